This design comes from an exercise in tuning for a short achievable clock period and few clock cycles on the open sky130 flow, not from production work.
At most, simulation tests tie the RTL to the original design; equivalence was not proved.
The runs stand in the order in which they began. Some may have run side by side, so a run need not build on the results above it, and the first need not be the original design.
Some runs may be left out. An edit can pass the tests and still lose a function that they never use.
No functional check of the RTL was part of runs 2 to 6.
No activity file was given, so power comes from the tool's default toggle rates.

<file path="flow/config.mk">
export PLATFORM = sky130hd
export DESIGN_NAME = processor
export DESIGN_NICKNAME = processor
export VERILOG_FILES = /design/flow/design.v
export SDC_FILE = /design/flow/constraint.sdc
export NUM_CORES = 4
export LEC_CHECK = 0
export CAP_MARGIN = 20
export CORE_MARGIN = 2
export CORE_UTILIZATION = 40
export SLEW_MARGIN = 20
</file>
<file path="flow/constraint.sdc">
create_clock -name core_clock -period 11.0 [get_ports {clk}]
set_input_delay 2.2000 -clock core_clock [delete_from_list [all_inputs] [get_ports {clk}]]
set_output_delay 2.2000 -clock core_clock [all_outputs]
set_load 0.01 [all_outputs]
</file>
<file path="flow/design.v">
`default_nettype none
module processor( input         clk, reset,
                  output [31:0] pc,
                  input  [31:0] instruction,
                  output        WE,
                  output [31:0] address_to_mem,
                  output [31:0] data_to_mem,
                  input  [31:0] data_from_mem
                );
    wire [31:0]PCPlus4, plusimm, ImmOp, BranchTarget, tores, res, PCn, SrcA, SrcB, writedata;
    wire BranchBeq, BranchJal, BranchJalr, BranchJalx, zero, BranchOutcome, MemWrite;
    wire ALUSrc, MemToReg, RegWrite;
    wire [2:0] ALUControl;
    wire [2:0] immControl; 
    adder pc4(pc, 4, PCPlus4);
    adder pcimm(pc, ImmOp, plusimm);
    mux32_1 branchJalop(address_to_mem, plusimm, BranchJalr, BranchTarget);
    mux32_1 muxa(PCPlus4, address_to_mem, BranchJalx, tores );
    mux32_1 muxres(data_from_mem, tores, MemToReg, res);
    mux32_1 muxPC(BranchTarget, PCPlus4, BranchOutcome, PCn);
    mux32_1 muxALU(ImmOp, writedata, ALUSrc, SrcB );
    alu ALU(SrcA, SrcB, ALUControl, address_to_mem, zero);
    registry registry(instruction [19:15], instruction [24:20], instruction [11:7],
                clk, RegWrite, SrcA, data_to_mem, res);
    pc ProgCount(PCn, clk, reset, pc);
    immDecode immdecoder(instruction, ImmOp, immControl);
    ControlUnit radic( instruction [31:0], BranchBeq, BranchJal, BranchJalr, RegWrite, MemToReg, MemWrite, ALUControl, ALUSrc, immControl [2:0]);
    branch branchout(BranchJalr, BranchJal, BranchBeq, zero, BranchJalx, BranchOutcome);
    assign writedata = data_to_mem;
    assign WE = MemWrite;
endmodule
module mux32_1(input [31:0] a, b, input select,
                 output reg [31:0] y);
    always @(*)
	if(select)
	y=a;
	else y=b;
endmodule
module adder(input [31:0] a,  b, output [31:0] sum);
    assign sum=a+b;
endmodule
module alu (
    input [31:0] SrcA, input [31:0] SrcB, input [2:0] ALUControl, 
    output reg [31:0] ALUResult, output reg zero );
    always @(*) begin
        casez (ALUControl)
        3'b000 :  ALUResult = SrcA + SrcB; 
        3'b001 : ALUResult = SrcA - SrcB;
        3'b010 : ALUResult = SrcA & SrcB;
        3'b011 :ALUResult = $signed(SrcA) >> $signed(SrcB[4:0]);
        3'b100 : ALUResult = $signed(SrcA) >= $signed(SrcB);
        3'b101 : ALUResult = SrcB;
        3'b111 : ALUResult = SrcA[30:23] - 8'd127;
        default: ALUResult = 32'b0;
    endcase
                zero = (ALUResult == 0);
    end
endmodule
module pc( input [31:0] PCN, input clk, input reset, output reg [31:0] pc);
    always @(posedge clk or posedge reset) begin
        if (reset)
            pc <= 32'b0;
        else
            pc <= PCN;
    end
endmodule
module immDecode(input [31:0] instruction, output reg [31:0] ImmOp, input [2:0] operand);
    always @(*) begin
        casez (operand)
            3'b000 : ImmOp = 32'b0;  
            3'b001 : ImmOp = {{20{instruction[31]}},instruction[31:20]};  
            3'b010 : ImmOp = {{20{instruction[31]}},instruction[31:25],instruction[11:7]};  
            3'b011 : ImmOp = {{19{instruction[31]}},instruction[31],instruction[7],instruction[30:25],instruction[11:8], 1'b0};  
            3'b100 : ImmOp = { instruction[31:12], 12'b0};  
            3'b101 : ImmOp = {{11{instruction[31]}},instruction[31],instruction[19:12],instruction[20],instruction[30:21],1'b0};  
            default: ImmOp = 32'b0;
        endcase
    end
endmodule
module ControlUnit(input [31:0] instruction, output reg BranchBeq, output reg BranchJal, output reg BranchJalr, output reg RegWrite, output reg MemToReg, output reg MemWrite, output reg [2:0] ALUControl, output reg ALUSrc, output reg [2:0] immControl);
    always @(*) begin
        BranchBeq = 0;
        BranchJal = 0;
        BranchJalr = 0;
        RegWrite = 0;
        MemToReg = 0;
        MemWrite = 0;
        ALUControl = 3'b000;
        ALUSrc = 0;
        immControl = 3'b000;
        casez (instruction [6:0])
            7'b0110011 : begin
                RegWrite=1;
                immControl=3'b000;
                casez (instruction [14:12])
                    3'b000 : begin
                        casez (instruction [31:30] )
                        2'b00 : ALUControl = 3'b000;
                        2'b01 : ALUControl = 3'b001;
                        endcase
                    end
                    3'b111 : ALUControl = 3'b010;
                    3'b101 : ALUControl = 3'b011;
                endcase
            end
            7'b0010011 : begin
                ALUSrc = 1;
                RegWrite = 1;
                ALUControl = 3'b000; 
                immControl = 3'b001;  
            end
            7'b1100011 : begin    
                immControl = 3'b011;  
                MemToReg = 0;
                BranchBeq = 1;              
                casez(instruction[14:12])
                    3'b000 : ALUControl = 3'b001;  
                    3'b100 : begin 
                        ALUControl = 3'b100;  
                    end
                endcase
            end
            7'b0000011 : begin
               ALUControl = 3'b000;  
               immControl = 3'b001;  
               RegWrite = 1;
               ALUSrc = 1;
               MemToReg = 1;
            end
            7'b0100011 : begin
                ALUControl = 3'b000;  
                MemWrite = 1;
                ALUSrc = 1;
                immControl = 3'b010; 
            end
            7'b0110111 : begin 
                RegWrite = 1; 
                immControl = 3'b100;  
                ALUSrc = 1;
                ALUControl = 3'b101;
            end
            7'b1101111 : begin
                immControl = 3'b101;  
                RegWrite = 1;
                ALUSrc = 1'b0;
                ALUControl = 3'b000;
                BranchJal=1;  
            end
            7'b1100111 : begin
                immControl = 3'b001;
                RegWrite = 1;
                ALUSrc = 1;
                BranchJalr= 1;
                ALUControl = 3'b000;  
            end
            7'b0001011 : begin
             RegWrite = 1;
             ALUControl = 3'b111;
             ALUSrc = 0;
             immControl = 3'b001;  
            end
        endcase
    end
endmodule
module branch(input BranchJalr, input BranchJal, input BranchBeq, input zero, output BranchJalx, output BranchOutcome );
    assign BranchJalx = BranchJalr | BranchJal;
    assign BranchOutcome = (BranchBeq & zero) | BranchJalx;
endmodule
module registry (
    input [4:0] A1, input [4:0] A2, input [4:0] A3, input CLK, input WE3,
    output reg [31:0] RD1, output reg [31:0] RD2, input [31:0] WD3 );
    reg [31:0] registry [31:1];
    always@(*)
    begin
        RD1 = (A1 == 5'd0) ? 32'b0 : registry[A1];
        RD2 = (A2 == 5'd0) ? 32'b0 : registry[A2];
    end
    always @(posedge CLK) begin
            if(A3!=0 && WE3 == 1)   
                registry[A3] <= WD3; 
        end
endmodule
`default_nettype wire
</file>
<file path="flow/run.sh">
#!/bin/bash
# synth_recipe.tcl (not shown) runs the flow's synth.tcl, then flattens the netlist and writes it again
# the make line also repeats each setting of config.mk as NAME=value (left out here)
make -C /OpenROAD-flow-scripts/flow DESIGN_CONFIG=/design/flow/config.mk WORK_HOME=/design/flow/orfs CLKGATE_MAP_FILE= SYNTH_SCRIPT=/design/flow/synth_recipe.tcl finish
</file>
==> flow_summary.toml, run 1 <==
[placement]
gp_congestion = 1.03
post-place-ws_ns = 0.210
dpl_cell_area_um2 = 63500
dp.cells = 6255
port_buffers = 162
dp_hpwl_mm = 147

[global_routing]
grt_antenna_before_repair = 9
overflow = 0
grt_usage_pct = 29.8
grt_pass1_wl_mm = 311
first_global_vias = 41000
grt_max_degree = 57

[critical_path]
start_kind = "primary input"
cp_top_family = "compound AO/OA/AOI/OAI gates"
path_buf_inv = 7
critPathKind = "primary input to primary output"
endpoint_kind = "primary output"
rr_startpoint = "registry.registry[27][5]"
cp_max_fo = 23
reg2reg_depth = 23
reg2reg_slack_ns = 3.50
cpPeakStageDelay_ns = 0.61
critPathMostFrequentCell = "buf_12"
crit_chain = "buf_8 -> buf_12 -> buf_12 -> buf_12 -> mux4_2 -> mux4_2 -> mux2i_1 -> nor2_1 -> nand2_1 -> o21ai_0 -> ha_1 -> inv_1 -> nand3_1 -> o311a_1 -> o31ai_1 -> a211oi_1 -> o21ai_0 -> buf_4 -> a221oi_1 -> o41a_1 -> a2bb2oi_1 -> clkdlybuf4s50_1"
cp_slowest_cell = "clkdlybuf4s50_1"
r2r_end = "ProgCount.pc[18]"
cp.arrival_ns = 8.61
critPathRequiredTime_ns = 8.80

[hold_path]
whs_endpoint = "ProgCount.pc[0]"
hp-class = "register to register"
worstHoldPathCells = 1
holdCritStartpoint = "ProgCount.pc[0]"

[die]
die_w_um = 383
die_h_um = 383
pin_count = 163
die_area_um2 = 147000
rows = 139
start_util_pct = 40.2
coreArea_um2 = 143000

[timing]
min_period_over_period_pct = 98.3
period_minus_slack_ns = 10.81
hold_ws_ns = 0.590
finClkSkew_ns = 0.0414
hold_viol_final = 0
totalNegativeSetupSlack_ns = 0
rsz0062_at_grt = "no"
layout_setup_ws_ns = 0.187
relSlewSlack_pct = 29.0
finalSetupViolCount = 0
timing.final.max_slew_violations = 0
max_freq_mhz = 92.5
worst_slew_pin_slew_ns = 1.06

[power]
power.internal_mw = 8.09
pwr-share-seq_pct = 41.5
switching_power_mw = 3.83
pwr-share-clk_pct = 31.1
ir_worst_vdd_uv = 138
leakagePower_nw = 23.3
powerDensity_nw_per_um2 = 178
sw_frac_of_total_pct = 32.1
p_comb_share_pct = 27.4
p_total_mw = 11.9

[clock_network]
cts-root-buf = "clkbuf_16"
cts_sinks = 1024
numCtsBuffers = 107
ctsHoldBuffers = 0
htreeDepth = 3
clk_latency_ns = 0.76
cts_tree = "yes"
cts_buffer_depth = 3
clkTransAtPathRegs_ns = 0.07

[route]
wire_per_inst_um = 34.5
routed_via_density = 6.61
drt-total-wl_mm = 223
drt_iter0_markers = 6207
vias = 42700
drtPass1Iterations = 8
drc = 0
final_antenna_net_count = 0

[cells_and_area]
syn_to_final_growth_pct = 16.7
final_util_pct = 46.9
nNetsFinal = 4627
final_area_um2 = 67100
multi_input_area_um2 = 25600
drive_above_1_share_pct = 24.4
num-fill-cells = 12500
post_layout_nonfiller_instances = 6459
seqCellArea_um2 = 30600

[logic_synthesis]
synth_cell_types = 99
synth_seq_cells = 1024
yosysMostFrequentCell = "edfxtp_1"
ys_top_cells_by_count = "992 x edfxtp_1, 439 x mux4_2, 285 x nor2_1"
syn_area_per_cell_um2 = 13.9
ys_top_cells_by_area = "edfxtp_1 52%, mux4_2 17%, mux2i_1 4.9%"
synth_top_area_cell = "edfxtp_1"
synth_edf_count = 992
yosysWarnings = 6
synth_async_sr_flop_share_pct = 3.13
syn-num-nets = 4298
syn-cell-area_um2 = 57500
netlist.area_leader.share_pct = 51.8
seq_area_frac_synth_pct = 53.2
synth_flop_cell = "edfxtp_1"
syn_inst = 4132

[run_status]
status = "finished clean"

[run]
max_cap_viol_count = 0
[power groups by stage]
stage / Sequential (mW) / Clock [mW] / Combinational (mW)
3_3_place_gp: 5.03 / 0 / 3.18
5_1_grt: 4.95 / 3.88 / 3.46
4_1_cts: 4.94 / 3.74 / 3.20
3_5_place_dp: 5.02 / 0 / 3.19
2_1_floorplan: 5.01 / 0 / 1.66
6_report: 4.95 / 3.71 / 3.27
[layout by cell type (no fill, tap or decap), types with 19 or more instances in the layout]
cell,n
a21o_1,25
mux2_2,21
a31oi_1,33
and3_1,29
a22oi_1,93
buf_12,21
o22ai_1,24
a221oi_1,37
nand3_1,80
a21oi_1,199
nor2_4,34
mux4_2,439
clkinv_2,20
buf_4,331
a211oi_1,50
mux2i_1,281
xor2_1,33
a21oi_2,24
clkbuf_16,108
and2_1,26
edfxtp_1,992
nand2_1,229
nor2_1,254
clkdlybuf4s50_1,154
a22o_1,27
o211ai_1,33
o21ai_0,164
nand4_1,26
nand2b_1,23
nor2b_1,19
inv_1,117
dfrtp_1,32
ha_1,96
nor3_1,53
xnor2_1,35
[registers in the layout, summed over array words and instances, names as in the netlist]
| register | count |
|---|---|
| registry.registry | 992 |
| ProgCount.pc | 32 |
[metal layers]
layer	global-route usage [%]	share of wire (%)	vias up
met1	39.9	38	22000
li1	-	-	17400
met5	0	0.0054	-
met3	6.61	11	519
met4	14.2	5.3	2
met2	46.2	46	2758
[repair_timing]
action                                  4_1_cts  5_1_grt
endpoints found under the setup margin        0        5
gates resized for setup                       0        8
setup buffers                                 0        0
[layout make-up]
| type | count | share of cell area (%) |
|---|---|---|
| Clock buffer | 125 | 4.12 |
| Clock inverter | 74 | 1.17 |
| Multi-Input combinational cell | 2695 | 38.1 |
| Sequential cell | 1024 | 45.6 |
| Antenna cell | 5 | 0.0186 |
| Inverter | 120 | 0.671 |
| Tap cell | 1903 | 3.55 |
| Timing Repair Buffer | 513 | 6.75 |
[how the worst max path moves through the flow]
stage	startpoint	to	depth (start not counted)	slack, ns
2_1_floorplan	instruction[20]	address_to_mem[31]	25	0.43
3_3_place_gp	instruction[20]	address_to_mem[30]	26	0.21
3_5_place_dp	instruction[20]	address_to_mem[30]	26	0.21
4_1_cts	instruction[15]	address_to_mem[31]	19	0.17
5_1_grt	instruction[20]	address_to_mem[30]	26	0.02
6_report	instruction[20]	address_to_mem[31]	22	0.19
[cells by family (layout without fill, tap and decap cells)]
family / after synthesis / after routing / share of synthesized area [%]
AOI/OAI and AO/OA: 902 / 902 / 10.5
other: 0 / 5 / 0
and+or+nand+nor: 880 / 880 / 7.35
adders and majority gates: 100 / 100 / 2.21
xor gates and xnor gates: 68 / 68 / 1.04
DFF: 1024 / 1024 / 53.2
muxes: 745 / 745 / 22.6
buffers and inverters: 413 / 832 / 3.18
Testbench counts, summed over its fixed seeds: cycles 59,656.
==> run 2: changes to the inputs <==
==> flow/design.v (replaced) <==
`default_nettype none
module processor( input         clk, reset,
                  output [31:0] pc,
                  input  [31:0] instruction,
                  output        WE,
                  output [31:0] address_to_mem,
                  output [31:0] data_to_mem,
                  input  [31:0] data_from_mem
                );
    reg  [31:0] pc_r;
    reg  [31:0] regs [1:31];
    reg  [3:0]  btb_v;
    reg  [31:0] btb_pc [0:3];
    reg  [31:0] btb_tg [0:3];
    reg  [1:0]  btb_ptr;
    reg         d_v;
    reg  [31:0] d_pc, d_pc4, d_imm, d_rv1, d_rv2;
    reg  [4:0]  d_rs1, d_rs2, d_rd;
    reg         d_wr, d_use1, d_use2;
    reg         d_ld, d_st, d_br, d_jal, d_jalr, d_lui, d_early;
    reg         d_sub, d_useimm, d_sel_sum, d_sel_and, d_sel_srl, d_sel_fl;
    reg         d_beq, d_blt, d_j4;
    reg         d_hit;
    reg  [1:0]  d_hidx;
    reg         e_v;
    reg  [31:0] e_pc, e_pc4, e_tgt, e_imm, e_opA, e_opB, e_early;
    reg         e_fA_m, e_fA_l, e_fB_m, e_fB_l;
    reg  [4:0]  e_rd;
    reg         e_wr, e_ld, e_st, e_br, e_jalr_u, e_earlyok;
    reg         e_sub, e_useimm, e_sel_sum, e_sel_and, e_sel_srl, e_sel_fl;
    reg         e_beq, e_blt;
    reg         e_res_d;       
    reg         e_pred;        
    reg         e_hit;
    reg  [1:0]  e_hidx;
    reg         e_uins, e_urem;  
    reg         m_v;
    reg  [31:0] m_res;
    reg  [4:0]  m_rd;
    reg         m_wr, m_ld, m_jalr_u;
    reg  [31:0] ar_r, dr_r;
    reg         we_r;
    reg         m_uins, m_urem;
    reg  [31:0] m_upc, m_utg;
    reg  [1:0]  m_hidx;
    reg         l_v;
    reg  [4:0]  l_rd;
    reg  [31:0] l_val;
    assign pc = pc_r;
    assign address_to_mem = ar_r;
    assign data_to_mem = dr_r;
    assign WE = we_r;
    wire [31:0] ins = instruction;
    wire [6:0]  op  = ins[6:0];
    wire [2:0]  f3  = ins[14:12];
    wire [4:0]  f_rs1 = ins[19:15];
    wire [4:0]  f_rs2 = ins[24:20];
    wire [4:0]  f_rd  = ins[11:7];
    wire f_op   = op == 7'b0110011;
    wire f_opi  = op == 7'b0010011;
    wire f_ld   = op == 7'b0000011;
    wire f_st   = op == 7'b0100011;
    wire f_br   = op == 7'b1100011;
    wire f_lui  = op == 7'b0110111;
    wire f_jal  = op == 7'b1101111;
    wire f_jalr = op == 7'b1100111;
    wire f_fl   = op == 7'b0001011;
    wire [31:0] immI = {{20{ins[31]}}, ins[31:20]};
    wire [31:0] immS = {{20{ins[31]}}, ins[31:25], ins[11:7]};
    wire [31:0] immB = {{19{ins[31]}}, ins[31], ins[7], ins[30:25], ins[11:8], 1'b0};
    wire [31:0] immU = {ins[31:12], 12'b0};
    wire [31:0] immJ = {{11{ins[31]}}, ins[31], ins[19:12], ins[20], ins[30:21], 1'b0};
    wire [31:0] f_imm = f_st ? immS : f_br ? immB : f_lui ? immU : f_jal ? immJ : immI;
    wire [31:0] f_rv1 = (f_rs1 == 5'd0) ? 32'b0 : regs[f_rs1];
    wire [31:0] f_rv2 = (f_rs2 == 5'd0) ? 32'b0 : regs[f_rs2];
    wire [31:0] pc4 = pc_r + 32'd4;
    wire [3:0] f_hitv;
    genvar gi;
    generate for (gi = 0; gi < 4; gi = gi + 1) begin : g_btb
        assign f_hitv[gi] = btb_v[gi] & (btb_pc[gi] == pc_r);
    end endgenerate
    wire f_hit = |f_hitv;
    wire [1:0] f_hidx = {f_hitv[3] | f_hitv[2], f_hitv[3] | f_hitv[1]};
    wire [31:0] f_ptg = ({32{f_hitv[0]}} & btb_tg[0]) | ({32{f_hitv[1]}} & btb_tg[1]) |
                        ({32{f_hitv[2]}} & btb_tg[2]) | ({32{f_hitv[3]}} & btb_tg[3]);
    wire hE1 = e_v & e_wr & (e_rd == d_rs1);
    wire hM1 = m_v & m_wr & (m_rd == d_rs1);
    wire hL1 = l_v & (l_rd == d_rs1);
    wire hE2 = e_v & e_wr & (e_rd == d_rs2);
    wire hM2 = m_v & m_wr & (m_rd == d_rs2);
    wire hL2 = l_v & (l_rd == d_rs2);
    wire [31:0] dv1 = hE1 ? e_early : hM1 ? m_res : hL1 ? l_val : d_rv1;
    wire [31:0] dv2 = hE2 ? e_early : hM2 ? m_res : hL2 ? l_val : d_rv2;
    wire rdy1 = ~(hE1 & ~e_earlyok) & ~(hM1 & m_ld);
    wire rdy2 = ~(hE2 & ~e_earlyok) & ~(hM2 & m_ld);
    wire stall = d_v & e_ld & ((d_use1 & hE1) | (d_use2 & hE2));
    wire d_eq = dv1 == dv2;
    wire d_lt = $signed(dv1) < $signed(dv2);
    wire d_z  = ~|((dv1 ^ dv2) ^ {(dv1 | dv2), 1'b0});
    wire d_taken = d_beq ? d_eq : d_blt ? d_lt : d_z;
    wire [31:0] d_tgt  = d_pc + d_imm;
    wire [31:0] d_jtgt = dv1 + d_imm;
    wire d_brrdy = d_br & rdy1 & rdy2;
    wire d_jrrdy = d_jalr & rdy1;
    wire d_pred = d_br ? (d_brrdy ? d_taken : (d_hit | d_imm[31])) : d_hit;
    wire d_redir_br  = d_br & (d_brrdy ? (d_taken != d_hit) : (~d_hit & d_imm[31]));
    wire d_redir_jal = d_jal & ~d_hit & ~d_j4;
    wire d_redir_bad = d_hit & ~d_br & ~d_jal;
    wire d_redir = d_redir_br | d_redir_jal | d_jrrdy | d_redir_bad;
    wire [31:0] d_rtgt = d_jrrdy ? d_jtgt :
                         ((d_br & d_pred) | d_jal) ? d_tgt : d_pc4;
    wire d_uins = (d_brrdy & d_taken & ~d_hit) | (d_jal & ~d_hit & ~d_j4);
    wire d_urem = d_brrdy & ~d_taken & d_hit;
    wire [31:0] A = e_fA_m ? m_res : e_fA_l ? l_val : e_opA;
    wire [31:0] B = e_fB_m ? m_res : e_fB_l ? l_val : e_opB;
    wire [31:0] bsrc = e_useimm ? e_imm : B;
    wire [31:0] sum = A + (e_sub ? ~bsrc : bsrc) + {31'b0, e_sub};
    wire [31:0] and_r = A & B;
    wire [31:0] srl_r = A >> B[4:0];
    wire [7:0]  flx = A[30:23] - 8'd127;
    wire [31:0] fl_r = {{24{A[30:23] < 8'd127}}, flx};
    wire [31:0] res = e_sel_sum ? sum : e_sel_and ? and_r : e_sel_srl ? srl_r :
                      e_sel_fl ? fl_r : e_early;
    wire e_eq = A == B;
    wire e_lt = $signed(A) < $signed(B);
    wire e_z  = ~|((A ^ B) ^ {(A | B), 1'b0});
    wire e_taken = e_beq ? e_eq : e_blt ? e_lt : e_z;
    wire e_misp = e_v & e_br & ~e_res_d & (e_taken != e_pred);
    wire [31:0] e_rtgt = e_taken ? e_tgt : e_pc4;
    wire e_uins_w = e_br & ~e_res_d ? (e_taken & ~e_hit) : e_uins;
    wire e_urem_w = e_br & ~e_res_d ? (~e_taken & e_hit) : e_urem;
    wire m_redir = m_v & m_jalr_u;
    wire [31:0] wdata = m_ld ? data_from_mem : m_res;
    wire kill_e = m_redir;              
    wire kill_d = m_redir | e_misp;      
    wire d_adv  = ~stall;
    wire d_fire = d_v & ~kill_d & ~stall;    
    always @(posedge clk or posedge reset) begin
        if (reset) begin
            pc_r <= 32'b0;
            d_v <= 1'b0; e_v <= 1'b0; m_v <= 1'b0; l_v <= 1'b0; we_r <= 1'b0;
            btb_v <= 4'b0; btb_ptr <= 2'b0;
            m_uins <= 1'b0; m_urem <= 1'b0;
        end else begin
            if (m_redir)                    pc_r <= ar_r;
            else if (e_misp)                pc_r <= e_rtgt;
            else if (stall)                 pc_r <= pc_r;
            else if (d_v & d_redir)         pc_r <= d_rtgt;
            else if (f_hit)                 pc_r <= f_ptg;
            else                            pc_r <= pc4;
            if (kill_d)                     d_v <= 1'b0;
            else if (stall)                 d_v <= d_v;
            else                            d_v <= ~(d_v & d_redir);
            e_v <= d_fire;
            m_v <= e_v & ~kill_e;
            we_r <= e_v & ~kill_e & e_st;
            l_v <= m_v & m_wr;
            m_uins <= e_v & ~kill_e & e_uins_w;
            m_urem <= e_v & ~kill_e & e_urem_w;
            if (m_v & m_uins) begin
                btb_v[btb_ptr] <= 1'b1;
                btb_ptr <= btb_ptr + 2'd1;
            end else if (m_v & m_urem)
                btb_v[m_hidx] <= 1'b0;
        end
    end
    always @(posedge clk) begin
        if (m_v & m_wr) regs[m_rd] <= wdata;
        l_rd <= m_rd;
        l_val <= wdata;
        if (m_v & m_uins) begin
            btb_pc[btb_ptr] <= m_upc;
            btb_tg[btb_ptr] <= m_utg;
        end
        if (stall) begin
            d_rv1 <= dv1;
            d_rv2 <= dv2;
        end else begin
            d_pc <= pc_r; d_pc4 <= pc4; d_imm <= f_imm;
            d_rv1 <= f_rv1; d_rv2 <= f_rv2;
            d_rs1 <= f_rs1; d_rs2 <= f_rs2; d_rd <= f_rd;
            d_wr <= (f_op | f_opi | f_ld | f_lui | f_jal | f_jalr | f_fl) & (f_rd != 5'd0);
            d_use1 <= (f_op | f_opi | f_ld | f_st | f_br | f_jalr | f_fl) & (f_rs1 != 5'd0);
            d_use2 <= (f_op | f_st | f_br) & (f_rs2 != 5'd0);
            d_ld <= f_ld; d_st <= f_st; d_br <= f_br; d_jal <= f_jal; d_jalr <= f_jalr; d_lui <= f_lui;
            d_early <= f_lui | f_jal | f_jalr;
            d_sub <= f_op & (f3 == 3'b000) & (ins[31:30] == 2'b01);
            d_useimm <= f_opi | f_ld | f_st | f_jalr;
            d_sel_sum <= f_opi | f_ld | f_st | f_jalr | (f_op & (f3 != 3'b111) & (f3 != 3'b101));
            d_sel_and <= f_op & (f3 == 3'b111);
            d_sel_srl <= f_op & (f3 == 3'b101);
            d_sel_fl <= f_fl;
            d_beq <= f3 == 3'b000;
            d_blt <= f3 == 3'b100;
            d_j4 <= f_jal & (immJ == 32'd4);
            d_hit <= f_hit;
            d_hidx <= f_hidx;
        end
        e_pc <= d_pc; e_pc4 <= d_pc4; e_tgt <= d_tgt; e_imm <= d_imm;
        e_opA <= dv1; e_opB <= dv2;
        e_early <= d_lui ? d_imm : d_pc4;
        e_fA_m <= hE1 & ~e_earlyok; e_fA_l <= ~hE1 & hM1 & m_ld;
        e_fB_m <= hE2 & ~e_earlyok; e_fB_l <= ~hE2 & hM2 & m_ld;
        e_rd <= d_rd; e_wr <= d_wr; e_ld <= d_ld; e_st <= d_st; e_br <= d_br;
        e_jalr_u <= d_jalr & ~d_jrrdy;
        e_earlyok <= d_early;
        e_sub <= d_sub; e_useimm <= d_useimm; e_sel_sum <= d_sel_sum & ~d_jalr;
        e_sel_and <= d_sel_and; e_sel_srl <= d_sel_srl; e_sel_fl <= d_sel_fl;
        e_beq <= d_beq; e_blt <= d_blt;
        e_res_d <= d_brrdy;
        e_pred <= d_pred;
        e_hit <= d_hit; e_hidx <= d_hidx;
        e_uins <= d_uins; e_urem <= d_urem;
        m_res <= res;
        m_rd <= e_rd; m_wr <= e_wr; m_ld <= e_ld;
        m_jalr_u <= e_jalr_u;
        ar_r <= sum;
        dr_r <= B;
        m_upc <= e_pc; m_utg <= e_tgt; m_hidx <= e_hidx;
    end
endmodule
`default_nettype wire
==> run 2 against run 1 <==
Net effect:
- still clean
- sequential share of layout area is 5.7 points higher
- cell area is 54% higher
- routed wire length is 43% higher
- flip-flop and latch count is 923 higher
- via count is 37% higher
- core utilization is 1.3 points lower
- die area is 58% higher
- sequential power is 100% higher
- non-clock buffer count is 201 lower
- global-route usage is 2.6 points lower
- combinational power is about 20% higher
- largest cell class unchanged
- largest power group unchanged
==> flow_summary.toml, run 2 <==
[logic_synthesis]
netlist.area_leader.share_pct = 45.4
yosysMostFrequentCell = "edfxtp_1"
synth_top_area_cell = "edfxtp_1"
synth_seq_cells = 1947
synth_cell_types = 91
synth_edf_count = 1379
ys_top_cells_by_count = "1379 x edfxtp_1, 576 x mux4_2, 523 x dfxtp_1"
syn-cell-area_um2 = 91200
yosysWarnings = 1
synth_async_sr_flop_share_pct = 2.31
syn-num-nets = 6562
syn_area_per_cell_um2 = 14.6
syn_inst = 6233
seq_area_frac_synth_pct = 58.1
ys_top_cells_by_area = "edfxtp_1 45%, mux4_2 14%, dfxtp_1 11%"
synth_flop_cell = "edfxtp_1"

[power]
p_total_mw = 20.9
powerDensity_nw_per_um2 = 202
switching_power_mw = 6.51
pwr-share-clk_pct = 33.5
power.internal_mw = 14.4
sw_frac_of_total_pct = 31.2
leakagePower_nw = 36.8
p_comb_share_pct = 18.8
ir_worst_vdd_uv = 144
pwr-share-seq_pct = 47.7

[timing]
rsz0062_at_grt = "no"
finClkSkew_ns = 0.0938
hold_ws_ns = 0.309
min_period_over_period_pct = 61.9
hold_viol_final = 0
relSlewSlack_pct = 23.5
timing.final.max_slew_violations = 0
layout_setup_ws_ns = 4.20
max_freq_mhz = 147
period_minus_slack_ns = 6.80
totalNegativeSetupSlack_ns = 0
worst_slew_pin_slew_ns = 1.15
finalSetupViolCount = 0

[cells_and_area]
num-fill-cells = 19700
drive_above_1_share_pct = 18.9
post_layout_nonfiller_instances = 9561
final_common_cell = "edfxtp_1"
largest_reg_flops = 992
largest_register = "regs"
nNetsFinal = 6694
final_area_um2 = 103000
largestRegisters = "regs: 992 flops, btb_pc: 128 flops, btb_tg: 128 flops"
final_util_pct = 45.6
mostFrequentLayoutCells = "1379 x edfxtp_1, 576 x mux4_2, 517 x dfxtp_1"
syn_to_final_growth_pct = 13.4

[global_routing]
grt_pass1_wl_mm = 444
grt_usage_pct = 27.2
grt_antenna_before_repair = 16
first_global_vias = 57500
grt_max_degree = 155
overflow = 0

[route]
drt_iter0_markers = 7352
routed_via_density = 6.12
drt-total-wl_mm = 320
drc = 0
drtPass1Iterations = 5
wl_met3_mm = 27.7
vias = 58600
wl_met1_mm = 128
final_antenna_net_count = 0
met2_length_mm = 147
wire_per_inst_um = 33.4
maxUsedRoutingLayer = "met5"

[clock_network]
clkTransAtPathRegs_ns = 0.06
cts-root-buf = "clkbuf_16"
cts_sinks = 1947
postCtsSetupRepairBufs = 0
post_cts_resized = 0
ctsHoldBuffers = 0
clk_latency_ns = 0.87
htreeDepth = 4
cts_buffer_depth = 3
cts_tree = "yes"
numCtsBuffers = 203

[critical_path]
endpoint_kind = "register"
start_kind = "register"
cp_max_fo = 32
cp.arrival_ns = 7.60
critPathKind = "register to register"
rr_startpoint = "d_rs1[1]"
critPathRequiredTime_ns = 11.79
crit_start = "d_rs1[1]"

[placement]
dpl_cell_area_um2 = 96600
dp_hpwl_mm = 215
post-place-ws_ns = 4.31
gp_congestion = 1.01
dp.cells = 9169
port_buffers = 162

[die]
die_w_um = 481
die_area_um2 = 232000
pin_count = 163
die_h_um = 481
start_util_pct = 40.2
rows = 175
coreArea_um2 = 227000

[run_status]
status = "finished clean"

[run]
max_cap_viol_count = 0

[hold_path]
hp-class = "register to register"
holdCritStartpoint = "d_rd[2]"
-- run 2: critical path, cell delays in order (launching register included) --
cell,delay (ns)
edfxtp_1,0.44
xor2_1,0.21
nor4_1,0.33
and3_2,0.23
buf_4,0.50
mux2i_1,0.25
a211oi_1,0.09
a21oi_1,0.45
inv_1,0.17
ha_1,0.27
fa_1,0.46
a211oi_1,0.32
o211ai_1,0.19
a211oi_1,0.79
nor2_1,0.14
o31ai_1,0.47
o221ai_1,0.22
o221a_2,0.29
xnor2_1,0.21
a221oi_2,0.40
nand3_1,0.13
a21oi_1,0.16
-- run 2: logic make-up (layout without fill, tap and decap cells) --
kind of cell / Yosys count / count (layout) / synth area share (%)
flip-flops: 1947 / 1947 / 58.1
multiplexers: 1111 / 1111 / 20.2
AO/OA/AOI/OAI: 1016 / 1016 / 7.10
AND/OR/NAND/NOR: 944 / 944 / 4.89
buffers and inverters: 580 / 887 / 2.43
XOR/XNOR: 372 / 372 / 3.57
adder cells (fa/ha/maj): 263 / 263 / 3.63
other: 0 / 12 / 0
-- run 2: power groups by stage --
stage	sequential, mW	clock [mW]	combinational [mW]
5_1_grt	9.97	7.39	4.16
3_5_place_dp	10.1	0	3.84
4_1_cts	9.93	7.10	3.87
3_3_place_gp	10.1	0	3.83
6_report	9.97	7.01	3.93
2_1_floorplan	9.41	0	2.36
-- run 2: path summary, 6_finish.rpt --
path | end | slack (ns) | cells after the start
hold reg to reg | e_rd[2] | 0.31 | 0
max in group asynchronous | pc_r[20] | 8.53 | 3
setup / recovery | pc_r[28] | 4.20 | 21
min in group asynchronous | we_r | 1.85 | 3
setup reg to reg | pc_r[28] | 4.20 | 21
hold / removal | e_rd[2] | 0.31 | 0
-- run 2: area by class of cell --
type / count / area [um2] / share of cell area (%)
well taps: 3009 / 3760 / 3.64
multi-input cells: 3706 / 36300 / 35.1
repair buffers: 312 / 2810 / 2.72
clock inverters: 94 / 1090 / 1.06
diodes: 12 / 30.0 / 0.0290
inverters: 195 / 739 / 0.715
clock buffers: 286 / 5700 / 5.51
flip-flops and latches: 1947 / 53000 / 51.3
-- run 2: per-layer routing --
layer,up-vias,GRT usage [%]
li1,24500,-
met1,30400,36.9
met2,3065,42.6
met3,606,4.76
met4,6,12.5
met5,-,0
==> run 3: changes to the inputs <==
--- a/flow/config.mk
+++ b/flow/config.mk
@@ -7,2 +7,3 @@
 export LEC_CHECK = 0
+export ABC_CLOCK_PERIOD_IN_PS = 3000
 export CAP_MARGIN = 20
==> run 3 against run 2 <==
Net effect:
- combinational power about the same
- area after synthesis unchanged
- clock skew unchanged
- first-iteration DRC count unchanged
- global-route usage unchanged
- largest power group unchanged
- setup slack unchanged
- maximum frequency unchanged
- worst hold slack unchanged
- sequential power about the same
- die area unchanged
- register-to-register slack about the same
- final cell count unchanged
==> flow_summary.toml, run 3 <==
[run_status]
status = "finished clean"

[logic_synthesis]
ys_top_cells_by_area = "edfxtp_1 45%, mux4_2 14%, dfxtp_1 11%"
synth_flop_cell = "edfxtp_1"
synth_seq_cells = 1947
yosysWarnings = 1
syn-num-nets = 6562
synth_cell_types = 91
syn-cell-area_um2 = 91200
syn_inst = 6233
synth_top_area_cell = "edfxtp_1"
yosysMostFrequentCell = "edfxtp_1"
syn_area_per_cell_um2 = 14.6
ys_top_cells_by_count = "1379 x edfxtp_1, 576 x mux4_2, 523 x dfxtp_1"
seq_area_frac_synth_pct = 58.1
synth_edf_count = 1379
synth_async_sr_flop_share_pct = 2.31
netlist.area_leader.share_pct = 45.4

[run]
max_cap_viol_count = 0

[global_routing]
grt_pass1_wl_mm = 444
first_global_vias = 57500
grt_antenna_before_repair = 16
grt_usage_pct = 27.2
overflow = 0
grt_max_degree = 155

[timing]
hold_viol_final = 0
timing.final.max_slew_violations = 0
finClkSkew_ns = 0.0938
min_period_over_period_pct = 61.9
worst_slew_pin_slew_ns = 1.15
period_minus_slack_ns = 6.80
rsz0062_at_grt = "no"
relSlewSlack_pct = 23.5
max_freq_mhz = 147
totalNegativeSetupSlack_ns = 0
finalSetupViolCount = 0

[critical_path]
cpPeakStageDelay_ns = 0.79
start_kind = "register"
endpoint_kind = "register"
path_buf_inv = 2
critPathKind = "register to register"
cp.arrival_ns = 7.60
cp.depth = 21
cp_max_fo = 32
critPathMostFrequentCell = "a211oi_1"
reg2reg_depth = 21
crit_chain = "xor2_1 -> nor4_1 -> and3_2 -> buf_4 -> mux2i_1 -> a211oi_1 -> a21oi_1 -> inv_1 -> ha_1 -> fa_1 -> a211oi_1 -> o211ai_1 -> a211oi_1 -> nor2_1 -> o31ai_1 -> o221ai_1 -> o221a_2 -> xnor2_1 -> a221oi_2 -> nand3_1 -> a21oi_1"
cp_top_family = "compound AO/OA/AOI/OAI gates"
cp_slowest_cell = "a211oi_1"
critPathRequiredTime_ns = 11.79

[clock_network]
cts_buffer_depth = 3
cts_sinks = 1947
ctsHoldBuffers = 0
clk_latency_ns = 0.87
post_cts_resized = 0
numCtsBuffers = 203
cts-root-buf = "clkbuf_16"
htreeDepth = 4
cts_tree = "yes"
postCtsSetupRepairBufs = 0
clkTransAtPathRegs_ns = 0.06

[die]
coreArea_um2 = 227000
start_util_pct = 40.2
die_w_um = 481
die_area_um2 = 232000
rows = 175
die_h_um = 481
pin_count = 163

[route]
wire_per_inst_um = 33.4
vias = 58600
drt_iter0_markers = 7352
drt-total-wl_mm = 320
drc = 0
drtPass1Iterations = 5
final_antenna_net_count = 0
routed_via_density = 6.12

[cells_and_area]
mostFrequentLayoutCells = "1379 x edfxtp_1, 576 x mux4_2, 517 x dfxtp_1"
drive_above_1_share_pct = 18.9
largestRegisters = "regs: 992 flops, btb_pc: 128 flops, btb_tg: 128 flops"
syn_to_final_growth_pct = 13.4
largest_register = "regs"
largest_reg_flops = 992
final_common_cell = "edfxtp_1"
nNetsFinal = 6694
num-fill-cells = 19700
final_util_pct = 45.6

[hold_path]
hp-class = "register to register"
worstHoldPathCells = 0

[power]
ir_worst_vdd_uv = 144
powerDensity_nw_per_um2 = 202
p_total_mw = 20.9
leakagePower_nw = 36.8

[placement]
dp_hpwl_mm = 215
gp_congestion = 1.01
port_buffers = 162
run 3: cell counts in the layout (fill, tap and decap cells not counted):
Identical to the previous run, type by type.
run 3: cell type report:
type / instances / area, um2 / area share [%]
antenna: 12 / 30.0 / 0.0290
clock inverter: 94 / 1090 / 1.06
clock buffer: 286 / 5700 / 5.51
inverter: 195 / 739 / 0.715
tap: 3009 / 3760 / 3.64
timing repair buffer: 312 / 2810 / 2.72
multi-input combinational: 3706 / 36300 / 35.1
sequential: 1947 / 53000 / 51.3
run 3: final timing paths:
check                      startpoint  slack [ns]       end
max                          d_rs1[1]        4.20  pc_r[28]
max reg2reg                  d_rs1[1]        4.20  pc_r[28]
max in group asynchronous       reset        8.53  pc_r[20]
min in group asynchronous       reset        1.85      we_r
min reg2reg                   d_rd[2]        0.31   e_rd[2]
min                           d_rd[2]        0.31   e_rd[2]
run 3: where the power goes:
group / total [mW] / internal [mW] / switching, mW
clock: 7.01 / 3.99 / 3.02
combinational: 3.93 / 1.47 / 2.46
sequential: 9.97 / 8.94 / 1.04
run 3: routing by layer:
metal / part of all wire, % / routed length (um) / vias up / track usage [%]
met5: 0.013 / 43 / - / 0
met4: 5.2 / 16600 / 6 / 12.5
met3: 8.7 / 27700 / 606 / 4.76
met2: 46 / 147000 / 3065 / 42.6
met1: 40 / 128000 / 30400 / 36.9
li1: - / - / 24500 / -
run 3: logic make-up after synthesis:
family	after synthesis	share of synthesized area, %
AND/OR/NAND/NOR	944	4.89
XOR/XNOR	372	3.57
adder cells (fa/ha/maj)	263	3.63
AO/OA/AOI/OAI	1016	7.10
flip-flops	1947	58.1
buffers and inverters	580	2.43
multiplexers	1111	20.2
run 3: stage by stage:
stage | std cells | hold slack, ns | instance area, um2 | setup WS [ns]
2_1_floorplan | 6233 | 0.310 | 91200 | 4.88
3_3_place_gp | 9169 | 0.310 | 96600 | 4.35
3_5_place_dp | 9169 | 0.312 | 96600 | 4.31
4_1_cts | 9549 | 0.305 | 103000 | 4.33
5_1_grt | 9551 | 0.319 | 103000 | 3.87
6_report | 9561 | 0.309 | 103000 | 4.20
run 3: worst register-to-register path: stages (launching register included):
cell      delay [ns]
edfxtp_1        0.44
xor2_1          0.21
nor4_1          0.33
and3_2          0.23
buf_4           0.50
mux2i_1         0.29
a211oi_1        0.09
a21oi_1         0.45
inv_1           0.17
ha_1            0.27
fa_1            0.46
a211oi_1        0.32
o211ai_1        0.19
a211oi_1        0.79
nor2_1          0.15
o31ai_1         0.47
o221ai_1        0.22
o221a_2         0.29
xnor2_1         0.21
a221oi_2        0.40
nand3_1         0.13
a21oi_1         0.16
==> run 4: changes to the inputs <==
==> flow/design.v (replaced) <==
`default_nettype none
module processor( input         clk, reset,
                  output [31:0] pc,
                  input  [31:0] instruction,
                  output        WE,
                  output [31:0] address_to_mem,
                  output [31:0] data_to_mem,
                  input  [31:0] data_from_mem
                );
    reg  [31:0] pc_r;
    reg  [31:0] regs [1:31];
    reg  [3:0]  btb_v;
    reg  [31:0] btb_pc [0:3];
    reg  [31:0] btb_tg [0:3];
    reg  [1:0]  btb_ptr;
    reg         x_v;
    reg  [31:0] x_pc, x_pc4, x_imm, x_rv1, x_rv2, x_ptg;
    reg  [4:0]  x_rd;
    reg         x_wr, x_use1, x_use2;
    reg         x_hM1, x_hL1, x_hM2, x_hL2;
    reg         x_ld, x_st, x_br, x_jal, x_jalr, x_lui, x_ctl, x_j4;
    reg         x_sub, x_useimm, x_sel_sum, x_sel_and, x_sel_srl, x_sel_fl;
    reg         x_beq, x_blt;
    reg         x_hit;
    reg  [1:0]  x_hidx;
    reg         m_v;
    reg  [31:0] m_res;
    reg  [4:0]  m_rd;
    reg         m_wr, m_ld;
    reg  [31:0] ar_r, dr_r;
    reg         we_r;
    reg         m_uins, m_urem;
    reg  [31:0] m_upc, m_utg;
    reg  [1:0]  m_hidx;
    reg         l_v;
    reg  [4:0]  l_rd;
    reg  [31:0] l_val;
    assign pc = pc_r;
    assign address_to_mem = ar_r;
    assign data_to_mem = dr_r;
    assign WE = we_r;
    wire [31:0] ins = instruction;
    wire [6:0]  op  = ins[6:0];
    wire [2:0]  f3  = ins[14:12];
    wire [4:0]  f_rs1 = ins[19:15];
    wire [4:0]  f_rs2 = ins[24:20];
    wire [4:0]  f_rd  = ins[11:7];
    wire f_op   = op == 7'b0110011;
    wire f_opi  = op == 7'b0010011;
    wire f_ld   = op == 7'b0000011;
    wire f_st   = op == 7'b0100011;
    wire f_br   = op == 7'b1100011;
    wire f_lui  = op == 7'b0110111;
    wire f_jal  = op == 7'b1101111;
    wire f_jalr = op == 7'b1100111;
    wire f_fl   = op == 7'b0001011;
    wire [31:0] immI = {{20{ins[31]}}, ins[31:20]};
    wire [31:0] immS = {{20{ins[31]}}, ins[31:25], ins[11:7]};
    wire [31:0] immB = {{19{ins[31]}}, ins[31], ins[7], ins[30:25], ins[11:8], 1'b0};
    wire [31:0] immU = {ins[31:12], 12'b0};
    wire [31:0] immJ = {{11{ins[31]}}, ins[31], ins[19:12], ins[20], ins[30:21], 1'b0};
    wire [31:0] f_imm = f_st ? immS : f_br ? immB : f_lui ? immU : f_jal ? immJ : immI;
    wire [31:0] f_rv1 = (f_rs1 == 5'd0) ? 32'b0 : regs[f_rs1];
    wire [31:0] f_rv2 = (f_rs2 == 5'd0) ? 32'b0 : regs[f_rs2];
    wire [31:0] pc4 = pc_r + 32'd4;
    wire [3:0] f_hitv;
    genvar gi;
    generate for (gi = 0; gi < 4; gi = gi + 1) begin : g_btb
        assign f_hitv[gi] = btb_v[gi] & (btb_pc[gi] == pc_r);
    end endgenerate
    wire f_hit = |f_hitv;
    wire [1:0] f_hidx = {f_hitv[3] | f_hitv[2], f_hitv[3] | f_hitv[1]};
    wire [31:0] f_ptg = ({32{f_hitv[0]}} & btb_tg[0]) | ({32{f_hitv[1]}} & btb_tg[1]) |
                        ({32{f_hitv[2]}} & btb_tg[2]) | ({32{f_hitv[3]}} & btb_tg[3]);
    wire [31:0] A = x_hM1 ? m_res : x_hL1 ? l_val : x_rv1;
    wire [31:0] B = x_hM2 ? m_res : x_hL2 ? l_val : x_rv2;
    wire stall = x_v & m_ld & ((x_use1 & x_hM1) | (x_use2 & x_hM2 & ~x_st));
    wire [31:0] sdata = (x_hM2 & m_ld) ? data_from_mem : B;
    wire [31:0] bsrc = x_useimm ? x_imm : B;
    wire [31:0] sum = A + (x_sub ? ~bsrc : bsrc) + {31'b0, x_sub};
    wire [31:0] and_r = A & B;
    wire [31:0] srl_r = A >> B[4:0];
    wire [7:0]  flx = A[30:23] - 8'd127;
    wire [31:0] fl_r = {{24{A[30:23] < 8'd127}}, flx};
    wire [31:0] early = x_lui ? x_imm : x_pc4;
    wire [31:0] res = x_sel_sum ? sum : x_sel_and ? and_r : x_sel_srl ? srl_r :
                      x_sel_fl ? fl_r : early;
    wire x_eq = A == B;
    wire x_lt = $signed(A) < $signed(B);
    wire x_z  = ~|((A ^ B) ^ {(A | B), 1'b0});
    wire x_taken = x_beq ? x_eq : x_blt ? x_lt : x_z;
    wire x_jfall = ~|((A ^ x_imm ^ x_pc4) ^ {((A & x_imm) | ((A | x_imm) & ~x_pc4)), 1'b0});
    wire [31:0] x_tgt = x_pc + x_imm;
    wire redir_br  = x_br & (x_taken != x_hit);
    wire redir_jal = x_jal & ~x_hit & ~x_j4;
    wire redir_jr  = x_jalr & ~(~x_hit & x_jfall);
    wire redir_bad = x_hit & ~x_ctl;
    wire redir = x_v & ~stall & (redir_br | redir_jal | redir_jr | redir_bad);
    wire [31:0] rtgt = x_jalr ? sum : ((x_br & x_taken) | x_jal) ? x_tgt : x_pc4;
    wire x_uins = (x_br & x_taken & ~x_hit) | (x_jal & ~x_hit & ~x_j4);
    wire x_urem = x_br & ~x_taken & x_hit;
    wire [31:0] wdata = m_ld ? data_from_mem : m_res;
    always @(posedge clk or posedge reset) begin
        if (reset) begin
            pc_r <= 32'b0;
            x_v <= 1'b0; m_v <= 1'b0; l_v <= 1'b0; we_r <= 1'b0;
            btb_v <= 4'b0; btb_ptr <= 2'b0;
            m_uins <= 1'b0; m_urem <= 1'b0;
        end else begin
            if (redir)          pc_r <= rtgt;
            else if (stall)     pc_r <= pc_r;
            else if (f_hit)     pc_r <= f_ptg;
            else                pc_r <= pc4;
            if (redir)          x_v <= 1'b0;
            else if (~stall)    x_v <= 1'b1;
            m_v <= x_v & ~stall;
            we_r <= x_v & ~stall & x_st;
            l_v <= m_v & m_wr;
            m_uins <= x_v & ~stall & x_uins;
            m_urem <= x_v & ~stall & x_urem;
            if (m_uins) begin
                btb_v[btb_ptr] <= 1'b1;
                btb_ptr <= btb_ptr + 2'd1;
            end else if (m_urem)
                btb_v[m_hidx] <= 1'b0;
        end
    end
    always @(posedge clk) begin
        if (m_v & m_wr) regs[m_rd] <= wdata;
        l_rd <= m_rd;
        l_val <= wdata;
        if (m_uins) begin
            btb_pc[btb_ptr] <= m_upc;
            btb_tg[btb_ptr] <= m_utg;
        end
        if (stall) begin
            x_rv1 <= A;  x_rv2 <= B;
            x_hM1 <= 1'b0; x_hL1 <= x_hM1;
            x_hM2 <= 1'b0; x_hL2 <= x_hM2;
        end else begin
            x_pc <= pc_r; x_pc4 <= pc4; x_imm <= f_imm; x_ptg <= f_ptg;
            x_rv1 <= f_rv1; x_rv2 <= f_rv2;
            x_hM1 <= x_v & x_wr & (x_rd == f_rs1);
            x_hM2 <= x_v & x_wr & (x_rd == f_rs2);
            x_hL1 <= m_v & m_wr & (m_rd == f_rs1);
            x_hL2 <= m_v & m_wr & (m_rd == f_rs2);
            x_rd <= f_rd;
            x_wr <= (f_op | f_opi | f_ld | f_lui | f_jal | f_jalr | f_fl) & (f_rd != 5'd0);
            x_use1 <= (f_op | f_opi | f_ld | f_st | f_br | f_jalr | f_fl) & (f_rs1 != 5'd0);
            x_use2 <= (f_op | f_st | f_br) & (f_rs2 != 5'd0);
            x_ld <= f_ld; x_st <= f_st; x_br <= f_br; x_jal <= f_jal; x_jalr <= f_jalr; x_lui <= f_lui;
            x_ctl <= f_br | f_jal;
            x_j4 <= f_jal & (immJ == 32'd4);
            x_sub <= f_op & (f3 == 3'b000) & (ins[31:30] == 2'b01);
            x_useimm <= f_opi | f_ld | f_st | f_jalr;
            x_sel_sum <= f_opi | f_ld | f_st | (f_op & (f3 != 3'b111) & (f3 != 3'b101));
            x_sel_and <= f_op & (f3 == 3'b111);
            x_sel_srl <= f_op & (f3 == 3'b101);
            x_sel_fl <= f_fl;
            x_beq <= f3 == 3'b000;
            x_blt <= f3 == 3'b100;
            x_hit <= f_hit;
            x_hidx <= f_hidx;
        end
        m_res <= res;
        m_rd <= x_rd; m_wr <= x_wr; m_ld <= x_ld;
        ar_r <= sum;
        dr_r <= sdata;
        m_upc <= x_pc; m_utg <= x_tgt; m_hidx <= x_hidx;
    end
endmodule
`default_nettype wire
==> flow/flow/run.sh (new file) <==
#!/bin/bash
# Standard ORFS layout, with timing repair aimed below the design's clock period.
set -euo pipefail
bash standard.sh SETUP_SLACK_MARGIN=7.6 finish > std_flow.log 2>&1
==> flow/standard.sh (new file) <==
#!/bin/bash
# synth_recipe.tcl (not shown) runs the flow's synth.tcl, then flattens the netlist and writes it again
# the make line also repeats each setting of config.mk as NAME=value (left out here)
make -C /OpenROAD-flow-scripts/flow DESIGN_CONFIG=/design/flow/config.mk WORK_HOME=/design/flow/orfs CLKGATE_MAP_FILE= SYNTH_SCRIPT=/design/flow/synth_recipe.tcl "${@:-finish}"
--- a/flow/config.mk
+++ b/flow/config.mk
@@ -7,3 +7,2 @@
 export LEC_CHECK = 0
-export ABC_CLOCK_PERIOD_IN_PS = 3000
 export CAP_MARGIN = 20
removed: flow/run.sh
==> run 4 against run 3 <==
Net effect:
- count of clock-buffer cells in the layout shrank 61
- largest cell class unchanged
- clock power shrank 12%
- sequential power shrank 19%
- critical path depth shrank 2
- synthesized cell count shrank 15%
- sequential share of layout area shrank 4.6 points
- area after synthesis shrank 11%
==> flow_summary.toml, run 4 <==
[power]
pwr-share-seq_pct = 42.7
sw_frac_of_total_pct = 30.5
switching_power_mw = 5.74
leakagePower_nw = 35.8
ir_worst_vdd_uv = 186
power.internal_mw = 13.1
pwr-share-clk_pct = 32.8
p_total_mw = 18.8
powerDensity_nw_per_um2 = 184
p_comb_share_pct = 24.5

[route]
final_antenna_net_count = 0
wl_met3_mm = 25.7
drt-total-wl_mm = 303
wl_met1_mm = 109
met2_length_mm = 147
drtPass1Iterations = 6
drt_iter0_markers = 7013
wire_per_inst_um = 34.8
drc = 0
vias = 54100
routed_via_density = 6.21
maxUsedRoutingLayer = "met5"

[clock_network]
ctsHoldBuffers = 0
htreeDepth = 4
cts-root-buf = "clkbuf_16"
clk_latency_ns = 0.86
numCtsBuffers = 179
cts_sinks = 1681
cts_tree = "yes"
cts_buffer_depth = 3
clkTransAtPathRegs_ns = 0.06

[cells_and_area]
largest_register = "regs"
post_layout_nonfiller_instances = 8723
final_common_cell = "edfxtp_1"
nNetsFinal = 6160
syn_to_final_growth_pct = 26.5
seqCellArea_um2 = 47700
largest_reg_flops = 992
mostFrequentLayoutCells = "1369 x edfxtp_1, 576 x mux4_2, 344 x buf_4"
multi_input_area_um2 = 35400
largestRegisters = "regs: 992 flops, btb_pc: 128 flops, btb_tg: 128 flops"
final_util_pct = 50.7
num-fill-cells = 16500
drive_above_1_share_pct = 36.8

[global_routing]
grt_max_degree = 93
grt_antenna_before_repair = 15
grt_pass1_wl_mm = 409
first_global_vias = 52700
overflow = 0
grt_usage_pct = 28.4

[run_status]
status = "finished clean"

[critical_path]
cp_max_fo = 8
cpPeakStageDelay_ns = 0.50
path_buf_inv = 5
critPathRequiredTime_ns = 11.72
endpoint_kind = "register"
reg2reg_slack_ns = 6.55
crit_chain = "buf_12 -> buf_16 -> mux2_4 -> mux2i_4 -> ha_4 -> nand2b_4 -> a221oi_2 -> nor3_2 -> o31ai_2 -> o311ai_4 -> a311o_2 -> a41oi_4 -> buf_12 -> buf_4 -> clkbuf_16 -> mux2i_1 -> nor2_1 -> a21oi_1 -> o21ai_1"
cp.arrival_ns = 5.18
cp_top_family = "compound AO/OA/AOI/OAI gates"
critPathKind = "register to register"
start_kind = "register"
cp_slowest_cell = "a311o_2"
critPathMostFrequentCell = "buf_12"

[logic_synthesis]
yosysMostFrequentCell = "edfxtp_1"
syn-cell-area_um2 = 80900
synth_seq_cells = 1681
synth_flop_cell = "edfxtp_1"
syn-num-nets = 5577
synth_edf_count = 1369
synth_top_area_cell = "edfxtp_1"
syn_inst = 5310
seq_area_frac_synth_pct = 58.8
ys_top_cells_by_area = "edfxtp_1 51%, mux4_2 16%, dfxtp_1 6.7%"
netlist.area_leader.share_pct = 50.8
syn_area_per_cell_um2 = 15.2
synth_cell_types = 77
yosysWarnings = 1
ys_top_cells_by_count = "1369 x edfxtp_1, 576 x mux4_2, 324 x mux2i_1, 324 x nor2_1, 269 x dfxtp_1"
synth_async_sr_flop_share_pct = 2.56

[placement]
dp.cells = 7892
dp_hpwl_mm = 171
gp_congestion = 0.984
port_buffers = 162

[timing]
finalSetupViolCount = 0
relSlewSlack_pct = 21.3
totalNegativeSetupSlack_ns = 0
period_minus_slack_ns = 4.45
min_period_over_period_pct = 40.5
hold_viol_final = 0
worst_slew_pin_slew_ns = 1.17
finClkSkew_ns = 0.0491
timing.final.max_slew_violations = 0
rsz0062_at_grt = "yes"
max_freq_mhz = 225

[hold_path]
hp-class = "register to register"

[die]
coreArea_um2 = 202000
start_util_pct = 40.1
die_w_um = 454
die_h_um = 454
die_area_um2 = 206000
rows = 165
pin_count = 163

[run]
max_cap_viol_count = 0
==> run 4: cell types whose count changed after synthesis, sizes merged, moves of 31 or more <==
cell    previous run  this run
fa                 3        34
a21oi            323       230
xor2             187       131
mux2i            432       324
ha               260       167
inv              194       154
mux2             103        67
dfxtp            523       269
a211oi           100        46
==> run 4: timing repair <==
item,in CTS,in global routing
pin swaps,103,117
buffers inserted,284,117
endpoints found under the hold margin,0,0
gates cloned,61,30
endpoints found under the setup margin,295,275
gates resized for setup,1181,326
==> run 4: through the flow <==
step / hold WS, ns / setup WS, ns / instance area [um2]
detailed placement: 0.329 / 5.13 / 86000
finish: 0.341 / 6.55 / 102000
floorplan: 0.323 / 7.02 / 82200
global route: 0.349 / 6.47 / 102000
global placement: 0.325 / 5.17 / 86000
CTS: 0.341 / 6.61 / 99200
==> run 4: worst paths after layout <==
path	cells past startpoint	end	from
min	0	m_hidx[0]	x_hidx[0]
max in group asynchronous	3	pc_r[19]	reset
min reg2reg	0	m_hidx[0]	x_hidx[0]
min in group asynchronous	3	we_r	reset
max reg2reg	19	pc_r[0]	x_hL1
max	19	pc_r[0]	x_hL1
==> run 4: power groups by stage <==
stage / clock, mW / combinational [mW] / sequential [mW]
floorplan: 0 / 2.02 / 7.94
global placement: 0 / 3.26 / 8.17
detailed placement: 0 / 3.28 / 8.18
CTS: 6.21 / 4.17 / 8.01
global route: 6.46 / 4.79 / 8.07
finish: 6.17 / 4.61 / 8.04
==> run 4: cell type report <==
type,instances,area share [%]
sequential,1681,46.6
multi-input combinational,3118,34.6
timing repair buffer,757,9.05
clock buffer,225,4.76
tap,2672,3.27
clock inverter,110,1.08
inverter,155,0.626
antenna,4,0.00978
timing repair inverter,1,0.00734
==> run 4: cells by family (layout without fill, tap and decap cells) <==
group                    count (synthesis)  in the layout  synth area share [%]
AO/OA/AOI/OAI                          800            800                  6.20
XOR/XNOR                               335            335                  3.63
adder cells (fa/ha/maj)                201            201                  3.42
buffers and inverters                  511           1248                  2.43
flip-flops                            1681           1681                  58.8
multiplexers                           967            967                  21.0
other                                    0              4                     0
AND/OR/NAND/NOR                        815            815                  4.55
==> run 4: metal layers <==
metal | up-vias | GRT usage, %
li1 | 22000 | -
met1 | 28000 | 35.4
met2 | 3225 | 47.1
met3 | 824 | 4.58
met4 | 4 | 16.4
met5 | - | 0
==> run 5: changes to the inputs <==
==> flow/run.sh (new file) <==
#!/bin/bash
# synth_recipe.tcl (not shown) runs the flow's synth.tcl, then flattens the netlist and writes it again
# the make line also repeats each setting of config.mk as NAME=value (left out here)
make -C /OpenROAD-flow-scripts/flow DESIGN_CONFIG=/design/flow/config.mk WORK_HOME=/design/flow/orfs CLKGATE_MAP_FILE= SYNTH_SCRIPT=/design/flow/synth_recipe.tcl finish
--- a/flow/config.mk
+++ b/flow/config.mk
@@ -10,2 +10,3 @@
 export CORE_UTILIZATION = 40
+export SETUP_SLACK_MARGIN = 5
 export SLEW_MARGIN = 20
removed: flow/flow/run.sh
removed: flow/standard.sh
==> run 5 against run 4 <==
Net effect:
- still clean
- count of clock-buffer cells in the layout grew 10
- non-clock buffer count decreased by 475
- critical path depth down 1
- sequential share of layout area increased by 5.3 points
- clock power fell by 2%
- global-route usage is 2.7 points lower
- register-to-register slack got worse by 1.3 ns
- routed wire length decreased by 12%
- clock skew grew 0.035 ns
- setup slack got worse by 1.3 ns
- critical path type unchanged
- largest cell class unchanged
- largest power group unchanged
==> flow_summary.toml, run 5 <==
[run_status]
status = "finished clean"

[timing]
min_period_over_period_pct = 52.8
totalNegativeSetupSlack_ns = 0
max_freq_mhz = 172
layout_setup_ws_ns = 5.20
finClkSkew_ns = 0.0844
timing.final.max_slew_violations = 0
worst_slew_pin_slew_ns = 1.25
period_minus_slack_ns = 5.80
rsz0062_at_grt = "no"
hold_ws_ns = 0.342
relSlewSlack_pct = 15.8
finalSetupViolCount = 0
hold_viol_final = 0

[cells_and_area]
largest_reg_flops = 992
post_layout_nonfiller_instances = 8244
drive_above_1_share_pct = 20.0
largestRegisters = "regs: 992 flops, btb_pc: 128 flops, btb_tg: 128 flops"
num-fill-cells = 17600
final_common_cell = "edfxtp_1"
nNetsFinal = 5681
mostFrequentLayoutCells = "1369 x edfxtp_1, 576 x mux4_2, 320 x mux2i_1"
syn_to_final_growth_pct = 13.3
largest_register = "regs"

[route]
drt-total-wl_mm = 267
drc = 0
routed_via_density = 6.06
drt_iter0_markers = 6145
drtPass1Iterations = 6
wire_per_inst_um = 32.4
vias = 50000
final_antenna_net_count = 0

[logic_synthesis]
yosysWarnings = 1
netlist.area_leader.share_pct = 50.8
synth_edf_count = 1369
syn_inst = 5310
ys_top_cells_by_count = "1369 x edfxtp_1, 576 x mux4_2, 324 x mux2i_1, 324 x nor2_1, 269 x dfxtp_1"
syn-num-nets = 5577
synthSimpleGateAreaFrac_pct = 4.55
synth_top_family_by_area = "multiplexers"
synth_async_sr_flop_share_pct = 2.56
syn_area_per_cell_um2 = 15.2
synthXorXnorAreaFrac_pct = 3.63
seq_area_frac_synth_pct = 58.8
synth_top_area_cell = "edfxtp_1"
yosysMostFrequentCell = "edfxtp_1"
ys_top_cells_by_area = "edfxtp_1 51%, mux4_2 16%, dfxtp_1 6.7%"
synth_adder_area_share_pct = 3.42
synth_flop_cell = "edfxtp_1"
syn-cell-area_um2 = 80900
synth_compound_area_share_pct = 6.20
synth_cell_types = 77
synth_mux_area_share_pct = 21.0
synth_seq_cells = 1681

[power]
ir_worst_vdd_uv = 139
sw_frac_of_total_pct = 29.5
powerDensity_nw_per_um2 = 190
p_comb_share_pct = 19.0
switching_power_mw = 5.14
pwr-share-seq_pct = 46.2
power.internal_mw = 12.3
pwr-share-clk_pct = 34.8
leakagePower_nw = 31.6

[die]
die_h_um = 454
coreArea_um2 = 202000
pin_count = 163
rows = 165
die_area_um2 = 206000
start_util_pct = 40.1
die_w_um = 454

[clock_network]
htreeDepth = 4
numCtsBuffers = 176
cts_sinks = 1681
ctsHoldBuffers = 0
clkTransAtPathRegs_ns = 0.06
clk_latency_ns = 0.87
cts-root-buf = "clkbuf_16"
cts_tree = "yes"
cts_buffer_depth = 3

[placement]
post-place-ws_ns = 4.78
gp_congestion = 1.01
dp_hpwl_mm = 171
dp.cells = 7908
port_buffers = 162

[global_routing]
grt_max_degree = 119
overflow = 0
grt_pass1_wl_mm = 375
first_global_vias = 49400
grt_antenna_before_repair = 26
grt_usage_pct = 25.7

[critical_path]
cp.arrival_ns = 6.45
start_kind = "register"
critPathRequiredTime_ns = 11.65
endpoint_kind = "register"
cp_max_fo = 32
critPathKind = "register to register"

[run]
max_cap_viol_count = 0

[hold_path]
hp-class = "register to register"
## run 5: changes by cell type in the layout (fill, tap and decap cells not counted), moves of 31 or more
cell,previous run,this run
o21ai_1,46,3
dfxtp_1,218,264
dfrtp_1,12,43
clkdlybuf4s50_1,53,152
buf_6,167,2
buf_12,54,4
buf_16,70,0
mux2i_4,96,0
a21oi_1,176,225
dfxtp_2,38,5
o21ai_0,91,172
mux2i_1,203,320
buf_4,344,120
## run 5: final cells by class
class / instances / area (um2) / area share, %
clock buffers: 235 / 4840 / 5.28
flip-flops and latches: 1681 / 47600 / 51.9
inverters: 155 / 589 / 0.643
repair buffers: 282 / 2580 / 2.82
multi-input cells: 3118 / 31700 / 34.6
well taps: 2672 / 3340 / 3.65
clock inverters: 95 / 1040 / 1.14
diodes: 6 / 15.0 / 0.0164
## run 5: cells by family (layout without fill, tap and decap cells)
| logic type | Yosys count | count (layout) |
|---|---|---|
| buf+inv | 511 | 767 |
| compound gates | 800 | 800 |
| simple gates | 815 | 815 |
| flops | 1681 | 1681 |
| fa+ha+maj | 201 | 201 |
| xor+xnor | 335 | 335 |
| mux | 967 | 967 |
| other cells | 0 | 6 |
## run 5: repair_timing
action	in CTS	in global routing
buffers inserted	0	0
resized for setup	2	7
cloned	0	0
setup endpoints to repair	31	34
## run 5: worst max-delay path: stages, from the launching register on
cell       delay [ns]
dfxtp_2          0.31
buf_4            0.53
mux2i_1          0.26
nor2_1           0.06
a21oi_1          0.77
o21ai_0          0.21
xor2_1           0.19
ha_1             0.26
a211oi_1         0.35
o21bai_1         0.18
a21oi_1          0.29
nor2_1           0.12
a21oi_1          0.31
a21oi_1          0.19
o2111ai_1        0.47
o21ai_0          0.21
xor2_1           0.44
nand2_1          0.16
o21ai_0          0.32
## run 5: routing by layer
layer | global-route usage [%] | wire length, um | share of wire [%] | up-vias
met5 | 0 | 39 | 0.015 | -
met4 | 11.1 | 12400 | 4.7 | 6
met3 | 4.17 | 18700 | 7.0 | 456
met2 | 43.2 | 132000 | 50 | 2224
met1 | 33.0 | 104000 | 39 | 26300
li1 | - | - | - | 21000
## run 5: power by group through the flow
stage               clock network [mW]  registers, mW  logic, mW
CTS                               6.14           8.04       3.27
detailed placement                   0           8.17       3.25
floorplan                            0           7.93       1.95
global route                      6.40           8.08       3.50
global placement                     0           8.16       3.23
finish                            6.05           8.05       3.31
## run 5: through the flow
stage / power (mW) / utilization, % / instance area (um2)
2_1_floorplan: 9.88 / - / 80900
3_3_place_gp: 11.4 / 42.5 / 85700
3_5_place_dp: 11.4 / 42.5 / 85800
4_1_cts: 17.5 / 45.4 / 91600
5_1_grt: 18.0 / 45.5 / 91700
6_report: 17.4 / 45.5 / 91700
## run 5: final timing paths
kind / from / endpoint / slack [ns] / cells after the start
setup / recovery: x_hL2 / m_res[27] / 5.20 / 18
hold / removal: x_hidx[1] / m_hidx[1] / 0.34 / 0
setup reg to reg: x_hL2 / m_res[27] / 5.20 / 18
hold reg to reg: x_hidx[1] / m_hidx[1] / 0.34 / 0
max in group asynchronous: reset / pc_r[21] / 8.45 / 3
min in group asynchronous: reset / we_r / 1.95 / 3
==> run 6: changes to the inputs <==
==> flow/design.v (replaced) <==
`default_nettype none
module processor( input         clk, reset,
                  output [31:0] pc,
                  input  [31:0] instruction,
                  output        WE,
                  output [31:0] address_to_mem,
                  output [31:0] data_to_mem,
                  input  [31:0] data_from_mem
                );
    reg  [31:0] pc_r;
    reg  [31:0] regs [1:31];
    reg         x_v;
    reg  [31:0] x_pc, x_pc4, x_imm, x_rv1, x_rv2;
    reg  [4:0]  x_rd;
    reg         x_wr, x_use1, x_use2;
    reg         x_hM1, x_hL1, x_hM2, x_hL2;       
    reg         x_hS1, x_hO1, x_hS2, x_hO2;       
    reg         x_ld, x_st, x_br, x_jalr, x_lui, x_pt;
    reg         x_sub, x_useimm, x_sel_sum, x_sel_and, x_sel_srl, x_sel_fl;
    reg         x_beq, x_blt;
    reg         m_v;
    reg  [31:0] m_sum, m_oth;
    reg         m_issum;
    reg  [4:0]  m_rd;
    reg         m_wr, m_ld;
    reg  [31:0] ar_r, dr_r;
    reg         we_r;
    reg         l_v;
    reg  [4:0]  l_rd;
    reg  [31:0] l_val;
    assign pc = pc_r;
    assign address_to_mem = ar_r;
    assign data_to_mem = dr_r;
    assign WE = we_r;
    wire [31:0] ins = instruction;
    wire [6:0]  op  = ins[6:0];
    wire [2:0]  f3  = ins[14:12];
    wire [4:0]  f_rs1 = ins[19:15];
    wire [4:0]  f_rs2 = ins[24:20];
    wire [4:0]  f_rd  = ins[11:7];
    wire f_op   = op == 7'b0110011;
    wire f_opi  = op == 7'b0010011;
    wire f_ld   = op == 7'b0000011;
    wire f_st   = op == 7'b0100011;
    wire f_br   = op == 7'b1100011;
    wire f_lui  = op == 7'b0110111;
    wire f_jal  = op == 7'b1101111;
    wire f_jalr = op == 7'b1100111;
    wire f_fl   = op == 7'b0001011;
    wire [31:0] immI = {{20{ins[31]}}, ins[31:20]};
    wire [31:0] immS = {{20{ins[31]}}, ins[31:25], ins[11:7]};
    wire [31:0] immB = {{19{ins[31]}}, ins[31], ins[7], ins[30:25], ins[11:8], 1'b0};
    wire [31:0] immU = {ins[31:12], 12'b0};
    wire [31:0] immJ = {{11{ins[31]}}, ins[31], ins[19:12], ins[20], ins[30:21], 1'b0};
    wire [31:0] f_imm = f_st ? immS : f_br ? immB : f_lui ? immU : f_jal ? immJ : immI;
    wire [31:0] f_rv1 = (f_rs1 == 5'd0) ? 32'b0 : regs[f_rs1];
    wire [31:0] f_rv2 = (f_rs2 == 5'd0) ? 32'b0 : regs[f_rs2];
    wire [31:0] pc4 = pc_r + 32'd4;
    wire        f_bneg = f_br & ins[31];
    wire        f_spred = f_bneg | f_jal;
    wire [13:0] bsum = {1'b0, pc_r[12:0]} + {1'b0, immB[12:0]};
    wire [18:0] pcb_hi = pc_r[31:13];
    wire [18:0] pcb_hm = pc_r[31:13] - 19'd1;
    wire [31:0] btgt = {bsum[13] ? pcb_hi : pcb_hm, bsum[12:0]};
    wire [21:0] jsum = {1'b0, pc_r[20:0]} + {1'b0, immJ[20:0]};
    wire [10:0] pcj_hi = pc_r[31:21];
    wire [10:0] pcj_hp = pc_r[31:21] + 11'd1;
    wire [10:0] pcj_hm = pc_r[31:21] - 11'd1;
    wire [10:0] jhi = ins[31] ? (jsum[21] ? pcj_hi : pcj_hm) : (jsum[21] ? pcj_hp : pcj_hi);
    wire [31:0] jtgt = {jhi, jsum[20:0]};
    wire [31:0] f_stgt = f_jal ? jtgt : btgt;
    wire [31:0] A = ({32{x_hS1}} & m_sum) | ({32{x_hO1}} & m_oth) | ({32{x_hL1}} & l_val) |
                    ({32{~(x_hM1 | x_hL1)}} & x_rv1);
    wire [31:0] B = ({32{x_hS2}} & m_sum) | ({32{x_hO2}} & m_oth) | ({32{x_hL2}} & l_val) |
                    ({32{~(x_hM2 | x_hL2)}} & x_rv2);
    wire stall = x_v & m_ld & ((x_use1 & x_hM1) | (x_use2 & x_hM2 & ~x_st));
    wire [31:0] sdata = (x_hM2 & m_ld) ? data_from_mem : B;
    wire [31:0] bsrc = x_useimm ? x_imm : B;
    wire [31:0] sum = A + (x_sub ? ~bsrc : bsrc) + {31'b0, x_sub};
    wire [31:0] and_r = A & B;
    wire [31:0] srl_r = A >> B[4:0];
    wire [7:0]  flx = A[30:23] - 8'd127;
    wire [31:0] fl_r = {{24{A[30:23] < 8'd127}}, flx};
    wire [31:0] early = x_lui ? x_imm : x_pc4;
    wire [31:0] oth = x_sel_and ? and_r : x_sel_srl ? srl_r : x_sel_fl ? fl_r : early;
    wire x_eq = A == B;
    wire x_lt = $signed(A) < $signed(B);
    wire x_z  = ~|((A ^ B) ^ {(A[30:0] | B[30:0]), 1'b0});
    wire x_taken = x_beq ? x_eq : x_blt ? x_lt : x_z;
    wire [31:0] jcy = (A & x_imm) | ((A | x_imm) & ~x_pc4);
    wire x_jfall = ~|((A ^ x_imm ^ x_pc4) ^ {jcy[30:0], 1'b0});
    wire [31:0] x_tgt = x_pc + x_imm;
    wire xgo = x_v & ~stall;
    wire redir_t  = xgo & x_br & ~x_pt;           
    wire redir_nt = xgo & x_br & x_pt;            
    wire redir_jr = xgo & x_jalr & ~x_jfall;
    wire tk = x_taken;
    wire xredir = redir_jr | (tk ? redir_t : redir_nt);
    wire [31:0] xtgt = x_jalr ? sum : (tk ? x_tgt : x_pc4);
    wire [31:0] seq_pc = stall ? pc_r : f_spred ? f_stgt : pc4;
    wire [31:0] pc_next = xredir ? xtgt : seq_pc;
    wire xv_next = ~xredir & (x_v | ~stall);
    wire [31:0] wdata = m_ld ? data_from_mem : m_issum ? m_sum : m_oth;
    always @(posedge clk or posedge reset) begin
        if (reset) begin
            pc_r <= 32'b0;
            x_v <= 1'b0; m_v <= 1'b0; l_v <= 1'b0; we_r <= 1'b0;
        end else begin
            pc_r <= pc_next;
            x_v <= xv_next;
            m_v <= xgo;
            we_r <= xgo & x_st;
            l_v <= m_v & m_wr;
        end
    end
    always @(posedge clk) begin
        if (m_v & m_wr) regs[m_rd] <= wdata;
        l_rd <= m_rd;
        l_val <= wdata;
        if (stall) begin
            x_rv1 <= A;  x_rv2 <= B;
            x_hM1 <= 1'b0; x_hL1 <= x_hM1; x_hS1 <= 1'b0; x_hO1 <= 1'b0;
            x_hM2 <= 1'b0; x_hL2 <= x_hM2; x_hS2 <= 1'b0; x_hO2 <= 1'b0;
        end else begin
            x_pc <= pc_r; x_pc4 <= pc4; x_imm <= f_imm;
            x_rv1 <= f_rv1; x_rv2 <= f_rv2;
            x_hM1 <= x_v & x_wr & (x_rd == f_rs1);
            x_hM2 <= x_v & x_wr & (x_rd == f_rs2);
            x_hS1 <= x_v & x_wr & x_sel_sum & ~x_ld & (x_rd == f_rs1);
            x_hS2 <= x_v & x_wr & x_sel_sum & ~x_ld & (x_rd == f_rs2);
            x_hO1 <= x_v & x_wr & ~x_sel_sum & ~x_ld & (x_rd == f_rs1);
            x_hO2 <= x_v & x_wr & ~x_sel_sum & ~x_ld & (x_rd == f_rs2);
            x_hL1 <= m_v & m_wr & (m_rd == f_rs1) & ~(x_v & x_wr & (x_rd == f_rs1));
            x_hL2 <= m_v & m_wr & (m_rd == f_rs2) & ~(x_v & x_wr & (x_rd == f_rs2));
            x_rd <= f_rd;
            x_wr <= (f_op | f_opi | f_ld | f_lui | f_jal | f_jalr | f_fl) & (f_rd != 5'd0);
            x_use1 <= (f_op | f_opi | f_ld | f_st | f_br | f_jalr | f_fl) & (f_rs1 != 5'd0);
            x_use2 <= (f_op | f_st | f_br) & (f_rs2 != 5'd0);
            x_ld <= f_ld; x_st <= f_st; x_br <= f_br; x_jalr <= f_jalr; x_lui <= f_lui;
            x_pt <= f_bneg;
            x_sub <= f_op & (f3 == 3'b000) & (ins[31:30] == 2'b01);
            x_useimm <= f_opi | f_ld | f_st | f_jalr;
            x_sel_sum <= f_opi | f_ld | f_st | (f_op & (f3 != 3'b111) & (f3 != 3'b101));
            x_sel_and <= f_op & (f3 == 3'b111);
            x_sel_srl <= f_op & (f3 == 3'b101);
            x_sel_fl <= f_fl;
            x_beq <= f3 == 3'b000;
            x_blt <= f3 == 3'b100;
        end
        m_sum <= sum; m_oth <= oth; m_issum <= x_sel_sum;
        m_rd <= x_rd; m_wr <= x_wr; m_ld <= x_ld;
        ar_r <= sum;
        dr_r <= sdata;
    end
endmodule
`default_nettype wire
==> flow/flow/run.sh (new file) <==
#!/bin/bash
# Standard ORFS layout, with timing repair aimed below the design's clock period.
set -euo pipefail
bash standard.sh SETUP_SLACK_MARGIN=7.6 finish > std_flow.log 2>&1
==> flow/standard.sh (new file) <==
#!/bin/bash
# synth_recipe.tcl (not shown) runs the flow's synth.tcl, then flattens the netlist and writes it again
# the make line also repeats each setting of config.mk as NAME=value (left out here)
make -C /OpenROAD-flow-scripts/flow DESIGN_CONFIG=/design/flow/config.mk WORK_HOME=/design/flow/orfs CLKGATE_MAP_FILE= SYNTH_SCRIPT=/design/flow/synth_recipe.tcl "${@:-finish}"
--- a/flow/config.mk
+++ b/flow/config.mk
@@ -10,3 +10,2 @@
 export CORE_UTILIZATION = 40
-export SETUP_SLACK_MARGIN = 5
 export SLEW_MARGIN = 20
removed: flow/run.sh
==> run 6 against run 5 <==
Net effect:
- synthesized cell count increased by 4.1%
- core utilization increased by 6.3 points
- total power increased by 3.2%
- via count increased by 14%
- global-route usage increased by 6.5 points
- flip-flop and latch count decreased by 330
- non-clock buffer count increased by 550
- maximum frequency increased by 25%
==> flow_summary.toml, run 6 <==
[critical_path]
critPathRequiredTime_ns = 11.69
cp_slowest_cell = "or4b_4"
crit_chain = "buf_12 -> buf_4 -> a222oi_1 -> and2_4 -> ha_4 -> nor4_4 -> and3_4 -> a21boi_4 -> or4b_4 -> a31oi_4 -> a221oi_4 -> buf_6 -> buf_12 -> nor2_4 -> buf_12 -> mux2i_1 -> o21ai_0 -> mux2_4"
cp_max_fo = 17
cp.arrival_ns = 5.35
critPathMostFrequentCell = "buf_12"
critPathKind = "register to register"
cpPeakStageDelay_ns = 0.48
cp_top_family = "simple AND/OR/NAND/NOR gates"
path_buf_inv = 5
reg2reg_slack_ns = 6.34
start_kind = "register"
endpoint_kind = "register"

[clock_network]
cts_buffer_depth = 3
cts-root-buf = "clkbuf_16"
htreeDepth = 4
cts_tree = "yes"
ctsHoldBuffers = 0
numCtsBuffers = 146
cts_sinks = 1351
clk_latency_ns = 0.82
clkTransAtPathRegs_ns = 0.06

[global_routing]
overflow = 0
first_global_vias = 53900
grt_antenna_before_repair = 8
grt_max_degree = 73
grt_pass1_wl_mm = 418
grt_usage_pct = 32.2

[cells_and_area]
mostFrequentLayoutCells = "1108 x edfxtp_1, 479 x nor2_1, 450 x mux2i_1"
largest_register = "regs"
final_common_cell = "edfxtp_1"
largest_reg_flops = 992
final_util_pct = 51.7
nNetsFinal = 6433
drive_above_1_share_pct = 32.6
syn_to_final_growth_pct = 28.9

[route]
drt-total-wl_mm = 312
vias = 57100
drc = 0
drtPass1Iterations = 10
wire_per_inst_um = 36.2
final_antenna_net_count = 0
drt_iter0_markers = 8515
routed_via_density = 6.61

[logic_synthesis]
synth_top_area_cell = "edfxtp_1"
synth_compound_area_share_pct = 10.7
synth_mux_area_share_pct = 19.8
yosysMostFrequentCell = "edfxtp_1"
ys_top_cells_by_count = "1108 x edfxtp_1, 542 x nor2_1, 510 x mux2i_1"
synth_edf_count = 1108
syn-num-nets = 5816
synth_top_family_by_area = "multiplexers"
syn_area_per_cell_um2 = 13.1
syn_inst = 5526
synth_cell_types = 91
synth_seq_cells = 1351
synth_async_sr_flop_share_pct = 2.59
synth_flop_cell = "edfxtp_1"
synthSimpleGateAreaFrac_pct = 6.69
syn-cell-area_um2 = 72300
ys_top_cells_by_area = "edfxtp_1 46%, mux4_2 13%, mux2i_1 7.1%"
netlist.area_leader.share_pct = 46.0
seq_area_frac_synth_pct = 53.0
yosysWarnings = 1
synth_adder_area_share_pct = 4.23
synthXorXnorAreaFrac_pct = 2.80

[placement]
gp_congestion = 1.00
port_buffers = 162
post-place-ws_ns = 4.63
dp_hpwl_mm = 174

[power]
power.internal_mw = 11.7
powerDensity_nw_per_um2 = 193
ir_worst_vdd_uv = 184
leakagePower_nw = 34.0
pwr-share-clk_pct = 27.8
switching_power_mw = 6.26
p_comb_share_pct = 33.4
sw_frac_of_total_pct = 34.8
pwr-share-seq_pct = 38.8

[run_status]
status = "finished clean"

[run]
max_cap_viol_count = 0

[timing]
finClkSkew_ns = 0.0402
period_minus_slack_ns = 4.66
timing.final.max_slew_violations = 0
relSlewSlack_pct = 23.2
hold_ws_ns = 0.482
hold_viol_final = 0
rsz0062_at_grt = "yes"
max_freq_mhz = 215
totalNegativeSetupSlack_ns = 0
finalSetupViolCount = 0
worst_slew_pin_slew_ns = 1.15
min_period_over_period_pct = 42.4
layout_setup_ws_ns = 6.34

[die]
start_util_pct = 40.1
rows = 156
die_h_um = 429
coreArea_um2 = 180000
die_w_um = 429
die_area_um2 = 184000
pin_count = 163

[hold_path]
hp-class = "register to register"
run 6: cell type report:
cell class              count  area [um2]
diodes                      5        12.5
clock buffers             190        4000
clock inverters            81         792
fillers                 14800       87000
inverters                 158         721
multi-input cells        3653       35500
flip-flops and latches   1351       38500
well taps                2370        2970
repair buffers            832       10700
repair inverters            1        11.3
run 6: final timing paths:
path | startpoint | endpoint | cells after the start
worst max-delay path | x_hL2 | pc_r[0] | 18
worst min-delay path | x_rd[3] | m_rd[3] | 0
worst max register to register | x_hL2 | pc_r[0] | 18
worst min register to register | x_rd[3] | m_rd[3] | 0
max in group asynchronous | reset | pc_r[15] | 3
min in group asynchronous | reset | pc_r[1] | 3
run 6: timing repair:
item / in CTS / in global routing
hold endpoints to repair: 0 / 0
pin swaps: 115 / 150
setup endpoints to repair: 285 / 242
setup buffers: 284 / 166
gates cloned: 81 / 31
gates resized for setup: 1151 / 355
run 6: kinds of logic after synthesis:
kind of cell             Yosys count
AND/OR/NAND/NOR                 1095
XOR/XNOR                         231
multiplexers                     925
flip-flops                      1351
buffers and inverters            529
AO/OA/AOI/OAI                   1170
adder cells (fa/ha/maj)          225
run 6: through the flow:
step / total power, mW / instance area, um2 / std cells
floorplan: 9.62 / 74200 / 5526
global placement: 11.5 / 77500 / 7803
detailed placement: 11.6 / 77600 / 7803
CTS: 17.4 / 89600 / 8439
global route: 18.4 / 93200 / 8637
finish: 18.0 / 93200 / 8641
run 6: per-layer routing:
layer | track usage (%) | vias to the layer above | wire, um
met5 | 0 | - | 13
met3 | 8.25 | 1090 | 37000
met1 | 40.0 | 28800 | 110000
li1 | - | 22900 | -
met4 | 20.4 | 2 | 24400
met2 | 50.1 | 4267 | 141000
run 6: power groups by stage:
stage                     Clock (mW)  Combinational (mW)  Sequential, mW
final                           4.99                6.00            6.98
after global routing            5.21                6.23            6.98
after CTS                       5.01                5.41            6.96
after detailed placement           0                4.42            7.15
after global placement             0                4.37            7.16
after floorplan                    0                2.76            6.85
==> run 7: changes to the inputs <==
==> flow/design.v (replaced) <==
`default_nettype none
module processor( input         clk, reset,
                  output [31:0] pc,
                  input  [31:0] instruction,
                  output        WE,
                  output [31:0] address_to_mem,
                  output [31:0] data_to_mem,
                  input  [31:0] data_from_mem
                );
    reg  [31:0] pc_r;
    reg  [31:0] regs [1:31];
    reg  [3:0]  btb_v;
    reg  [31:0] btb_pc [0:3];
    reg  [31:0] btb_tg [0:3];
    reg  [1:0]  btb_ptr;
    reg         x_v;
    reg  [31:0] x_pc, x_pc4, x_imm, x_rv1, x_rv2, x_ptg;
    reg  [4:0]  x_rd;
    reg         x_wr, x_use1, x_use2;
    reg         x_hM1, x_hL1, x_hM2, x_hL2;
    reg         x_ld, x_st, x_br, x_jal, x_jalr, x_lui, x_ctl, x_j4;
    reg         x_sub, x_useimm, x_sel_sum, x_sel_and, x_sel_srl, x_sel_fl;
    reg         x_beq, x_blt;
    reg         x_hit;
    reg  [1:0]  x_hidx;
    reg         m_v;
    reg  [31:0] m_res;
    reg  [4:0]  m_rd;
    reg         m_wr, m_ld;
    reg  [31:0] ar_r, dr_r;
    reg         we_r;
    reg         m_uins, m_urem;
    reg  [31:0] m_upc, m_utg;
    reg  [1:0]  m_hidx;
    reg         l_v;
    reg  [4:0]  l_rd;
    reg  [31:0] l_val;
    assign pc = pc_r;
    assign address_to_mem = ar_r;
    assign data_to_mem = dr_r;
    assign WE = we_r;
    wire [31:0] ins = instruction;
    wire [6:0]  op  = ins[6:0];
    wire [2:0]  f3  = ins[14:12];
    wire [4:0]  f_rs1 = ins[19:15];
    wire [4:0]  f_rs2 = ins[24:20];
    wire [4:0]  f_rd  = ins[11:7];
    wire f_op   = op == 7'b0110011;
    wire f_opi  = op == 7'b0010011;
    wire f_ld   = op == 7'b0000011;
    wire f_st   = op == 7'b0100011;
    wire f_br   = op == 7'b1100011;
    wire f_lui  = op == 7'b0110111;
    wire f_jal  = op == 7'b1101111;
    wire f_jalr = op == 7'b1100111;
    wire f_fl   = op == 7'b0001011;
    wire [31:0] immI = {{20{ins[31]}}, ins[31:20]};
    wire [31:0] immS = {{20{ins[31]}}, ins[31:25], ins[11:7]};
    wire [31:0] immB = {{19{ins[31]}}, ins[31], ins[7], ins[30:25], ins[11:8], 1'b0};
    wire [31:0] immU = {ins[31:12], 12'b0};
    wire [31:0] immJ = {{11{ins[31]}}, ins[31], ins[19:12], ins[20], ins[30:21], 1'b0};
    wire [31:0] f_imm = f_st ? immS : f_br ? immB : f_lui ? immU : f_jal ? immJ : immI;
    wire [31:0] f_rv1 = (f_rs1 == 5'd0) ? 32'b0 : regs[f_rs1];
    wire [31:0] f_rv2 = (f_rs2 == 5'd0) ? 32'b0 : regs[f_rs2];
    wire [31:0] pc4 = pc_r + 32'd4;
    wire [3:0] f_hitv;
    genvar gi;
    generate for (gi = 0; gi < 4; gi = gi + 1) begin : g_btb
        assign f_hitv[gi] = btb_v[gi] & (btb_pc[gi] == pc_r);
    end endgenerate
    wire f_hit = |f_hitv;
    wire [1:0] f_hidx = {f_hitv[3] | f_hitv[2], f_hitv[3] | f_hitv[1]};
    wire [31:0] f_ptg = ({32{f_hitv[0]}} & btb_tg[0]) | ({32{f_hitv[1]}} & btb_tg[1]) |
                        ({32{f_hitv[2]}} & btb_tg[2]) | ({32{f_hitv[3]}} & btb_tg[3]);
    wire [31:0] A = x_hM1 ? m_res : x_hL1 ? l_val : x_rv1;
    wire [31:0] B = x_hM2 ? m_res : x_hL2 ? l_val : x_rv2;
    wire stall = x_v & m_ld & ((x_use1 & x_hM1) | (x_use2 & x_hM2 & ~x_st));
    wire [31:0] sdata = (x_hM2 & m_ld) ? data_from_mem : B;
    wire [31:0] bsrc = x_useimm ? x_imm : B;
    wire [31:0] sum = A + (x_sub ? ~bsrc : bsrc) + {31'b0, x_sub};
    wire [31:0] and_r = A & B;
    wire [31:0] srl_r = A >> B[4:0];
    wire [7:0]  flx = A[30:23] - 8'd127;
    wire [31:0] fl_r = {{24{A[30:23] < 8'd127}}, flx};
    wire [31:0] early = x_lui ? x_imm : x_pc4;
    wire [31:0] res = x_sel_sum ? sum : x_sel_and ? and_r : x_sel_srl ? srl_r :
                      x_sel_fl ? fl_r : early;
    wire x_eq = A == B;
    wire x_lt = $signed(A) < $signed(B);
    wire x_z  = ~|((A ^ B) ^ {(A[30:0] | B[30:0]), 1'b0});
    wire x_taken = x_beq ? x_eq : x_blt ? x_lt : x_z;
    wire [31:0] jcy = (A & x_imm) | ((A | x_imm) & ~x_pc4);
    wire x_jfall = ~|((A ^ x_imm ^ x_pc4) ^ {jcy[30:0], 1'b0});
    wire [31:0] x_tgt = x_pc + x_imm;
    wire redir_br  = x_br & (x_taken != x_hit);
    wire redir_jal = x_jal & ~x_hit & ~x_j4;
    wire redir_jr  = x_jalr & ~(~x_hit & x_jfall);
    wire redir_bad = x_hit & ~x_ctl;
    wire redir = x_v & ~stall & (redir_br | redir_jal | redir_jr | redir_bad);
    wire [31:0] rtgt = x_jalr ? sum : ((x_br & x_taken) | x_jal) ? x_tgt : x_pc4;
    wire x_uins = (x_br & x_taken & ~x_hit) | (x_jal & ~x_hit & ~x_j4);
    wire x_urem = x_br & ~x_taken & x_hit;
    wire [31:0] wdata = m_ld ? data_from_mem : m_res;
    always @(posedge clk or posedge reset) begin
        if (reset) begin
            pc_r <= 32'b0;
            x_v <= 1'b0; m_v <= 1'b0; l_v <= 1'b0; we_r <= 1'b0;
            btb_v <= 4'b0; btb_ptr <= 2'b0;
            m_uins <= 1'b0; m_urem <= 1'b0;
        end else begin
            if (redir)          pc_r <= rtgt;
            else if (stall)     pc_r <= pc_r;
            else if (f_hit)     pc_r <= f_ptg;
            else                pc_r <= pc4;
            if (redir)          x_v <= 1'b0;
            else if (~stall)    x_v <= 1'b1;
            m_v <= x_v & ~stall;
            we_r <= x_v & ~stall & x_st;
            l_v <= m_v & m_wr;
            m_uins <= x_v & ~stall & x_uins;
            m_urem <= x_v & ~stall & x_urem;
            if (m_uins) begin
                btb_v[btb_ptr] <= 1'b1;
                btb_ptr <= btb_ptr + 2'd1;
            end else if (m_urem)
                btb_v[m_hidx] <= 1'b0;
        end
    end
    always @(posedge clk) begin
        if (m_v & m_wr) regs[m_rd] <= wdata;
        l_rd <= m_rd;
        l_val <= wdata;
        if (m_uins) begin
            btb_pc[btb_ptr] <= m_upc;
            btb_tg[btb_ptr] <= m_utg;
        end
        if (stall) begin
            x_rv1 <= A;  x_rv2 <= B;
            x_hM1 <= 1'b0; x_hL1 <= x_hM1;
            x_hM2 <= 1'b0; x_hL2 <= x_hM2;
        end else begin
            x_pc <= pc_r; x_pc4 <= pc4; x_imm <= f_imm; x_ptg <= f_ptg;
            x_rv1 <= f_rv1; x_rv2 <= f_rv2;
            x_hM1 <= x_v & x_wr & (x_rd == f_rs1);
            x_hM2 <= x_v & x_wr & (x_rd == f_rs2);
            x_hL1 <= m_v & m_wr & (m_rd == f_rs1);
            x_hL2 <= m_v & m_wr & (m_rd == f_rs2);
            x_rd <= f_rd;
            x_wr <= (f_op | f_opi | f_ld | f_lui | f_jal | f_jalr | f_fl) & (f_rd != 5'd0);
            x_use1 <= (f_op | f_opi | f_ld | f_st | f_br | f_jalr | f_fl) & (f_rs1 != 5'd0);
            x_use2 <= (f_op | f_st | f_br) & (f_rs2 != 5'd0);
            x_ld <= f_ld; x_st <= f_st; x_br <= f_br; x_jal <= f_jal; x_jalr <= f_jalr; x_lui <= f_lui;
            x_ctl <= f_br | f_jal;
            x_j4 <= f_jal & (immJ == 32'd4);
            x_sub <= f_op & (f3 == 3'b000) & (ins[31:30] == 2'b01);
            x_useimm <= f_opi | f_ld | f_st | f_jalr;
            x_sel_sum <= f_opi | f_ld | f_st | (f_op & (f3 != 3'b111) & (f3 != 3'b101));
            x_sel_and <= f_op & (f3 == 3'b111);
            x_sel_srl <= f_op & (f3 == 3'b101);
            x_sel_fl <= f_fl;
            x_beq <= f3 == 3'b000;
            x_blt <= f3 == 3'b100;
            x_hit <= f_hit;
            x_hidx <= f_hidx;
        end
        m_res <= res;
        m_rd <= x_rd; m_wr <= x_wr; m_ld <= x_ld;
        ar_r <= sum;
        dr_r <= sdata;
        m_upc <= x_pc; m_utg <= x_tgt; m_hidx <= x_hidx;
    end
endmodule
`default_nettype wire
==> run 7 against run 6 <==
Net effect:
- sequential share of layout area increased by 5.7 points
- non-clock buffer count shrank 129
- register-to-register slack improved by 0.32 ns
- final cell count up 3.1%
- via count down 1.7%
- count of clock-buffer cells in the layout increased by 52
- clock power rose by 22%
- area after synthesis up 13%
- flip-flop and latch count up 330
- die area up 13%
- maximum frequency increased by 7.3%
- highest routed layer unchanged
==> flow_summary.toml, run 7 <==
[cells_and_area]
largestRegisters = "regs: 992 flops, btb_pc: 128 flops, btb_tg: 128 flops"
largest_register = "regs"
final_common_cell = "edfxtp_1"
syn_to_final_growth_pct = 24.2
mostFrequentLayoutCells = "1369 x edfxtp_1, 506 x mux4_2, 341 x buf_4"
num-fill-cells = 16800
drive_above_1_share_pct = 33.2
largest_reg_flops = 992
nNetsFinal = 6343

[critical_path]
critPathRequiredTime_ns = 11.71
cp_max_fo = 8
start_kind = "register"
endpoint_kind = "register"
critPathKind = "register to register"
cp.arrival_ns = 5.05
reg2reg_depth = 19

[logic_synthesis]
syn-cell-area_um2 = 81700
yosysWarnings = 1
ys_top_cells_by_count = "1369 x edfxtp_1, 506 x mux4_2, 344 x mux2i_1"
syn_inst = 5555
synth_async_sr_flop_share_pct = 2.56
syn-num-nets = 5820
synth_edf_count = 1369
synth_seq_cells = 1681
yosysMostFrequentCell = "edfxtp_1"
synth_top_area_cell = "edfxtp_1"
ys_top_cells_by_area = "edfxtp_1 50%, mux4_2 14%, dfxtp_1 6.6%"
syn_area_per_cell_um2 = 14.7
netlist.area_leader.share_pct = 50.3
synth_flop_cell = "edfxtp_1"
seq_area_frac_synth_pct = 58.2
synth_cell_types = 84

[timing]
finClkSkew_ns = 0.0688
rsz0062_at_grt = "yes"
totalNegativeSetupSlack_ns = 0
layout_setup_ws_ns = 6.66
relSlewSlack_pct = 5.51
finalSetupViolCount = 0
timing.final.max_slew_violations = 0
hold_viol_final = 0
max_freq_mhz = 230
min_period_over_period_pct = 39.5
worst_slew_pin_slew_ns = 1.40
period_minus_slack_ns = 4.34

[clock_network]
clk_latency_ns = 0.88
ctsHoldBuffers = 0
numCtsBuffers = 180
cts_tree = "yes"
clkTransAtPathRegs_ns = 0.06
htreeDepth = 4
cts_sinks = 1681
cts-root-buf = "clkbuf_16"
cts_buffer_depth = 3

[global_routing]
grt_usage_pct = 28.8
first_global_vias = 54800
overflow = 0
grt_pass1_wl_mm = 424
grt_max_degree = 65
grt_antenna_before_repair = 11

[hold_path]
hp-class = "register to register"
worstHoldPathCells = 0

[die]
die_area_um2 = 208000
rows = 165
die_w_um = 456
start_util_pct = 40.3
pin_count = 163
die_h_um = 456
coreArea_um2 = 203000

[power]
switching_power_mw = 5.84
powerDensity_nw_per_um2 = 185
ir_worst_vdd_uv = 144
pwr-share-seq_pct = 43.3
leakagePower_nw = 35.6
sw_frac_of_total_pct = 31.1
p_comb_share_pct = 24.2
pwr-share-clk_pct = 32.5
power.internal_mw = 13.0
p_total_mw = 18.8

[run]
max_cap_viol_count = 0

[route]
vias = 56100
drtPass1Iterations = 6
final_antenna_net_count = 0
wire_per_inst_um = 35.0
drt_iter0_markers = 7104
drt-total-wl_mm = 312
drc = 0
routed_via_density = 6.30

[run_status]
status = "finished clean"

[placement]
post-place-ws_ns = 5.09
port_buffers = 162
gp_congestion = 1.01
dp_hpwl_mm = 184
run 7: worst paths after layout:
kind / from / to / slack (ns)
worst max-delay path: x_hL2 / m_res[25] / 6.66
max in group asynchronous: reset / pc_r[17] / 8.53
worst min-delay path: x_ld / m_ld / 0.35
min in group asynchronous: reset / btb_ptr[0] / 1.86
worst min register to register: x_ld / m_ld / 0.35
worst max register to register: x_hL2 / m_res[25] / 6.66
run 7: logic make-up after synthesis:
| group | after synthesis | share of synthesized area, % |
|---|---|---|
| buffers and inverters | 520 | 2.46 |
| AO/OA/AOI/OAI | 945 | 7.52 |
| AND/OR/NAND/NOR | 938 | 5.47 |
| flip-flops | 1681 | 58.2 |
| adder cells (fa/ha/maj) | 199 | 3.35 |
| XOR/XNOR | 334 | 3.58 |
| multiplexers | 938 | 19.4 |
run 7: through the flow:
| stage | hold slack (ns) | utilization (%) | std cells | instance area (um2) |
|---|---|---|---|---|
| after floorplan | 0.323 | - | 5555 | 83300 |
| after global placement | 0.326 | 43.0 | 8143 | 87100 |
| after detailed placement | 0.337 | 43.0 | 8146 | 87200 |
| after CTS | 0.351 | 48.6 | 8731 | 98400 |
| after global routing | 0.359 | 50.1 | 8909 | 101000 |
| final | 0.346 | 50.1 | 8913 | 101000 |
run 7: final cells by class:
type | instances | area [um2] | area share (%)
Sequential cell | 1681 | 47700 | 47.0
Multi-Input combinational cell | 3358 | 35400 | 34.9
Timing Repair Buffer | 703 | 8320 | 8.20
Clock buffer | 242 | 4960 | 4.89
Tap cell | 2672 | 3340 | 3.29
Clock inverter | 94 | 962 | 0.948
Inverter | 152 | 688 | 0.678
Timing Repair inverter | 2 | 32.5 | 0.0321
Antenna cell | 9 | 22.5 | 0.0222
run 7: critical path: stages (launching register included):
cell and delay, ns:
dfxtp_4 0.46, buf_12 0.20, mux2i_2 0.25, nor2_2 0.08, a21oi_4 0.16, buf_12 0.13, o21ai_2 0.05, xor2_1 0.17
ha_1 0.36, a21o_1 0.18, a21o_1 0.18, a21o_1 0.19, a21o_1 0.18, a211o_1 0.29, a311oi_4 0.27, buf_12 0.17
or2_4 0.12, nor3_1 0.06, or3_4 0.42, mux2_4 0.27
run 7: layer usage:
layer | wire length (um) | vias up | global-route usage [%]
met5 | 43 | - | 0
met3 | 27300 | 811 | 5.08
met2 | 148000 | 3349 | 46.8
met4 | 22600 | 8 | 16.7
li1 | - | 22900 | -
met1 | 114000 | 29000 | 36.3
run 7: what timing repair did:
item,CTS,global route
pin swaps,72,93
setup buffers,207,149
setup endpoints to repair,310,305
resized for setup,1026,295
cloned,42,24
run 7: power by group through the flow:
stage | Combinational (mW) | Clock (mW) | Sequential [mW]
floorplan | 2.11 | 0 | 7.99
global placement | 3.40 | 0 | 8.27
detailed placement | 3.41 | 0 | 8.28
CTS | 4.18 | 6.17 | 8.11
global route | 4.75 | 6.42 | 8.16
finish | 4.56 | 6.11 | 8.13
Testbench counts for the RTL of run 7, summed over its fixed seeds: cycles 64,204.
==> run 8: changes to the inputs <==
==> flow/flow/run.sh (replaced) <==
#!/bin/bash
# Standard ORFS layout, with timing repair aimed below the design's clock
# period, plain buffers on the ports and free resizing of cells.
set -euo pipefail
bash standard.sh SETUP_SLACK_MARGIN=7.6 'BUFFER_PORTS_ARGS=-buffer_cell sky130_fd_sc_hd__buf_8' MATCH_CELL_FOOTPRINT=0 finish > std_flow.log 2>&1
==> run 8 against run 7 <==
Net effect:
- first-iteration DRC count is 0.76% higher
- flip-flop and latch count stayed put
- routed wire length is 0.26% lower
- still clean on timing, DRC and antenna
- via count is 0.18% higher
==> flow_summary.toml, run 8 <==
[die]
start_util_pct = 40.3
die_h_um = 456
coreArea_um2 = 203000
die_w_um = 456
rows = 165
pin_count = 163
die_area_um2 = 208000

[timing]
worst_slew_pin_slew_ns = 1.15
layout_setup_ws_ns = 6.63
relSlewSlack_pct = 22.4
rsz0062_at_grt = "yes"
finalSetupViolCount = 0
hold_viol_final = 0
finClkSkew_ns = 0.0905
totalNegativeSetupSlack_ns = 0
max_freq_mhz = 229
timing.final.max_slew_violations = 0
min_period_over_period_pct = 39.7
period_minus_slack_ns = 4.37

[logic_synthesis]
seq_area_frac_synth_pct = 58.2
synth_adder_area_share_pct = 3.35
synth_edf_count = 1369
syn_area_per_cell_um2 = 14.7
syn-cell-area_um2 = 81700
synth_seq_cells = 1681
synthXorXnorAreaFrac_pct = 3.58
netlist.area_leader.share_pct = 50.3
synth_top_area_cell = "edfxtp_1"
yosysMostFrequentCell = "edfxtp_1"
yosysWarnings = 1
synth_async_sr_flop_share_pct = 2.56
syn_inst = 5555
syn-num-nets = 5820
synth_cell_types = 84
synthSimpleGateAreaFrac_pct = 5.47
synth_flop_cell = "edfxtp_1"
synth_top_family_by_area = "multiplexers"
ys_top_cells_by_count = "1369 x edfxtp_1, 506 x mux4_2, 344 x mux2i_1"
synth_compound_area_share_pct = 7.52
synth_mux_area_share_pct = 19.4
ys_top_cells_by_area = "edfxtp_1 50%, mux4_2 14%, dfxtp_1 6.6%"

[route]
drc = 0
drt-total-wl_mm = 311
final_antenna_net_count = 0
wire_per_inst_um = 34.8
routed_via_density = 6.30
drtPass1Iterations = 6
vias = 56200
drt_iter0_markers = 7158

[critical_path]
critPathRequiredTime_ns = 11.73
cp_max_fo = 5
start_kind = "register"
cp.arrival_ns = 5.10
endpoint_kind = "register"
critPathKind = "register to register"
r2r_end = "m_res[25]"
rr_startpoint = "x_hL2"
reg2reg_slack_ns = 6.63
reg2reg_depth = 19

[clock_network]
numCtsBuffers = 178
cts_buffer_depth = 3
clk_latency_ns = 0.89
htreeDepth = 4
cts_sinks = 1681
cts_tree = "yes"
clkTransAtPathRegs_ns = 0.06
cts-root-buf = "clkbuf_16"

[cells_and_area]
largestRegisters = "regs: 992 flops, btb_pc: 128 flops, btb_tg: 128 flops"
largest_reg_flops = 992
drive_above_1_share_pct = 34.0
mostFrequentLayoutCells = "1369 x edfxtp_1, 506 x mux4_2, 364 x buf_4"
nNetsFinal = 6350
num-fill-cells = 16800
final_common_cell = "edfxtp_1"
syn_to_final_growth_pct = 24.6
largest_register = "regs"
multi_input_area_um2 = 35000
seqCellArea_um2 = 47700

[power]
leakagePower_nw = 35.9
ir_worst_vdd_uv = 156
p_total_mw = 19.2
powerDensity_nw_per_um2 = 189

[placement]
dp_hpwl_mm = 184
port_buffers = 162
gp_congestion = 0.954
post-place-ws_ns = 4.91

[global_routing]
grt_usage_pct = 28.9
met1_usage_pct = 36.7
overflow = 0
first_global_vias = 54500
use_met2_pct = 47.0
grt_max_degree = 88
grt_pass1_wl_mm = 424
grt_use_met3_pct = 5.23
grt_antenna_before_repair = 9
top_usage_layer = "met2"

[run]
max_cap_viol_count = 0

[hold_path]
holdCritStartpoint = "x_hidx[0]"
worstHoldPathCells = 0
hp-class = "register to register"
whs_endpoint = "m_hidx[0]"

[run_status]
status = "finished clean"
## run 8: cell counts after synthesis
Identical to the previous run, type by type.
## run 8: layout make-up
class	count	share of cell area, %
inverters	152	0.664
multi-input cells	3361	34.4
well taps	2672	3.29
flip-flops and latches	1681	46.9
repair buffers	708	8.47
clock inverters	82	1.03
clock buffers	253	5.14
repair inverters	3	0.0566
diodes	12	0.0295
## run 8: cells by family (layout without fill, tap and decap cells)
| logic type | count (synthesis) | after routing |
|---|---|---|
| flops | 1681 | 1681 |
| compound gates | 945 | 945 |
| mux | 938 | 938 |
| simple gates | 938 | 945 |
| buf+inv | 520 | 1198 |
| xor+xnor | 334 | 334 |
| fa+ha+maj | 199 | 199 |
| other cells | 0 | 12 |
## run 8: critical path, stage by stage (launching register included)
cell and delay, ns:
dfxtp_4 0.45, buf_12 0.17, buf_12 0.14, mux2i_1 0.19, nor2_1 0.07, a21oi_2 0.20, buf_6 0.17, o21ai_4 0.07
xor2_1 0.16, ha_2 0.41, and3_4 0.21, and2_1 0.24, nand4_1 0.14, o21ai_2 0.24, a311oi_4 0.08, buf_12 0.18
or2_4 0.25, and3_4 0.17, or3_4 0.40, mux2_4 0.27
## run 8: through the flow
step / instance area, um2 / util, % / instances / hold WS (ns)
3_5_place_dp: 88000 / 43.4 / 8148 / 0.330
4_1_cts: 99000 / 48.9 / 8734 / 0.344
6_report: 102000 / 50.3 / 8924 / 0.342
2_1_floorplan: 83200 / - / 5555 / 0.323
5_1_grt: 102000 / 50.2 / 8919 / 0.354
3_3_place_gp: 87900 / 43.4 / 8147 / 0.327
## run 8: worst max path at each step
stage               start        end  slack [ns]  cells after the start
CTS                 x_hL2    pc_r[3]        6.61                     18
global placement    x_hM1    pc_r[8]        4.87                     16
floorplan           x_hL2  m_res[25]        6.91                     17
finish              x_hL2  m_res[25]        6.63                     19
detailed placement  x_hM1    pc_r[7]        4.91                     16
global route        x_hL2   pc_r[23]        6.54                     20
## run 8: metal layers
| layer | part of all wire, % | vias up |
|---|---|---|
| met5 | 0.011 | - |
| met4 | 6.7 | 6 |
| met3 | 9.1 | 800 |
| met2 | 47 | 3396 |
| met1 | 37 | 29100 |
| li1 | - | 22900 |
## run 8: timing repair
| item | in CTS | in global routing |
|---|---|---|
| hold buffers | 0 | 0 |
| endpoints found under the setup margin | 287 | 233 |
| resized for setup | 526 | 240 |
| pin swaps | 52 | 95 |
| buffers inserted | 210 | 163 |
| gates cloned | 41 | 13 |
## run 8: report_power, final
| part | internal (mW) | total (mW) | switching (mW) |
|---|---|---|---|
| Clock | 3.71 | 6.40 | 2.70 |
| Sequential | 7.68 | 8.16 | 0.480 |
| Combinational | 1.95 | 4.63 | 2.69 |
| Total | 13.3 | 19.2 | 5.86 |
==> run 9: changes to the inputs <==
--- a/flow/design.v
+++ b/flow/design.v
@@ -10,3 +10,2 @@
     reg  [31:0] pc_r;
-    reg  [31:0] regs [1:31];
     reg  [3:0]  btb_v;
@@ -15,14 +14,18 @@
     reg  [1:0]  btb_ptr;
+    reg  [31:0] regs [1:31];
     reg         x_v;
-    reg  [31:0] x_pc, x_pc4, x_imm, x_rv1, x_rv2, x_ptg;
+    reg  [31:0] x_pc, x_pc4, x_imm, x_rv1, x_rv2;
     reg  [4:0]  x_rd;
     reg         x_wr, x_use1, x_use2;
-    reg         x_hM1, x_hL1, x_hM2, x_hL2;
+    reg         x_hM1, x_hM2;                     
+    reg         x_hS1, x_hO1, x_hS2, x_hO2;       
+    reg         x_bS, x_bO, x_bR;                 
     reg         x_ld, x_st, x_br, x_jal, x_jalr, x_lui, x_ctl, x_j4;
+    reg         x_hit;
+    reg  [1:0]  x_hidx;
     reg         x_sub, x_useimm, x_sel_sum, x_sel_and, x_sel_srl, x_sel_fl;
     reg         x_beq, x_blt;
-    reg         x_hit;
-    reg  [1:0]  x_hidx;
     reg         m_v;
-    reg  [31:0] m_res;
+    reg  [31:0] m_sum, m_oth;
+    reg         m_issum;
     reg  [4:0]  m_rd;
@@ -34,5 +37,2 @@
     reg  [1:0]  m_hidx;
-    reg         l_v;
-    reg  [4:0]  l_rd;
-    reg  [31:0] l_val;
     assign pc = pc_r;
@@ -62,4 +62,8 @@
     wire [31:0] f_imm = f_st ? immS : f_br ? immB : f_lui ? immU : f_jal ? immJ : immI;
-    wire [31:0] f_rv1 = (f_rs1 == 5'd0) ? 32'b0 : regs[f_rs1];
-    wire [31:0] f_rv2 = (f_rs2 == 5'd0) ? 32'b0 : regs[f_rs2];
+    wire f_useimm = f_opi | f_ld | f_st | f_jalr;
+    wire [31:0] wdata;
+    wire f_mh1 = m_v & m_wr & (m_rd == f_rs1);
+    wire f_mh2 = m_v & m_wr & (m_rd == f_rs2);
+    wire [31:0] f_rv1 = f_mh1 ? wdata : (f_rs1 == 5'd0) ? 32'b0 : regs[f_rs1];
+    wire [31:0] f_rv2 = f_mh2 ? wdata : (f_rs2 == 5'd0) ? 32'b0 : regs[f_rs2];
     wire [31:0] pc4 = pc_r + 32'd4;
@@ -74,8 +78,10 @@
                         ({32{f_hitv[2]}} & btb_tg[2]) | ({32{f_hitv[3]}} & btb_tg[3]);
-    wire [31:0] A = x_hM1 ? m_res : x_hL1 ? l_val : x_rv1;
-    wire [31:0] B = x_hM2 ? m_res : x_hL2 ? l_val : x_rv2;
+    wire [31:0] A = ({32{x_hS1}} & m_sum) | ({32{x_hO1}} & m_oth) | ({32{~x_hM1}} & x_rv1);
+    wire [31:0] B = ({32{x_hS2}} & m_sum) | ({32{x_hO2}} & m_oth) | ({32{~x_hM2}} & x_rv2);
     wire stall = x_v & m_ld & ((x_use1 & x_hM1) | (x_use2 & x_hM2 & ~x_st));
     wire [31:0] sdata = (x_hM2 & m_ld) ? data_from_mem : B;
-    wire [31:0] bsrc = x_useimm ? x_imm : B;
-    wire [31:0] sum = A + (x_sub ? ~bsrc : bsrc) + {31'b0, x_sub};
+    wire [31:0] bsrc = ({32{x_bS}} & m_sum) | ({32{x_bO}} & m_oth) |
+                       ({32{x_bR}} & x_rv2) | ({32{x_useimm}} & x_imm);
+    wire [31:0] sum = A + (bsrc ^ {32{x_sub}}) + {31'b0, x_sub};
+    wire [31:0] jrsum = A + x_imm;
     wire [31:0] and_r = A & B;
@@ -85,4 +91,3 @@
     wire [31:0] early = x_lui ? x_imm : x_pc4;
-    wire [31:0] res = x_sel_sum ? sum : x_sel_and ? and_r : x_sel_srl ? srl_r :
-                      x_sel_fl ? fl_r : early;
+    wire [31:0] oth = x_sel_and ? and_r : x_sel_srl ? srl_r : x_sel_fl ? fl_r : early;
     wire x_eq = A == B;
@@ -94,11 +99,20 @@
     wire [31:0] x_tgt = x_pc + x_imm;
-    wire redir_br  = x_br & (x_taken != x_hit);
+    wire xgo = x_v & ~stall;
     wire redir_jal = x_jal & ~x_hit & ~x_j4;
-    wire redir_jr  = x_jalr & ~(~x_hit & x_jfall);
     wire redir_bad = x_hit & ~x_ctl;
-    wire redir = x_v & ~stall & (redir_br | redir_jal | redir_jr | redir_bad);
-    wire [31:0] rtgt = x_jalr ? sum : ((x_br & x_taken) | x_jal) ? x_tgt : x_pc4;
+    wire redir_t  = xgo & ((x_br & ~x_hit) | redir_jal | redir_bad);    
+    wire redir_nt = xgo & ((x_br & x_hit) | redir_jal | redir_bad);     
+    wire redir_jr = xgo & x_jalr & ~(~x_hit & x_jfall);
+    wire [31:0] seq_pc = stall ? pc_r : f_hit ? f_ptg : pc4;
+    wire [31:0] tgt_t  = (x_br | x_jal) ? x_tgt : x_pc4;
+    wire [31:0] tgt_nt = x_jal ? x_tgt : x_pc4;
+    wire [31:0] pc_tk = redir_jr ? jrsum : redir_t  ? tgt_t  : seq_pc;
+    wire [31:0] pc_nt = redir_jr ? jrsum : redir_nt ? tgt_nt : seq_pc;
     wire x_uins = (x_br & x_taken & ~x_hit) | (x_jal & ~x_hit & ~x_j4);
     wire x_urem = x_br & ~x_taken & x_hit;
-    wire [31:0] wdata = m_ld ? data_from_mem : m_res;
+    wire [31:0] pc_next = x_taken ? pc_tk : pc_nt;
+    wire xv_tk = ~redir_jr & ~redir_t  & (x_v | ~stall);
+    wire xv_nt = ~redir_jr & ~redir_nt & (x_v | ~stall);
+    wire xv_next = x_taken ? xv_tk : xv_nt;
+    assign wdata = m_ld ? data_from_mem : m_issum ? m_sum : m_oth;
     always @(posedge clk or posedge reset) begin
@@ -106,3 +120,3 @@
             pc_r <= 32'b0;
-            x_v <= 1'b0; m_v <= 1'b0; l_v <= 1'b0; we_r <= 1'b0;
+            x_v <= 1'b0; m_v <= 1'b0; we_r <= 1'b0;
             btb_v <= 4'b0; btb_ptr <= 2'b0;
@@ -110,13 +124,8 @@
         end else begin
-            if (redir)          pc_r <= rtgt;
-            else if (stall)     pc_r <= pc_r;
-            else if (f_hit)     pc_r <= f_ptg;
-            else                pc_r <= pc4;
-            if (redir)          x_v <= 1'b0;
-            else if (~stall)    x_v <= 1'b1;
-            m_v <= x_v & ~stall;
-            we_r <= x_v & ~stall & x_st;
-            l_v <= m_v & m_wr;
-            m_uins <= x_v & ~stall & x_uins;
-            m_urem <= x_v & ~stall & x_urem;
+            pc_r <= pc_next;
+            x_v <= xv_next;
+            m_v <= xgo;
+            we_r <= xgo & x_st;
+            m_uins <= xgo & x_uins;
+            m_urem <= xgo & x_urem;
             if (m_uins) begin
@@ -130,4 +139,2 @@
         if (m_v & m_wr) regs[m_rd] <= wdata;
-        l_rd <= m_rd;
-        l_val <= wdata;
         if (m_uins) begin
@@ -137,7 +144,9 @@
         if (stall) begin
-            x_rv1 <= A;  x_rv2 <= B;
-            x_hM1 <= 1'b0; x_hL1 <= x_hM1;
-            x_hM2 <= 1'b0; x_hL2 <= x_hM2;
+            if (x_hM1) x_rv1 <= data_from_mem;
+            if (x_hM2) x_rv2 <= data_from_mem;
+            x_hM1 <= 1'b0; x_hS1 <= 1'b0; x_hO1 <= 1'b0;
+            x_hM2 <= 1'b0; x_hS2 <= 1'b0; x_hO2 <= 1'b0;
+            x_bS <= 1'b0; x_bO <= 1'b0; x_bR <= ~x_useimm;
         end else begin
-            x_pc <= pc_r; x_pc4 <= pc4; x_imm <= f_imm; x_ptg <= f_ptg;
+            x_pc <= pc_r; x_pc4 <= pc4; x_imm <= f_imm;
             x_rv1 <= f_rv1; x_rv2 <= f_rv2;
@@ -145,4 +154,9 @@
             x_hM2 <= x_v & x_wr & (x_rd == f_rs2);
-            x_hL1 <= m_v & m_wr & (m_rd == f_rs1);
-            x_hL2 <= m_v & m_wr & (m_rd == f_rs2);
+            x_hS1 <= x_v & x_wr & x_sel_sum & ~x_ld & (x_rd == f_rs1);
+            x_hS2 <= x_v & x_wr & x_sel_sum & ~x_ld & (x_rd == f_rs2);
+            x_hO1 <= x_v & x_wr & ~x_sel_sum & ~x_ld & (x_rd == f_rs1);
+            x_hO2 <= x_v & x_wr & ~x_sel_sum & ~x_ld & (x_rd == f_rs2);
+            x_bS <= x_v & x_wr & x_sel_sum & ~x_ld & (x_rd == f_rs2) & ~f_useimm;
+            x_bO <= x_v & x_wr & ~x_sel_sum & ~x_ld & (x_rd == f_rs2) & ~f_useimm;
+            x_bR <= ~(x_v & x_wr & (x_rd == f_rs2)) & ~f_useimm;
             x_rd <= f_rd;
@@ -154,4 +168,6 @@
             x_j4 <= f_jal & (immJ == 32'd4);
+            x_hit <= f_hit;
+            x_hidx <= f_hidx;
             x_sub <= f_op & (f3 == 3'b000) & (ins[31:30] == 2'b01);
-            x_useimm <= f_opi | f_ld | f_st | f_jalr;
+            x_useimm <= f_useimm;
             x_sel_sum <= f_opi | f_ld | f_st | (f_op & (f3 != 3'b111) & (f3 != 3'b101));
@@ -162,6 +178,5 @@
             x_blt <= f3 == 3'b100;
-            x_hit <= f_hit;
-            x_hidx <= f_hidx;
         end
-        m_res <= res;
+        m_sum <= sum; m_oth <= oth; m_issum <= x_sel_sum;
+        m_upc <= x_pc; m_utg <= x_tgt; m_hidx <= x_hidx;
         m_rd <= x_rd; m_wr <= x_wr; m_ld <= x_ld;
@@ -169,3 +184,2 @@
         dr_r <= sdata;
-        m_upc <= x_pc; m_utg <= x_tgt; m_hidx <= x_hidx;
     end
==> run 9 against run 8 <==
Net effect:
- sequential share of layout area shrank 1.9 points
- total power increased by 7.8%
- count of clock-buffer cells in the layout shrank 33
- critical endpoint is now pc_r[16]
- sequential power up 7.8%
==> flow_summary.toml, run 9 <==
[cells_and_area]
largestRegisters = "regs: 992 flops, btb_pc: 128 flops, btb_tg: 128 flops"
nNetsFinal = 7012
drive_above_1_share_pct = 32.0
seqCellArea_um2 = 47900
post_layout_nonfiller_instances = 9694
largest_reg_flops = 992
final_common_cell = "edfxtp_1"
mostFrequentLayoutCells = "1433 x edfxtp_1, 506 x mux4_2, 405 x buf_4"
num-fill-cells = 17700
largest_register = "regs"
multi_input_area_um2 = 38000
syn_to_final_growth_pct = 25.2

[power]
p_total_mw = 20.7
ir_worst_vdd_uv = 201
leakagePower_nw = 37.8
powerDensity_nw_per_um2 = 194

[die]
rows = 169
die_h_um = 465
die_area_um2 = 217000
pin_count = 163
start_util_pct = 40.2
coreArea_um2 = 212000
die_w_um = 465

[clock_network]
cts_sinks = 1655
cts-root-buf = "clkbuf_16"
numCtsBuffers = 176
cts_tree = "yes"
htreeDepth = 4
ctsHoldBuffers = 0
clkTransAtPathRegs_ns = 0.06
clk_latency_ns = 0.87
cts_buffer_depth = 3

[logic_synthesis]
ys_top_cells_by_area = "edfxtp_1 51%, mux4_2 13%, dfxtp_1 4.2%"
synth_cell_types = 96
ys_top_cells_by_count = "1433 x edfxtp_1, 506 x mux4_2, 382 x nor2_1"
synth_flop_cell = "edfxtp_1"
synth_async_sr_flop_share_pct = 2.60
yosysMostFrequentCell = "edfxtp_1"
netlist.area_leader.share_pct = 50.5
syn-num-nets = 6430
syn_area_per_cell_um2 = 13.9
syn_inst = 6130
synth_top_area_cell = "edfxtp_1"
seq_area_frac_synth_pct = 56.0
yosysWarnings = 1
synth_edf_count = 1433
synth_seq_cells = 1655
syn-cell-area_um2 = 85100

[placement]
dp.cells = 8902
dp_hpwl_mm = 204
gp_congestion = 1.00
port_buffers = 162
post-place-ws_ns = 4.93

[run]
max_cap_viol_count = 0

[timing]
min_period_over_period_pct = 38.9
timing.final.max_slew_violations = 0
finalSetupViolCount = 0
hold_viol_final = 0
period_minus_slack_ns = 4.28
totalNegativeSetupSlack_ns = 0
worst_slew_pin_slew_ns = 1.12
rsz0062_at_grt = "yes"
max_freq_mhz = 233
relSlewSlack_pct = 24.6
finClkSkew_ns = 0.0877
layout_setup_ws_ns = 6.72

[critical_path]
cp_max_fo = 16
cp.arrival_ns = 5.01
critPathKind = "register to register"
reg2reg_depth = 17
endpoint_kind = "register"
rr_startpoint = "x_hS1"
start_kind = "register"
critPathRequiredTime_ns = 11.73
crit_start = "x_hS1"

[route]
routed_via_density = 6.59
vias = 63900
wire_per_inst_um = 37.1
drt_iter0_markers = 9807
final_antenna_net_count = 0
drtPass1Iterations = 7
maxUsedRoutingLayer = "met5"
wl_met3_mm = 42.9
wl_met1_mm = 125
drc = 0
met2_length_mm = 162
drt-total-wl_mm = 360

[global_routing]
grt_pass1_wl_mm = 487
grt_usage_pct = 32.2
grt_antenna_before_repair = 14
first_global_vias = 61400
overflow = 0
grt_max_degree = 93

[hold_path]
holdCritStartpoint = "x_hidx[1]"
hp-class = "register to register"
worstHoldPathCells = 0

[run_status]
status = "finished clean"
-- run 9: cell types whose count changed in the layout (fill, tap and decap cells not counted), sizes merged, moves of 68 or more --
| cell | change |
|---|---|
| nor2 | +139 |
| a21oi | +131 |
| dfxtp | -90 |
| buf | +68 |
| mux2i | -111 |
| o21ai | +84 |
-- run 9: power by group --
| part | internal, mW | leakage [nW] | switching [mW] | total, mW |
|---|---|---|---|---|
| clock | 3.44 | 2.82 | 2.65 | 6.09 |
| sequential | 7.96 | 15.4 | 0.842 | 8.80 |
| combinational | 2.37 | 19.6 | 3.43 | 5.80 |
-- run 9: path summary, 6_finish.rpt --
check | slack [ns] | endpoint
worst max register to register | 6.72 | pc_r[16]
max in group asynchronous | 8.73 | pc_r[23]
worst min register to register | 0.30 | m_hidx[1]
worst min-delay path | 0.30 | m_hidx[1]
min in group asynchronous | 1.53 | btb_v[1]
worst max-delay path | 6.72 | pc_r[16]
-- run 9: area by class of cell --
class,count,share of cell area [%]
clock buffer,220,4.39
clock inverter,106,1.09
multi-input combinational,3878,35.6
sequential,1655,45.0
inverter,181,0.693
tap,2821,3.31
timing repair buffer,819,9.88
timing repair inverter,1,0.00470
antenna,13,0.0305
-- run 9: through the flow --
| stage | hold WS (ns) | util (%) | area (um2) |
|---|---|---|---|
| 2_1_floorplan | 0.323 | - | 86400 |
| 3_3_place_gp | 0.327 | 43.4 | 91900 |
| 3_5_place_dp | 0.330 | 43.4 | 91900 |
| 4_1_cts | 0.299 | 49.4 | 105000 |
| 5_1_grt | 0.312 | 50.3 | 107000 |
| 6_report | 0.300 | 50.3 | 107000 |
-- run 9: critical path: stages, from the launching register on --
cell and delay (ns):
dfxtp_4 0.44, clkbuf_16 0.23, a22oi_1 0.09, o21ai_0 0.09, buf_4 0.23, clkinvlp_4 0.21
fa_1 0.49, xnor2_1 0.14, nor4_1 0.26, nand4_1 0.33, nor3_4 0.28, nand3_2 0.11
o211ai_1 0.34, clkbuf_16 0.22, nand3_4 0.14, buf_12 0.18, clkbuf_16 0.15, o211ai_1 0.20
-- run 9: repair_timing --
action,in CTS,in global routing
buffers inserted,257,85
endpoints found under the setup margin,306,295
pin swaps,104,99
gates cloned,99,11
gates resized for setup,673,175
-- run 9: routing by layer --
layer / vias to the layer above / GRT usage [%]
met5: - / 0
met4: 10 / 21.2
met3: 1258 / 8.59
met2: 4820 / 50.2
met1: 32400 / 39.5
li1: 25400 / -
-- run 9: logic make-up (layout without fill, tap and decap cells) --
group,after synthesis,count (layout),share of synthesized area [%]
compound gates,1306,1306,10.1
xor+xnor,350,350,3.60
fa+ha+maj,244,244,3.79
buf+inv,599,1327,2.73
flops,1655,1655,56.0
mux,843,843,17.5
other cells,0,13,0
simple gates,1133,1135,6.26
Testbench counts for the RTL of run 9, summed over its fixed seeds: cycles 64,204.
==> run 10: changes to the inputs <==
--- a/flow/design.v
+++ b/flow/design.v
@@ -79,2 +79,3 @@
     wire [31:0] A = ({32{x_hS1}} & m_sum) | ({32{x_hO1}} & m_oth) | ({32{~x_hM1}} & x_rv1);
+    wire [31:0] A2 = x_hS1 ? m_sum : x_hO1 ? m_oth : x_rv1;
     wire [31:0] B = ({32{x_hS2}} & m_sum) | ({32{x_hO2}} & m_oth) | ({32{~x_hM2}} & x_rv2);
@@ -85,15 +86,35 @@
     wire [31:0] sum = A + (bsrc ^ {32{x_sub}}) + {31'b0, x_sub};
-    wire [31:0] jrsum = A + x_imm;
-    wire [31:0] and_r = A & B;
-    wire [31:0] srl_r = A >> B[4:0];
-    wire [7:0]  flx = A[30:23] - 8'd127;
-    wire [31:0] fl_r = {{24{A[30:23] < 8'd127}}, flx};
+    wire [31:0] and_r = A2 & B;
+    wire [31:0] srl_r = A2 >> B[4:0];
+    wire [7:0]  flx = A2[30:23] - 8'd127;
+    wire [31:0] fl_r = {{24{A2[30:23] < 8'd127}}, flx};
     wire [31:0] early = x_lui ? x_imm : x_pc4;
     wire [31:0] oth = x_sel_and ? and_r : x_sel_srl ? srl_r : x_sel_fl ? fl_r : early;
-    wire x_eq = A == B;
-    wire x_lt = $signed(A) < $signed(B);
-    wire x_z  = ~|((A ^ B) ^ {(A[30:0] | B[30:0]), 1'b0});
-    wire x_taken = x_beq ? x_eq : x_blt ? x_lt : x_z;
-    wire [31:0] jcy = (A & x_imm) | ((A | x_imm) & ~x_pc4);
-    wire x_jfall = ~|((A ^ x_imm ^ x_pc4) ^ {jcy[30:0], 1'b0});
+    wire [31:0] srcA [0:2];
+    wire [31:0] srcB [0:2];
+    assign srcA[0] = m_sum; assign srcA[1] = m_oth; assign srcA[2] = x_rv1;
+    assign srcB[0] = m_sum; assign srcB[1] = m_oth; assign srcB[2] = x_rv2;
+    wire [2:0] selA = {~x_hM1, x_hO1, x_hS1};
+    wire [2:0] selB = {~x_hM2, x_hO2, x_hS2};
+    wire [8:0] cmp_ab;
+    wire [31:0] jr_m [0:2];
+    genvar ga, gb;
+    generate
+        for (ga = 0; ga < 3; ga = ga + 1) begin : g_a
+            for (gb = 0; gb < 3; gb = gb + 1) begin : g_c
+                wire [31:0] a = srcA[ga];
+                wire [31:0] b = srcB[gb];
+                wire eq = a == b;
+                wire lt = $signed(a) < $signed(b);
+                wire z  = ~|((a ^ b) ^ {(a[30:0] | b[30:0]), 1'b0});
+                assign cmp_ab[ga*3+gb] = selA[ga] & selB[gb] & (x_beq ? eq : x_blt ? lt : z);
+            end
+            wire [31:0] jr = srcA[ga] + x_imm;
+            assign jr_m[ga] = {32{selA[ga]}} & jr;
+        end
+    endgenerate
+    wire x_taken = |cmp_ab;
+    wire [31:0] jrsum = jr_m[0] | jr_m[1] | jr_m[2];
+    wire [31:0] jcy = (A2 & x_imm) | ((A2 | x_imm) & ~x_pc4);
+    wire x_jfall = ~|((A2 ^ x_imm ^ x_pc4) ^ {jcy[30:0], 1'b0});
     wire [31:0] x_tgt = x_pc + x_imm;
==> run 10 against run 9 <==
Net effect:
- still clean
- cell area rose by 16%
- routed wire length rose by 26%
- maximum frequency rose by 2.3%
- count of clock-buffer cells in the layout rose by 15
- combinational power rose by 110%
- final cell count rose by 20%
- flip-flop and latch count did not move
- via count rose by 21%
- area after synthesis rose by 12%
- worst hold slack improved by 0.042 ns
- die area rose by 12%
- sequential share of layout area fell by 6.1 points
- largest power group is now combinational cells
- highest routed layer unchanged
==> flow_summary.toml, run 10 <==
[clock_network]
numCtsBuffers = 181
clkTransAtPathRegs_ns = 0.07
clk_latency_ns = 0.89
ctsHoldBuffers = 0
cts_buffer_depth = 3
cts-root-buf = "clkbuf_16"
htreeDepth = 4
cts_sinks = 1655
cts_tree = "yes"

[logic_synthesis]
synth_compound_area_share_pct = 11.3
seq_area_frac_synth_pct = 50.1
yosysMostFrequentCell = "edfxtp_1"
synth_cell_types = 97
synth_async_sr_flop_share_pct = 2.60
syn-num-nets = 7996
syn_area_per_cell_um2 = 12.9
synthXorXnorAreaFrac_pct = 5.23
synth_edf_count = 1433
synth_top_family_by_area = "multiplexers"
yosysWarnings = 1
synth_seq_cells = 1655
ys_top_cells_by_count = "1433 x edfxtp_1, 542 x ha_1, 494 x mux4_2"
synth_flop_cell = "edfxtp_1"
syn-cell-area_um2 = 95100
syn_inst = 7352
synth_mux_area_share_pct = 15.8
synth_adder_area_share_pct = 7.89
netlist.area_leader.share_pct = 45.2
ys_top_cells_by_area = "edfxtp_1 45%, mux4_2 12%, ha_1 7.1%"
synthSimpleGateAreaFrac_pct = 6.73
synth_top_area_cell = "edfxtp_1"

[die]
coreArea_um2 = 237000
start_util_pct = 40.1
die_h_um = 492
rows = 179
die_area_um2 = 242000
pin_count = 163
die_w_um = 492

[global_routing]
grt_usage_pct = 36.1
first_global_vias = 73400
grt_antenna_before_repair = 18
grt_pass1_wl_mm = 606
grt_use_met3_pct = 11.3
met1_usage_pct = 44.5
grt_max_degree = 73
use_met2_pct = 53.6
top_usage_layer = "met2"
overflow = 0

[critical_path]
critPathRequiredTime_ns = 11.75
start_kind = "register"
cp.arrival_ns = 4.94
crit_chain = "inv_1 -> o211ai_1 -> o221ai_2 -> a2111o_1 -> nor4_4 -> nand4_4 -> buf_12 -> clkbuf_16 -> buf_4 -> nand2_2 -> a221oi_1 -> a211o_1"
cp_slowest_cell = "edfxtp_1"
endpoint_kind = "register"
cp_max_fo = 9
critPathKind = "register to register"
cpPeakStageDelay_ns = 1.05

[power]
leakagePower_nw = 44.8
powerDensity_nw_per_um2 = 222
ir_worst_vdd_uv = 198
p_total_mw = 27.3

[cells_and_area]
drive_above_1_share_pct = 33.6
final_common_cell = "edfxtp_1"
largest_register = "regs"
largestRegisters = "regs: 992 flops, btb_pc: 128 flops, btb_tg: 128 flops"
num-fill-cells = 19700
final_area_um2 = 123000
nNetsFinal = 8907
syn_to_final_growth_pct = 29.5
mostFrequentLayoutCells = "1433 x edfxtp_1, 622 x buf_4, 494 x mux4_2"
largest_reg_flops = 992

[placement]
port_buffers = 162
gp_congestion = 1.06
dp_hpwl_mm = 271
dpl_cell_area_um2 = 103000

[timing]
finClkSkew_ns = 0.0998
period_minus_slack_ns = 4.19
max_freq_mhz = 239
hold_viol_final = 0
totalNegativeSetupSlack_ns = 0
min_period_over_period_pct = 38.1
timing.final.max_slew_violations = 0
finalSetupViolCount = 0
worst_slew_pin_slew_ns = 1.23
relSlewSlack_pct = 17.0
rsz0062_at_grt = "yes"

[route]
drt_iter0_markers = 11800
wire_per_inst_um = 39.0
routed_via_density = 6.67
drtPass1Iterations = 10
drc = 0
final_antenna_net_count = 0
vias = 77300
drt-total-wl_mm = 452

[hold_path]
hp-class = "register to register"

[run_status]
status = "finished clean"

[run]
max_cap_viol_count = 0
-- run 10: changes by cell type in the layout (fill, tap and decap cells not counted), moves of 48 or more --
cell,change
ha_4,+50
ha_1,+276
clkinvlp_4,+48
buf_4,+217
inv_1,+59
buf_12,+86
a21oi_1,+72
xor2_1,+146
-- run 10: path summary, 6_finish.rpt --
| check | from | cells after the start | slack, ns | endpoint |
|---|---|---|---|---|
| max in group asynchronous | reset | 3 | 8.81 | pc_r[8] |
| worst max register to register | x_beq | 12 | 6.81 | pc_r[18] |
| worst min register to register | x_hidx[1] | 0 | 0.34 | m_hidx[1] |
| worst min-delay path | x_hidx[1] | 0 | 0.34 | m_hidx[1] |
| min in group asynchronous | reset | 3 | 1.53 | btb_ptr[1] |
| worst max-delay path | x_beq | 12 | 6.81 | pc_r[18] |
-- run 10: stage by stage --
stage | util, % | hold WS [ns] | std cells | setup WS (ns)
global route | 51.9 | 0.353 | 11600 | 6.88
finish | 51.9 | 0.342 | 11600 | 6.81
detailed placement | 43.4 | 0.329 | 10500 | 4.56
CTS | 49.8 | 0.344 | 11400 | 6.89
floorplan | - | 0.323 | 7352 | 6.64
global placement | 43.3 | 0.327 | 10500 | 4.58
-- run 10: cell families after synthesis --
| kind of cell | count (synthesis) |
|---|---|
| buffers and inverters | 721 |
| AND/OR/NAND/NOR | 1327 |
| flip-flops | 1655 |
| XOR/XNOR | 568 |
| multiplexers | 867 |
| adder cells (fa/ha/maj) | 578 |
| AO/OA/AOI/OAI | 1636 |
-- run 10: critical path, delay by kind of cell (launching register included) --
kind	cells	cell delay, ns
buffers and inverters	4	1.12
AOI/OAI and AO/OA	5	1.33
and+or+nand+nor	3	0.60
DFF	1	1.05
-- run 10: power breakdown --
part | internal [mW] | switching, mW | leakage [nW]
combinational | 4.75 | 7.62 | 26.5
sequential | 8.03 | 0.606 | 15.4
clock | 3.60 | 2.71 | 2.95
-- run 10: cell type report --
cell class	instances	area (um2)	area share (%)
multi-input cells	4984	49700	40.4
flip-flops and latches	1655	47900	38.9
repair buffers	1155	14200	11.5
clock buffers	235	4920	3.99
well taps	3167	3960	3.22
inverters	286	1310	1.07
clock inverters	96	1190	0.969
diodes	9	22.5	0.0183
-- run 10: repair_timing --
action | 4_1_cts | 5_1_grt
pin swaps | 86 | 230
cloned | 90 | 9
setup endpoints to repair | 417 | 252
buffers inserted | 381 | 219
gates resized for setup | 888 | 535
-- run 10: metal layers --
metal	routed length, um	part of all wire (%)
met3	58400	13
met2	196000	43
met1	157000	35
met5	242	0.054
met4	40400	8.9
Testbench counts for the RTL of run 10, summed over its fixed seeds: cycles 64,204.
==> run 11: changes to the inputs <==
--- a/flow/design.v
+++ b/flow/design.v
@@ -17,2 +17,4 @@
     reg  [31:0] x_pc, x_pc4, x_imm, x_rv1, x_rv2;
+    reg  [31:0] x_pc_h, x_pc4_h, x_imm_h;
+    reg         x_sub_h, x_useimm_h, x_beq_h, x_blt_h;
     reg  [4:0]  x_rd;
@@ -34,3 +36,3 @@
     reg         we_r;
-    reg         m_uins, m_urem;
+    reg         m_ubr, m_ujal, m_tk, m_uhit;    
     reg  [31:0] m_upc, m_utg;
@@ -63,2 +65,3 @@
     wire f_useimm = f_opi | f_ld | f_st | f_jalr;
+    wire f_sub = f_op & (f3 == 3'b000) & (ins[31:30] == 2'b01);
     wire [31:0] wdata;
@@ -80,2 +83,3 @@
     wire [31:0] A2 = x_hS1 ? m_sum : x_hO1 ? m_oth : x_rv1;
+    wire [31:0] B2 = x_hS2 ? m_sum : x_hO2 ? m_oth : x_rv2;
     wire [31:0] B = ({32{x_hS2}} & m_sum) | ({32{x_hO2}} & m_oth) | ({32{~x_hM2}} & x_rv2);
@@ -131,4 +135,4 @@
     wire [31:0] pc_nt = redir_jr ? jrsum : redir_nt ? tgt_nt : seq_pc;
-    wire x_uins = (x_br & x_taken & ~x_hit) | (x_jal & ~x_hit & ~x_j4);
-    wire x_urem = x_br & ~x_taken & x_hit;
+    wire m_uins = (m_ubr & m_tk & ~m_uhit) | m_ujal;
+    wire m_urem = m_ubr & ~m_tk & m_uhit;
     wire [31:0] pc_next = x_taken ? pc_tk : pc_nt;
@@ -143,3 +147,3 @@
             btb_v <= 4'b0; btb_ptr <= 2'b0;
-            m_uins <= 1'b0; m_urem <= 1'b0;
+            m_ubr <= 1'b0; m_ujal <= 1'b0;
         end else begin
@@ -149,4 +153,4 @@
             we_r <= xgo & x_st;
-            m_uins <= xgo & x_uins;
-            m_urem <= xgo & x_urem;
+            m_ubr <= xgo & x_br;
+            m_ujal <= xgo & x_jal & ~x_hit & ~x_j4;
             if (m_uins) begin
@@ -165,4 +169,4 @@
         if (stall) begin
-            if (x_hM1) x_rv1 <= data_from_mem;
-            if (x_hM2) x_rv2 <= data_from_mem;
+            x_rv1 <= x_hM1 ? data_from_mem : A2;
+            x_rv2 <= x_hM2 ? data_from_mem : B2;
             x_hM1 <= 1'b0; x_hS1 <= 1'b0; x_hO1 <= 1'b0;
@@ -171,3 +175,3 @@
         end else begin
-            x_pc <= pc_r; x_pc4 <= pc4; x_imm <= f_imm;
+            x_pc_h <= pc_r; x_pc4_h <= pc4; x_imm_h <= f_imm;
             x_rv1 <= f_rv1; x_rv2 <= f_rv2;
@@ -191,4 +195,4 @@
             x_hidx <= f_hidx;
-            x_sub <= f_op & (f3 == 3'b000) & (ins[31:30] == 2'b01);
-            x_useimm <= f_useimm;
+            x_sub_h <= f_sub;
+            x_useimm_h <= f_useimm;
             x_sel_sum <= f_opi | f_ld | f_st | (f_op & (f3 != 3'b111) & (f3 != 3'b101));
@@ -197,6 +201,14 @@
             x_sel_fl <= f_fl;
-            x_beq <= f3 == 3'b000;
-            x_blt <= f3 == 3'b100;
-        end
+            x_beq_h <= f3 == 3'b000;
+            x_blt_h <= f3 == 3'b100;
+        end
+        x_pc <= stall ? x_pc_h : pc_r;
+        x_pc4 <= stall ? x_pc4_h : pc4;
+        x_imm <= stall ? x_imm_h : f_imm;
+        x_sub <= stall ? x_sub_h : f_sub;
+        x_useimm <= stall ? x_useimm_h : f_useimm;
+        x_beq <= stall ? x_beq_h : (f3 == 3'b000);
+        x_blt <= stall ? x_blt_h : (f3 == 3'b100);
         m_sum <= sum; m_oth <= oth; m_issum <= x_sel_sum;
+        m_tk <= x_taken; m_uhit <= x_hit;
         m_upc <= x_pc; m_utg <= x_tgt; m_hidx <= x_hidx;
==> run 11 against run 10 <==
Net effect:
- total power down 0.23%
- flip-flop and latch count up 2
- sequential power up 2%
- count of clock-buffer cells in the layout down 21
- global-route usage down 0.76 points
- register-to-register slack better by 0.03 ns
- sequential share of layout area up 0.20 points
- maximum frequency up 0.80%
- setup slack better by 0.033 ns
- routed wire length down 1.1%
- final cell count up 0.16%
- critical path type unchanged
==> flow_summary.toml, run 11 <==
[run_status]
status = "finished clean"

[route]
drt_iter0_markers = 12200
drtPass1Iterations = 9
wire_per_inst_um = 38.5
drt-total-wl_mm = 447
vias = 78200
drc = 0
final_antenna_net_count = 0
routed_via_density = 6.74

[global_routing]
first_global_vias = 73600
overflow = 0
grt_max_degree = 106
grt_usage_pct = 35.3
grt_pass1_wl_mm = 600
grt_antenna_before_repair = 39

[logic_synthesis]
synth_async_sr_flop_share_pct = 2.60
synth_top_family_by_area = "multiplexers"
synth_top_area_cell = "edfxtp_1"
syn_inst = 7520
syn-cell-area_um2 = 97000
synth_mux_area_share_pct = 16.6
synth_cell_types = 99
synth_flop_cell = "edfxtp_1"
syn_area_per_cell_um2 = 12.9
synth_adder_area_share_pct = 7.68
yosysWarnings = 1
ys_top_cells_by_count = "1401 x edfxtp_1, 544 x mux4_2, 538 x ha_1"
syn-num-nets = 8160
yosysMostFrequentCell = "edfxtp_1"
synth_seq_cells = 1657
synth_edf_count = 1401
seq_area_frac_synth_pct = 48.9
synthXorXnorAreaFrac_pct = 5.09
netlist.area_leader.share_pct = 43.4
ys_top_cells_by_area = "edfxtp_1 43%, mux4_2 13%, ha_1 6.9%"
synthSimpleGateAreaFrac_pct = 6.78
synth_compound_area_share_pct = 11.7

[placement]
port_buffers = 162
dp_hpwl_mm = 262
gp_congestion = 1.10

[die]
coreArea_um2 = 241000
die_h_um = 496
rows = 180
start_util_pct = 40.3
pin_count = 163
die_w_um = 496
die_area_um2 = 246000

[timing]
hold_viol_final = 0
min_period_over_period_pct = 37.8
period_minus_slack_ns = 4.16
timing.final.max_slew_violations = 0
totalNegativeSetupSlack_ns = 0
worst_slew_pin_slew_ns = 1.37
max_freq_mhz = 241
relSlewSlack_pct = 7.77
finalSetupViolCount = 0
finClkSkew_ns = 0.0860
rsz0062_at_grt = "yes"

[power]
powerDensity_nw_per_um2 = 223
p_comb_share_pct = 44.5
pwr-share-seq_pct = 32.3
sw_frac_of_total_pct = 40.5
pwr-share-clk_pct = 23.2
ir_worst_vdd_uv = 162
leakagePower_nw = 44.1
power.internal_mw = 16.2
switching_power_mw = 11.0

[clock_network]
ctsHoldBuffers = 0
clk_latency_ns = 0.91
htreeDepth = 4
cts-root-buf = "clkbuf_16"
clkTransAtPathRegs_ns = 0.06
cts_tree = "yes"
cts_sinks = 1657
cts_buffer_depth = 3
numCtsBuffers = 178

[cells_and_area]
nNetsFinal = 8881
final_common_cell = "edfxtp_1"
largestRegisters = "regs: 992 flops, btb_pc: 128 flops, btb_tg: 128 flops"
seqCellArea_um2 = 47700
final_util_pct = 50.7
largest_register = "regs"
num-fill-cells = 20200
multi_input_area_um2 = 49700
drive_above_1_share_pct = 30.8
mostFrequentLayoutCells = "1401 x edfxtp_1, 544 x mux4_2, 515 x buf_4"
syn_to_final_growth_pct = 25.9
largest_reg_flops = 992

[critical_path]
critPathRequiredTime_ns = 11.73
start_kind = "register"
endpoint_kind = "register"
cp.arrival_ns = 4.89
critPathKind = "register to register"
cp_max_fo = 5

[run]
max_cap_viol_count = 0

[hold_path]
hp-class = "register to register"
## run 11: cell count changes in the layout (fill, tap and decap cells not counted), sizes merged, moves of 32 or more
cell / previous run / this run
xor2: 308 / 216
buf: 1084 / 938
dfxtp: 179 / 213
a211oi: 61 / 159
mux4: 494 / 544
nor2: 426 / 359
o211ai: 71 / 104
nand2: 317 / 364
a21oi: 481 / 408
xnor2: 260 / 348
o221ai: 64 / 3
edfxtp: 1433 / 1401
## run 11: metrics by stage
stage          instance area (um2)  setup slack (ns)  hold WS, ns  instances  power [mW]
2_1_floorplan                97800              6.76        0.323       7520        14.2
3_3_place_gp                104000              4.98        0.327      10700        18.2
3_5_place_dp                104000              4.97        0.336      10700        18.3
6_report                    122000              6.84        0.348      11600        27.3
5_1_grt                     122000              6.92        0.358      11600        27.9
4_1_cts                     119000              7.00        0.352      11500        26.2
## run 11: cell type report
cell class                      instances  share of cell area, %
Tap cell                             3185                   3.26
Inverter                              296                   1.09
Timing Repair Buffer                 1018                   10.8
Clock buffer                          214                   3.86
Multi-Input combinational cell       5090                   40.7
Sequential cell                      1657                   39.0
Clock inverter                        118                   1.18
Antenna cell                           28                 0.0574
## run 11: final timing paths
path | startpoint | endpoint | slack [ns] | depth (start not counted)
setup reg to reg | x_rv1[28] | pc_r[7] | 6.84 | 18
setup / recovery | x_rv1[28] | pc_r[7] | 6.84 | 18
hold reg to reg | x_hidx[0] | m_hidx[0] | 0.35 | 0
min in group asynchronous | reset | pc_r[15] | 1.54 | 3
max in group asynchronous | reset | we_r | 8.80 | 3
hold / removal | x_hidx[0] | m_hidx[0] | 0.35 | 0
## run 11: critical path, cell delays in order, from the launching register on
cell        delay, ns
dfxtp_4          0.39
buf_12           0.15
clkinvlp_4       0.22
buf_6            0.19
ha_4             0.23
or4b_4           0.52
nor3_4           0.25
a31o_1           0.19
o31a_1           0.16
or4b_1           0.13
a21oi_2          0.08
o41ai_2          0.31
o211ai_1         0.18
buf_6            0.18
clkbuf_16        0.18
buf_12           0.15
o211ai_1         0.08
o21ai_1          0.11
mux2_2           0.26
## run 11: cells by family (layout without fill, tap and decap cells)
logic type / Yosys count / count (layout)
fa+ha+maj: 574 / 574
other cells: 0 / 28
compound gates: 1696 / 1696
simple gates: 1334 / 1338
mux: 918 / 918
flops: 1657 / 1657
xor+xnor: 564 / 564
buf+inv: 777 / 1646
## run 11: what timing repair did
item	CTS	global route
gates resized for setup	866	268
pin swaps	82	105
setup endpoints to repair	295	256
setup buffers	365	95
hold endpoints to repair	0	0
gates cloned	109	12
## run 11: metal layers
metal	wire length (um)	vias to the layer above	track usage (%)	share of wire, %
met2	191000	6471	51.8	43
met5	218	-	0	0.049
met3	60200	1838	12.5	13
met4	44700	30	27.6	10
li1	-	31000	-	-
met1	151000	38900	42.3	34
## run 11: power by group through the flow
stage	combinational [mW]	clock, mW	sequential, mW
final	12.1	6.33	8.80
after global routing	12.5	6.61	8.80
after CTS	11.1	6.36	8.73
after detailed placement	9.35	0	8.98
after global placement	9.24	0	8.96
after floorplan	5.54	0	8.63
Testbench counts for the RTL of run 11, summed over its fixed seeds: cycles 64,204.
==> run 12: changes to the inputs <==
==> flow/design.v: back to that of run 10 <==
--- a/flow/config.mk
+++ b/flow/config.mk
@@ -10,2 +10,4 @@
 export CORE_UTILIZATION = 40
+export CTS_CLUSTER_DIAMETER = 50
+export CTS_CLUSTER_SIZE = 30
 export SLEW_MARGIN = 20
==> run 12 against run 11 <==
Net effect:
- the layout now fails its checks (max-slew violations)
- count of clock-buffer cells in the layout is 14 lower
- routed wire length is 1.7% higher
- worst hold slack worse by 0.00073 ns
- critical path depth is 2 lower
- largest cell class unchanged
==> flow_summary.toml, run 12 <==
[run_status]
status = "complete, but fails checks"
so_faults = "max-slew violations"

[route]
drc = 0
final_antenna_net_count = 0
routed_via_density = 6.69
vias = 77700
drtPass1Iterations = 17
drt_iter0_markers = 12000
drt-total-wl_mm = 455
wire_per_inst_um = 39.1

[cells_and_area]
drive_above_1_share_pct = 34.5
seqCellArea_um2 = 47900
largestRegisters = "regs: 992 flops, btb_pc: 128 flops, btb_tg: 128 flops"
multi_input_area_um2 = 49800
syn_to_final_growth_pct = 30.4
largest_register = "regs"
nNetsFinal = 8917
num-fill-cells = 19600
final_common_cell = "edfxtp_1"
mostFrequentLayoutCells = "1433 x edfxtp_1, 609 x buf_4, 494 x mux4_2"
largest_reg_flops = 992

[power]
leakagePower_nw = 45.1
ir_worst_vdd_uv = 169
powerDensity_nw_per_um2 = 224

[clock_network]
cts_tree = "yes"
numCtsBuffers = 180
ctsHoldBuffers = 0
cts_sinks = 1655
cts_buffer_depth = 3
cts-root-buf = "clkbuf_16"
htreeDepth = 4
clkTransAtPathRegs_ns = 0.08
clk_latency_ns = 0.90

[global_routing]
first_global_vias = 73600
grt_antenna_before_repair = 22
overflow = 0
grt_max_degree = 73
grt_usage_pct = 36.3
grt_pass1_wl_mm = 609

[logic_synthesis]
synth_flop_cell = "edfxtp_1"
ys_top_cells_by_count = "1433 x edfxtp_1, 542 x ha_1, 494 x mux4_2"
synth_edf_count = 1433
yosysWarnings = 1
netlist.area_leader.share_pct = 45.2
synthSimpleGateAreaFrac_pct = 6.73
synth_async_sr_flop_share_pct = 2.60
ys_top_cells_by_area = "edfxtp_1 45%, mux4_2 12%, ha_1 7.1%"
syn_area_per_cell_um2 = 12.9
seq_area_frac_synth_pct = 50.1
synth_seq_cells = 1655
synth_compound_area_share_pct = 11.3
syn_inst = 7352
synth_top_family_by_area = "multiplexers"
yosysMostFrequentCell = "edfxtp_1"
synth_top_area_cell = "edfxtp_1"
syn-num-nets = 7996
synthXorXnorAreaFrac_pct = 5.23
synth_cell_types = 97
syn-cell-area_um2 = 95100
synth_adder_area_share_pct = 7.89
synth_mux_area_share_pct = 15.8

[timing]
max_freq_mhz = 241
min_period_over_period_pct = 37.7
relSlewSlack_pct = -9.55
rsz0062_at_grt = "yes"
layout_setup_ws_ns = 6.85
timing.final.max_slew_violations = 2
worst_slew_pin_slew_ns = 1.64
finClkSkew_ns = 0.0977
hold_viol_final = 0
period_minus_slack_ns = 4.15
finalSetupViolCount = 0
totalNegativeSetupSlack_ns = 0

[placement]
post-place-ws_ns = 4.56
gp_congestion = 1.06
dp_hpwl_mm = 271
port_buffers = 162

[critical_path]
endpoint_kind = "register"
start_kind = "register"
crit_chain = "clkbuf_8 -> a22oi_2 -> a211oi_2 -> nor2_1 -> fa_2 -> a21o_4 -> a21oi_4 -> nor2b_2 -> or4_4 -> a21oi_4 -> o21ai_4 -> a41oi_4 -> a211oi_4 -> a211oi_2 -> a21oi_1 -> xor2_1"
critPathRequiredTime_ns = 11.74
rr_startpoint = "x_bO"
cp.arrival_ns = 4.89
cpPeakStageDelay_ns = 0.46
cp_slowest_cell = "or4_4"
crit_start = "x_bO"
critPathKind = "register to register"
cp_max_fo = 32

[die]
die_area_um2 = 242000
start_util_pct = 40.1
die_w_um = 492
coreArea_um2 = 237000
die_h_um = 492
pin_count = 163
rows = 179

[hold_path]
holdCritStartpoint = "x_hidx[1]"
hp-class = "register to register"

[run]
max_cap_viol_count = 0
## run 12: cell count changes after synthesis, sizes merged, moves of 36 or more
cell / change
nor2: +69
nand2: -48
o221ai: +61
clkbuf: -36
mux4: -50
xor2: +92
a211oi: -98
a21oi: +73
xnor2: -88
## run 12: report_power, final
group          switching, mW  total, mW  leakage (nW)  internal (mW)
registers              0.571       8.60          15.4           8.03
clock network           3.01       6.56          3.12           3.56
logic                   7.79       12.6          26.6           4.82
total                   11.4       27.8          45.1           16.4
## run 12: final cells by class
cell class              count  area share, %
flip-flops and latches   1655           38.6
clock inverters           141           1.49
well taps                3167           3.19
clock buffers             200           3.77
inverters                 286           1.06
multi-input cells        4982           40.1
repair buffers           1168           11.8
diodes                     17         0.0343
## run 12: repair_timing
item,in CTS,in global routing
setup endpoints to repair,415,277
buffers inserted,469,136
cloned,91,14
pin swaps,133,170
resized for setup,1073,360
## run 12: path summary, 6_finish.rpt
kind                       slack (ns)         end  depth (start not counted)
setup / recovery                 6.85    ar_r[30]                         16
hold / removal                   0.35   m_hidx[1]                          0
setup reg to reg                 6.85    ar_r[30]                         16
hold reg to reg                  0.35   m_hidx[1]                          0
max in group asynchronous        8.81    pc_r[18]                          3
min in group asynchronous        1.49  btb_ptr[1]                          3
## run 12: cells by family after synthesis
group / count (synthesis)
DFF: 1655
AOI/OAI and AO/OA: 1636
and+or+nand+nor: 1327
muxes: 867
buffers and inverters: 721
adders and majority gates: 578
xor gates and xnor gates: 568
## run 12: metrics by stage
step / total power [mW] / instances / area [um2] / util [%] / hold slack, ns
2_1_floorplan: 13.8 / 7352 / 96400 / - / 0.323
3_3_place_gp: 18.0 / 10500 / 103000 / 43.3 / 0.327
3_5_place_dp: 18.0 / 10500 / 103000 / 43.4 / 0.329
4_1_cts: 26.7 / 11400 / 121000 / 50.9 / 0.349
5_1_grt: 28.3 / 11600 / 124000 / 52.3 / 0.358
6_report: 27.8 / 11600 / 124000 / 52.3 / 0.347
## run 12: layer usage
metal	share of wire [%]	vias up	wire, um	global-route usage [%]
li1	-	30700	-	-
met1	35	39200	159000	45.0
met2	43	6204	195000	53.9
met3	13	1676	59500	11.3
met4	9.1	14	41200	25.4
met5	0.066	-	300	0.496
## run 12: critical path: cells and delay by family (launching register included)
| family | cells | cell delay, ns |
|---|---|---|
| AND/OR/NAND/NOR | 3 | 0.63 |
| flip-flops | 1 | 0.33 |
| XOR/XNOR | 1 | 0.28 |
| AO/OA/AOI/OAI | 10 | 2.01 |
| buffers and inverters | 1 | 0.37 |
| adder cells (fa/ha/maj) | 1 | 0.39 |
Testbench counts for the RTL of run 12, summed over its fixed seeds: cycles 64,204.
==> run 13: changes to the inputs <==
==> flow/flow/run.sh (replaced) <==
#!/bin/bash
# Standard ORFS layout, with timing repair aimed below the design's clock
# period, plain buffers on the ports and free resizing of cells.
set -euo pipefail
bash standard.sh SETUP_SLACK_MARGIN=7.2 'BUFFER_PORTS_ARGS=-buffer_cell sky130_fd_sc_hd__buf_8' MATCH_CELL_FOOTPRINT=0 finish > std_flow.log 2>&1
--- a/flow/config.mk
+++ b/flow/config.mk
@@ -10,4 +10,2 @@
 export CORE_UTILIZATION = 40
-export CTS_CLUSTER_DIAMETER = 50
-export CTS_CLUSTER_SIZE = 30
 export SLEW_MARGIN = 20
==> run 13 against run 12 <==
Net effect:
- now clean on timing, DRC and antenna
- flip-flop and latch count is the same
- first-iteration DRC count down 1.9%
- synthesized cell count did not move
- setup slack gained 0.051 ns
- clock skew grew 0.0085 ns
- worst hold slack worse by 0.064 ns
- maximum frequency up 1.2%
- core utilization is 2.6 points lower
- critical path type unchanged
- largest cell class unchanged
- largest power group unchanged
==> flow_summary.toml, run 13 <==
[logic_synthesis]
synth_flop_cell = "edfxtp_1"
syn_inst = 7352
netlist.area_leader.share_pct = 45.2
syn-cell-area_um2 = 95100
syn-num-nets = 7996
ys_top_cells_by_area = "edfxtp_1 45%, mux4_2 12%, ha_1 7.1%"
yosysMostFrequentCell = "edfxtp_1"
synth_async_sr_flop_share_pct = 2.60
seq_area_frac_synth_pct = 50.1
ys_top_cells_by_count = "1433 x edfxtp_1, 542 x ha_1, 494 x mux4_2"
synth_seq_cells = 1655
yosysWarnings = 1
synth_edf_count = 1433
synth_cell_types = 97
syn_area_per_cell_um2 = 12.9
synth_top_area_cell = "edfxtp_1"

[critical_path]
start_kind = "register"
reg2reg_slack_ns = 6.90
endpoint_kind = "register"
cp_max_fo = 9
cp.arrival_ns = 4.86
critPathKind = "register to register"
r2r_end = "pc_r[31]"
rr_startpoint = "m_oth[0]"
reg2reg_depth = 15
critPathRequiredTime_ns = 11.77

[route]
drt_iter0_markers = 11800
final_antenna_net_count = 0
wire_per_inst_um = 38.8
drt-total-wl_mm = 438
drtPass1Iterations = 9
routed_via_density = 6.65
drc = 0
vias = 75200

[clock_network]
cts-root-buf = "clkbuf_16"
numCtsBuffers = 180
cts_tree = "yes"
cts_sinks = 1655
clkTransAtPathRegs_ns = 0.06
cts_buffer_depth = 3
clk_latency_ns = 0.92
htreeDepth = 4

[die]
die_h_um = 492
rows = 179
pin_count = 163
coreArea_um2 = 237000
start_util_pct = 40.1
die_area_um2 = 242000
die_w_um = 492

[run]
max_cap_viol_count = 0

[run_status]
status = "finished clean"

[hold_path]
worstHoldPathCells = 0
holdCritStartpoint = "x_hidx[0]"
hp-class = "register to register"
whs_endpoint = "m_hidx[0]"

[cells_and_area]
syn_to_final_growth_pct = 23.8
final_util_pct = 49.7
drive_above_1_share_pct = 28.5
mostFrequentLayoutCells = "1433 x edfxtp_1, 494 x mux4_2, 485 x buf_4"
largestRegisters = "regs: 992 flops, btb_pc: 128 flops, btb_tg: 128 flops"
final_area_um2 = 118000
largest_register = "regs"
post_layout_nonfiller_instances = 11300
largest_reg_flops = 992
final_common_cell = "edfxtp_1"
nNetsFinal = 8624

[power]
ir_worst_vdd_uv = 248
leakagePower_nw = 42.2
powerDensity_nw_per_um2 = 226

[placement]
dp.cells = 10500
gp_congestion = 1.13
dp_hpwl_mm = 275
port_buffers = 162
dpl_cell_area_um2 = 103000

[timing]
min_period_over_period_pct = 37.3
period_minus_slack_ns = 4.10
finalSetupViolCount = 0
max_freq_mhz = 244
timing.final.max_slew_violations = 0
totalNegativeSetupSlack_ns = 0
hold_ws_ns = 0.283
finClkSkew_ns = 0.106
worst_slew_pin_slew_ns = 1.32
rsz0062_at_grt = "yes"
hold_viol_final = 0
relSlewSlack_pct = 11.3

[global_routing]
overflow = 0
first_global_vias = 72000
grt_antenna_before_repair = 20
grt_max_degree = 85
grt_pass1_wl_mm = 591
grt_usage_pct = 35.2
[run 13: kinds of logic after synthesis]
logic type	count (synthesis)	share of synthesized area, %
flip-flops	1655	50.1
AO/OA/AOI/OAI	1636	11.3
AND/OR/NAND/NOR	1327	6.73
multiplexers	867	15.8
buffers and inverters	721	2.97
adder cells (fa/ha/maj)	578	7.89
XOR/XNOR	568	5.23
[run 13: per-stage QoR]
| stage | setup slack [ns] | power, mW |
|---|---|---|
| floorplan | 6.64 | 13.7 |
| global placement | 4.56 | 18.0 |
| global route | 6.88 | 27.1 |
| finish | 6.90 | 26.6 |
| detailed placement | 4.52 | 18.0 |
| CTS | 7.05 | 25.6 |
[run 13: how the worst max path moves through the flow]
stage          slack [ns]       startpoint   endpoint
4_1_cts              7.05        x_rv1[30]   pc_r[16]
5_1_grt              6.88            x_hS1   ar_r[30]
6_report             6.90         m_oth[0]   pc_r[31]
3_5_place_dp         4.52  instruction[21]  x_rv2[12]
2_1_floorplan        6.64  instruction[20]  x_rv2[22]
3_3_place_gp         4.56  instruction[21]  x_rv2[12]
[run 13: critical path, stage by stage (launching register included)]
cell	delay, ns
dfxtp_1	0.31
buf_4	0.26
inv_1	0.26
ha_1	0.26
xor2_1	0.48
nand4_1	0.20
nor4_2	0.47
a31oi_1	0.20
o211ai_1	0.27
a2111o_1	0.20
nor4_4	0.06
nand4_4	0.23
buf_12	0.18
nand2_4	0.06
or3_1	0.39
a41oi_2	0.16
[run 13: area by class of cell]
cell class	count	area [um2]
diodes	11	27.5
fillers	20200	119000
multi-input cells	4981	48300
well taps	3167	3960
clock inverters	97	1210
repair buffers	876	10400
flip-flops and latches	1655	47800
inverters	286	1340
clock buffers	234	4760
[run 13: power by group]
| part | switching, mW | internal [mW] | leakage, nW |
|---|---|---|---|
| Clock | 2.73 | 3.46 | 2.85 |
| Sequential | 0.633 | 8.03 | 15.4 |
| Combinational | 7.41 | 4.32 | 24.0 |
[run 13: layer usage]
metal  GRT usage, %  share of wire, %  vias to the layer above
li1               -                 -                    30000
met1           43.3                35                    38000
met2           52.5                43                     5629
met3           11.5                13                     1598
met4           24.2               8.9                       22
met5          0.516             0.095                        -
[run 13: repair_timing]
item	in CTS	in global routing
gates cloned	50	10
gates resized for setup	737	184
buffers inserted	300	65
setup endpoints to repair	213	145
pin swaps	102	73
hold buffers	0	0

[separate check: timing with driven ports]
Ports are ideal in the flow. The routed layouts listed here were re-timed in OpenROAD. Step 1 assumes that a clkbuf_16 drives the clock port and a buf_2 every other input. Step 2 times the ports against the registers' clock, not the clock port: input delays grow and output delays shrink by t, the midpoint of the rising clock arrivals with the driver on. Three values: ideal ports, drivers, drivers and shift; two values: the first two.
run	t (ns)	slack for setup (ns)	worst setup path at the end	clock arrival spread, ns	pins driven straight from the clock port
run 1	0.811	0.187 / 0.129 / 0.129	input to output	0.041 / 0.042	1
run 2	0.913	4.196 / 4.196 / 4.196	register to register	0.102 / 0.102	1
run 3	0.913	4.196 / 4.196 / 4.196	register to register	0.102 / 0.102	1
run 4	0.928	6.546 / 6.546 / 6.218	input to register	0.049 / 0.049	1
run 5	0.915	5.197 / 5.197 / 5.105	input to register	0.086 / 0.086	1
run 6	0.903	6.339 / 6.339 / 5.548	input to register	0.044 / 0.045	1
run 7	0.948	6.656 / 6.656 / 6.435	input to register	0.070 / 0.070	1
run 8	0.940	6.629 / 6.629 / 6.355	input to register	0.098 / 0.098	1
run 9	0.931	6.716 / 6.716 / 5.943	input to register	0.092 / 0.092	1
run 10	0.947	6.811 / 6.791 / 5.844	input to register	0.117 / 0.116	1
run 11	0.949	6.844 / 6.844 / 5.951	input to register	0.097 / 0.096	1
run 12	0.937	6.850 / 6.678 / 5.741	input to register	0.098 / 0.098	1
run 13	0.964	6.901 / 6.901 / 5.949	input to register	0.111 / 0.111	1
The setup slack of run 12, which loses most, moves by -0.172 ns with the drivers and by -1.109 ns with both steps.
